This design comes from an exercise in tuning for small area and a short achievable clock period on the open sky130 flow, not from production work.
RTL that was checked went through simulation tests only; none was proved equivalent to the original.
The runs stand in the order in which they began. Some may have run side by side, so a run need not build on the results above it, and the first need not be the original design.
Some runs may be left out. An edit can pass the tests and still lose a function that they never use.
Function not checked in runs 12 and 13: the RTL went through the layout flow alone.

## flow/run.sh

```bash
#!/bin/bash
# synth_recipe.tcl (not shown) runs the flow's synth.tcl, then flattens the netlist and writes it again
# the make line also repeats each setting of config.mk as NAME=value (left out here)
make -C /OpenROAD-flow-scripts/flow DESIGN_CONFIG=/design/flow/config.mk WORK_HOME=/design/flow/orfs CLKGATE_MAP_FILE= SYNTH_SCRIPT=/design/flow/synth_recipe.tcl finish
```

## flow/config.mk

```make
export PLATFORM = sky130hd
export DESIGN_NAME = ALU_TOP
export DESIGN_NICKNAME = ALU_TOP
export VERILOG_FILES = /design/flow/design.v
export SDC_FILE = /design/flow/constraint.sdc
export NUM_CORES = 4
export LEC_CHECK = 0
export CAP_MARGIN = 20
export CORE_MARGIN = 2
export CORE_UTILIZATION = 40
export SLEW_MARGIN = 20
```

## flow/constraint.sdc

```tcl
create_clock -name core_clock -period 106.0 [get_ports {CLK}]
set_input_delay 21.2000 -clock core_clock [delete_from_list [all_inputs] [get_ports {CLK}]]
set_output_delay 21.2000 -clock core_clock [all_outputs]
set_load 0.01 [all_outputs]
```

## flow/design.v

```verilog
module Decoder (
input  wire [1:0] IN ,
output reg  [3:0] OUT
);
always @(*)
  begin
  OUT = 4'b0000 ;
    case (IN)
     2'b00 : OUT = 4'b0001 ;
     2'b01 : OUT = 4'b0010 ;          
     2'b10 : OUT = 4'b0100 ;     
     2'b11 : OUT = 4'b1000 ;     
   endcase
 end 
 endmodule
module ARITHMETIC_UNIT 
#( parameter IN_DATA_WIDTH = 16,
             OUT_DATA_WIDTH = 32
)
(
input  wire [IN_DATA_WIDTH-1:0]   A   ,
input  wire [IN_DATA_WIDTH-1:0]   B   ,
input  wire [1:0]                 ALU_FUNC ,
input  wire                       CLK ,
input  wire                       RST ,
input  wire                       Arith_enable ,
output reg                        Carry_OUT,
output reg [OUT_DATA_WIDTH-1:0]   Arith_OUT,
output reg                        Arith_Flag
);
reg [OUT_DATA_WIDTH-1:0]  Arith_OUT_comb  ;
reg                       Arith_Flag_comb ;
wire                      Carry_OUT_comb  ;
always @ (posedge CLK or negedge RST)
 begin 
   if (!RST)
     begin
      Arith_OUT  <= 'b0 ;
      Carry_OUT  <= 'b0 ;	
      Arith_Flag <= 'b0 ;		  
	 end
   else
     begin   
      Arith_OUT  <= Arith_OUT_comb ;
      Carry_OUT  <= Carry_OUT_comb ;
      Arith_Flag <= Arith_Flag_comb ;
	 end
 end		
always @ (*)
 begin 
    Arith_OUT_comb = 1'b0 ;
    Arith_Flag_comb = 1'b0 ;
	if(Arith_enable)
      case (ALU_FUNC)
      2'b00 : begin
              Arith_OUT_comb = A + B ;
              Arith_Flag_comb = 1'b1 ;              
		      end
      2'b01 : begin
              Arith_OUT_comb = A - B ;
              Arith_Flag_comb = 1'b1 ;           
		      end
      2'b10 : begin
              Arith_OUT_comb = A * B ;
              Arith_Flag_comb = 1'b1 ;           
		      end
      2'b11 : begin
              Arith_OUT_comb = (B == 'b0) ? {{(OUT_DATA_WIDTH-IN_DATA_WIDTH){1'b0}}, {IN_DATA_WIDTH{1'b1}}} : A / B ;
              Arith_Flag_comb = 1'b1 ;           
		      end
      endcase
	else
	 begin
      Arith_OUT_comb = 'b0 ;
      Arith_Flag_comb = 1'b0 ;
     end
 end
assign Carry_OUT_comb = Arith_OUT_comb [IN_DATA_WIDTH] ;
 endmodule
module LOGIC_UNIT 
#( parameter IN_DATA_WIDTH = 16 ,
             OUT_DATA_WIDTH = 16
)
(
input  wire [IN_DATA_WIDTH-1:0]  A   ,
input  wire [IN_DATA_WIDTH-1:0]  B   ,
input  wire [1:0]                ALU_FUNC ,
input  wire                      CLK ,
input  wire                      RST ,
input  wire                      Logic_enable ,
output reg [OUT_DATA_WIDTH-1:0]  Logic_OUT,
output reg                       Logic_Flag
);
reg [OUT_DATA_WIDTH-1:0]  Logic_OUT_comb  ;
reg                       Logic_Flag_comb ;
always @ (posedge CLK or negedge RST)
 begin 
   if (!RST)
     begin
      Logic_OUT  <= 'b0 ;
      Logic_Flag <= 'b0 ;	
	 end
   else
     begin   
      Logic_OUT  <= Logic_OUT_comb ;
      Logic_Flag <= Logic_Flag_comb ;
	 end
 end	 
always @ (*)
 begin 
    Logic_OUT_comb = 1'b0 ;
    Logic_Flag_comb = 1'b0 ;
	if(Logic_enable)
      case (ALU_FUNC)
      2'b00 : begin
              Logic_OUT_comb = A & B ;
              Logic_Flag_comb = 1'b1 ;              
		      end
      2'b01 : begin
              Logic_OUT_comb = A | B ;
              Logic_Flag_comb = 1'b1 ;           
		      end
      2'b10 : begin
              Logic_OUT_comb = ~(A & B) ;
              Logic_Flag_comb = 1'b1 ;           
		      end
      2'b11 : begin
              Logic_OUT_comb = ~(A | B) ;
              Logic_Flag_comb = 1'b1 ;           
		      end
      endcase
	else
	 begin
      Logic_OUT_comb = 1'b0 ;
      Logic_Flag_comb = 1'b0 ;
     end
 end
 endmodule
module SHIFT_UNIT 
#( parameter IN_DATA_WIDTH = 16 ,
             OUT_DATA_WIDTH = 16
)
(
input  wire [IN_DATA_WIDTH-1:0]  A   ,
input  wire [IN_DATA_WIDTH-1:0]  B   ,
input  wire [1:0]                ALU_FUNC ,
input  wire                      CLK ,
input  wire                      RST ,
input  wire                      Shift_enable ,
output reg  [OUT_DATA_WIDTH-1:0] Shift_OUT,
output reg                       Shift_Flag
);
reg [OUT_DATA_WIDTH-1:0]  Shift_OUT_comb  ;
reg                       Shift_Flag_comb ;
always @ (posedge CLK or negedge RST)
 begin 
   if (!RST)
     begin
      Shift_OUT  <= 'b0 ;
      Shift_Flag <= 'b0 ;	
	 end
   else
     begin   
      Shift_OUT  <= Shift_OUT_comb ;
      Shift_Flag <= Shift_Flag_comb ;
	 end
 end	
always @ (*)
 begin 
    Shift_OUT_comb = 1'b0 ;
    Shift_Flag_comb = 1'b0 ;
	if(Shift_enable)
      case (ALU_FUNC)
      2'b00 : begin
              Shift_OUT_comb = A >> 1  ;
              Shift_Flag_comb = 1'b1 ;              
		      end
      2'b01 : begin
              Shift_OUT_comb = A << 1 ;
              Shift_Flag_comb = 1'b1 ;           
		      end
      2'b10 : begin
              Shift_OUT_comb = B >> 1 ;
              Shift_Flag_comb = 1'b1 ;           
		      end
      2'b11 : begin
              Shift_OUT_comb = B << 1 ;
              Shift_Flag_comb = 1'b1 ;           
		      end
      endcase
	else
	 begin
      Shift_OUT_comb = 'b0 ;
      Shift_Flag_comb = 1'b0 ;
     end
 end
 endmodule
module CMP_UNIT 
#( parameter IN_DATA_WIDTH  = 16,
             OUT_DATA_WIDTH = 16
)
(
input  wire [IN_DATA_WIDTH-1:0]   A   ,
input  wire [IN_DATA_WIDTH-1:0]   B   ,
input  wire [1:0]                 ALU_FUNC ,
input  wire                       CLK ,
input  wire                       RST ,
input  wire                       CMP_enable ,
output reg  [OUT_DATA_WIDTH-1:0]  CMP_OUT ,
output reg                        CMP_Flag
);
reg [OUT_DATA_WIDTH-1:0]  CMP_OUT_comb  ;
reg                       CMP_Flag_comb ;
always @ (posedge CLK or negedge RST)
 begin 
   if (!RST)
     begin
      CMP_OUT  <= 'b0 ;
      CMP_Flag <= 'b0 ;	
	 end
   else
     begin   
      CMP_OUT  <= CMP_OUT_comb ;
      CMP_Flag <= CMP_Flag_comb ;
	 end
 end	
always @ (*)
 begin 
    CMP_OUT_comb = 1'b0 ;
    CMP_Flag_comb = 1'b0 ;
	if(CMP_enable)
      case (ALU_FUNC)
      2'b00 : begin
              CMP_OUT_comb = 'b0  ;
              CMP_Flag_comb = 1'b1 ;              
		      end
      2'b01 : begin
              CMP_Flag_comb = 1'b1 ;  
              if (A==B)
                CMP_OUT_comb = 'b1;
              else
                CMP_OUT_comb = 'b0;			  
		      end
      2'b10 : begin
              CMP_Flag_comb = 1'b1 ;  
              if (A>B)
                CMP_OUT_comb = 'b10;
              else
                CMP_OUT_comb = 'b0;			  
		      end
      2'b11 : begin
              CMP_Flag_comb = 1'b1 ; 
              if (A<B)
                CMP_OUT_comb = 'b11;
              else
                CMP_OUT_comb = 'b0;			  
		      end
      endcase
	else
	 begin
      CMP_OUT_comb = 'b0 ;
      CMP_Flag_comb = 1'b0 ;
     end
 end
 endmodule
module ALU_TOP 
#( parameter OP_DATA_WIDTH = 16 ,
             Arith_OUT_WIDTH = OP_DATA_WIDTH + OP_DATA_WIDTH ,            
             Logic_OUT_WIDTH = OP_DATA_WIDTH ,
             Shift_OUT_WIDTH = OP_DATA_WIDTH ,
             CMP_OUT_WIDTH = 3 
)
(
input  wire [OP_DATA_WIDTH-1:0]    A   ,
input  wire [OP_DATA_WIDTH-1:0]    B   ,
input  wire [3:0]                  ALU_FUNC ,
input  wire                        CLK ,
input  wire                        RST ,
output wire [Arith_OUT_WIDTH-1:0]  Arith_OUT,
output wire                        Carry_OUT,
output wire                        Arith_Flag,
output wire [Logic_OUT_WIDTH-1:0]  Logic_OUT,
output wire                        Logic_Flag,
output wire [Shift_OUT_WIDTH-1:0]  Shift_OUT,
output wire                        Shift_Flag,
output wire [CMP_OUT_WIDTH-1:0]    CMP_OUT,
output wire                        CMP_Flag
);
wire                  CMP_enable ;
wire                  Shift_enable ;
wire                  Logic_enable ;
wire                  Arith_enable ;
Decoder U0 (
.IN(ALU_FUNC[3:2]),
.OUT({Shift_enable,CMP_enable,Logic_enable,Arith_enable})
);
ARITHMETIC_UNIT # ( .IN_DATA_WIDTH(OP_DATA_WIDTH), .OUT_DATA_WIDTH(Arith_OUT_WIDTH)) U0_ARITHMETIC_UNIT (
.A(A),
.B(B),
.ALU_FUNC(ALU_FUNC[1:0]),
.CLK(CLK),
.RST(RST),
.Arith_enable(Arith_enable),
.Arith_OUT(Arith_OUT),
.Carry_OUT(Carry_OUT),
.Arith_Flag(Arith_Flag)
);
LOGIC_UNIT # ( .IN_DATA_WIDTH(OP_DATA_WIDTH), .OUT_DATA_WIDTH(Logic_OUT_WIDTH)) U0_LOGIC_UNIT (
.A(A),
.B(B),
.ALU_FUNC(ALU_FUNC[1:0]),
.CLK(CLK),
.RST(RST),
.Logic_enable(Logic_enable),
.Logic_OUT(Logic_OUT),
.Logic_Flag(Logic_Flag)
);
SHIFT_UNIT # ( .IN_DATA_WIDTH(OP_DATA_WIDTH), .OUT_DATA_WIDTH(Shift_OUT_WIDTH)) U0_SHIFT_UNIT (
.A(A),
.B(B),
.ALU_FUNC(ALU_FUNC[1:0]),
.CLK(CLK),
.RST(RST),
.Shift_enable(Shift_enable),
.Shift_OUT(Shift_OUT),
.Shift_Flag(Shift_Flag)
);
CMP_UNIT # ( .IN_DATA_WIDTH(OP_DATA_WIDTH), .OUT_DATA_WIDTH(CMP_OUT_WIDTH)) U0_CMP_UNIT (
.A(A),
.B(B),
.ALU_FUNC(ALU_FUNC[1:0]),
.CLK(CLK),
.RST(RST),
.CMP_enable(CMP_enable),
.CMP_OUT(CMP_OUT),
.CMP_Flag(CMP_Flag)
);
endmodule
```

==> results.txt, run 1 <==
maximum buffer depth of the clock tree -> 2
site row count -> 107
die width -> 298 microns
TritonCTS clock tree -> done
Routed wire per std cell -> 20.9 microns
actual slew at the worst max-slew pin -> 0.939 ns
Antenna Violating Nets Remaining -> 0
number of pins with negative max-slew slack in the final report -> 0
Max-Slew Margin vs Limit -> 37.4%
most used flip-flop cell after synthesis -> sky130_fd_sc_hd__dfrtp_1
fraction of final layout cells sized beyond drive strength 1 -> 19.9%
number of buffers created by CTS -> 9
post-layout minimum cycle time -> 102.93 ns
start-to-end type of the worst setup path -> input port to flip-flop
total count of hold-check failures in the final report -> 0
detail-routed via count per cell -> 5.89
kind of cell adding the most delay to the critical path -> compound AO/OA/AOI/OAI gates
distinct cell type count of the synthesized netlist -> 119
final WL -> 129,000 microns
overall fraction of global-route tracks in use -> 27.8%
Critical Path Most Common Cell -> sky130_fd_sc_hd__o21a_1
asr flop ratio synth -> 100%
CP max stage cell -> sky130_fd_sc_hd__or4_4
top-level I/O count -> 110
number of instances in the synthesized netlist -> 4,596
starting DRC count in detailed routing -> 2,892
CP endpoint kind -> flip-flop
maximum number of pins on one net before global-route repair -> 58
number of hold buffers added after CTS -> 0
ant diodes -> 0
required time of the worst setup path -> 106.27 ns
setup violation total in the final timing report -> 0
data arrival time at the worst-slack endpoint -> 103.20 ns
Post-layout nets -> 5,797
Worst Hold Margin -> 20.68 ns
antenna violations before repair -> 4
global-route wire length before repair -> 196,000 microns
TritonCTS Sinks -> 70
fraction of synthesized cell area taken by the top area cell type -> 19.7%
grt ovf -> 0
buffer type at the clock tree root -> sky130_fd_sc_hd__clkbuf_16
number of synthesized register bits -> 70
most frequent cells after synthesis -> sky130_fd_sc_hd__ha_1, sky130_fd_sc_hd__nor2_1, sky130_fd_sc_hd__nand2_1
type of element launching the critical path -> input port
CTS clk-pin slew, worst paths -> 0.07 ns
via total after detailed routing -> 36,300
peak per-stage delay on the critical path -> 0.56 ns
unrepaired setup endpoints after global routing -> yes
largest fanout on the critical path -> 7
Post-synth EDFFs -> 0
syn_area_per_cell -> 7.54 sq um
leading cell types by total area after synthesis -> sky130_fd_sc_hd__ha_1, sky130_fd_sc_hd__fa_1, sky130_fd_sc_hd__nor2_1
part of the Yosys area used for sequential elements -> 5.05%
run status -> no timing/DRC/antenna violations
Final HPWL DP -> 99,800 microns
post-synthesis cell type with the largest combined area -> sky130_fd_sc_hd__ha_1
number of global-route vias before repair -> 33,900
final weighted congestion in routability-driven placement -> 0.950
cell with the most instances after synthesis -> sky130_fd_sc_hd__ha_1
post-route DRC violation count -> 0
Max Cap Viol -> 0
class of the tightest hold or removal check -> input port to asynchronous set/reset pin
layout-stage area growth over the synthesis result -> 21.9%
area of the die -> 89,000 sq um
core area -> 85,500 sq um
number of port buffers -> 108
initial standard-cell utilization of the core -> 40.5%
peak clock frequency supported by timing -> 0.00972 GHz
portion of the clock cycle consumed by the worst path in the final layout -> 97.1%
number of H-tree levels -> 3
warnings from Yosys -> 5
die boundary height -> 298 microns
post-synthesis instance area -> 34,700 sq um
detailed-router iteration count before antenna repair -> 5
count of buffering cells on the critical path with inverters included -> 21
[stage by stage]
step	instances	setup WS (ns)	area [sq um]	util [%]	TNS, ns
floorplan	4612	0.0115	35300	-	0
global route	6166	-1.20	42300	49.4	-1.20
CTS	6046	0.00551	39800	46.6	0
global placement	6027	-0.668	39400	46.1	-0.668
detailed placement	6027	-2.24	39400	46.1	-2.24
finish	6166	3.07	42300	49.4	0
[cell type report]
| cell class | count | area [sq um] |
|---|---|---|
| fill | 8303 | 43300 |
| multi-input combinational | 4034 | 32900 |
| timing repair buffer | 560 | 4620 |
| sequential | 70 | 1750 |
| tap | 1144 | 1430 |
| inverter | 342 | 1280 |
| clock buffer | 9 | 225 |
| clock inverter | 7 | 80.1 |
[placed cells by master (no fill, tap or decap), drive strengths merged, types with 70 or more instances in the layout]
cell           Yosys  routed
nor3             219     219
o21a             204     204
a21oi            335     335
ha               546     546
nor2             480     481
xor2              70      70
dfrtp             70      70
buf               49     453
clkdlybuf4s50      0      94
nand3             69      71
or2               80      80
a21o              84      84
mux2              85      85
o31ai             79      79
nand2            442     442
o21ai            194     194
xnor2            179     179
fa               196     196
inv              338     340
[metal layers]
metal	wire, microns	part of all wire, %	vias up	track usage, %
li1	-	-	17300	-
met1	58500	45	17500	39.7
met2	57700	45	1311	44.3
met3	9340	7.2	178	3.18
met4	3420	2.6	4	7.30
met5	27	0.021	-	0
[sequential cells by signal, indices dropped and copies added (netlist names)]
name and flops:
U0_LOGIC_UNIT.Logic_Flag 1, U0_CMP_UNIT.CMP_Flag 1, U0_ARITHMETIC_UNIT.Arith_OUT 32, U0_CMP_UNIT.CMP_OUT 2
U0_SHIFT_UNIT.Shift_OUT 16, U0_LOGIC_UNIT.Logic_OUT 16, U0_ARITHMETIC_UNIT.Arith_Flag 1, U0_SHIFT_UNIT.Shift_Flag 1
[cells by family after synthesis]
group	synth area share [%]
simple gates	22.5
compound gates	24.8
fa+ha+maj	31.0
buf+inv	5.81
xor+xnor	6.38
mux	4.37
flops	5.05
other cells	0.0108
[repair_timing]
item,4_1_cts,5_1_grt
cloned,2,6
pin swaps,1,165
gates resized for setup,16,299
setup buffers,1,114
endpoints found under the setup margin,1,2
[final timing paths]
path | start | to | slack [ns] | cells past startpoint
worst min-delay path | RST | U0_ARITHMETIC_UNIT.Arith_OUT[24] | 20.68 | 1
max in group asynchronous | RST | U0_ARITHMETIC_UNIT.Arith_OUT[12] | 84.26 | 2
worst max-delay path | A[5] | U0_ARITHMETIC_UNIT.Arith_OUT[0] | 3.07 | 434
min in group core_clock | ALU_FUNC[0] | U0_SHIFT_UNIT.Shift_OUT[13] | 21.33 | 3
Power of run 1 is not shown: default switching activity piles up to over one toggle a cycle in this logic, so the estimate is an artifact.
==> run 2: changes to the inputs <==
==> flow/design.v (replaced) <==
module Decoder (
input  wire [1:0] IN ,
output wire [3:0] OUT
);
assign OUT = 4'b0001 << IN;
endmodule
module ARITHMETIC_UNIT (
input  wire [15:0] A ,
input  wire [15:0] B ,
input  wire [3:0]  ALU_FUNC ,
input  wire        Arith_enable ,
input  wire        CMP_enable ,
output reg  [31:0] Arith_OUT ,
output wire [1:0]  CMP_OUT
);
wire sub = ALU_FUNC[0] | ALU_FUNC[3];
wire [15:0] s;
wire        co;
ADDSUB16 u_add (.A(A), .B(B), .sub(sub), .S(s), .CO(co));
CMP_UNIT u_cmp (.ge(co), .zero(~|s), .ALU_FUNC(ALU_FUNC[1:0]),
                .CMP_enable(CMP_enable), .CMP_OUT(CMP_OUT));
wire [31:0] p;
MUL16 u_mul (.A(A), .B(B), .P(p));
wire [15:0] q;
DIV16 u_div (.A(A), .B(B), .Q(q));
always @(*) begin
  Arith_OUT = 32'b0;
  if (Arith_enable)
    case (ALU_FUNC[1:0])
      2'b00: Arith_OUT = {15'b0, co, s};
      2'b01: Arith_OUT = {{16{~co}}, s};
      2'b10: Arith_OUT = p;
      default: Arith_OUT = {16'b0, q};
    endcase
end
endmodule
module ADDSUB16 (
input  wire [15:0] A ,
input  wire [15:0] B ,
input  wire        sub ,
output wire [15:0] S ,
output wire        CO
);
wire [15:0] b = B ^ {16{sub}};
wire [16:0] c;
assign c[0] = sub;
genvar j;
generate for (j = 0; j < 16; j = j + 1) begin : g_bit
  assign S[j]   = A[j] ^ b[j] ^ c[j];
  assign c[j+1] = (A[j] & b[j]) | (A[j] & c[j]) | (b[j] & c[j]);
end endgenerate
assign CO = c[16];
endmodule
module MUL16 (
input  wire [15:0] A ,
input  wire [15:0] B ,
output wire [31:0] P
);
wire [15:0] s [0:15];
wire [15:0] c [0:15];
assign s[0] = A & {16{B[0]}};
assign c[0] = 16'b0;
assign P[0] = s[0][0];
genvar j, k;
generate for (j = 1; j < 16; j = j + 1) begin : g_row
  for (k = 0; k < 16; k = k + 1) begin : g_cell
    wire x = A[k] & B[j];
    wire y = (k == 15) ? 1'b0 : s[j-1][(k == 15) ? 0 : k+1];
    wire z = c[j-1][k];
    assign s[j][k] = x ^ y ^ z;
    assign c[j][k] = (x & y) | (x & z) | (y & z);
  end
  assign P[j] = s[j][0];
end endgenerate
wire [16:0] fc;
assign fc[0] = 1'b0;
generate for (k = 0; k < 16; k = k + 1) begin : g_fin
  wire x = (k == 15) ? 1'b0 : s[15][(k == 15) ? 0 : k+1];
  wire y = c[15][k];
  assign P[16+k] = x ^ y ^ fc[k];
  assign fc[k+1] = (x & y) | (x & fc[k]) | (y & fc[k]);
end endgenerate
endmodule
module DIV16 (
input  wire [15:0] A ,
input  wire [15:0] B ,
output wire [15:0] Q
);
wire [16:0] bz;
assign bz[16] = 1'b1;
genvar i, j;
generate for (j = 15; j >= 1; j = j - 1) begin : g_bz
  assign bz[j] = bz[j+1] & ~B[j];
end endgenerate
assign bz[0] = 1'b0;
wire [15:0] rem [0:16];
assign rem[16] = 16'b0;
generate for (i = 15; i >= 0; i = i - 1) begin : g_row
  localparam W = 16 - i;
  wire [W-1:0] t;
  wire [15:0] tw = {rem[i+1][14:0], A[i]};
  assign t = tw[W-1:0];
  wire [W:0] c;
  wire [W-1:0] d;
  assign c[0] = 1'b1;
  for (j = 0; j < W; j = j + 1) begin : g_bit
    wire nb = ~B[j];
    assign d[j]   = t[j] ^ nb ^ c[j];
    assign c[j+1] = (t[j] & nb) | (t[j] & c[j]) | (nb & c[j]);
  end
  assign Q[i] = c[W] & bz[W];
  if (W < 16) begin : g_r
    assign rem[i] = {{(16-W){1'b0}}, Q[i] ? d : t};
  end else begin : g_r
    assign rem[i] = 16'b0;
  end
end endgenerate
endmodule
module LOGIC_UNIT (
input  wire [15:0] A ,
input  wire [15:0] B ,
input  wire [1:0]  ALU_FUNC ,
input  wire        Logic_enable ,
output wire [15:0] Logic_OUT
);
wire [15:0] r = (ALU_FUNC[0] ? (A | B) : (A & B)) ^ {16{ALU_FUNC[1]}};
assign Logic_OUT = Logic_enable ? r : 16'b0;
endmodule
module SHIFT_UNIT (
input  wire [15:0] A ,
input  wire [15:0] B ,
input  wire [1:0]  ALU_FUNC ,
input  wire        Shift_enable ,
output wire [15:0] Shift_OUT
);
wire [15:0] x = ALU_FUNC[1] ? B : A;
wire [15:0] r = ALU_FUNC[0] ? {x[14:0], 1'b0} : {1'b0, x[15:1]};
assign Shift_OUT = Shift_enable ? r : 16'b0;
endmodule
module CMP_UNIT (
input  wire       ge ,
input  wire       zero ,
input  wire [1:0] ALU_FUNC ,
input  wire       CMP_enable ,
output wire [1:0] CMP_OUT
);
wire eq = zero;
wire lt = ~ge;
wire gt = ge & ~zero;
reg [1:0] r;
always @(*)
  case (ALU_FUNC)
    2'b00: r = 2'b00;
    2'b01: r = {1'b0, eq};
    2'b10: r = {gt, 1'b0};
    default: r = {lt, lt};
  endcase
assign CMP_OUT = CMP_enable ? r : 2'b00;
endmodule
module ALU_TOP
#( parameter OP_DATA_WIDTH = 16 ,
             Arith_OUT_WIDTH = OP_DATA_WIDTH + OP_DATA_WIDTH ,
             Logic_OUT_WIDTH = OP_DATA_WIDTH ,
             Shift_OUT_WIDTH = OP_DATA_WIDTH ,
             CMP_OUT_WIDTH = 3
)
(
input  wire [OP_DATA_WIDTH-1:0]    A   ,
input  wire [OP_DATA_WIDTH-1:0]    B   ,
input  wire [3:0]                  ALU_FUNC ,
input  wire                        CLK ,
input  wire                        RST ,
output reg  [Arith_OUT_WIDTH-1:0]  Arith_OUT,
output wire                        Carry_OUT,
output reg                         Arith_Flag,
output reg  [Logic_OUT_WIDTH-1:0]  Logic_OUT,
output reg                         Logic_Flag,
output reg  [Shift_OUT_WIDTH-1:0]  Shift_OUT,
output reg                         Shift_Flag,
output wire [CMP_OUT_WIDTH-1:0]    CMP_OUT,
output reg                         CMP_Flag
);
wire CMP_enable, Shift_enable, Logic_enable, Arith_enable;
Decoder U0 (
.IN(ALU_FUNC[3:2]),
.OUT({Shift_enable,CMP_enable,Logic_enable,Arith_enable})
);
wire [31:0] arith_d;
wire [15:0] logic_d, shift_d;
wire [1:0]  cmp_d;
ARITHMETIC_UNIT U0_ARITHMETIC_UNIT (
.A(A), .B(B), .ALU_FUNC(ALU_FUNC), .Arith_enable(Arith_enable),
.CMP_enable(CMP_enable), .Arith_OUT(arith_d), .CMP_OUT(cmp_d)
);
LOGIC_UNIT U0_LOGIC_UNIT (
.A(A), .B(B), .ALU_FUNC(ALU_FUNC[1:0]), .Logic_enable(Logic_enable),
.Logic_OUT(logic_d)
);
SHIFT_UNIT U0_SHIFT_UNIT (
.A(A), .B(B), .ALU_FUNC(ALU_FUNC[1:0]), .Shift_enable(Shift_enable),
.Shift_OUT(shift_d)
);
reg [1:0] cmp_q;
always @(posedge CLK or negedge RST)
  if (!RST) begin
    Arith_OUT  <= 32'b0;
    Arith_Flag <= 1'b0;
    Logic_OUT  <= 16'b0;
    Logic_Flag <= 1'b0;
    Shift_OUT  <= 16'b0;
    Shift_Flag <= 1'b0;
    cmp_q      <= 2'b0;
    CMP_Flag   <= 1'b0;
  end else begin
    Arith_OUT  <= arith_d;
    Arith_Flag <= Arith_enable;
    Logic_OUT  <= logic_d;
    Logic_Flag <= Logic_enable;
    Shift_OUT  <= shift_d;
    Shift_Flag <= Shift_enable;
    cmp_q      <= cmp_d;
    CMP_Flag   <= CMP_enable;
  end
assign Carry_OUT = Arith_OUT[16];
assign CMP_OUT = {1'b0, cmp_q};
endmodule
--- a/flow/config.mk
+++ b/flow/config.mk
@@ -6,4 +6,5 @@
 export NUM_CORES = 4
 export LEC_CHECK = 0
+export ABC_AREA = 1
 export CAP_MARGIN = 20
 export CORE_MARGIN = 2
==> run 2 against run 1 <==
Net effect:
- largest cell class unchanged
- hold slack better by 0.30 ns
- setup slack better by 29 ns
- non-clock buffer count down 419
- final cell count down 60%
- synthesized area down 54%
- highest routed layer is now met4
- clock-buffer cell count up 4
- maximum frequency up 39%
- first-iteration DRC count down 71%
- critical path depth down 233
==> results.txt, run 2 <==
run status -> no timing/DRC/antenna violations (unchanged)
data arrival time at the worst-slack endpoint -> 74.46 ns (was 103.20 ns)
part of the Yosys area used for sequential elements -> 11.1% (was 5.05%)
count of buffering cells on the critical path with inverters included -> 19 (was 21)
die boundary height -> 203 microns (was 298 microns)
Placement Setup Slack -> 31.70 ns (was -2.24 ns)
antenna violations before repair -> 0 (was 4)
overall fraction of global-route tracks in use -> 22.5% (was 27.8%)
detailed-router iteration count before antenna repair -> 6 (was 5)
number of synthesized register bits -> 70 (unchanged)
worst setup margin -> 31.82 ns (was 3.07 ns)
required time of the worst setup path -> 106.27 ns (about the same)
starting DRC count in detailed routing -> 842 (was 2,892)
post-layout minimum cycle time -> 74.18 ns (was 102.93 ns)
syn_area_per_cell -> 8.41 sq um (was 7.54 sq um)
met1 layer usage reported by global route -> 31.7% (was 39.7%)
start-to-end type of the worst setup path -> input port to flip-flop (unchanged)
met3 track utilization from global routing -> 2.92% (was 3.18%)
CP endpoint kind -> flip-flop (unchanged)
Finished Cell Area -> 17,500 sq um (was 42,300 sq um)
number of pins with negative max-slew slack in the final report -> 0 (unchanged)
fraction of final layout cells sized beyond drive strength 1 -> 8.88% (was 19.9%)
most heavily used metal layer in global routing -> met2 (unchanged)
via total after detailed routing -> 12,300 (was 36,300)
actual slew at the worst max-slew pin -> 0.985 ns (was 0.939 ns)
cell with the most instances after synthesis -> sky130_fd_sc_hd__nand2_1 (was sky130_fd_sc_hd__ha_1)
number of buffers created by CTS -> 9 (unchanged)
peak clock frequency supported by timing -> 0.0135 GHz (was 0.00972 GHz)
CP max stage cell -> sky130_fd_sc_hd__nor2_2 (was sky130_fd_sc_hd__or4_4)
Worst Hold Margin -> 20.98 ns (was 20.68 ns)
maximum number of pins on one net before global-route repair -> 71 (was 58)
most frequent cells after synthesis -> sky130_fd_sc_hd__nand2_1, sky130_fd_sc_hd__inv_1, sky130_fd_sc_hd__fa_1 (was sky130_fd_sc_hd__ha_1, sky130_fd_sc_hd__nor2_1, sky130_fd_sc_hd__nand2_1)
placed cell areas -> 17,200 sq um (was 39,400 sq um)
distinct cell type count of the synthesized netlist -> 45 (was 119)
layout-stage area growth over the synthesis result -> 10.5% (was 21.9%)
number of buffers inserted to repair setup after CTS -> 0 (was 1)
maximum buffer depth of the clock tree -> 2 (unchanged)
top-level I/O count -> 110 (unchanged)
largest reg by FF count -> Arith_OUT (was U0_ARITHMETIC_UNIT.Arith_OUT)
Critical Path Most Common Cell -> sky130_fd_sc_hd__fa_1 (was sky130_fd_sc_hd__o21a_1)
buffer type at the clock tree root -> sky130_fd_sc_hd__clkbuf_16 (unchanged)
Final HPWL DP -> 33,800 microns (was 99,800 microns)
final WL -> 43,800 microns (was 129,000 microns)
Layout fillers -> 3,825 (was 8,303)
warnings from Yosys -> 5 (unchanged)
TritonCTS Sinks -> 70 (unchanged)
final-layout setup total negative slack -> 0 ns (unchanged)
number of instances in the synthesized netlist -> 1,879 (was 4,596)
number of hold buffers added after CTS -> 0 (unchanged)
grt ovf -> 0 (unchanged)
global-route wire length before repair -> 71,400 microns (was 196,000 microns)
flip-flop count of the largest register after layout -> 32 (unchanged)
largest registers -> Arith_OUT: 32 flops, Logic_OUT: 16 flops, Shift_OUT: 16 flops (was U0_ARITHMETIC_UNIT.Arith_OUT: 32 flops, U0_LOGIC_UNIT.Logic_OUT: 16 flops, U0_SHIFT_UNIT.Shift_OUT: 16 flops)
leading cell types by total area after synthesis -> sky130_fd_sc_hd__fa_1, sky130_fd_sc_hd__nand2_1, sky130_fd_sc_hd__dfrtp_1 (was sky130_fd_sc_hd__ha_1, sky130_fd_sc_hd__fa_1, sky130_fd_sc_hd__nor2_1)
Max Cap Viol -> 0 (unchanged)
number of H-tree levels -> 3 (unchanged)
commonest cells after routing, fill and taps aside -> sky130_fd_sc_hd__nand2_1, sky130_fd_sc_hd__inv_1, sky130_fd_sc_hd__fa_1 (was sky130_fd_sc_hd__ha_1, sky130_fd_sc_hd__nor2_1, sky130_fd_sc_hd__buf_4)
post-synthesis cell type with the largest combined area -> sky130_fd_sc_hd__fa_1 (was sky130_fd_sc_hd__ha_1)
Post-layout nets -> 2,363 (was 5,797)
type of element launching the critical path -> input port (unchanged)
post-cts gate resize count -> 0 (was 16)
initial standard-cell utilization of the core -> 40.7% (was 40.5%)
kind of cell adding the most delay to the critical path -> adder cells (was compound AO/OA/AOI/OAI gates)
Antenna Violating Nets Remaining -> 0 (unchanged)
number of port buffers -> 108 (unchanged)
fraction of synthesized cell area taken by the top area cell type -> 42.8% (was 19.7%)
Routed wire per std cell -> 17.8 microns (was 20.9 microns)
Max-Slew Margin vs Limit -> 34.4% (was 37.4%)
post-route DRC violation count -> 0 (unchanged)
setup violation total in the final timing report -> 0 (unchanged)
class of the tightest hold or removal check -> input port to asynchronous set/reset pin (unchanged)
portion of the clock cycle consumed by the worst path in the final layout -> 70.0% (was 97.1%)
peak per-stage delay on the critical path -> 0.53 ns (was 0.56 ns)
leading cell type in the layout, fill and taps excluded -> sky130_fd_sc_hd__nand2_1 (was sky130_fd_sc_hd__ha_1)
total count of hold-check failures in the final report -> 0 (unchanged)
area of the die -> 41,100 sq um (was 89,000 sq um)
TritonCTS clock tree -> done (unchanged)
Post-synth EDFFs -> 0 (unchanged)
WP depth -> 201 (was 434)
post-synthesis instance area -> 15,800 sq um (was 34,700 sq um)
largest fanout on the critical path -> 29 (was 7)
CTS clk-pin slew, worst paths -> 0.06 ns (was 0.07 ns)
met2 track demand over resource in global routing -> 36.7% (was 44.3%)
detail-routed via count per cell -> 4.99 (was 5.89)
ant diodes -> 0 (unchanged)
die width -> 203 microns (was 298 microns)
asr flop ratio synth -> 100% (unchanged)
unrepaired setup endpoints after global routing -> no (was yes)
final weighted congestion in routability-driven placement -> 0.870 (was 0.950)
number of global-route vias before repair -> 13,000 (was 33,900)
core area -> 38,800 sq um (was 85,500 sq um)
most used flip-flop cell after synthesis -> sky130_fd_sc_hd__dfrtp_1 (unchanged)
site row count -> 72 (was 107)
## run 2: cell families after synthesis
| family | after synthesis | share of synthesized area [%] |
|---|---|---|
| fa+ha+maj | 393 | 47.2 |
| buf+inv | 505 | 13.3 |
| flops | 70 | 11.1 |
| simple gates | 740 | 21.6 |
| xor+xnor | 24 | 1.33 |
| other cells | 1 | 0.0237 |
| compound gates | 146 | 5.50 |
## run 2: worst paths after layout
path,start,end,slack [ns]
setup / recovery,B[11],Arith_OUT[0],31.82
hold / removal,RST,Arith_OUT[30],20.98
max in group asynchronous,RST,Shift_OUT[9],84.43
min in group core_clock,ALU_FUNC[1],Logic_OUT[3],21.54
## run 2: layer usage
metal	wire length, microns	vias up
met5	0	-
met4	1130	0
met3	3110	60
met2	20300	407
met1	19200	6167
li1	-	5627
## run 2: area by class of cell
class | count | area, sq um | share of cell area (%)
clock buffer | 13 | 260 | 1.49
clock inverter | 3 | 42.5 | 0.244
inverter | 406 | 1520 | 8.73
multi-input combinational | 1304 | 11900 | 68.4
sequential | 70 | 1750 | 10.0
tap | 518 | 648 | 3.71
timing repair buffer | 141 | 1290 | 7.37
## run 2: per-stage QoR
step	cells	util, %
after floorplan	1879	-
after global placement	2439	44.2
after detailed placement	2439	44.2
after CTS	2455	45.0
after global routing	2455	45.0
final	2455	45.0
Power of run 2 is not shown: the default activity estimate is doubtful for this run.
==> run 3: changes to the inputs <==
--- a/flow/design.v
+++ b/flow/design.v
@@ -94,22 +94,30 @@
 end endgenerate
 assign bz[0] = 1'b0;
+wire [15:0] nb = ~B;
 wire [15:0] rem [0:16];
 assign rem[16] = 16'b0;
 generate for (i = 15; i >= 0; i = i - 1) begin : g_row
   localparam W = 16 - i;
-  wire [W-1:0] t;
   wire [15:0] tw = {rem[i+1][14:0], A[i]};
-  assign t = tw[W-1:0];
-  wire [W:0] c;
-  wire [W-1:0] d;
-  assign c[0] = 1'b1;
-  for (j = 0; j < W; j = j + 1) begin : g_bit
-    wire nb = ~B[j];
-    assign d[j]   = t[j] ^ nb ^ c[j];
-    assign c[j+1] = (t[j] & nb) | (t[j] & c[j]) | (nb & c[j]);
+  wire [W-1:0] t = tw[W-1:0];
+  reg  [W-1:0] g, p, d;
+  reg  [W:0]   c;
+  integer k, s;
+  always @(*) begin
+    p = t | nb[W-1:0];
+    g = t & nb[W-1:0];
+    g[0] = p[0];                   
+    for (s = 1; s < W; s = s * 2)
+      for (k = 0; k < W; k = k + 1)
+        if ((k & s) != 0) begin
+          g[k] = g[k] | (p[k] & g[(k & ~(2*s-1)) + s - 1]);
+          p[k] = p[k] & p[(k & ~(2*s-1)) + s - 1];
+        end
+    c = {g, 1'b1};                 
+    d = B[W-1:0] ~^ c[W-1:0];
   end
   assign Q[i] = c[W] & bz[W];
   if (W < 16) begin : g_r
-    assign rem[i] = {{(16-W){1'b0}}, Q[i] ? d : t};
+    assign rem[i] = {{(16-W){1'b0}}, t ^ ({W{Q[i]}} & d)};
   end else begin : g_r
     assign rem[i] = 16'b0;
==> run 3 against run 2 <==
Net effect:
- still clean
- via count rose by 52%
- wire length rose by 34%
- clock-buffer cell count fell by 3
- sequential cell count did not move
- first-iteration DRC count rose by 38%
- final cell count rose by 46%
- sequential share of layout area fell by 1.5 points
- synthesized cell count rose by 57%
- critical endpoint unchanged
- largest cell class unchanged
==> results.txt, run 3 <==
kind of cell adding the most delay to the critical path -> simple AND/OR/NAND/NOR gates (was adder cells)
initial standard-cell utilization of the core -> 40.4% (was 40.7%)
maximum buffer depth of the clock tree -> 2 (unchanged)
post-synthesis cell type with the largest combined area -> sky130_fd_sc_hd__fa_1 (unchanged)
TritonCTS Sinks -> 70 (unchanged)
cell with the most instances after synthesis -> sky130_fd_sc_hd__nand2_1 (unchanged)
Final HPWL DP -> 44,200 microns (was 33,800 microns)
syn_area_per_cell -> 6.52 sq um (was 8.41 sq um)
overall fraction of global-route tracks in use -> 24.5% (was 22.5%)
asr flop ratio synth -> 100% (unchanged)
commonest cells after routing, fill and taps aside -> sky130_fd_sc_hd__nand2_1, sky130_fd_sc_hd__inv_1, sky130_fd_sc_hd__nand3_1 (was sky130_fd_sc_hd__nand2_1, sky130_fd_sc_hd__inv_1, sky130_fd_sc_hd__fa_1)
post-layout minimum cycle time -> 37.73 ns (was 74.18 ns)
maximum number of pins on one net before global-route repair -> 71 (unchanged)
start-to-end type of the worst setup path -> input port to flip-flop (unchanged)
peak per-stage delay on the critical path -> 0.71 ns (was 0.53 ns)
top-level I/O count -> 110 (unchanged)
leading cell types by total area after synthesis -> sky130_fd_sc_hd__fa_1, sky130_fd_sc_hd__nand2_1, sky130_fd_sc_hd__inv_1 (was sky130_fd_sc_hd__fa_1, sky130_fd_sc_hd__nand2_1, sky130_fd_sc_hd__dfrtp_1)
starting DRC count in detailed routing -> 1,163 (was 842)
peak clock frequency supported by timing -> 0.0265 GHz (was 0.0135 GHz)
number of port buffers -> 108 (unchanged)
site row count -> 80 (was 72)
number of synthesized register bits -> 70 (unchanged)
most used flip-flop cell after synthesis -> sky130_fd_sc_hd__dfrtp_1 (unchanged)
type of element launching the critical path -> input port (unchanged)
count of buffering cells on the critical path with inverters included -> 10 (was 19)
antenna violations before repair -> 0 (unchanged)
Post-synth EDFFs -> 0 (unchanged)
core area -> 47,500 sq um (was 38,800 sq um)
distinct cell type count of the synthesized netlist -> 62 (was 45)
final WL -> 58,700 microns (was 43,800 microns)
Critical Path Most Common Cell -> sky130_fd_sc_hd__nand2_1 (was sky130_fd_sc_hd__fa_1)
number of global-route vias before repair -> 19,200 (was 13,000)
largest fanout on the critical path -> 24 (was 29)
TritonCTS clock tree -> done (unchanged)
number of instances in the synthesized netlist -> 2,951 (was 1,879)
fraction of synthesized cell area taken by the top area cell type -> 24.9% (was 42.8%)
largest registers -> Arith_OUT: 32 flops, Logic_OUT: 16 flops, Shift_OUT: 16 flops (unchanged)
post-cts gate resize count -> 0 (unchanged)
data arrival time at the worst-slack endpoint -> 37.94 ns (was 74.46 ns)
required time of the worst setup path -> 106.22 ns (was 106.27 ns)
leading cell type in the layout, fill and taps excluded -> sky130_fd_sc_hd__nand2_1 (unchanged)
final weighted congestion in routability-driven placement -> 0.895 (was 0.870)
CTS clk-pin slew, worst paths -> 0.06 ns (about the same)
actual slew at the worst max-slew pin -> 0.976 ns (was 0.985 ns)
Antenna Violating Nets Remaining -> 0 (unchanged)
Max-Slew Margin vs Limit -> 34.9% (was 34.4%)
area of the die -> 49,800 sq um (was 41,100 sq um)
CP max stage cell -> sky130_fd_sc_hd__nor2_2 (unchanged)
Max Cap Viol -> 0 (unchanged)
post-synthesis instance area -> 19,200 sq um (was 15,800 sq um)
grt ovf -> 0 (unchanged)
global-route wire length before repair -> 98,200 microns (was 71,400 microns)
number of buffers inserted to repair setup after CTS -> 0 (unchanged)
flip-flop count of the largest register after layout -> 32 (unchanged)
most frequent cells after synthesis -> sky130_fd_sc_hd__nand2_1, sky130_fd_sc_hd__inv_1, sky130_fd_sc_hd__nand3_1 (was sky130_fd_sc_hd__nand2_1, sky130_fd_sc_hd__inv_1, sky130_fd_sc_hd__fa_1)
largest reg by FF count -> Arith_OUT (unchanged)
detail-routed via count per cell -> 5.19 (was 4.99)
number of buffers created by CTS -> 9 (unchanged)
Post-layout nets -> 3,266 (was 2,363)
buffer type at the clock tree root -> sky130_fd_sc_hd__clkbuf_16 (unchanged)
layout-stage area growth over the synthesis result -> 7.24% (was 10.5%)
Routed wire per std cell -> 16.3 microns (was 17.8 microns)
run status -> no timing/DRC/antenna violations (unchanged)
die width -> 223 microns (was 203 microns)
part of the Yosys area used for sequential elements -> 9.11% (was 11.1%)
post-route DRC violation count -> 0 (unchanged)
CP endpoint kind -> flip-flop (unchanged)
die boundary height -> 223 microns (was 203 microns)
setup violation total in the final timing report -> 0 (unchanged)
fraction of final layout cells sized beyond drive strength 1 -> 9.48% (was 8.88%)
total count of hold-check failures in the final report -> 0 (unchanged)
detailed-router iteration count before antenna repair -> 6 (unchanged)
portion of the clock cycle consumed by the worst path in the final layout -> 35.6% (was 70.0%)
number of H-tree levels -> 3 (unchanged)
number of hold buffers added after CTS -> 0 (unchanged)
ant diodes -> 0 (unchanged)
final-layout setup total negative slack -> 0 ns (unchanged)
class of the tightest hold or removal check -> input port to asynchronous set/reset pin (unchanged)
number of pins with negative max-slew slack in the final report -> 0 (unchanged)
unrepaired setup endpoints after global routing -> no (unchanged)
warnings from Yosys -> 5 (unchanged)
via total after detailed routing -> 18,600 (was 12,300)
-- run 3: cell types whose count changed after synthesis, moves of 26 or more --
cell and delta:
sky130_fd_sc_hd__fa_1 -99, sky130_fd_sc_hd__nand2_1 +482, sky130_fd_sc_hd__xor2_1 +26, sky130_fd_sc_hd__nand3_1 +216, sky130_fd_sc_hd__nor2_1 +110, sky130_fd_sc_hd__ha_1 -36
sky130_fd_sc_hd__and2_1 -31, sky130_fd_sc_hd__inv_1 +144, sky130_fd_sc_hd__nand4_1 +73, sky130_fd_sc_hd__nand2_2 +59, sky130_fd_sc_hd__or2_2 -39
-- run 3: layout make-up --
| cell class | instances | area (sq um) |
|---|---|---|
| fillers | 4903 | 26900 |
| clock buffers | 10 | 229 |
| well taps | 615 | 769 |
| clock inverters | 6 | 45.0 |
| flip-flops and latches | 70 | 1750 |
| multi-input cells | 2149 | 14200 |
| repair buffers | 151 | 1370 |
| inverters | 589 | 2260 |
-- run 3: kinds of logic (layout without fill, tap and decap cells) --
logic type                 Yosys count  count (layout)  synth area share [%]
buffers and inverters              732             756                  17.1
and+or+nand+nor                   1646            1646                  39.1
AOI/OAI and AO/OA                  194             194                  6.27
adders and majority gates          258             258                  26.1
xor gates and xnor gates            50              50                  2.28
DFF                                 70              70                  9.11
other                                1               1                0.0195
-- run 3: metrics by stage --
stage	utilization (%)	worst slack (ns)	area [sq um]	cells	hold WS [ns]
after floorplan	-	70.90	19200	2951	20.90
after global placement	42.8	68.66	20300	3573	21.40
after detailed placement	42.8	68.13	20300	3573	21.41
after CTS	43.3	68.49	20600	3589	21.05
after global routing	43.4	66.13	20600	3590	21.09
final	43.4	68.27	20600	3590	21.01
-- run 3: how the worst max path moves through the flow --
stage	from	endpoint	slack [ns]	depth (start not counted)
final	B[15]	Arith_OUT[0]	68.27	136
after global routing	B[15]	Arith_OUT[0]	66.13	132
after CTS	B[15]	Arith_OUT[0]	68.49	138
after detailed placement	B[15]	Arith_OUT[0]	68.13	136
after global placement	B[15]	Arith_OUT[0]	68.66	134
after floorplan	B[1]	Arith_OUT[30]	70.90	45
-- run 3: per-layer routing --
metal	wire (microns)	share of wire, %	up-vias	track usage (%)
li1	-	-	8981	-
met1	24100	41	9002	29.0
met2	29400	50	473	44.9
met3	2160	3.7	163	1.70
met4	3040	5.2	0	12.0
met5	0	0	-	0
Power of run 3 is not shown: the default activity estimate is doubtful for this run.
==> run 4: changes to the inputs <==
--- a/flow/design.v
+++ b/flow/design.v
@@ -51,34 +51,4 @@
 end endgenerate
 assign CO = c[16];
-endmodule
-module MUL16 (
-input  wire [15:0] A ,
-input  wire [15:0] B ,
-output wire [31:0] P
-);
-wire [15:0] s [0:15];
-wire [15:0] c [0:15];
-assign s[0] = A & {16{B[0]}};
-assign c[0] = 16'b0;
-assign P[0] = s[0][0];
-genvar j, k;
-generate for (j = 1; j < 16; j = j + 1) begin : g_row
-  for (k = 0; k < 16; k = k + 1) begin : g_cell
-    wire x = A[k] & B[j];
-    wire y = (k == 15) ? 1'b0 : s[j-1][(k == 15) ? 0 : k+1];
-    wire z = c[j-1][k];
-    assign s[j][k] = x ^ y ^ z;
-    assign c[j][k] = (x & y) | (x & z) | (y & z);
-  end
-  assign P[j] = s[j][0];
-end endgenerate
-wire [16:0] fc;
-assign fc[0] = 1'b0;
-generate for (k = 0; k < 16; k = k + 1) begin : g_fin
-  wire x = (k == 15) ? 1'b0 : s[15][(k == 15) ? 0 : k+1];
-  wire y = c[15][k];
-  assign P[16+k] = x ^ y ^ fc[k];
-  assign fc[k+1] = (x & y) | (x & fc[k]) | (y & fc[k]);
-end endgenerate
 endmodule
 module DIV16 (
@@ -125,4 +95,26 @@
 end endgenerate
 endmodule
+module MUL16 (
+input  wire [15:0] A ,
+input  wire [15:0] B ,
+output wire [31:0] P
+);
+wire [15:0] s [0:15];
+wire [15:0] c [0:15];
+assign s[0] = A & {16{B[0]}};
+assign c[0] = 16'b0;
+assign P[0] = s[0][0];
+genvar j, k;
+generate for (j = 1; j < 16; j = j + 1) begin : g_row
+  for (k = 0; k < 16; k = k + 1) begin : g_cell
+    wire x = A[k] & B[j];
+    wire y = (k == 15) ? 1'b0 : s[j-1][(k == 15) ? 0 : k+1];
+    wire z = c[j-1][k];
+    assign {c[j][k], s[j][k]} = x + y + z;
+  end
+  assign P[j] = s[j][0];
+end endgenerate
+assign P[31:16] = {1'b0, s[15][15:1]} + c[15];
+endmodule
 module LOGIC_UNIT (
 input  wire [15:0] A ,
==> run 4 against run 3 <==
Net effect:
- highest routed layer is now met5
- maximum frequency down 1.7%
- die area up 0.37%
- setup slack worse by 0.67 ns
- core utilization down 0.35 points
- critical path type unchanged
- first-iteration DRC count up 13%
- synthesized cell count down 4.0%
- synthesized area up 0.38%
- final cell count down 3.4%
==> results.txt, run 4 <==
unrepaired setup endpoints after global routing -> no (unchanged)
Layout fillers -> 5,051 (was 4,903)
top-level I/O count -> 110 (unchanged)
leading cell types by total area after synthesis -> sky130_fd_sc_hd__fa_1, sky130_fd_sc_hd__nand2_1, sky130_fd_sc_hd__dfrtp_1 (was sky130_fd_sc_hd__fa_1, sky130_fd_sc_hd__nand2_1, sky130_fd_sc_hd__inv_1)
final-layout setup total negative slack -> 0 ns (unchanged)
met2 wire len -> 28,400 microns (was 29,400 microns)
Routed wire per std cell -> 17.6 microns (was 16.3 microns)
maximum buffer depth of the clock tree -> 2 (unchanged)
number of pins with negative max-slew slack in the final report -> 0 (unchanged)
Max-Slew Margin vs Limit -> 28.1% (was 34.9%)
largest registers -> Arith_OUT: 32 flops, Logic_OUT: 16 flops, Shift_OUT: 16 flops (unchanged)
Final HPWL DP -> 46,100 microns (was 44,200 microns)
Post-synth EDFFs -> 0 (unchanged)
layout-stage area growth over the synthesis result -> 6.19% (was 7.24%)
detail-routed via count per cell -> 5.33 (was 5.19)
number of global-route vias before repair -> 18,600 (was 19,200)
final WL -> 60,900 microns (was 58,700 microns)
CTS clk-pin slew, worst paths -> 0.07 ns (was 0.06 ns)
type of element launching the critical path -> input port (unchanged)
CP max stage cell -> sky130_fd_sc_hd__clkdlybuf4s50_1 (was sky130_fd_sc_hd__nor2_2)
wl on met1 -> 26,500 microns (was 24,100 microns)
number of H-tree levels -> 3 (unchanged)
fraction of synthesized cell area taken by the top area cell type -> 23.4% (was 24.9%)
core area -> 47,600 sq um (was 47,500 sq um)
start-to-end type of the worst setup path -> input port to flip-flop (unchanged)
post-synthesis cell type with the largest combined area -> sky130_fd_sc_hd__fa_1 (unchanged)
asr flop ratio synth -> 100% (unchanged)
CP endpoint kind -> flip-flop (unchanged)
starting DRC count in detailed routing -> 1,311 (was 1,163)
area of the die -> 50,000 sq um (was 49,800 sq um)
global-route wire length before repair -> 98,300 microns (was 98,200 microns)
actual slew at the worst max-slew pin -> 1.07 ns (was 0.976 ns)
placed cell areas -> 20,200 sq um (was 20,300 sq um)
number of instances in the synthesized netlist -> 2,832 (was 2,951)
Util after Layout -> 43.0% (was 43.4%)
largest reg by FF count -> Arith_OUT (unchanged)
number of buffers created by CTS -> 9 (unchanged)
via total after detailed routing -> 18,500 (was 18,600)
Worst Hold Margin -> 20.84 ns (was 21.01 ns)
Post-layout nets -> 3,143 (was 3,266)
number of synthesized register bits -> 70 (unchanged)
Routed met3 length -> 3920 microns (was 2160 microns)
TritonCTS Sinks -> 70 (unchanged)
post-layout minimum cycle time -> 38.40 ns (was 37.73 ns)
cell with the most instances after synthesis -> sky130_fd_sc_hd__nand2_1 (unchanged)
post-synthesis instance area -> 19,300 sq um (was 19,200 sq um)
Finished Cell Area -> 20,500 sq um (was 20,600 sq um)
flip-flop count of the largest register after layout -> 32 (unchanged)
fraction of final layout cells sized beyond drive strength 1 -> 12.5% (was 9.48%)
leading cell type in the layout, fill and taps excluded -> sky130_fd_sc_hd__nand2_1 (unchanged)
die width -> 224 microns (was 223 microns)
overall fraction of global-route tracks in use -> 24.9% (was 24.5%)
total count of hold-check failures in the final report -> 0 (unchanged)
warnings from Yosys -> 5 (unchanged)
buffer type at the clock tree root -> sky130_fd_sc_hd__clkbuf_16 (unchanged)
syn_area_per_cell -> 6.82 sq um (was 6.52 sq um)
required time of the worst setup path -> 106.26 ns (was 106.22 ns)
class of the tightest hold or removal check -> input port to asynchronous set/reset pin (unchanged)
Max Cap Viol -> 0 (unchanged)
antenna violations before repair -> 2 (was 0)
final weighted congestion in routability-driven placement -> 0.905 (was 0.895)
run status -> no timing/DRC/antenna violations (unchanged)
number of buffers inserted to repair setup after CTS -> 0 (unchanged)
largest fanout on the critical path -> 22 (was 24)
number of port buffers -> 108 (unchanged)
peak clock frequency supported by timing -> 0.0260 GHz (was 0.0265 GHz)
initial standard-cell utilization of the core -> 40.5% (was 40.4%)
Antenna Violating Nets Remaining -> 0 (unchanged)
most used flip-flop cell after synthesis -> sky130_fd_sc_hd__dfrtp_1 (unchanged)
most frequent cells after synthesis -> sky130_fd_sc_hd__nand2_1, sky130_fd_sc_hd__inv_1, sky130_fd_sc_hd__nand3_1 (unchanged)
post-route DRC violation count -> 0 (unchanged)
detailed-router iteration count before antenna repair -> 5 (was 6)
part of the Yosys area used for sequential elements -> 9.08% (was 9.11%)
grt ovf -> 0 (unchanged)
post-cts gate resize count -> 0 (unchanged)
die boundary height -> 224 microns (was 223 microns)
data arrival time at the worst-slack endpoint -> 38.66 ns (was 37.94 ns)
distinct cell type count of the synthesized netlist -> 67 (was 62)
highest routed metal layer -> met5 (was met4)
commonest cells after routing, fill and taps aside -> sky130_fd_sc_hd__nand2_1, sky130_fd_sc_hd__inv_1, sky130_fd_sc_hd__nand3_1 (unchanged)
Critical Path Most Common Cell -> sky130_fd_sc_hd__nand2_1 (unchanged)
setup violation total in the final timing report -> 0 (unchanged)
peak per-stage delay on the critical path -> 0.94 ns (was 0.71 ns)
portion of the clock cycle consumed by the worst path in the final layout -> 36.2% (was 35.6%)
number of hold buffers added after CTS -> 0 (unchanged)
maximum number of pins on one net before global-route repair -> 71 (unchanged)
TritonCTS clock tree -> done (unchanged)
site row count -> 80 (unchanged)
==> run 4: logic make-up after synthesis <==
kind of cell	count (synthesis)	synth area share (%)
buffers and inverters	546	14.6
AO/OA/AOI/OAI	223	7.14
XOR/XNOR	54	2.45
adder cells (fa/ha/maj)	259	25.6
flip-flops	70	9.08
AND/OR/NAND/NOR	1679	41.2
other	1	0.0194
==> run 4: final timing paths <==
| check | from | to | slack, ns | cells past startpoint |
|---|---|---|---|---|
| hold / removal | RST | Logic_OUT[6] | 20.84 | 1 |
| min in group core_clock | ALU_FUNC[1] | Logic_OUT[11] | 21.43 | 3 |
| setup / recovery | B[14] | Arith_OUT[0] | 67.60 | 124 |
| max in group asynchronous | RST | Arith_OUT[5] | 84.61 | 1 |
==> run 4: final cells by class <==
class                           instances  area [sq um]  area share (%)
Multi-Input combinational cell       2216         14700            71.9
Sequential cell                        70          1750            8.55
Inverter                              400          1560            7.61
Timing Repair Buffer                  149          1350            6.59
Tap cell                              615           769            3.75
Clock buffer                            9           225            1.10
Clock inverter                          7          98.8           0.482
Antenna cell                            1          2.50          0.0122
==> run 4: through the flow <==
step / setup WS [ns] / cells
after floorplan: 72.94 / 2832
final: 67.60 / 3467
after CTS: 67.85 / 3466
after global placement: 68.11 / 3450
after global routing: 65.38 / 3466
after detailed placement: 67.47 / 3450
==> run 4: critical path: cells and delay by family <==
kind / cells / cell delay (ns)
simple gates: 111 / 14.28
xor+xnor: 1 / 0.31
buf+inv: 5 / 1.20
compound gates: 7 / 1.61
==> run 4: metal layers <==
metal,vias to the layer above,global-route usage [%]
li1,8844,-
met1,8884,32.6
met2,621,42.1
met3,126,2.77
met4,4,9.55
met5,-,0
Power of run 4 is not shown: the default activity estimate is doubtful for this run.
==> run 5: changes to the inputs <==
--- a/flow/config.mk
+++ b/flow/config.mk
@@ -9,4 +9,5 @@
 export CAP_MARGIN = 20
 export CORE_MARGIN = 2
-export CORE_UTILIZATION = 40
+export CORE_UTILIZATION = 70
+export PLACE_DENSITY = 0.85
 export SLEW_MARGIN = 20
==> run 5 against run 4 <==
Net effect:
- clock-buffer cell count is 1 higher
- setup slack better by 0.64 ns
- die area is 42% lower
- cell area is 1.9% lower
- final cell count is 8.2% lower
- core utilization increased by 31 points
- non-clock buffer count is 7 lower
==> results.txt, run 5 <==
Max-Slew Margin vs Limit -> 22.5% (was 28.1%)
start-to-end type of the worst setup path -> input port to flip-flop (unchanged)
site row count -> 60 (was 80)
final WL -> 60,400 microns (was 60,900 microns)
most used flip-flop cell after synthesis -> sky130_fd_sc_hd__dfrtp_1 (unchanged)
run status -> no timing/DRC/antenna violations (unchanged)
number of buffers inserted to repair setup after CTS -> 0 (unchanged)
syn_area_per_cell -> 6.82 sq um (unchanged)
data arrival time at the worst-slack endpoint -> 38.04 ns (was 38.66 ns)
peak clock frequency supported by timing -> 0.0265 GHz (was 0.0260 GHz)
leading cell type in the layout, fill and taps excluded -> sky130_fd_sc_hd__nand2_1 (unchanged)
maximum buffer depth of the clock tree -> 2 (unchanged)
post-synthesis cell type with the largest combined area -> sky130_fd_sc_hd__fa_1 (unchanged)
initial standard-cell utilization of the core -> 71.4% (was 40.5%)
distinct cell type count of the synthesized netlist -> 67 (unchanged)
largest registers -> Arith_OUT: 32 flops, Logic_OUT: 16 flops, Shift_OUT: 16 flops (unchanged)
post-layout minimum cycle time -> 37.76 ns (was 38.40 ns)
number of instances in the synthesized netlist -> 2,832 (unchanged)
setup violation total in the final timing report -> 0 (unchanged)
Routed wire per std cell -> 19.0 microns (was 17.6 microns)
Max Cap Viol -> 0 (unchanged)
fraction of synthesized cell area taken by the top area cell type -> 23.4% (unchanged)
number of hold buffers added after CTS -> 0 (unchanged)
post-synthesis instance area -> 19,300 sq um (unchanged)
warnings from Yosys -> 5 (unchanged)
leading cell types by total area after synthesis -> sky130_fd_sc_hd__fa_1, sky130_fd_sc_hd__nand2_1, sky130_fd_sc_hd__dfrtp_1 (unchanged)
Final HPWL DP -> 44,000 microns (was 46,100 microns)
overall fraction of global-route tracks in use -> 43.2% (was 24.9%)
number of port buffers -> 108 (unchanged)
layout-stage area growth over the synthesis result -> 4.17% (was 6.19%)
core area -> 27,000 sq um (was 47,600 sq um)
number of pins with negative max-slew slack in the final report -> 0 (unchanged)
via total after detailed routing -> 19,300 (was 18,500)
CTS clk-pin slew, worst paths -> 0.06 ns (was 0.07 ns)
maximum number of pins on one net before global-route repair -> 71 (unchanged)
Layout fillers -> 2,199 (was 5,051)
actual slew at the worst max-slew pin -> 1.16 ns (was 1.07 ns)
number of buffers created by CTS -> 9 (unchanged)
CP max stage cell -> sky130_fd_sc_hd__nor2_2 (was sky130_fd_sc_hd__clkdlybuf4s50_1)
flip-flop count of the largest register after layout -> 32 (unchanged)
portion of the clock cycle consumed by the worst path in the final layout -> 35.6% (was 36.2%)
largest reg by FF count -> Arith_OUT (unchanged)
buffer type at the clock tree root -> sky130_fd_sc_hd__clkbuf_16 (unchanged)
Post-layout nets -> 3,136 (was 3,143)
TritonCTS Sinks -> 70 (unchanged)
class of the tightest hold or removal check -> input port to asynchronous set/reset pin (unchanged)
grt ovf -> 0 (unchanged)
unrepaired setup endpoints after global routing -> no (unchanged)
post-cts gate resize count -> 0 (unchanged)
kind of cell adding the most delay to the critical path -> simple AND/OR/NAND/NOR gates (unchanged)
ant diodes -> 0 (was 1)
cell with the most instances after synthesis -> sky130_fd_sc_hd__nand2_1 (unchanged)
number of global-route vias before repair -> 19,100 (was 18,600)
detailed-router iteration count before antenna repair -> 8 (was 5)
fraction of final layout cells sized beyond drive strength 1 -> 12.1% (was 12.5%)
global-route wire length before repair -> 96,900 microns (was 98,300 microns)
final-layout setup total negative slack -> 0 ns (unchanged)
detail-routed via count per cell -> 6.07 (was 5.33)
peak per-stage delay on the critical path -> 0.74 ns (was 0.94 ns)
number of instances in the placed design -> 3,169 (was 3,450)
die width -> 170 microns (was 224 microns)
area of the die -> 28,900 sq um (was 50,000 sq um)
final weighted congestion in routability-driven placement -> 0.960 (was 0.905)
starting DRC count in detailed routing -> 2,085 (was 1,311)
Post-synth EDFFs -> 0 (unchanged)
count of placed standard cells in the final layout, fillers left out -> 3,184 (was 3,467)
most frequent cells after synthesis -> sky130_fd_sc_hd__nand2_1, sky130_fd_sc_hd__inv_1, sky130_fd_sc_hd__nand3_1 (unchanged)
total count of hold-check failures in the final report -> 0 (unchanged)
top-level I/O count -> 110 (unchanged)
Critical Path Most Common Cell -> sky130_fd_sc_hd__nand2_1 (unchanged)
number of H-tree levels -> 3 (unchanged)
required time of the worst setup path -> 106.28 ns (was 106.26 ns)
die boundary height -> 170 microns (was 224 microns)
number of synthesized register bits -> 70 (unchanged)
type of element launching the critical path -> input port (unchanged)
CP endpoint kind -> flip-flop (unchanged)
commonest cells after routing, fill and taps aside -> sky130_fd_sc_hd__nand2_1, sky130_fd_sc_hd__inv_1, sky130_fd_sc_hd__nand3_1 (unchanged)
TritonCTS clock tree -> done (unchanged)
asr flop ratio synth -> 100% (unchanged)
count of buffering cells on the critical path with inverters included -> 9 (was 5)
antenna violations before repair -> 2 (unchanged)
largest fanout on the critical path -> 22 (unchanged)
Antenna Violating Nets Remaining -> 0 (unchanged)
part of the Yosys area used for sequential elements -> 9.08% (unchanged)
post-route DRC violation count -> 0 (unchanged)
[run 5: cell counts after synthesis]
Identical to the previous run, type by type.
[run 5: metrics by stage]
step	setup WS, ns	util [%]	hold slack, ns	cell area [sq um]
after floorplan	72.94	-	20.90	19300
after global placement	69.04	73.2	21.39	19800
after detailed placement	68.36	73.2	21.41	19800
after CTS	68.68	74.4	21.04	20100
after global routing	66.51	74.4	21.10	20100
final	68.24	74.4	21.02	20100
[run 5: routing by layer]
metal / vias to the layer above / track usage [%] / wire (microns)
met5: - / 0 / 11
met4: 2 / 27.4 / 4240
met3: 290 / 8.16 / 6360
met2: 1126 / 70.4 / 27600
met1: 9085 / 53.0 / 22100
li1: 8822 / - / -
[run 5: logic make-up after synthesis]
group | after synthesis | synth area share, %
other cells | 1 | 0.0194
buf+inv | 546 | 14.6
fa+ha+maj | 259 | 25.6
simple gates | 1679 | 41.2
compound gates | 223 | 7.14
xor+xnor | 54 | 2.45
flops | 70 | 9.08
[run 5: worst max-delay path by stage]
| stage | from | endpoint | slack (ns) | cells past startpoint |
|---|---|---|---|---|
| final | B[14] | Arith_OUT[0] | 68.24 | 130 |
| after global routing | B[14] | Arith_OUT[0] | 66.51 | 127 |
| after CTS | B[15] | Arith_OUT[0] | 68.68 | 130 |
| after detailed placement | B[14] | Arith_OUT[0] | 68.36 | 130 |
| after global placement | B[14] | Arith_OUT[0] | 69.04 | 131 |
| after floorplan | B[14] | Arith_OUT[0] | 72.94 | 137 |
[run 5: layout make-up]
type / count / area, sq um / share of cell area (%)
clock buffers: 10 / 239 / 1.19
clock inverters: 5 / 81.3 / 0.405
inverters: 400 / 1560 / 7.76
multi-input cells: 2216 / 14700 / 73.3
flip-flops and latches: 70 / 1750 / 8.71
well taps: 341 / 427 / 2.12
repair buffers: 142 / 1310 / 6.51
Power of run 5 is not shown: the default activity estimate is doubtful for this run.
==> run 6: changes to the inputs <==
--- a/flow/design.v
+++ b/flow/design.v
@@ -57,4 +57,73 @@
 output wire [15:0] Q
 );
+function automatic [5:0] topq (input [5:0] x);
+  case (x)
+    6'd0: topq = 6'd56;
+    6'd1: topq = 6'd0;
+    6'd2: topq = 6'd0;
+    6'd3: topq = 6'd0;
+    6'd4: topq = 6'd0;
+    6'd5: topq = 6'd0;
+    6'd6: topq = 6'd0;
+    6'd7: topq = 6'd0;
+    6'd8: topq = 6'd57;
+    6'd9: topq = 6'd8;
+    6'd10: topq = 6'd1;
+    6'd11: topq = 6'd1;
+    6'd12: topq = 6'd1;
+    6'd13: topq = 6'd1;
+    6'd14: topq = 6'd1;
+    6'd15: topq = 6'd1;
+    6'd16: topq = 6'd58;
+    6'd17: topq = 6'd16;
+    6'd18: topq = 6'd8;
+    6'd19: topq = 6'd2;
+    6'd20: topq = 6'd2;
+    6'd21: topq = 6'd2;
+    6'd22: topq = 6'd2;
+    6'd23: topq = 6'd2;
+    6'd24: topq = 6'd59;
+    6'd25: topq = 6'd24;
+    6'd26: topq = 6'd9;
+    6'd27: topq = 6'd8;
+    6'd28: topq = 6'd3;
+    6'd29: topq = 6'd3;
+    6'd30: topq = 6'd3;
+    6'd31: topq = 6'd3;
+    6'd32: topq = 6'd60;
+    6'd33: topq = 6'd32;
+    6'd34: topq = 6'd16;
+    6'd35: topq = 6'd9;
+    6'd36: topq = 6'd8;
+    6'd37: topq = 6'd4;
+    6'd38: topq = 6'd4;
+    6'd39: topq = 6'd4;
+    6'd40: topq = 6'd61;
+    6'd41: topq = 6'd40;
+    6'd42: topq = 6'd17;
+    6'd43: topq = 6'd10;
+    6'd44: topq = 6'd9;
+    6'd45: topq = 6'd8;
+    6'd46: topq = 6'd5;
+    6'd47: topq = 6'd5;
+    6'd48: topq = 6'd62;
+    6'd49: topq = 6'd48;
+    6'd50: topq = 6'd24;
+    6'd51: topq = 6'd16;
+    6'd52: topq = 6'd10;
+    6'd53: topq = 6'd9;
+    6'd54: topq = 6'd8;
+    6'd55: topq = 6'd6;
+    6'd56: topq = 6'd63;
+    6'd57: topq = 6'd56;
+    6'd58: topq = 6'd25;
+    6'd59: topq = 6'd17;
+    6'd60: topq = 6'd11;
+    6'd61: topq = 6'd10;
+    6'd62: topq = 6'd9;
+    6'd63: topq = 6'd8;
+    default: topq = 6'd0;
+  endcase
+endfunction
 wire [16:0] bz;
 assign bz[16] = 1'b1;
@@ -66,6 +135,8 @@
 wire [15:0] nb = ~B;
 wire [15:0] rem [0:16];
-assign rem[16] = 16'b0;
-generate for (i = 15; i >= 0; i = i - 1) begin : g_row
+wire [5:0] tq = topq({A[15:13], B[2:0]});
+assign Q[15:13] = bz[3] ? tq[5:3] : 3'd0;
+assign rem[13] = {13'b0, bz[3] ? tq[2:0] : A[15:13]};
+generate for (i = 12; i >= 0; i = i - 1) begin : g_row
   localparam W = 16 - i;
   wire [15:0] tw = {rem[i+1][14:0], A[i]};
==> run 6 against run 5 <==
Net effect:
- non-clock buffer count up 3
- wire length rose by 2.2%
- cell area down 2.1%
- via count is 3.5% higher
- synthesized area is 4.5% lower
- core utilization rose by 1.4 points
- global-route usage is 1.2 points higher
- synthesized cell count is 0.95% higher
- first-iteration DRC count rose by 25%
- maximum frequency grew 1.9%
- critical endpoint unchanged
- largest cell class unchanged
==> results.txt, run 6 <==
Routed wire per std cell -> 19.2 microns (was 19.0 microns)
start-to-end type of the worst setup path -> input port to flip-flop (unchanged)
number of hold buffers added after CTS -> 0 (unchanged)
most used flip-flop cell after synthesis -> sky130_fd_sc_hd__dfrtp_1 (unchanged)
leading cell type in the layout, fill and taps excluded -> sky130_fd_sc_hd__nand2_1 (unchanged)
number of port buffers -> 108 (unchanged)
flip-flop count of the largest register after layout -> 32 (unchanged)
number of synthesized register bits -> 70 (unchanged)
Post-layout nets -> 3,170 (was 3,136)
TritonCTS Sinks -> 70 (unchanged)
Antenna Violating Nets Remaining -> 0 (unchanged)
commonest cells after routing, fill and taps aside -> sky130_fd_sc_hd__nand2_1, sky130_fd_sc_hd__inv_1, sky130_fd_sc_hd__nand3_1 (unchanged)
number of buffers inserted to repair setup after CTS -> 0 (unchanged)
antenna violations before repair -> 1 (was 2)
CP max stage cell -> sky130_fd_sc_hd__inv_1 (was sky130_fd_sc_hd__nor2_2)
final-layout setup total negative slack -> 0 ns (unchanged)
initial standard-cell utilization of the core -> 71.0% (was 71.4%)
detailed-router iteration count before antenna repair -> 9 (was 8)
setup violation total in the final timing report -> 0 (unchanged)
syn_area_per_cell -> 6.45 sq um (was 6.82 sq um)
maximum buffer depth of the clock tree -> 2 (unchanged)
post-cts gate resize count -> 0 (unchanged)
CTS clk-pin slew, worst paths -> 0.07 ns (was 0.06 ns)
via total after detailed routing -> 20,000 (was 19,300)
Critical Path Sink -> Arith_OUT[0] (unchanged)
Critical Path Most Common Cell -> sky130_fd_sc_hd__nand2_1 (unchanged)
warnings from Yosys -> 5 (unchanged)
Post-synth EDFFs -> 0 (unchanged)
startpoint of the most critical setup path -> B[12] (was B[14])
asr flop ratio synth -> 100% (unchanged)
layout-stage area growth over the synthesis result -> 6.81% (was 4.17%)
leading cell types by total area after synthesis -> sky130_fd_sc_hd__fa_1, sky130_fd_sc_hd__nand2_1, sky130_fd_sc_hd__dfrtp_1 (unchanged)
CP endpoint kind -> flip-flop (unchanged)
number of buffers created by CTS -> 9 (unchanged)
top-level I/O count -> 110 (unchanged)
die boundary height -> 166 microns (was 170 microns)
portion of the clock cycle consumed by the worst path in the final layout -> 35.0% (was 35.6%)
peak per-stage delay on the critical path -> 0.62 ns (was 0.74 ns)
Util after Layout -> 75.8% (was 74.4%)
TritonCTS clock tree -> done (unchanged)
post-synthesis instance area -> 18,400 sq um (was 19,300 sq um)
actual slew at the worst max-slew pin -> 1.17 ns (was 1.16 ns)
maximum number of pins on one net before global-route repair -> 71 (unchanged)
post-layout minimum cycle time -> 37.06 ns (was 37.76 ns)
run status -> no timing/DRC/antenna violations (unchanged)
site row count -> 59 (was 60)
core area -> 26,000 sq um (was 27,000 sq um)
Final HPWL DP -> 43,900 microns (was 44,000 microns)
die width -> 166 microns (was 170 microns)
area of the die -> 27,700 sq um (was 28,900 sq um)
detail-routed via count per cell -> 6.23 (was 6.07)
distinct cell type count of the synthesized netlist -> 63 (was 67)
Finished Cell Area -> 19,700 sq um (was 20,100 sq um)
data arrival time at the worst-slack endpoint -> 37.28 ns (was 38.04 ns)
most frequent cells after synthesis -> sky130_fd_sc_hd__nand2_1, sky130_fd_sc_hd__inv_1, sky130_fd_sc_hd__nand3_1 (unchanged)
number of global-route vias before repair -> 19,500 (was 19,100)
class of the tightest hold or removal check -> input port to asynchronous set/reset pin (unchanged)
total count of hold-check failures in the final report -> 0 (unchanged)
Max-Slew Margin vs Limit -> 20.8% (was 22.5%)
type of element launching the critical path -> input port (unchanged)
unrepaired setup endpoints after global routing -> no (unchanged)
cell with the most instances after synthesis -> sky130_fd_sc_hd__nand2_1 (unchanged)
overall fraction of global-route tracks in use -> 44.5% (was 43.2%)
fraction of final layout cells sized beyond drive strength 1 -> 7.24% (was 12.1%)
required time of the worst setup path -> 106.21 ns (was 106.28 ns)
number of instances in the synthesized netlist -> 2,859 (was 2,832)
Max Cap Viol -> 0 (unchanged)
ant diodes -> 0 (unchanged)
largest fanout on the critical path -> 23 (was 22)
post-route DRC violation count -> 0 (unchanged)
largest registers -> Arith_OUT: 32 flops, Logic_OUT: 16 flops, Shift_OUT: 16 flops (unchanged)
placed cell areas -> 19,400 sq um (was 19,800 sq um)
global-route wire length before repair -> 97,900 microns (was 96,900 microns)
largest reg by FF count -> Arith_OUT (unchanged)
post-synthesis cell type with the largest combined area -> sky130_fd_sc_hd__fa_1 (unchanged)
fraction of synthesized cell area taken by the top area cell type -> 24.5% (was 23.4%)
final WL -> 61,700 microns (was 60,400 microns)
grt ovf -> 0 (unchanged)
part of the Yosys area used for sequential elements -> 9.50% (was 9.08%)
number of pins with negative max-slew slack in the final report -> 0 (unchanged)
peak clock frequency supported by timing -> 0.0270 GHz (was 0.0265 GHz)
buffer type at the clock tree root -> sky130_fd_sc_hd__clkbuf_16 (unchanged)
final weighted congestion in routability-driven placement -> 1.00 (was 0.960)
number of H-tree levels -> 3 (unchanged)
starting DRC count in detailed routing -> 2,600 (was 2,085)
## run 6: changes by cell type in the layout (fill, tap and decap cells not counted), sizes merged, moves of 3 or more
cell,change
nand3b,+7
clkinv,-5
bufinv,-3
buf,+3
ha,+6
nand3,-10
nor2,-19
o21ai,+5
xor2,-4
inv,+10
nand2,+23
nand4,+8
## run 6: through the flow
| stage | setup WS, ns | hold slack [ns] | instances |
|---|---|---|---|
| detailed placement | 69.07 | 21.40 | 3191 |
| floorplan | 73.37 | 20.90 | 2859 |
| finish | 68.94 | 21.02 | 3207 |
| global route | 67.27 | 21.09 | 3207 |
| CTS | 69.35 | 21.03 | 3207 |
| global placement | 69.47 | 21.38 | 3191 |
## run 6: cell type report
class,instances,area (sq um)
tap,335,419
fill,2020,6290
inverter,401,1530
multi-input combinational,2240,14400
clock inverter,6,68.8
sequential,70,1750
clock buffer,10,229
timing repair buffer,145,1330
## run 6: kinds of logic (layout without fill, tap and decap cells)
kind of cell    Yosys count  after routing  synth area share (%)
compound gates          230            230                  7.54
xor+xnor                 50             50                  2.38
fa+ha+maj               265            265                  27.2
buf+inv                 549            562                  12.6
flops                    70             70                  9.50
other cells               1              1                0.0203
simple gates           1694           1694                  40.8
## run 6: worst min path at each step
stage / from / end / slack (ns) / cells after the start
detailed placement: RST / Arith_OUT[22] / 21.40 / 1
CTS: RST / Logic_OUT[1] / 21.03 / 1
global route: RST / Arith_OUT[20] / 21.09 / 1
floorplan: RST / Arith_Flag / 20.90 / 0
global placement: RST / Arith_OUT[24] / 21.38 / 1
finish: RST / Arith_OUT[20] / 21.02 / 1
## run 6: worst max-delay path: cells and delay by family
kind,cells,cell delay (ns)
buf+inv,5,1.39
compound gates,11,2.09
simple gates,104,12.49
## run 6: routing by layer
metal	GRT usage, %	wire, microns
met4	28.7	4670
met3	9.18	7800
met1	54.5	21200
met5	0	0
met2	71.8	28100
Power of run 6 is not shown: the default activity estimate is doubtful for this run.
==> run 7: changes to the inputs <==
--- a/flow/config.mk
+++ b/flow/config.mk
@@ -7,7 +7,7 @@
 export LEC_CHECK = 0
 export ABC_AREA = 1
-export CAP_MARGIN = 20
+export CAP_MARGIN = 70
 export CORE_MARGIN = 2
 export CORE_UTILIZATION = 70
 export PLACE_DENSITY = 0.85
-export SLEW_MARGIN = 20
+export SLEW_MARGIN = 70
==> run 7 against run 6 <==
Net effect:
- still clean on timing, DRC and antenna
- clock-buffer cell count is the same
- first-iteration DRC count grew 3.5%
- via count grew 1.4%
- hold slack lost 0.36 ns
- setup slack gained 0.68 ns
- critical path depth grew 3
- wire length grew 3.3%
- maximum frequency grew 1.9%
- final cell count grew 0.16%
- sequential cell count is the same
- sequential share of layout area shrank 0.089 points
- critical endpoint unchanged
==> results.txt, run 7 <==
run status -> no timing/DRC/antenna violations (unchanged)
ant diodes -> 0 (unchanged)
largest reg by FF count -> Arith_OUT (unchanged)
class of the tightest hold or removal check -> input port to asynchronous set/reset pin (unchanged)
number of buffers created by CTS -> 9 (unchanged)
number of global-route vias before repair -> 19,900 (was 19,500)
largest registers -> Arith_OUT: 32 flops, Logic_OUT: 16 flops, Shift_OUT: 16 flops (unchanged)
post-synthesis instance area -> 18,400 sq um (unchanged)
CP max stage cell -> sky130_fd_sc_hd__clkdlybuf4s50_1 (was sky130_fd_sc_hd__inv_1)
Post-layout nets -> 3,175 (was 3,170)
area of the die -> 27,700 sq um (unchanged)
startpoint of the most critical setup path -> B[11] (was B[12])
portion of the clock cycle consumed by the worst path in the final layout -> 34.3% (was 35.0%)
overall fraction of global-route tracks in use -> 45.9% (was 44.5%)
buffer type at the clock tree root -> sky130_fd_sc_hd__clkbuf_16 (unchanged)
total count of hold-check failures in the final report -> 0 (unchanged)
Post-synth EDFFs -> 0 (unchanged)
grt ovf -> 0 (unchanged)
fraction of final layout cells sized beyond drive strength 1 -> 8.41% (was 7.24%)
fraction of synthesized cell area taken by the top area cell type -> 24.5% (unchanged)
antenna violations before repair -> 1 (unchanged)
start-to-end type of the worst setup path -> input port to flip-flop (unchanged)
unrepaired setup endpoints after global routing -> no (unchanged)
top-level I/O count -> 110 (unchanged)
number of H-tree levels -> 3 (unchanged)
Antenna Violating Nets Remaining -> 0 (unchanged)
final weighted congestion in routability-driven placement -> 1.00 (unchanged)
number of buffers inserted to repair setup after CTS -> 0 (unchanged)
setup violation total in the final timing report -> 0 (unchanged)
number of synthesized register bits -> 70 (unchanged)
Max Cap Viol -> 0 (unchanged)
post-cts gate resize count -> 0 (unchanged)
Critical Path Most Common Cell -> sky130_fd_sc_hd__nand2_1 (unchanged)
CP endpoint kind -> flip-flop (unchanged)
worst setup margin -> 69.62 ns (was 68.94 ns)
initial standard-cell utilization of the core -> 71.0% (unchanged)
site row count -> 59 (unchanged)
peak per-stage delay on the critical path -> 0.40 ns (was 0.62 ns)
CTS clk-pin slew, worst paths -> 0.07 ns (about the same)
Worst Hold Margin -> 20.67 ns (was 21.02 ns)
final WL -> 63,800 microns (was 61,700 microns)
die width -> 166 microns (unchanged)
leading cell type in the layout, fill and taps excluded -> sky130_fd_sc_hd__nand2_1 (unchanged)
Placement Setup Slack -> 69.66 ns (was 69.07 ns)
number of pins with negative max-slew slack in the final report -> 0 (unchanged)
maximum number of pins on one net before global-route repair -> 47 (was 71)
post-route DRC violation count -> 0 (unchanged)
cell with the most instances after synthesis -> sky130_fd_sc_hd__nand2_1 (unchanged)
detail-routed via count per cell -> 6.31 (was 6.23)
distinct cell type count of the synthesized netlist -> 63 (unchanged)
core area -> 26,000 sq um (unchanged)
starting DRC count in detailed routing -> 2,690 (was 2,600)
global-route wire length before repair -> 101,000 microns (was 97,900 microns)
peak clock frequency supported by timing -> 0.0275 GHz (was 0.0270 GHz)
required time of the worst setup path -> 106.29 ns (was 106.21 ns)
Layout fillers -> 1,972 (was 2,020)
most frequent cells after synthesis -> sky130_fd_sc_hd__nand2_1, sky130_fd_sc_hd__inv_1, sky130_fd_sc_hd__nand3_1 (unchanged)
number of port buffers -> 108 (unchanged)
Final HPWL DP -> 44,400 microns (was 43,900 microns)
number of instances in the placed design -> 3,195 (was 3,191)
asr flop ratio synth -> 100% (unchanged)
maximum buffer depth of the clock tree -> 2 (unchanged)
commonest cells after routing, fill and taps aside -> sky130_fd_sc_hd__nand2_1, sky130_fd_sc_hd__inv_1, sky130_fd_sc_hd__nand3_1 (unchanged)
via total after detailed routing -> 20,300 (was 20,000)
post-synthesis cell type with the largest combined area -> sky130_fd_sc_hd__fa_1 (unchanged)
final-layout setup total negative slack -> 0 ns (unchanged)
post-layout minimum cycle time -> 36.38 ns (was 37.06 ns)
TritonCTS Sinks -> 70 (unchanged)
most used flip-flop cell after synthesis -> sky130_fd_sc_hd__dfrtp_1 (unchanged)
die boundary height -> 166 microns (unchanged)
part of the Yosys area used for sequential elements -> 9.50% (unchanged)
detailed-router iteration count before antenna repair -> 9 (unchanged)
warnings from Yosys -> 5 (unchanged)
TritonCTS clock tree -> done (unchanged)
layout-stage area growth over the synthesis result -> 7.89% (was 6.81%)
flip-flop count of the largest register after layout -> 32 (unchanged)
leading cell types by total area after synthesis -> sky130_fd_sc_hd__fa_1, sky130_fd_sc_hd__nand2_1, sky130_fd_sc_hd__dfrtp_1 (unchanged)
data arrival time at the worst-slack endpoint -> 36.67 ns (was 37.28 ns)
type of element launching the critical path -> input port (unchanged)
largest fanout on the critical path -> 25 (was 23)
Routed wire per std cell -> 19.9 microns (was 19.2 microns)
number of hold buffers added after CTS -> 0 (unchanged)
number of instances in the synthesized netlist -> 2,859 (unchanged)
syn_area_per_cell -> 6.45 sq um (unchanged)
count of placed standard cells in the final layout, fillers left out -> 3,212 (was 3,207)
## run 7: critical path, delay by kind of cell
kind	cells	cell delay (ns)
AND/OR/NAND/NOR	108	12.60
AO/OA/AOI/OAI	8	1.55
buffers and inverters	7	1.28
## run 7: logic make-up after synthesis
group | count (synthesis) | share of synthesized area, %
fa+ha+maj | 265 | 27.2
simple gates | 1694 | 40.8
compound gates | 230 | 7.54
flops | 70 | 9.50
other cells | 1 | 0.0203
xor+xnor | 50 | 2.38
buf+inv | 549 | 12.6
## run 7: layer usage
metal	part of all wire, %	GRT usage [%]	up-vias
li1	-	-	8946
met1	34	55.7	9392
met2	45	73.0	1482
met3	14	11.2	443
met4	8.2	30.7	2
met5	0.020	0	-
## run 7: worst paths after layout
path / endpoint / slack (ns) / cells past startpoint
max: Arith_OUT[0] / 69.62 / 123
min: Logic_OUT[13] / 20.67 / 1
max in group asynchronous: Arith_OUT[14] / 84.69 / 3
min in group core_clock: Shift_OUT[1] / 21.43 / 3
## run 7: cell type report
cell class	count	area, sq um	share of cell area [%]
clock buffers	10	239	1.20
clock inverters	6	45.0	0.226
inverters	401	1550	7.77
multi-input cells	2240	14400	72.5
flip-flops and latches	70	1750	8.81
well taps	335	419	2.11
repair buffers	150	1480	7.42
## run 7: through the flow
stage                     cell area, sq um  util (%)
after floorplan                      18400         -
after global placement               19400      74.6
after detailed placement             19600      75.3
after CTS                            19800      76.3
after global routing                 19900      76.5
final                                19900      76.5
Power of run 7 is not shown: the default activity estimate is doubtful for this run.
==> run 8: changes to the inputs <==
--- a/flow/config.mk
+++ b/flow/config.mk
@@ -7,7 +7,8 @@
 export LEC_CHECK = 0
 export ABC_AREA = 1
-export CAP_MARGIN = 70
+export CAP_MARGIN = 20
 export CORE_MARGIN = 2
 export CORE_UTILIZATION = 70
+export GPL_TIMING_DRIVEN = 0
 export PLACE_DENSITY = 0.85
-export SLEW_MARGIN = 70
+export SLEW_MARGIN = 20
==> run 8 against run 7 <==
Net effect:
- cell area rose by 1.5%
- hold slack improved by 0.070 ns
- sequential cell count did not move
- first-iteration DRC count fell by 16%
- critical path depth fell by 3
- die area did not move
- sequential share of layout area fell by 0.13 points
- via count barely moved
- final cell count rose by 3.1%
- non-clock buffer count rose by 98
==> results.txt, run 8 <==
warnings from Yosys -> 5 (unchanged)
final-layout setup total negative slack -> 0 ns (unchanged)
maximum buffer depth of the clock tree -> 2 (unchanged)
Post-layout nets -> 3,273 (was 3,175)
grt ovf -> 0 (unchanged)
final weighted congestion in routability-driven placement -> 0.983 (was 1.00)
detail-routed via count per cell -> 6.12 (was 6.31)
CP max stage cell -> sky130_fd_sc_hd__clkdlybuf4s50_1 (unchanged)
post-layout minimum cycle time -> 36.69 ns (was 36.38 ns)
Max-Slew Margin vs Limit -> 27.8%
largest fanout on the critical path -> 12 (was 25)
fraction of synthesized cell area taken by the top area cell type -> 24.5% (unchanged)
via total after detailed routing -> 20,200 (was 20,300)
leading cell type in the layout, fill and taps excluded -> sky130_fd_sc_hd__nand2_1 (unchanged)
detailed-router iteration count before antenna repair -> 8 (was 9)
unrepaired setup endpoints after global routing -> no (unchanged)
ant diodes -> 0 (unchanged)
run status -> no timing/DRC/antenna violations (unchanged)
number of H-tree levels -> 3 (unchanged)
number of pins with negative max-slew slack in the final report -> 0 (unchanged)
largest registers -> Arith_OUT: 32 flops, Logic_OUT: 16 flops, Shift_OUT: 16 flops (unchanged)
most frequent cells after synthesis -> sky130_fd_sc_hd__nand2_1, sky130_fd_sc_hd__inv_1, sky130_fd_sc_hd__nand3_1 (unchanged)
sequential cell area -> 1750 sq um (unchanged)
fraction of final layout cells sized beyond drive strength 1 -> 7.76% (was 8.41%)
peak clock frequency supported by timing -> 0.0273 GHz (was 0.0275 GHz)
syn_area_per_cell -> 6.45 sq um (unchanged)
antenna violations before repair -> 1 (unchanged)
global-route wire length before repair -> 97,800 microns (was 101,000 microns)
start-to-end type of the worst setup path -> input port to flip-flop (unchanged)
number of buffers created by CTS -> 9 (unchanged)
CTS clk-pin slew, worst paths -> 0.07 ns (about the same)
post-cts gate resize count -> 0 (unchanged)
number of hold buffers added after CTS -> 0 (unchanged)
initial standard-cell utilization of the core -> 71.0% (unchanged)
core area -> 26,000 sq um (unchanged)
CP endpoint kind -> flip-flop (unchanged)
number of buffers inserted to repair setup after CTS -> 0 (unchanged)
part of the Yosys area used for sequential elements -> 9.50% (unchanged)
die boundary height -> 166 microns (unchanged)
Util after Layout -> 77.7% (was 76.5%)
Critical Path Most Common Cell -> sky130_fd_sc_hd__nand2_1 (unchanged)
asr flop ratio synth -> 100% (unchanged)
post-synthesis cell type with the largest combined area -> sky130_fd_sc_hd__fa_1 (unchanged)
overall fraction of global-route tracks in use -> 44.3% (was 45.9%)
cell with the most instances after synthesis -> sky130_fd_sc_hd__nand2_1 (unchanged)
buffer type at the clock tree root -> sky130_fd_sc_hd__clkbuf_16 (unchanged)
area of the die -> 27,700 sq um (unchanged)
most used flip-flop cell after synthesis -> sky130_fd_sc_hd__dfrtp_1 (unchanged)
final WL -> 61,300 microns (was 63,800 microns)
data arrival time at the worst-slack endpoint -> 36.92 ns (was 36.67 ns)
class of the tightest hold or removal check -> input port to asynchronous set/reset pin (unchanged)
Final HPWL DP -> 49,300 microns (was 44,400 microns)
post-synthesis instance area -> 18,400 sq um (unchanged)
required time of the worst setup path -> 106.22 ns (was 106.29 ns)
total count of hold-check failures in the final report -> 0 (unchanged)
actual slew at the worst max-slew pin -> 1.08 ns
maximum number of pins on one net before global-route repair -> 54 (was 47)
largest reg by FF count -> Arith_OUT (unchanged)
portion of the clock cycle consumed by the worst path in the final layout -> 34.6% (was 34.3%)
number of port buffers -> 99 (was 108)
TritonCTS Sinks -> 70 (unchanged)
Post-synth EDFFs -> 0 (unchanged)
number of synthesized register bits -> 70 (unchanged)
Max Cap Viol -> 0 (unchanged)
starting DRC count in detailed routing -> 2,268 (was 2,690)
number of global-route vias before repair -> 20,000 (was 19,900)
layout-stage area growth over the synthesis result -> 9.46% (was 7.89%)
area used by multi-input combinational logic -> 14,400 sq um (about the same)
distinct cell type count of the synthesized netlist -> 63 (unchanged)
top-level I/O count -> 110 (unchanged)
TritonCTS clock tree -> done (unchanged)
number of instances in the synthesized netlist -> 2,859 (unchanged)
Layout fillers -> 2,069 (was 1,972)
setup violation total in the final timing report -> 0 (unchanged)
post-route DRC violation count -> 0 (unchanged)
Antenna Violating Nets Remaining -> 0 (unchanged)
Routed wire per std cell -> 18.5 microns (was 19.9 microns)
leading cell types by total area after synthesis -> sky130_fd_sc_hd__fa_1, sky130_fd_sc_hd__nand2_1, sky130_fd_sc_hd__dfrtp_1 (unchanged)
peak per-stage delay on the critical path -> 0.89 ns (was 0.40 ns)
flip-flop count of the largest register after layout -> 32 (unchanged)
commonest cells after routing, fill and taps aside -> sky130_fd_sc_hd__nand2_1, sky130_fd_sc_hd__inv_1, sky130_fd_sc_hd__nand3_1 (unchanged)
site row count -> 59 (unchanged)
die width -> 166 microns (unchanged)
type of element launching the critical path -> input port (unchanged)
run 8: cell families after synthesis:
kind of cell,synth area share (%)
simple gates,40.8
buf+inv,12.6
fa+ha+maj,27.2
compound gates,7.54
flops,9.50
xor+xnor,2.38
other cells,0.0203
run 8: cell type report:
| cell class | instances | share of cell area (%) |
|---|---|---|
| Buffer | 148 | 3.94 |
| Timing Repair Buffer | 100 | 5.03 |
| Clock inverter | 6 | 0.347 |
| Inverter | 401 | 7.56 |
| Multi-Input combinational cell | 2240 | 71.2 |
| Sequential cell | 70 | 8.68 |
| Tap cell | 335 | 2.08 |
| Clock buffer | 10 | 1.18 |
run 8: final timing paths:
path                       startpoint            end  slack, ns  cells past startpoint
min in group core_clock         A[15]  Arith_OUT[13]      21.45                      5
max in group asynchronous         RST  Arith_OUT[13]      84.70                      2
max                              B[0]   Arith_OUT[0]      69.31                    120
min                               RST  Arith_OUT[25]      20.74                      1
run 8: per-stage QoR:
| stage | area, sq um | hold WS, ns | worst slack [ns] | std cells |
|---|---|---|---|---|
| 3_5_place_dp | 19900 | 21.12 | 69.56 | 3294 |
| 4_1_cts | 20200 | 20.74 | 69.88 | 3310 |
| 5_1_grt | 20200 | 20.75 | 67.59 | 3310 |
| 6_report | 20200 | 20.74 | 69.31 | 3310 |
| 3_3_place_gp | 19800 | 21.77 | 69.87 | 3293 |
| 2_1_floorplan | 18400 | 20.90 | 73.37 | 2859 |
run 8: layer usage:
layer | vias to the layer above | track usage (%) | routed length [microns]
met3 | 299 | 7.65 | 6290
met2 | 1232 | 75.0 | 28800
met5 | - | 0 | 9
met1 | 9567 | 52.6 | 21800
li1 | 9145 | - | -
met4 | 2 | 27.7 | 4450
run 8: worst max-delay path, delay by kind of cell:
kind            cells  cell delay [ns]
simple gates       95            10.63
compound gates     13             2.44
fa+ha+maj           1             0.24
buf+inv            11             2.30
Power of run 8 is not shown: the default activity estimate is doubtful for this run.
==> run 9: changes to the inputs <==
==> flow/flow/run.sh (new file) <==
#!/bin/bash
# The standard layout, except that the port buffers are plain buffers
# (buf_4 on inputs, buf_2 on outputs) instead of ORFS's default delay cells.
set -euo pipefail
here=$(pwd)
export BUFFER_PORTS_ARGS="-buffer_cell sky130_fd_sc_hd__buf_2"
export PRE_RESIZE_TCL="$here/flow/port_buffers.tcl"
bash standard.sh > "$here/standard_flow.log" 2>&1
==> flow/flow/port_buffers.tcl (new file) <==
# Before repair_design: input port buffers drive the operands' large fanout,
# so make them buf_4; output port buffers stay buf_2.
set n 0
foreach port [get_ports -filter "direction == input"] {
  set net [get_nets -of_objects $port]
  foreach pin [get_pins -of_objects $net -filter "direction == input"] {
    set inst [get_cells -of_objects $pin]
    if {[get_property $inst ref_name] == "sky130_fd_sc_hd__buf_2"} {
      replace_cell $inst sky130_fd_sc_hd__buf_4
      incr n
    }
  }
}
puts "port_buffers.tcl: $n input port buffers made buf_4"
==> flow/standard.sh (new file) <==
#!/bin/bash
# synth_recipe.tcl (not shown) runs the flow's synth.tcl, then flattens the netlist and writes it again
# the make line also repeats each setting of config.mk as NAME=value (left out here)
make -C /OpenROAD-flow-scripts/flow DESIGN_CONFIG=/design/flow/config.mk WORK_HOME=/design/flow/orfs CLKGATE_MAP_FILE= SYNTH_SCRIPT=/design/flow/synth_recipe.tcl "${@:-finish}"
--- a/flow/config.mk
+++ b/flow/config.mk
@@ -10,5 +10,4 @@
 export CORE_MARGIN = 2
 export CORE_UTILIZATION = 70
-export GPL_TIMING_DRIVEN = 0
 export PLACE_DENSITY = 0.85
 export SLEW_MARGIN = 20
removed: flow/run.sh
==> run 9 against run 8 <==
Net effect:
- the run now fails in placement repair (3_4_place_resized)
- synthesized area stayed put
- synthesized cell count is the same
==> results.txt, run 9 <==
run status -> did not finish (was no timing/DRC/antenna violations)
stage where the flow stopped -> placement repair (3_4_place_resized)
Run Error -> [ERROR STA-0100] unsupported object type Port.
post-synthesis cell type with the largest combined area -> sky130_fd_sc_hd__fa_1 (unchanged)
warnings from Yosys -> 5 (unchanged)
most frequent cells after synthesis -> sky130_fd_sc_hd__nand2_1, sky130_fd_sc_hd__inv_1, sky130_fd_sc_hd__nand3_1 (unchanged)
most used flip-flop cell after synthesis -> sky130_fd_sc_hd__dfrtp_1 (unchanged)
cell with the most instances after synthesis -> sky130_fd_sc_hd__nand2_1 (unchanged)
leading cell types by total area after synthesis -> sky130_fd_sc_hd__fa_1, sky130_fd_sc_hd__nand2_1, sky130_fd_sc_hd__dfrtp_1 (unchanged)
top-level I/O count -> 110 (unchanged)
site row count -> 59 (unchanged)
die boundary height -> 166 microns (unchanged)
fraction of synthesized cell area taken by the top area cell type -> 24.5% (unchanged)
die width -> 166 microns (unchanged)
number of synthesized register bits -> 70 (unchanged)
Post-synth EDFFs -> 0 (unchanged)
part of the Yosys area used for sequential elements -> 9.50% (unchanged)
syn_area_per_cell -> 6.45 sq um (unchanged)
distinct cell type count of the synthesized netlist -> 63 (unchanged)
asr flop ratio synth -> 100% (unchanged)
number of port buffers -> 108 (was 99)
final weighted congestion in routability-driven placement -> 0.980 (was 0.983)
number of instances in the synthesized netlist -> 2,859 (unchanged)
post-synthesis instance area -> 18,400 sq um (unchanged)
initial standard-cell utilization of the core -> 71.0% (unchanged)
run 9: cell counts after synthesis:
Identical to the previous run, type by type.
run 9: worst min path at each step:
stage                   startpoint  cells past startpoint            end  slack, ns
after floorplan                RST                      0     Arith_Flag      20.90
after global placement         RST                      1  Arith_OUT[24]      21.38
run 9: cell families after synthesis:
family          synth area share (%)
flops                           9.50
simple gates                    40.8
buf+inv                         12.6
xor+xnor                        2.38
other cells                   0.0203
compound gates                  7.54
fa+ha+maj                       27.2
run 9: metrics by stage:
step	area [sq um]	cells	hold WS, ns	worst slack, ns
after floorplan	18400	2859	20.90	73.37
after global placement	18700	3170	21.38	69.83
==> run 10: changes to the inputs <==
==> flow/flow/port_buffers.tcl (replaced) <==
# Before repair_design: input port buffers drive the operands' large fanout,
# so make them buf_4; output port buffers stay buf_2.
set n 0
foreach inst [get_cells input*] {
  if {[get_property $inst ref_name] == "sky130_fd_sc_hd__buf_2"} {
    replace_cell $inst sky130_fd_sc_hd__buf_4
    incr n
  }
}
puts "port_buffers.tcl: $n input port buffers made buf_4"
==> run 10 against run 9 <==
Net effect:
- now clean on timing, DRC and antenna
- synthesized area unchanged
- synthesized cell count unchanged
==> results.txt, run 10 <==
run status -> no timing/DRC/antenna violations (was did not finish)
unrepaired setup endpoints after global routing -> no
part of the Yosys area used for sequential elements -> 9.50% (unchanged)
detailed-router iteration count before antenna repair -> 8
syn_area_per_cell -> 6.45 sq um (unchanged)
final WL -> 59,800 microns
post-synthesis instance area -> 18,400 sq um (unchanged)
Routed wire per std cell -> 18.8 microns
number of pins with negative max-slew slack in the final report -> 0
Post-synth EDFFs -> 0 (unchanged)
initial standard-cell utilization of the core -> 71.0% (unchanged)
number of buffers inserted to repair setup after CTS -> 0
most frequent cells after synthesis -> sky130_fd_sc_hd__nand2_1, sky130_fd_sc_hd__inv_1, sky130_fd_sc_hd__nand3_1 (unchanged)
largest reg by FF count -> Arith_OUT
grt ovf -> 0
Final HPWL DP -> 42,600 microns
maximum buffer depth of the clock tree -> 2
antenna violations before repair -> 0
number of port buffers -> 108 (unchanged)
global-route wire length before repair -> 96,500 microns
required time of the worst setup path -> 106.22 ns
portion of the clock cycle consumed by the worst path in the final layout -> 34.5%
CP max stage cell -> sky130_fd_sc_hd__inv_1
post-layout minimum cycle time -> 36.62 ns
data arrival time at the worst-slack endpoint -> 36.84 ns
asr flop ratio synth -> 100% (unchanged)
start-to-end type of the worst setup path -> input port to flip-flop
number of instances in the synthesized netlist -> 2,859 (unchanged)
core area -> 26,000 sq um
cell with the most instances after synthesis -> sky130_fd_sc_hd__nand2_1 (unchanged)
most used flip-flop cell after synthesis -> sky130_fd_sc_hd__dfrtp_1 (unchanged)
overall fraction of global-route tracks in use -> 43.5%
warnings from Yosys -> 5 (unchanged)
die boundary height -> 166 microns (unchanged)
buffer type at the clock tree root -> sky130_fd_sc_hd__clkbuf_16
area of the die -> 27,700 sq um
Antenna Violating Nets Remaining -> 0
detail-routed via count per cell -> 6.19
final weighted congestion in routability-driven placement -> 0.980 (unchanged)
CP endpoint kind -> flip-flop
via total after detailed routing -> 19,700
number of synthesized register bits -> 70 (unchanged)
starting DRC count in detailed routing -> 2,213
top-level I/O count -> 110 (unchanged)
number of hold buffers added after CTS -> 0
number of H-tree levels -> 3
largest fanout on the critical path -> 39
fraction of synthesized cell area taken by the top area cell type -> 24.5% (unchanged)
peak clock frequency supported by timing -> 0.0273 GHz
distinct cell type count of the synthesized netlist -> 63 (unchanged)
class of the tightest hold or removal check -> input port to asynchronous set/reset pin
flip-flop count of the largest register after layout -> 32
fraction of final layout cells sized beyond drive strength 1 -> 10.2%
number of buffers created by CTS -> 9
final-layout setup total negative slack -> 0 ns
site row count -> 59 (unchanged)
Post-layout nets -> 3,149
kind of cell adding the most delay to the critical path -> simple AND/OR/NAND/NOR gates
Critical Path Most Common Cell -> sky130_fd_sc_hd__nand2_1
leading cell types by total area after synthesis -> sky130_fd_sc_hd__fa_1, sky130_fd_sc_hd__nand2_1, sky130_fd_sc_hd__dfrtp_1 (unchanged)
actual slew at the worst max-slew pin -> 1.00 ns
leading cell type in the layout, fill and taps excluded -> sky130_fd_sc_hd__nand2_1
die width -> 166 microns (unchanged)
post-synthesis cell type with the largest combined area -> sky130_fd_sc_hd__fa_1 (unchanged)
count of buffering cells on the critical path with inverters included -> 6
setup violation total in the final timing report -> 0
TritonCTS Sinks -> 70
Max Cap Viol -> 0
commonest cells after routing, fill and taps aside -> sky130_fd_sc_hd__nand2_1, sky130_fd_sc_hd__inv_1, sky130_fd_sc_hd__nand3_1
Max-Slew Margin vs Limit -> 32.9%
type of element launching the critical path -> input port
TritonCTS clock tree -> done
total count of hold-check failures in the final report -> 0
number of global-route vias before repair -> 19,500
largest registers -> Arith_OUT: 32 flops, Logic_OUT: 16 flops, Shift_OUT: 16 flops
CTS clk-pin slew, worst paths -> 0.07 ns
post-cts gate resize count -> 0
post-route DRC violation count -> 0
peak per-stage delay on the critical path -> 0.58 ns
layout-stage area growth over the synthesis result -> 3.85%
maximum number of pins on one net before global-route repair -> 71
## run 10: path summary, 6_finish.rpt
check,start,end,depth (start not counted)
max in group asynchronous,RST,Arith_OUT[8],1
min,RST,Logic_OUT[12],1
max,B[0],Arith_OUT[0],123
min in group core_clock,ALU_FUNC[2],CMP_Flag,2
## run 10: logic make-up after synthesis
kind of cell / after synthesis / synth area share, %
buffers and inverters: 549 / 12.6
other: 1 / 0.0203
AND/OR/NAND/NOR: 1694 / 40.8
flip-flops: 70 / 9.50
AO/OA/AOI/OAI: 230 / 7.54
XOR/XNOR: 50 / 2.38
adder cells (fa/ha/maj): 265 / 27.2
## run 10: layout make-up
| type | count | area [sq um] |
|---|---|---|
| fill | 2200 | 6840 |
| clock inverter | 7 | 103 |
| inverter | 401 | 1530 |
| tap | 335 | 419 |
| antenna | 2 | 5.00 |
| timing repair buffer | 124 | 753 |
| clock buffer | 9 | 225 |
| multi-input combinational | 2240 | 14400 |
| sequential | 70 | 1750 |
## run 10: per-stage QoR
step | hold WS, ns | worst slack [ns] | instances | utilization [%] | cell area (sq um)
after CTS | 21.01 | 69.85 | 3186 | 73.7 | 19100
after global routing | 21.06 | 67.61 | 3186 | 73.7 | 19100
final | 21.00 | 69.38 | 3188 | 73.7 | 19100
after floorplan | 20.90 | 73.37 | 2859 | - | 18400
after global placement | 21.38 | 69.83 | 3170 | 72.1 | 18700
after detailed placement | 21.39 | 69.53 | 3170 | 72.4 | 18800
## run 10: layer usage
layer / wire, microns / track usage (%) / vias up
met3: 6950 / 9.22 / 367
met4: 4280 / 26.2 / 2
met1: 21800 / 54.5 / 9165
li1: - / - / 8915
met2: 26800 / 69.6 / 1296
met5: 44 / 1.22 / -
Power of run 10 is not shown: the default activity estimate is doubtful for this run.
==> run 11: changes to the inputs <==
--- a/flow/config.mk
+++ b/flow/config.mk
@@ -7,7 +7,8 @@
 export LEC_CHECK = 0
 export ABC_AREA = 1
-export CAP_MARGIN = 20
+export CAP_MARGIN = 70
 export CORE_MARGIN = 2
 export CORE_UTILIZATION = 70
+export CTS_BUF_LIST = sky130_fd_sc_hd__clkbuf_8
 export PLACE_DENSITY = 0.85
-export SLEW_MARGIN = 20
+export SLEW_MARGIN = 70
==> run 11 against run 10 <==
Net effect:
- still clean on timing, DRC and antenna
- clock-buffer cell count is the same
- synthesized cell count did not move
- die area unchanged
- critical path depth is 1 higher
- non-clock buffer count increased by 3
- synthesized area is the same
- cell area increased by 0.17%
- highest routed layer is now met4
==> results.txt, run 11 <==
detail-routed via count per cell -> 6.17 (was 6.19)
run status -> no timing/DRC/antenna violations (unchanged)
mux share of post-synthesis cell area -> 0% (unchanged)
number of buffers inserted to repair setup after CTS -> 0 (unchanged)
largest registers -> Arith_OUT: 32 flops, Logic_OUT: 16 flops, Shift_OUT: 16 flops (unchanged)
commonest cells after routing, fill and taps aside -> sky130_fd_sc_hd__nand2_1, sky130_fd_sc_hd__inv_1, sky130_fd_sc_hd__nand3_1 (unchanged)
Synth Area in Simple Gates -> 40.8% (unchanged)
Post-synth EDFFs -> 0 (unchanged)
number of H-tree levels -> 3 (unchanged)
portion of the clock cycle consumed by the worst path in the final layout -> 33.8% (was 34.5%)
post-layout minimum cycle time -> 35.80 ns (was 36.62 ns)
global-route wire length before repair -> 95,500 microns (was 96,500 microns)
leading cell type in the layout, fill and taps excluded -> sky130_fd_sc_hd__nand2_1 (unchanged)
total count of hold-check failures in the final report -> 0 (unchanged)
CP endpoint kind -> flip-flop (unchanged)
largest fanout on the critical path -> 29 (was 39)
area of the die -> 27,700 sq um (unchanged)
area used by multi-input combinational logic -> 14,400 sq um (about the same)
number of instances in the synthesized netlist -> 2,859 (unchanged)
flip-flop count of the largest register after layout -> 32 (unchanged)
asr flop ratio synth -> 100% (unchanged)
ant diodes -> 0 (was 2)
post-synthesis compound-gate area fraction -> 7.54% (unchanged)
site row count -> 59 (unchanged)
final WL -> 59,500 microns (was 59,800 microns)
number of synthesized register bits -> 70 (unchanged)
Final HPWL DP -> 43,200 microns (was 42,600 microns)
final-layout setup total negative slack -> 0 ns (unchanged)
post-cts gate resize count -> 0 (unchanged)
Layout fillers -> 2,157 (was 2,200)
unrepaired setup endpoints after global routing -> no (unchanged)
class of the tightest hold or removal check -> input port to asynchronous set/reset pin (unchanged)
core area -> 26,000 sq um (unchanged)
post-synthesis instance area -> 18,400 sq um (unchanged)
grt ovf -> 0 (unchanged)
die boundary height -> 166 microns (unchanged)
leading cell types by total area after synthesis -> sky130_fd_sc_hd__fa_1, sky130_fd_sc_hd__nand2_1, sky130_fd_sc_hd__dfrtp_1 (unchanged)
most frequent cells after synthesis -> sky130_fd_sc_hd__nand2_1, sky130_fd_sc_hd__inv_1, sky130_fd_sc_hd__nand3_1 (unchanged)
post-route DRC violation count -> 0 (unchanged)
warnings from Yosys -> 5 (unchanged)
fraction of final layout cells sized beyond drive strength 1 -> 10.9% (was 10.2%)
starting DRC count in detailed routing -> 2,289 (was 2,213)
Critical Path Most Common Cell -> sky130_fd_sc_hd__nand2_1 (unchanged)
post-synthesis cell type with the largest combined area -> sky130_fd_sc_hd__fa_1 (unchanged)
setup violation total in the final timing report -> 0 (unchanged)
number of port buffers -> 108 (unchanged)
Antenna Violating Nets Remaining -> 0 (unchanged)
number of global-route vias before repair -> 19,200 (was 19,500)
syn_area_per_cell -> 6.45 sq um (unchanged)
Routed wire per std cell -> 18.6 microns (was 18.8 microns)
number of buffers created by CTS -> 9 (unchanged)
distinct cell type count of the synthesized netlist -> 63 (unchanged)
largest reg by FF count -> Arith_OUT (unchanged)
data arrival time at the worst-slack endpoint -> 36.07 ns (was 36.84 ns)
CP max stage cell -> sky130_fd_sc_hd__inv_2 (was sky130_fd_sc_hd__inv_1)
maximum number of pins on one net before global-route repair -> 47 (was 71)
peak per-stage delay on the critical path -> 0.35 ns (was 0.58 ns)
detailed-router iteration count before antenna repair -> 10 (was 8)
synthesized-area fraction occupied by adder cells -> 27.2% (unchanged)
number of hold buffers added after CTS -> 0 (unchanged)
fraction of synthesized cell area taken by the top area cell type -> 24.5% (unchanged)
via total after detailed routing -> 19,700 (about the same)
final weighted congestion in routability-driven placement -> 0.980 (unchanged)
overall fraction of global-route tracks in use -> 43.0% (was 43.5%)
buffer type at the clock tree root -> sky130_fd_sc_hd__clkbuf_8 (was sky130_fd_sc_hd__clkbuf_16)
most used flip-flop cell after synthesis -> sky130_fd_sc_hd__dfrtp_1 (unchanged)
xor/xnor share of the synthesized area -> 2.38% (unchanged)
initial standard-cell utilization of the core -> 71.0% (unchanged)
top-level I/O count -> 110 (unchanged)
layout-stage area growth over the synthesis result -> 4.02% (was 3.85%)
sequential cell area -> 1750 sq um (unchanged)
maximum buffer depth of the clock tree -> 2 (unchanged)
type of element launching the critical path -> input port (unchanged)
TritonCTS clock tree -> done (unchanged)
part of the Yosys area used for sequential elements -> 9.50% (unchanged)
die width -> 166 microns (unchanged)
start-to-end type of the worst setup path -> input port to flip-flop (unchanged)
largest family of logic cells by synthesized area -> simple AND/OR/NAND/NOR gates (unchanged)
Post-layout nets -> 3,152 (was 3,149)
number of pins with negative max-slew slack in the final report -> 0 (unchanged)
cell with the most instances after synthesis -> sky130_fd_sc_hd__nand2_1 (unchanged)
CTS clk-pin slew, worst paths -> 0.10 ns (was 0.07 ns)
required time of the worst setup path -> 106.27 ns (was 106.22 ns)
antenna violations before repair -> 1 (was 0)
TritonCTS Sinks -> 70 (unchanged)
peak clock frequency supported by timing -> 0.0279 GHz (was 0.0273 GHz)
Max Cap Viol -> 0 (unchanged)
-- run 11: cell count changes in the layout (fill, tap and decap cells not counted), moves of 4 or more --
cell                        before   now
sky130_fd_sc_hd__buf_4          53    40
sky130_fd_sc_hd__buf_6           0     9
sky130_fd_sc_hd__clkbuf_16       9     0
sky130_fd_sc_hd__clkbuf_8        0    13
sky130_fd_sc_hd__inv_1         352   341
sky130_fd_sc_hd__inv_2          31    36
sky130_fd_sc_hd__inv_4           5    10
sky130_fd_sc_hd__nand2_1      1030  1026
sky130_fd_sc_hd__nand2_2        40    44
-- run 11: cell type report --
cell class / instances / area share, %
Multi-Input combinational cell: 2240 / 75.0
Sequential cell: 70 / 9.13
Clock buffer: 9 / 0.646
Clock inverter: 7 / 0.411
Timing Repair Buffer: 127 / 4.52
Inverter: 401 / 8.06
Tap cell: 335 / 2.19
-- run 11: through the flow --
stage	cell area (sq um)	setup slack [ns]	util [%]	hold slack, ns	std cells
2_1_floorplan	18400	73.37	-	20.90	2859
3_3_place_gp	18700	69.83	72.1	21.38	3170
3_5_place_dp	18900	70.06	72.9	21.15	3173
4_1_cts	19200	70.43	73.7	20.74	3189
5_1_grt	19200	68.57	73.8	20.75	3189
6_report	19200	70.20	73.8	20.74	3189
-- run 11: cell families after synthesis --
| logic type | count (synthesis) |
|---|---|
| buffers and inverters | 549 |
| AO/OA/AOI/OAI | 230 |
| XOR/XNOR | 50 |
| other | 1 |
| adder cells (fa/ha/maj) | 265 |
| flip-flops | 70 |
| AND/OR/NAND/NOR | 1694 |
-- run 11: metal layers --
layer / track usage, % / wire length (microns) / vias up / part of all wire [%]
met5: 0 / 0 / - / 0
li1: - / - / 8900 / -
met4: 23.7 / 3950 / 0 / 6.6
met1: 54.9 / 21500 / 9187 / 36
met3: 7.75 / 6990 / 330 / 12
met2: 69.9 / 27000 / 1258 / 45
-- run 11: final timing paths --
path	slack, ns	endpoint	cells past startpoint	start
min	20.74	Arith_OUT[18]	2	RST
max in group asynchronous	84.79	Arith_OUT[8]	3	RST
min in group core_clock	21.03	CMP_Flag	2	ALU_FUNC[2]
max	70.20	Arith_OUT[0]	124	B[11]
-- run 11: critical path, delay by kind of cell --
kind	cells	cell delay, ns
AOI/OAI and AO/OA	10	1.92
buffers and inverters	8	0.98
and+or+nand+nor	106	11.89
Power of run 11 is not shown: the default activity estimate is doubtful for this run.
==> run 12: changes to the inputs <==
--- a/flow/design.v
+++ b/flow/design.v
@@ -151,7 +151,13 @@
     for (s = 1; s < W; s = s * 2)
       for (k = 0; k < W; k = k + 1)
-        if ((k & s) != 0) begin
-          g[k] = g[k] | (p[k] & g[(k & ~(2*s-1)) + s - 1]);
-          p[k] = p[k] & p[(k & ~(2*s-1)) + s - 1];
+        if ((k + 1) % (2 * s) == 0) begin
+          g[k] = g[k] | (p[k] & g[k-s]);
+          p[k] = p[k] & p[k-s];
+        end
+    for (s = 8; s >= 1; s = s / 2)
+      for (k = 0; k < W; k = k + 1)
+        if (((k + 1) % (2 * s) == s) && (k + 1 > 2 * s)) begin
+          g[k] = g[k] | (p[k] & g[k-s]);
+          p[k] = p[k] & p[k-s];
         end
     c = {g, 1'b1};                 
--- a/flow/flow/run.sh
+++ b/flow/flow/run.sh
@@ -1,5 +1,5 @@
 #!/bin/bash
 # The standard layout, except that the port buffers are plain buffers
-# (buf_4 on inputs, buf_2 on outputs) instead of ORFS's default delay cells.
+# (buf_4 on inputs, buf_1 on outputs) instead of ORFS's default delay cells.
 set -euo pipefail
 here=$(pwd)
==> flow/flow/port_buffers.tcl (replaced) <==
# Runs before repair_design. buffer_ports put a buf_2 on every port: input
# port buffers drive the operands' large fanout, so make them buf_4; output
# port buffers drive only the port, so make them buf_1.
set n_in 0
set n_out 0
foreach inst [get_cells input*] {
  if {[get_property $inst ref_name] == "sky130_fd_sc_hd__buf_2"} {
    replace_cell $inst sky130_fd_sc_hd__buf_4
    incr n_in
  }
}
foreach inst [get_cells output*] {
  if {[get_property $inst ref_name] == "sky130_fd_sc_hd__buf_2"} {
    replace_cell $inst sky130_fd_sc_hd__buf_1
    incr n_out
  }
}
puts "port_buffers.tcl: $n_in input port buffers made buf_4, $n_out output port buffers made buf_1"
==> run 12 against run 11 <==
Net effect:
- non-clock buffer count rose by 11
- final cell count fell by 4.3%
- sequential share of layout area rose by 0.19 points
- core utilization rose by 0.83 points
- sequential cell count did not move
==> results.txt, run 12 <==
CP max stage cell -> sky130_fd_sc_hd__nor2_4 (was sky130_fd_sc_hd__inv_2)
site row count -> 58 (was 59)
die width -> 164 microns (was 166 microns)
leading cell type in the layout, fill and taps excluded -> sky130_fd_sc_hd__nand2_1 (unchanged)
final WL -> 57,100 microns (was 59,500 microns)
number of H-tree levels -> 3 (unchanged)
run status -> no timing/DRC/antenna violations (unchanged)
peak per-stage delay on the critical path -> 0.34 ns (was 0.35 ns)
Routed wire per std cell -> 18.7 microns (was 18.6 microns)
commonest cells after routing, fill and taps aside -> sky130_fd_sc_hd__nand2_1, sky130_fd_sc_hd__inv_1, sky130_fd_sc_hd__nand3_1 (unchanged)
leading cell types by total area after synthesis -> sky130_fd_sc_hd__fa_1, sky130_fd_sc_hd__nand2_1, sky130_fd_sc_hd__dfrtp_1 (unchanged)
overall fraction of global-route tracks in use -> 43.7% (was 43.0%)
number of global-route vias before repair -> 17,800 (was 19,200)
detailed-router iteration count before antenna repair -> 6 (was 10)
post-route DRC violation count -> 0 (unchanged)
part of the Yosys area used for sequential elements -> 9.76% (was 9.50%)
post-synthesis cell type with the largest combined area -> sky130_fd_sc_hd__fa_1 (unchanged)
Post-synth EDFFs -> 0 (unchanged)
global-route wire length before repair -> 91,100 microns (was 95,500 microns)
largest reg by FF count -> Arith_OUT (unchanged)
portion of the clock cycle consumed by the worst path in the final layout -> 34.4% (was 33.8%)
CP endpoint kind -> flip-flop (unchanged)
Post-layout nets -> 3,021 (was 3,152)
starting DRC count in detailed routing -> 2,134 (was 2,289)
detail-routed via count per cell -> 6.10 (was 6.17)
total count of hold-check failures in the final report -> 0 (unchanged)
cell with the most instances after synthesis -> sky130_fd_sc_hd__nand2_1 (unchanged)
fraction of final layout cells sized beyond drive strength 1 -> 9.40% (was 10.9%)
number of pins with negative max-slew slack in the final report -> 0 (unchanged)
area of the die -> 26,900 sq um (was 27,700 sq um)
largest fanout on the critical path -> 24 (was 29)
asr flop ratio synth -> 100% (unchanged)
Finished Cell Area -> 18,800 sq um (was 19,200 sq um)
final weighted congestion in routability-driven placement -> 1.00 (was 0.980)
top-level I/O count -> 110 (unchanged)
buffer type at the clock tree root -> sky130_fd_sc_hd__clkbuf_8 (unchanged)
unrepaired setup endpoints after global routing -> no (unchanged)
type of element launching the critical path -> input port (unchanged)
number of port buffers -> 108 (unchanged)
most used flip-flop cell after synthesis -> sky130_fd_sc_hd__dfrtp_1 (unchanged)
syn_area_per_cell -> 6.61 sq um (was 6.45 sq um)
maximum buffer depth of the clock tree -> 2 (unchanged)
TritonCTS Sinks -> 70 (unchanged)
number of buffers created by CTS -> 9 (unchanged)
class of the tightest hold or removal check -> input port to asynchronous set/reset pin (unchanged)
peak clock frequency supported by timing -> 0.0274 GHz (was 0.0279 GHz)
Final HPWL DP -> 42,100 microns (was 43,200 microns)
via total after detailed routing -> 18,600 (was 19,700)
post-cts gate resize count -> 0 (unchanged)
number of instances in the synthesized netlist -> 2,717 (was 2,859)
fraction of synthesized cell area taken by the top area cell type -> 25.2% (was 24.5%)
die boundary height -> 164 microns (was 166 microns)
maximum number of pins on one net before global-route repair -> 49 (was 47)
Critical Path Most Common Cell -> sky130_fd_sc_hd__nand2_1 (unchanged)
required time of the worst setup path -> 106.32 ns (was 106.27 ns)
grt ovf -> 0 (unchanged)
number of hold buffers added after CTS -> 0 (unchanged)
post-synthesis instance area -> 18,000 sq um (was 18,400 sq um)
layout-stage area growth over the synthesis result -> 4.68% (was 4.02%)
CTS clk-pin slew, worst paths -> 0.10 ns (about the same)
flip-flop count of the largest register after layout -> 32 (unchanged)
initial standard-cell utilization of the core -> 71.3% (was 71.0%)
final-layout setup total negative slack -> 0 ns (unchanged)
setup violation total in the final timing report -> 0 (unchanged)
start-to-end type of the worst setup path -> input port to flip-flop (unchanged)
placed cell areas -> 18,500 sq um (was 18,900 sq um)
post-layout minimum cycle time -> 36.44 ns (was 35.80 ns)
Antenna Violating Nets Remaining -> 0 (unchanged)
data arrival time at the worst-slack endpoint -> 36.76 ns (was 36.07 ns)
Max Cap Viol -> 0 (unchanged)
largest registers -> Arith_OUT: 32 flops, Logic_OUT: 16 flops, Shift_OUT: 16 flops (unchanged)
core area -> 25,200 sq um (was 26,000 sq um)
antenna violations before repair -> 1 (unchanged)
most frequent cells after synthesis -> sky130_fd_sc_hd__nand2_1, sky130_fd_sc_hd__inv_1, sky130_fd_sc_hd__nand3_1 (unchanged)
number of buffers inserted to repair setup after CTS -> 0 (unchanged)
Worst Hold Margin -> 20.63 ns (was 20.74 ns)
number of synthesized register bits -> 70 (unchanged)
TritonCTS clock tree -> done (unchanged)
startpoint of the most critical setup path -> B[14] (was B[11])
warnings from Yosys -> 5 (unchanged)
ant diodes -> 0 (unchanged)
distinct cell type count of the synthesized netlist -> 61 (was 63)
-- run 12: changes by cell type in the layout (fill, tap and decap cells not counted), moves of 6 or more --
| cell | change |
|---|---|
| sky130_fd_sc_hd__inv_4 | -8 |
| sky130_fd_sc_hd__inv_1 | -31 |
| sky130_fd_sc_hd__buf_1 | +71 |
| sky130_fd_sc_hd__nand3_2 | +11 |
| sky130_fd_sc_hd__nand2_1 | -110 |
| sky130_fd_sc_hd__nor2_1 | +11 |
| sky130_fd_sc_hd__nand4_2 | +6 |
| sky130_fd_sc_hd__buf_2 | -71 |
| sky130_fd_sc_hd__xor2_1 | +24 |
| sky130_fd_sc_hd__buf_4 | +10 |
| sky130_fd_sc_hd__nand3_1 | -32 |
-- run 12: cell type report --
cell class / instances / area (sq um)
timing repair buffer: 138 / 893
clock inverter: 6 / 61.3
inverter: 355 / 1340
sequential: 70 / 1750
fill: 2053 / 6390
multi-input combinational: 2144 / 14200
tap: 330 / 413
clock buffer: 10 / 138
-- run 12: worst max-delay path by stage --
stage	endpoint
2_1_floorplan	Arith_OUT[0]
3_3_place_gp	Arith_OUT[0]
3_5_place_dp	Arith_OUT[0]
4_1_cts	Arith_OUT[0]
5_1_grt	Arith_OUT[0]
6_report	Arith_OUT[0]
-- run 12: cells by family after synthesis --
| group | count (synthesis) | share of synthesized area (%) |
|---|---|---|
| adder cells (fa/ha/maj) | 265 | 27.9 |
| XOR/XNOR | 78 | 3.85 |
| other | 1 | 0.0209 |
| flip-flops | 70 | 9.76 |
| AND/OR/NAND/NOR | 1579 | 39.5 |
| AO/OA/AOI/OAI | 221 | 7.34 |
| buffers and inverters | 503 | 11.6 |
-- run 12: critical path, delay by kind of cell --
kind / cells / cell delay, ns
and+or+nand+nor: 102 / 12.58
xor gates and xnor gates: 2 / 0.59
buffers and inverters: 8 / 0.91
AOI/OAI and AO/OA: 8 / 1.42
-- run 12: metal layers --
| metal | wire [microns] | vias up | GRT usage (%) |
|---|---|---|---|
| li1 | - | 8512 | - |
| met3 | 7450 | 252 | 9.87 |
| met4 | 3420 | 0 | 22.0 |
| met2 | 25500 | 1240 | 68.5 |
| met1 | 20800 | 8610 | 57.0 |
| met5 | 0 | - | 0 |
-- run 12: metrics by stage --
stage	cells	worst slack [ns]	utilization [%]
after floorplan	2717	72.95	-
after global placement	3030	69.30	72.8
after detailed placement	3035	69.63	73.6
after CTS	3051	69.98	74.4
after global routing	3053	67.98	74.6
final	3053	69.56	74.6
Power of run 12 is not shown: the default activity estimate is doubtful for this run.
==> run 13: changes to the inputs <==
--- a/flow/config.mk
+++ b/flow/config.mk
@@ -9,6 +9,6 @@
 export CAP_MARGIN = 70
 export CORE_MARGIN = 2
-export CORE_UTILIZATION = 70
+export CORE_UTILIZATION = 80
 export CTS_BUF_LIST = sky130_fd_sc_hd__clkbuf_8
-export PLACE_DENSITY = 0.85
+export PLACE_DENSITY = 0.9
 export SLEW_MARGIN = 70
==> run 13 against run 12 <==
Net effect:
- synthesized area is the same
- synthesized cell count unchanged
- hold slack gained 0.020 ns
- core utilization up 10 points
- non-clock buffer count decreased by 5
- critical path depth fell by 9
- first-iteration DRC count is 60% higher
- setup slack got worse by 0.35 ns
- final cell count fell by 1.8%
- global-route usage up 11 points
==> results.txt, run 13 <==
via total after detailed routing -> 20,100 (was 18,600)
Max Cap Viol -> 0 (unchanged)
number of H-tree levels -> 3 (unchanged)
Worst Hold Margin -> 20.65 ns (was 20.63 ns)
start-to-end type of the worst setup path -> input port to flip-flop (unchanged)
antenna violations before repair -> 1 (unchanged)
maximum buffer depth of the clock tree -> 2 (unchanged)
die width -> 154 microns (was 164 microns)
post-synthesis cell type with the largest combined area -> sky130_fd_sc_hd__fa_1 (unchanged)
Final HPWL DP -> 43,800 microns (was 42,100 microns)
kind of cell adding the most delay to the critical path -> simple AND/OR/NAND/NOR gates (unchanged)
largest reg by FF count -> Arith_OUT (unchanged)
Critical Path Most Common Cell -> sky130_fd_sc_hd__nand2_1 (unchanged)
TritonCTS Sinks -> 70 (unchanged)
post-layout minimum cycle time -> 36.79 ns (was 36.44 ns)
final-layout setup total negative slack -> 0 ns (unchanged)
fraction of final layout cells sized beyond drive strength 1 -> 9.24% (was 9.40%)
cell with the most instances after synthesis -> sky130_fd_sc_hd__nand2_1 (unchanged)
count of buffering cells on the critical path with inverters included -> 8 (unchanged)
Routed wire per std cell -> 21.3 microns (was 18.7 microns)
detailed-router iteration count before antenna repair -> 10 (was 6)
CTS clk-pin slew, worst paths -> 0.10 ns (about the same)
detail-routed via count per cell -> 6.69 (was 6.10)
post-route DRC violation count -> 0 (unchanged)
post-cts gate resize count -> 0 (unchanged)
grt ovf -> 0 (unchanged)
setup violation total in the final timing report -> 0 (unchanged)
die boundary height -> 154 microns (was 164 microns)
buffer type at the clock tree root -> sky130_fd_sc_hd__clkbuf_8 (unchanged)
flip-flop count of the largest register after layout -> 32 (unchanged)
number of buffers created by CTS -> 9 (unchanged)
initial standard-cell utilization of the core -> 81.8% (was 71.3%)
CP max stage cell -> sky130_fd_sc_hd__xor2_1 (was sky130_fd_sc_hd__nor2_4)
number of pins with negative max-slew slack in the final report -> 0 (unchanged)
top-level I/O count -> 110 (unchanged)
distinct cell type count of the synthesized netlist -> 61 (unchanged)
overall fraction of global-route tracks in use -> 55.0% (was 43.7%)
number of port buffers -> 108 (unchanged)
largest fanout on the critical path -> 24 (unchanged)
warnings from Yosys -> 5 (unchanged)
required time of the worst setup path -> 106.33 ns (was 106.32 ns)
Post-synth EDFFs -> 0 (unchanged)
post-synthesis instance area -> 18,000 sq um (unchanged)
Post-layout nets -> 3,016 (was 3,021)
number of synthesized register bits -> 70 (unchanged)
largest registers -> Arith_OUT: 32 flops, Logic_OUT: 16 flops, Shift_OUT: 16 flops (unchanged)
starting DRC count in detailed routing -> 3,411 (was 2,134)
peak clock frequency supported by timing -> 0.0272 GHz (was 0.0274 GHz)
number of global-route vias before repair -> 20,400 (was 17,800)
CP endpoint kind -> flip-flop (unchanged)
leading cell types by total area after synthesis -> sky130_fd_sc_hd__fa_1, sky130_fd_sc_hd__nand2_1, sky130_fd_sc_hd__dfrtp_1 (unchanged)
area of the die -> 23,700 sq um (was 26,900 sq um)
final weighted congestion in routability-driven placement -> 1.01 (was 1.00)
unrepaired setup endpoints after global routing -> no (unchanged)
area used by multi-input combinational logic -> 14,200 sq um (about the same)
global-route wire length before repair -> 101,000 microns (was 91,100 microns)
final WL -> 63,900 microns (was 57,100 microns)
type of element launching the critical path -> input port (unchanged)
core area -> 22,000 sq um (was 25,200 sq um)
number of hold buffers added after CTS -> 0 (unchanged)
commonest cells after routing, fill and taps aside -> sky130_fd_sc_hd__nand2_1, sky130_fd_sc_hd__inv_1, sky130_fd_sc_hd__nand3_1 (unchanged)
site row count -> 54 (was 58)
portion of the clock cycle consumed by the worst path in the final layout -> 34.7% (was 34.4%)
ant diodes -> 0 (unchanged)
Antenna Violating Nets Remaining -> 0 (unchanged)
layout-stage area growth over the synthesis result -> 3.85% (was 4.68%)
maximum number of pins on one net before global-route repair -> 49 (unchanged)
part of the Yosys area used for sequential elements -> 9.76% (unchanged)
most frequent cells after synthesis -> sky130_fd_sc_hd__nand2_1, sky130_fd_sc_hd__inv_1, sky130_fd_sc_hd__nand3_1 (unchanged)
WP depth -> 111 (was 120)
syn_area_per_cell -> 6.61 sq um (unchanged)
leading cell type in the layout, fill and taps excluded -> sky130_fd_sc_hd__nand2_1 (unchanged)
total count of hold-check failures in the final report -> 0 (unchanged)
number of instances in the synthesized netlist -> 2,717 (unchanged)
most used flip-flop cell after synthesis -> sky130_fd_sc_hd__dfrtp_1 (unchanged)
number of buffers inserted to repair setup after CTS -> 0 (unchanged)
class of the tightest hold or removal check -> input port to asynchronous set/reset pin (unchanged)
asr flop ratio synth -> 100% (unchanged)
fraction of synthesized cell area taken by the top area cell type -> 25.2% (unchanged)
run status -> no timing/DRC/antenna violations (unchanged)
TritonCTS clock tree -> done (unchanged)
data arrival time at the worst-slack endpoint -> 37.12 ns (was 36.76 ns)
sequential cell area -> 1750 sq um (unchanged)
peak per-stage delay on the critical path -> 0.37 ns (was 0.34 ns)
Layout fillers -> 1,341 (was 2,053)
run 13: cell counts after synthesis:
No cell type changed its count.
run 13: final cells by class:
| cell class | instances | share of cell area [%] |
|---|---|---|
| Tap cell | 280 | 1.88 |
| Sequential cell | 70 | 9.39 |
| Inverter | 355 | 7.22 |
| Timing Repair Buffer | 133 | 4.37 |
| Clock inverter | 5 | 0.315 |
| Clock buffer | 10 | 0.738 |
| Multi-Input combinational cell | 2144 | 76.1 |
run 13: logic make-up after synthesis:
kind of cell    share of synthesized area [%]
flops                                    9.76
compound gates                           7.34
xor+xnor                                 3.85
simple gates                             39.5
fa+ha+maj                                27.9
other cells                            0.0209
buf+inv                                  11.6
run 13: layer usage:
metal	wire length, microns	GRT usage, %	vias to the layer above
met1	20100	64.5	8984
met4	6060	43.9	0
met2	27000	81.7	1923
li1	-	-	8502
met3	10700	20.1	654
met5	0	1.04	-
run 13: path summary, 6_finish.rpt:
check                       startpoint       endpoint  slack (ns)
setup / recovery                 B[14]   Arith_OUT[0]       69.21
hold / removal                     RST  Arith_OUT[20]       20.65
max in group asynchronous          RST   Arith_OUT[2]       84.81
min in group core_clock    ALU_FUNC[2]       CMP_Flag       21.04
run 13: metrics by stage:
step                cells  setup WS [ns]  instance area [sq um]  utilization, %
detailed placement   2982          69.55                  18400            83.9
finish               2997          69.21                  18600            84.9
global placement     2980          69.39                  18300            83.2
CTS                  2997          69.87                  18600            84.8
global route         2997          67.95                  18600            84.9
floorplan            2717          72.95                  18000               -
Power of run 13 is not shown: default switching activity piles up to over one toggle a cycle in this logic, so the estimate is an artifact.
==> run 14: changes to the inputs <==
--- a/flow/design.v
+++ b/flow/design.v
@@ -149,20 +149,16 @@
     g = t & nb[W-1:0];
     g[0] = p[0];                   
+    g[W-1] = g[W-1] & bz[W];
+    p[W-1] = p[W-1] & bz[W];
     for (s = 1; s < W; s = s * 2)
       for (k = 0; k < W; k = k + 1)
-        if ((k + 1) % (2 * s) == 0) begin
-          g[k] = g[k] | (p[k] & g[k-s]);
-          p[k] = p[k] & p[k-s];
-        end
-    for (s = 8; s >= 1; s = s / 2)
-      for (k = 0; k < W; k = k + 1)
-        if (((k + 1) % (2 * s) == s) && (k + 1 > 2 * s)) begin
-          g[k] = g[k] | (p[k] & g[k-s]);
-          p[k] = p[k] & p[k-s];
+        if ((k & s) != 0) begin
+          g[k] = g[k] | (p[k] & g[(k & ~(2*s-1)) + s - 1]);
+          p[k] = p[k] & p[(k & ~(2*s-1)) + s - 1];
         end
     c = {g, 1'b1};                 
     d = B[W-1:0] ~^ c[W-1:0];
   end
-  assign Q[i] = c[W] & bz[W];
+  assign Q[i] = c[W];
   if (W < 16) begin : g_r
     assign rem[i] = {{(16-W){1'b0}}, t ^ ({W{Q[i]}} & d)};
--- a/flow/config.mk
+++ b/flow/config.mk
@@ -9,6 +9,6 @@
 export CAP_MARGIN = 70
 export CORE_MARGIN = 2
-export CORE_UTILIZATION = 80
+export CORE_UTILIZATION = 70
 export CTS_BUF_LIST = sky130_fd_sc_hd__clkbuf_8
-export PLACE_DENSITY = 0.9
+export PLACE_DENSITY = 0.85
 export SLEW_MARGIN = 70
==> run 14 against run 13 <==
Net effect:
- largest cell class unchanged
- global-route usage decreased by 13 points
- non-clock buffer count decreased by 8
- cell area increased by 0.37%
- die area increased by 16%
- first-iteration DRC count decreased by 41%
- sequential share of layout area about the same
- setup slack improved by 1.3 ns
- wire length decreased by 12%
- hold slack got worse by 0.0050 ns
==> results.txt, run 14 <==
run status -> no timing/DRC/antenna violations (unchanged)
Layout fillers -> 2,179 (was 1,341)
TritonCTS clock tree -> done (unchanged)
asr flop ratio synth -> 100% (unchanged)
leading cell types by total area after synthesis -> sky130_fd_sc_hd__fa_1, sky130_fd_sc_hd__nand2_1, sky130_fd_sc_hd__nand3_1 (was sky130_fd_sc_hd__fa_1, sky130_fd_sc_hd__nand2_1, sky130_fd_sc_hd__dfrtp_1)
via total after detailed routing -> 19,000 (was 20,100)
die width -> 165 microns (was 154 microns)
commonest cells after routing, fill and taps aside -> sky130_fd_sc_hd__nand2_1, sky130_fd_sc_hd__nand3_1, sky130_fd_sc_hd__inv_1 (was sky130_fd_sc_hd__nand2_1, sky130_fd_sc_hd__inv_1, sky130_fd_sc_hd__nand3_1)
Post-synth EDFFs -> 0 (unchanged)
start-to-end type of the worst setup path -> input port to flip-flop (unchanged)
post-synthesis cell type with the largest combined area -> sky130_fd_sc_hd__fa_1 (unchanged)
cell with the most instances after synthesis -> sky130_fd_sc_hd__nand2_1 (unchanged)
initial standard-cell utilization of the core -> 70.5% (was 81.8%)
warnings from Yosys -> 5 (unchanged)
die boundary height -> 165 microns (was 154 microns)
CTS clk-pin slew, worst paths -> 0.10 ns (about the same)
highest routed metal layer -> met5 (was met4)
count of buffering cells on the critical path with inverters included -> 7 (was 8)
most frequent cells after synthesis -> sky130_fd_sc_hd__nand2_1, sky130_fd_sc_hd__nand3_1, sky130_fd_sc_hd__inv_1 (was sky130_fd_sc_hd__nand2_1, sky130_fd_sc_hd__inv_1, sky130_fd_sc_hd__nand3_1)
maximum buffer depth of the clock tree -> 2 (unchanged)
CP endpoint kind -> flip-flop (unchanged)
Critical Path Sink -> Arith_OUT[0] (unchanged)
TritonCTS Sinks -> 70 (unchanged)
global-route wire length before repair -> 89,900 microns (was 101,000 microns)
post-synthesis instance area -> 18,200 sq um (was 18,000 sq um)
met2 wire len -> 24,900 microns (was 27,000 microns)
number of H-tree levels -> 3 (unchanged)
fraction of synthesized cell area taken by the top area cell type -> 24.8% (was 25.2%)
Post-layout nets -> 3,112 (was 3,016)
number of buffers created by CTS -> 9 (unchanged)
overall fraction of global-route tracks in use -> 42.2% (was 55.0%)
Critical Path Most Common Cell -> sky130_fd_sc_hd__nand2_1 (unchanged)
flip-flop count of the largest register after layout -> 32 (unchanged)
antenna violations before repair -> 1 (unchanged)
Routed wire per std cell -> 17.8 microns (was 21.3 microns)
portion of the clock cycle consumed by the worst path in the final layout -> 33.5% (was 34.7%)
peak clock frequency supported by timing -> 0.0282 GHz (was 0.0272 GHz)
grt ovf -> 0 (unchanged)
part of the Yosys area used for sequential elements -> 9.61% (was 9.76%)
most used flip-flop cell after synthesis -> sky130_fd_sc_hd__dfrtp_1 (unchanged)
kind of cell adding the most delay to the critical path -> simple AND/OR/NAND/NOR gates (unchanged)
number of synthesized register bits -> 70 (unchanged)
detail-routed via count per cell -> 6.03 (was 6.69)
number of pins with negative max-slew slack in the final report -> 0 (unchanged)
peak per-stage delay on the critical path -> 0.37 ns (about the same)
detailed-router iteration count before antenna repair -> 8 (was 10)
required time of the worst setup path -> 106.31 ns (was 106.33 ns)
final-layout setup total negative slack -> 0 ns (unchanged)
post-route DRC violation count -> 0 (unchanged)
largest registers -> Arith_OUT: 32 flops, Logic_OUT: 16 flops, Shift_OUT: 16 flops (unchanged)
post-layout minimum cycle time -> 35.47 ns (was 36.79 ns)
unrepaired setup endpoints after global routing -> no (unchanged)
wl on met1 -> 20,900 microns (was 20,100 microns)
Final HPWL DP -> 41,700 microns (was 43,800 microns)
startpoint of the most critical setup path -> B[12] (was B[14])
number of hold buffers added after CTS -> 0 (unchanged)
total count of hold-check failures in the final report -> 0 (unchanged)
largest reg by FF count -> Arith_OUT (unchanged)
type of element launching the critical path -> input port (unchanged)
Antenna Violating Nets Remaining -> 0 (unchanged)
buffer type at the clock tree root -> sky130_fd_sc_hd__clkbuf_8 (unchanged)
leading cell type in the layout, fill and taps excluded -> sky130_fd_sc_hd__nand2_1 (unchanged)
Max Cap Viol -> 0 (unchanged)
CP max stage cell -> sky130_fd_sc_hd__nor2_2 (was sky130_fd_sc_hd__xor2_1)
number of instances in the synthesized netlist -> 2,822 (was 2,717)
area used by multi-input combinational logic -> 14,000 sq um (was 14,200 sq um)
Routed met3 length -> 6450 microns (was 10,700 microns)
starting DRC count in detailed routing -> 2,022 (was 3,411)
data arrival time at the worst-slack endpoint -> 35.78 ns (was 37.12 ns)
top-level I/O count -> 110 (unchanged)
setup violation total in the final timing report -> 0 (unchanged)
fraction of final layout cells sized beyond drive strength 1 -> 8.17% (was 9.24%)
syn_area_per_cell -> 6.46 sq um (was 6.61 sq um)
number of buffers inserted to repair setup after CTS -> 0 (unchanged)
sequential cell area -> 1750 sq um (unchanged)
WP depth -> 118 (was 111)
number of global-route vias before repair -> 18,200 (was 20,400)
site row count -> 59 (was 54)
class of the tightest hold or removal check -> input port to asynchronous set/reset pin (unchanged)
post-cts gate resize count -> 0 (unchanged)
final WL -> 56,000 microns (was 63,900 microns)
area of the die -> 27,300 sq um (was 23,700 sq um)
largest fanout on the critical path -> 31 (was 24)
layout-stage area growth over the synthesis result -> 2.69% (was 3.85%)
core area -> 25,800 sq um (was 22,000 sq um)
distinct cell type count of the synthesized netlist -> 53 (was 61)
number of port buffers -> 108 (unchanged)
maximum number of pins on one net before global-route repair -> 57 (was 49)
final weighted congestion in routability-driven placement -> 0.995 (was 1.01)
ant diodes -> 0 (unchanged)
[run 14: logic make-up after synthesis]
group / share of synthesized area [%]
fa+ha+maj: 27.5
xor+xnor: 2.31
other cells: 0.0206
simple gates: 40.3
compound gates: 6.44
buf+inv: 13.8
flops: 9.61
[run 14: layout make-up]
type,instances,share of cell area [%]
clock buffers,10,0.735
clock inverters,6,0.281
inverters,406,8.51
multi-input cells,2197,74.9
flip-flops and latches,70,9.36
well taps,335,2.24
repair buffers,125,4.02
[run 14: per-stage QoR]
step / setup WS, ns / cells / hold slack [ns] / utilization [%] / area [sq um]
after global routing: 68.70 / 3149 / 20.67 / 72.4 / 18700
after CTS: 70.72 / 3149 / 20.65 / 72.3 / 18700
final: 70.53 / 3149 / 20.65 / 72.4 / 18700
after global placement: 70.33 / 3132 / 21.36 / 71.1 / 18400
after floorplan: 73.58 / 2822 / 20.90 / - / 18200
after detailed placement: 70.31 / 3133 / 21.08 / 71.6 / 18500
[run 14: how the worst min path moves through the flow]
stage / slack, ns / depth (start not counted) / startpoint / endpoint
3_5_place_dp: 21.08 / 1 / RST / Arith_OUT[26]
2_1_floorplan: 20.90 / 0 / RST / Arith_Flag
5_1_grt: 20.67 / 1 / RST / Arith_OUT[17]
3_3_place_gp: 21.36 / 1 / RST / Arith_OUT[22]
6_report: 20.65 / 1 / RST / Logic_OUT[14]
4_1_cts: 20.65 / 1 / RST / Arith_OUT[17]
[run 14: routing by layer]
metal / vias to the layer above / GRT usage, %
met5: - / 0
met4: 2 / 25.9
met3: 276 / 10.6
met2: 1142 / 65.8
met1: 8823 / 53.0
li1: 8748 / -
Power of run 14 is not shown: the default activity estimate is doubtful for this run.
==> run 15: changes to the inputs <==
==> flow/flow/run.sh (replaced) <==
#!/bin/bash
# The standard layout with two changes:
# - synthesis is the standard flow's own script, but ABC maps with flow/map.abc: ORFS's
#   area script without its buffering pass (placement removes those buffers);
# - the port buffers are buf_4 on inputs and buf_1 on outputs instead of
#   ORFS's default delay cells (flow/port_buffers.tcl).
set -euo pipefail
here=$(pwd)
{ head -n 1 synth_recipe.tcl; cat flow/abc_wrap.tcl; tail -n +2 synth_recipe.tcl; } > my_synth.tcl
sed "s#SYNTH_SCRIPT=[^ ]*#SYNTH_SCRIPT=$here/my_synth.tcl#" standard.sh > my_standard.sh
grep -q "SYNTH_SCRIPT=$here/my_synth.tcl" my_standard.sh
export FLOW_ABC_SCRIPT="$here/flow/map.abc"
export BUFFER_PORTS_ARGS="-buffer_cell sky130_fd_sc_hd__buf_2"
export PRE_RESIZE_TCL="$here/flow/port_buffers.tcl"
bash my_standard.sh > "$here/standard_flow.log" 2>&1
==> flow/flow/abc_wrap.tcl (new file) <==
# ABC runs with this flow's mapping script (flow/map.abc) in place of ORFS's
# abc_area.script; everything else is the standard flow's own synthesis script.
proc abc {args} {
  set i [lsearch $args -script]
  if {$i >= 0} { lset args [expr {$i + 1}] $::env(FLOW_ABC_SCRIPT) }
  yosys abc {*}$args
}
==> flow/flow/map.abc (new file) <==
strash
dch
map -B 0.9
topo
stime -c
upsize -c
dnsize -c
==> run 15 against run 14 <==
Net effect:
- still clean
- global-route usage is 1.1 points higher
- final cell count is 0.38% lower
- first-iteration DRC count is 5.2% higher
- maximum frequency is 2.0% higher
- clock-buffer cell count is 1 lower
- cell area is 1.3% higher
- sequential share of layout area is 0.12 points lower
- synthesized cell count is 5.2% lower
- core utilization is 5.1 points higher
- synthesized area is 3.6% lower
- sequential cell count stayed put
- largest cell class unchanged
==> results.txt, run 15 <==
layout-stage area growth over the synthesis result -> 7.89% (was 2.69%)
Critical Path Most Common Cell -> sky130_fd_sc_hd__nand2_1 (unchanged)
Finished Cell Area -> 19,000 sq um (was 18,700 sq um)
syn_area_per_cell -> 6.57 sq um (was 6.46 sq um)
part of the Yosys area used for sequential elements -> 9.97% (was 9.61%)
post-layout minimum cycle time -> 34.78 ns (was 35.47 ns)
die boundary height -> 162 microns (was 165 microns)
warnings from Yosys -> 5 (unchanged)
distinct cell type count of the synthesized netlist -> 53 (unchanged)
TritonCTS Sinks -> 70 (unchanged)
leading cell types by total area after synthesis -> sky130_fd_sc_hd__fa_1, sky130_fd_sc_hd__nand2_1, sky130_fd_sc_hd__nand3_1 (unchanged)
number of pins with negative max-slew slack in the final report -> 0 (unchanged)
CTS clk-pin slew, worst paths -> 0.10 ns (about the same)
detail-routed via count per cell -> 6.10 (was 6.03)
number of hold buffers added after CTS -> 0 (unchanged)
number of buffers inserted to repair setup after CTS -> 0 (unchanged)
grt ovf -> 0 (unchanged)
fraction of final layout cells sized beyond drive strength 1 -> 9.78% (was 8.17%)
most used flip-flop cell after synthesis -> sky130_fd_sc_hd__dfrtp_1 (unchanged)
flip-flop count of the largest register after layout -> 32 (unchanged)
number of instances in the synthesized netlist -> 2,675 (was 2,822)
final-layout setup total negative slack -> 0 ns (unchanged)
starting DRC count in detailed routing -> 2,127 (was 2,022)
required time of the worst setup path -> 106.26 ns (was 106.31 ns)
antenna violations before repair -> 0 (was 1)
data arrival time at the worst-slack endpoint -> 35.04 ns (was 35.78 ns)
detailed-router iteration count before antenna repair -> 7 (was 8)
number of synthesized register bits -> 70 (unchanged)
peak clock frequency supported by timing -> 0.0288 GHz (was 0.0282 GHz)
initial standard-cell utilization of the core -> 71.8% (was 70.5%)
run status -> no timing/DRC/antenna violations (unchanged)
maximum number of pins on one net before global-route repair -> 57 (unchanged)
ant diodes -> 0 (unchanged)
Post-synth EDFFs -> 0 (unchanged)
Worst Hold Margin -> 20.66 ns (was 20.65 ns)
unrepaired setup endpoints after global routing -> no (unchanged)
Routed wire per std cell -> 17.8 microns (about the same)
site row count -> 57 (was 59)
final weighted congestion in routability-driven placement -> 0.949 (was 0.995)
most frequent cells after synthesis -> sky130_fd_sc_hd__nand2_1, sky130_fd_sc_hd__nand3_1, sky130_fd_sc_hd__clkinv_1 (was sky130_fd_sc_hd__nand2_1, sky130_fd_sc_hd__nand3_1, sky130_fd_sc_hd__inv_1)
leading cell type in the layout, fill and taps excluded -> sky130_fd_sc_hd__nand2_1 (unchanged)
Post-layout nets -> 3,111 (was 3,112)
buffer type at the clock tree root -> sky130_fd_sc_hd__clkbuf_8 (unchanged)
peak per-stage delay on the critical path -> 0.38 ns (was 0.37 ns)
largest fanout on the critical path -> 31 (unchanged)
Placement Setup Slack -> 71.23 ns (was 70.31 ns)
placed cell areas -> 18,700 sq um (was 18,500 sq um)
post-synthesis instance area -> 17,600 sq um (was 18,200 sq um)
largest reg by FF count -> Arith_OUT (unchanged)
post-cts gate resize count -> 0 (unchanged)
die width -> 162 microns (was 165 microns)
commonest cells after routing, fill and taps aside -> sky130_fd_sc_hd__nand2_1, sky130_fd_sc_hd__nand3_1, sky130_fd_sc_hd__clkinv_1 (was sky130_fd_sc_hd__nand2_1, sky130_fd_sc_hd__nand3_1, sky130_fd_sc_hd__inv_1)
post-synthesis cell type with the largest combined area -> sky130_fd_sc_hd__fa_1 (unchanged)
asr flop ratio synth -> 100% (unchanged)
core area -> 24,500 sq um (was 25,800 sq um)
TritonCTS clock tree -> done (unchanged)
maximum buffer depth of the clock tree -> 2 (unchanged)
via total after detailed routing -> 19,100 (was 19,000)
number of buffers created by CTS -> 9 (unchanged)
global-route wire length before repair -> 90,700 microns (was 89,900 microns)
portion of the clock cycle consumed by the worst path in the final layout -> 32.8% (was 33.5%)
start-to-end type of the worst setup path -> input port to flip-flop (unchanged)
overall fraction of global-route tracks in use -> 43.3% (was 42.2%)
number of H-tree levels -> 3 (unchanged)
CP max stage cell -> sky130_fd_sc_hd__nand4_1 (was sky130_fd_sc_hd__nor2_2)
worst setup margin -> 71.22 ns (was 70.53 ns)
Antenna Violating Nets Remaining -> 0 (unchanged)
Max Cap Viol -> 0 (unchanged)
post-route DRC violation count -> 0 (unchanged)
CP endpoint kind -> flip-flop (unchanged)
largest registers -> Arith_OUT: 32 flops, Logic_OUT: 16 flops, Shift_OUT: 16 flops (unchanged)
total count of hold-check failures in the final report -> 0 (unchanged)
cell with the most instances after synthesis -> sky130_fd_sc_hd__nand2_1 (unchanged)
top-level I/O count -> 110 (unchanged)
Final HPWL DP -> 40,900 microns (was 41,700 microns)
setup violation total in the final timing report -> 0 (unchanged)
number of port buffers -> 108 (unchanged)
area of the die -> 26,400 sq um (was 27,300 sq um)
class of the tightest hold or removal check -> input port to asynchronous set/reset pin (unchanged)
fraction of synthesized cell area taken by the top area cell type -> 25.7% (was 24.8%)
type of element launching the critical path -> input port (unchanged)
final WL -> 56,000 microns (about the same)
number of global-route vias before repair -> 18,600 (was 18,200)
==> run 15: final timing paths <==
check                       startpoint       endpoint  slack (ns)  cells after the start
max                              B[12]   Arith_OUT[0]       71.22                    121
min                                RST  Arith_OUT[20]       20.66                      1
max in group asynchronous          RST  Arith_OUT[18]       84.83                      2
min in group core_clock    ALU_FUNC[2]       CMP_Flag       21.03                      2
==> run 15: cells by family after synthesis <==
| kind of cell | Yosys count | share of synthesized area (%) |
|---|---|---|
| other cells | 1 | 0.0213 |
| flops | 70 | 9.97 |
| xor+xnor | 48 | 2.39 |
| compound gates | 206 | 6.74 |
| fa+ha+maj | 265 | 28.5 |
| buf+inv | 408 | 9.24 |
| simple gates | 1677 | 43.1 |
==> run 15: per-stage QoR <==
step                      cells  util, %
after detailed placement   3121     76.5
after floorplan            2675        -
final                      3137     77.5
after CTS                  3137     77.4
after global routing       3137     77.5
after global placement     3118     76.0
==> run 15: final cells by class <==
class / count / area, sq um
Inverter: 406 / 1620
Tap cell: 324 / 405
Clock buffer: 9 / 124
Clock inverter: 7 / 103
Sequential cell: 70 / 1750
Fill cell: 1933 / 5500
Timing Repair Buffer: 124 / 732
Multi-Input combinational cell: 2197 / 14200
==> run 15: routing by layer <==
| layer | up-vias | routed length, microns | track usage [%] |
|---|---|---|---|
| met5 | - | 0 | 0 |
| met3 | 257 | 7560 | 10.8 |
| met4 | 0 | 2740 | 19.1 |
| li1 | 8772 | - | - |
| met2 | 1276 | 24800 | 69.4 |
| met1 | 8816 | 20900 | 56.1 |
==> run 15: worst max-delay path, delay by kind of cell <==
family | cells | cell delay, ns
AO/OA/AOI/OAI | 2 | 0.28
buffers and inverters | 5 | 0.64
AND/OR/NAND/NOR | 114 | 12.83
Power of run 15 is not shown: the default activity estimate is doubtful for this run.
==> run 16: changes to the inputs <==
--- a/flow/flow/run.sh
+++ b/flow/flow/run.sh
@@ -2,5 +2,6 @@
 # The standard layout with two changes:
 # - synthesis is the standard flow's own script, but ABC maps with flow/map.abc: ORFS's
-#   area script without its buffering pass (placement removes those buffers);
+#   area script with an extra dc2 restructuring pass and without its
+#   buffering pass (placement removes those buffers);
 # - the port buffers are buf_4 on inputs and buf_1 on outputs instead of
 #   ORFS's default delay cells (flow/port_buffers.tcl).
==> flow/flow/map.abc (replaced) <==
strash
dc2
dch
map -B 0.9
topo
stime -c
upsize -c
dnsize -c
==> run 16 against run 15 <==
Net effect:
- critical path depth is 97 higher
- critical path type unchanged
- synthesized area fell by 16%
- sequential share of layout area up 1.7 points
- critical endpoint unchanged
- core utilization decreased by 0.59 points
==> results.txt, run 16 <==
largest reg by FF count -> Arith_OUT (unchanged)
worst setup margin -> 61.71 ns (was 71.22 ns)
commonest cells after routing, fill and taps aside -> sky130_fd_sc_hd__nand2_1, sky130_fd_sc_hd__fa_1, sky130_fd_sc_hd__clkinv_1, sky130_fd_sc_hd__nand3_1, sky130_fd_sc_hd__nor2_1 (was sky130_fd_sc_hd__nand2_1, sky130_fd_sc_hd__nand3_1, sky130_fd_sc_hd__clkinv_1)
post-cts gate resize count -> 0 (unchanged)
post-route DRC violation count -> 0 (unchanged)
peak clock frequency supported by timing -> 0.0226 GHz (was 0.0288 GHz)
peak per-stage delay on the critical path -> 0.34 ns (was 0.38 ns)
portion of the clock cycle consumed by the worst path in the final layout -> 41.8% (was 32.8%)
post-synthesis cell type with the largest combined area -> sky130_fd_sc_hd__fa_1 (unchanged)
distinct cell type count of the synthesized netlist -> 49 (was 53)
asr flop ratio synth -> 100% (unchanged)
Max Cap Viol -> 0 (unchanged)
number of global-route vias before repair -> 14,100 (was 18,600)
syn_area_per_cell -> 7.48 sq um (was 6.57 sq um)
top-level I/O count -> 110 (unchanged)
Finished Cell Area -> 16,100 sq um (was 19,000 sq um)
site row count -> 53 (was 57)
number of H-tree levels -> 3 (unchanged)
data arrival time at the worst-slack endpoint -> 44.54 ns (was 35.04 ns)
post-layout minimum cycle time -> 44.29 ns (was 34.78 ns)
fraction of final layout cells sized beyond drive strength 1 -> 10.7% (was 9.78%)
type of element launching the critical path -> input port (unchanged)
Final HPWL DP -> 31,800 microns (was 40,900 microns)
maximum buffer depth of the clock tree -> 2 (unchanged)
kind of cell adding the most delay to the critical path -> simple AND/OR/NAND/NOR gates (unchanged)
most used flip-flop cell after synthesis -> sky130_fd_sc_hd__dfrtp_1 (unchanged)
start-to-end type of the worst setup path -> input port to flip-flop (unchanged)
area of the die -> 22,300 sq um (was 26,400 sq um)
number of instances in the placed design -> 2,364 (was 3,121)
via total after detailed routing -> 14,400 (was 19,100)
core area -> 20,900 sq um (was 24,500 sq um)
CP max stage cell -> sky130_fd_sc_hd__nor2_1 (was sky130_fd_sc_hd__nand4_1)
largest fanout on the critical path -> 20 (was 31)
initial standard-cell utilization of the core -> 70.7% (was 71.8%)
detailed-router iteration count before antenna repair -> 8 (was 7)
buffer type at the clock tree root -> sky130_fd_sc_hd__clkbuf_8 (unchanged)
final-layout setup total negative slack -> 0 ns (unchanged)
warnings from Yosys -> 5 (unchanged)
post-synthesis instance area -> 14,800 sq um (was 17,600 sq um)
antenna violations before repair -> 1 (was 0)
die width -> 149 microns (was 162 microns)
Placement Setup Slack -> 61.90 ns (was 71.23 ns)
final weighted congestion in routability-driven placement -> 0.925 (was 0.949)
Routed wire per std cell -> 18.0 microns (was 17.8 microns)
cell with the most instances after synthesis -> sky130_fd_sc_hd__nand2_1 (unchanged)
leading cell type in the layout, fill and taps excluded -> sky130_fd_sc_hd__nand2_1 (unchanged)
overall fraction of global-route tracks in use -> 40.1% (was 43.3%)
TritonCTS clock tree -> done (unchanged)
CP endpoint kind -> flip-flop (unchanged)
part of the Yosys area used for sequential elements -> 11.9% (was 9.97%)
layout-stage area growth over the synthesis result -> 8.85% (was 7.89%)
class of the tightest hold or removal check -> input port to asynchronous set/reset pin (unchanged)
grt ovf -> 0 (unchanged)
Antenna Violating Nets Remaining -> 0 (unchanged)
Critical Path Most Common Cell -> sky130_fd_sc_hd__nand2_1 (unchanged)
die boundary height -> 149 microns (was 162 microns)
global-route wire length before repair -> 69,600 microns (was 90,700 microns)
number of port buffers -> 108 (unchanged)
count of placed standard cells in the final layout, fillers left out -> 2,381 (was 3,137)
setup violation total in the final timing report -> 0 (unchanged)
number of hold buffers added after CTS -> 0 (unchanged)
largest registers -> Arith_OUT: 32 flops, Logic_OUT: 16 flops, Shift_OUT: 16 flops (unchanged)
number of buffers inserted to repair setup after CTS -> 0 (unchanged)
total count of hold-check failures in the final report -> 0 (unchanged)
number of buffers created by CTS -> 9 (unchanged)
number of pins with negative max-slew slack in the final report -> 0 (unchanged)
final WL -> 42,900 microns (was 56,000 microns)
actual slew at the worst max-slew pin -> 0.500 ns
Max-Slew Margin vs Limit -> 66.3%
number of instances in the synthesized netlist -> 1,974 (was 2,675)
detail-routed via count per cell -> 6.06 (was 6.10)
ant diodes -> 0 (unchanged)
placed cell areas -> 15,800 sq um (was 18,700 sq um)
most frequent cells after synthesis -> sky130_fd_sc_hd__nand2_1, sky130_fd_sc_hd__fa_1, sky130_fd_sc_hd__clkinv_1 (was sky130_fd_sc_hd__nand2_1, sky130_fd_sc_hd__nand3_1, sky130_fd_sc_hd__clkinv_1)
TritonCTS Sinks -> 70 (unchanged)
unrepaired setup endpoints after global routing -> no (unchanged)
fraction of synthesized cell area taken by the top area cell type -> 30.7% (was 25.7%)
run status -> no timing/DRC/antenna violations (unchanged)
required time of the worst setup path -> 106.26 ns (about the same)
leading cell types by total area after synthesis -> sky130_fd_sc_hd__fa_1, sky130_fd_sc_hd__nand2_1, sky130_fd_sc_hd__dfrtp_1 (was sky130_fd_sc_hd__fa_1, sky130_fd_sc_hd__nand2_1, sky130_fd_sc_hd__nand3_1)
flip-flop count of the largest register after layout -> 32 (unchanged)
number of synthesized register bits -> 70 (unchanged)
count of buffering cells on the critical path with inverters included -> 7 (was 5)
Post-synth EDFFs -> 0 (unchanged)
CTS clk-pin slew, worst paths -> 0.12 ns (was 0.10 ns)
starting DRC count in detailed routing -> 1,374 (was 2,127)
Post-layout nets -> 2,404 (was 3,111)
maximum number of pins on one net before global-route repair -> 66 (was 57)
startpoint of the most critical setup path -> B[14] (was B[12])
==> run 16: changes by cell type in the layout (fill, tap and decap cells not counted), sizes merged, moves of 21 or more <==
| cell | before | now |
|---|---|---|
| nor2 | 138 | 99 |
| nand3 | 394 | 227 |
| xnor2 | 0 | 21 |
| inv | 99 | 46 |
| xor2 | 48 | 78 |
| nand2 | 1078 | 709 |
| clkinv | 307 | 204 |
==> run 16: metrics by stage <==
step | utilization (%) | hold WS, ns
floorplan | - | 20.90
global placement | 75.1 | 21.37
detailed placement | 75.5 | 21.08
CTS | 76.7 | 20.65
global route | 76.9 | 20.66
finish | 76.9 | 20.64
==> run 16: worst max path at each step <==
stage,to,depth (start not counted),slack [ns]
floorplan,Arith_OUT[0],216,65.87
global placement,Arith_OUT[0],219,62.55
detailed placement,Arith_OUT[0],218,61.90
CTS,Arith_OUT[0],218,62.22
global route,Arith_OUT[0],224,58.81
finish,Arith_OUT[0],218,61.71
==> run 16: area by class of cell <==
cell class	count	area (sq um)
Tap cell	275	344
Inverter	255	1100
Multi-Input combinational cell	1647	11900
Fill cell	1608	4820
Sequential cell	70	1750
Clock buffer	10	138
Clock inverter	6	116
Timing Repair Buffer	118	674
==> run 16: routing by layer <==
layer	global-route usage [%]	vias to the layer above	wire length [microns]
met2	61.7	932	18600
met1	55.3	6789	16900
li1	-	6543	-
met4	16.9	2	1770
met5	0	-	16
met3	8.90	166	5650
==> run 16: kinds of logic after synthesis <==
group	after synthesis	share of synthesized area [%]
and+or+nand+nor	1081	32.7
adders and majority gates	265	34.0
buffers and inverters	257	7.54
AOI/OAI and AO/OA	201	7.98
xor gates and xnor gates	99	5.98
DFF	70	11.9
other	1	0.0254
Power of run 16 is left out: the tool's default activity adds up to more than one toggle a clock period on the data nets, which glitch-free logic cannot reach.
==> run 17: changes to the inputs <==
--- a/flow/design.v
+++ b/flow/design.v
@@ -138,5 +138,5 @@
 assign Q[15:13] = bz[3] ? tq[5:3] : 3'd0;
 assign rem[13] = {13'b0, bz[3] ? tq[2:0] : A[15:13]};
-generate for (i = 12; i >= 0; i = i - 1) begin : g_row
+generate for (i = 12; i >= 2; i = i - 1) begin : g_row
   localparam W = 16 - i;
   wire [15:0] tw = {rem[i+1][14:0], A[i]};
@@ -167,4 +167,40 @@
   end
 end endgenerate
+wire [15:0] T = {rem[2][13:0], A[1:0]};
+wire [17:0] b1 = {2'b00, B};
+wire [17:0] b2 = {1'b0, B, 1'b0};
+wire [17:0] b3;
+wire [17:0] b3c;
+assign b3[0]  = B[0];
+assign b3c[0] = 1'b0;
+generate for (j = 1; j < 18; j = j + 1) begin : g_b3
+  assign {b3c[j], b3[j]} = b1[j] + b2[j] + b3c[j-1];
+end endgenerate
+wire ge1, ge2, ge3;
+GE18 u_ge1 (.X({2'b00, T}), .Y(b1), .GE(ge1));
+GE18 u_ge2 (.X({2'b00, T}), .Y(b2), .GE(ge2));
+GE18 u_ge3 (.X({2'b00, T}), .Y(b3), .GE(ge3));
+assign Q[1] = ge2;
+assign Q[0] = ge3 | (ge1 & ~ge2);
+endmodule
+module GE18 (
+input  wire [17:0] X ,
+input  wire [17:0] Y ,
+output wire        GE
+);
+reg [17:0] g, p;
+integer k, s;
+always @(*) begin
+  p = X | ~Y;
+  g = X & ~Y;
+  g[0] = p[0];                     
+  for (s = 1; s < 18; s = s * 2)
+    for (k = 0; k < 18; k = k + 1)
+      if ((k & s) != 0) begin
+        g[k] = g[k] | (p[k] & g[(k & ~(2*s-1)) + s - 1]);
+        p[k] = p[k] & p[(k & ~(2*s-1)) + s - 1];
+      end
+end
+assign GE = g[17];
 endmodule
 module MUL16 (
==> flow/flow/run.sh (replaced) <==
#!/bin/bash
# The standard layout, except that the port buffers are plain buffers
# (buf_4 on inputs, buf_1 on outputs) instead of ORFS's default delay cells.
set -euo pipefail
here=$(pwd)
export BUFFER_PORTS_ARGS="-buffer_cell sky130_fd_sc_hd__buf_2"
export PRE_RESIZE_TCL="$here/flow/port_buffers.tcl"
bash standard.sh > "$here/standard_flow.log" 2>&1
removed: flow/flow/abc_wrap.tcl
removed: flow/flow/map.abc
==> run 17 against run 16 <==
Net effect:
- hold slack improved by 0.13 ns
- synthesized area up 22%
- critical path type unchanged
- synthesized cell count grew 40%
- cell area grew 16%
- sequential cell count did not move
==> results.txt, run 17 <==
syn_area_per_cell -> 6.51 sq um (was 7.48 sq um)
sequential cell area -> 1750 sq um (unchanged)
leading cell type in the layout, fill and taps excluded -> sky130_fd_sc_hd__nand2_1 (unchanged)
number of port buffers -> 108 (unchanged)
overall fraction of global-route tracks in use -> 43.2% (was 40.1%)
largest reg by FF count -> Arith_OUT (unchanged)
class of the tightest hold or removal check -> input port to asynchronous set/reset pin (unchanged)
number of global-route vias before repair -> 18,000 (was 14,100)
via total after detailed routing -> 18,700 (was 14,400)
Final HPWL DP -> 42,300 microns (was 31,800 microns)
top-level I/O count -> 110 (unchanged)
CTS clk-pin slew, worst paths -> 0.10 ns (was 0.12 ns)
maximum number of pins on one net before global-route repair -> 58 (was 66)
number of pins with negative max-slew slack in the final report -> 0 (unchanged)
site row count -> 58 (was 53)
required time of the worst setup path -> 106.30 ns (was 106.26 ns)
post-cts gate resize count -> 0 (unchanged)
peak clock frequency supported by timing -> 0.0286 GHz (was 0.0226 GHz)
die width -> 164 microns (was 149 microns)
flip-flop count of the largest register after layout -> 32 (unchanged)
detail-routed via count per cell -> 6.04 (was 6.06)
cell with the most instances after synthesis -> sky130_fd_sc_hd__nand2_1 (unchanged)
most frequent cells after synthesis -> sky130_fd_sc_hd__nand2_1, sky130_fd_sc_hd__nand3_1, sky130_fd_sc_hd__inv_1 (was sky130_fd_sc_hd__nand2_1, sky130_fd_sc_hd__fa_1, sky130_fd_sc_hd__clkinv_1)
Routed wire per std cell -> 18.4 microns (was 18.0 microns)
post-synthesis instance area -> 18,000 sq um (was 14,800 sq um)
warnings from Yosys -> 6 (was 5)
TritonCTS clock tree -> done (unchanged)
commonest cells after routing, fill and taps aside -> sky130_fd_sc_hd__nand2_1, sky130_fd_sc_hd__nand3_1, sky130_fd_sc_hd__inv_1 (was sky130_fd_sc_hd__nand2_1, sky130_fd_sc_hd__fa_1, sky130_fd_sc_hd__clkinv_1, sky130_fd_sc_hd__nand3_1, sky130_fd_sc_hd__nor2_1)
start-to-end type of the worst setup path -> input port to flip-flop (unchanged)
Layout fillers -> 2,115 (was 1,608)
starting DRC count in detailed routing -> 2,166 (was 1,374)
CP max stage cell -> sky130_fd_sc_hd__nor2_2 (was sky130_fd_sc_hd__nor2_1)
area of the die -> 27,000 sq um (was 22,300 sq um)
post-layout minimum cycle time -> 34.96 ns (was 44.29 ns)
detailed-router iteration count before antenna repair -> 9 (was 8)
total count of hold-check failures in the final report -> 0 (unchanged)
Util after Layout -> 74.1% (was 76.9%)
asr flop ratio synth -> 100% (unchanged)
antenna violations before repair -> 0 (was 1)
area used by multi-input combinational logic -> 14,000 sq um (was 11,900 sq um)
final WL -> 56,900 microns (was 42,900 microns)
number of synthesized register bits -> 70 (unchanged)
leading cell types by total area after synthesis -> sky130_fd_sc_hd__fa_1, sky130_fd_sc_hd__nand2_1, sky130_fd_sc_hd__nand3_1 (was sky130_fd_sc_hd__fa_1, sky130_fd_sc_hd__nand2_1, sky130_fd_sc_hd__dfrtp_1)
grt ovf -> 0 (unchanged)
post-synthesis cell type with the largest combined area -> sky130_fd_sc_hd__fa_1 (unchanged)
number of H-tree levels -> 3 (unchanged)
core area -> 25,200 sq um (was 20,900 sq um)
Max-Slew Margin vs Limit -> 66.4% (was 66.3%)
final weighted congestion in routability-driven placement -> 0.933 (was 0.925)
setup violation total in the final timing report -> 0 (unchanged)
Critical Path Most Common Cell -> sky130_fd_sc_hd__nand2_1 (unchanged)
fraction of final layout cells sized beyond drive strength 1 -> 7.16% (was 10.7%)
Finished Cell Area -> 18,700 sq um (was 16,100 sq um)
count of buffering cells on the critical path with inverters included -> 6 (was 7)
die boundary height -> 164 microns (was 149 microns)
post-route DRC violation count -> 0 (unchanged)
type of element launching the critical path -> input port (unchanged)
Antenna Violating Nets Remaining -> 0 (unchanged)
run status -> no timing/DRC/antenna violations (unchanged)
part of the Yosys area used for sequential elements -> 9.74% (was 11.9%)
data arrival time at the worst-slack endpoint -> 35.26 ns (was 44.54 ns)
peak per-stage delay on the critical path -> 0.34 ns (about the same)
number of instances in the synthesized netlist -> 2,761 (was 1,974)
CP endpoint kind -> flip-flop (unchanged)
largest registers -> Arith_OUT: 32 flops, Logic_OUT: 16 flops, Shift_OUT: 16 flops (unchanged)
initial standard-cell utilization of the core -> 71.4% (was 70.7%)
distinct cell type count of the synthesized netlist -> 53 (was 49)
kind of cell adding the most delay to the critical path -> simple AND/OR/NAND/NOR gates (unchanged)
fraction of synthesized cell area taken by the top area cell type -> 26.7% (was 30.7%)
TritonCTS Sinks -> 70 (unchanged)
Post-synth EDFFs -> 0 (unchanged)
portion of the clock cycle consumed by the worst path in the final layout -> 33.0% (was 41.8%)
number of buffers created by CTS -> 9 (unchanged)
largest fanout on the critical path -> 34 (was 20)
ant diodes -> 0 (unchanged)
buffer type at the clock tree root -> sky130_fd_sc_hd__clkbuf_8 (unchanged)
Post-layout nets -> 3,077 (was 2,404)
most used flip-flop cell after synthesis -> sky130_fd_sc_hd__dfrtp_1 (unchanged)
maximum buffer depth of the clock tree -> 2 (unchanged)
final-layout setup total negative slack -> 0 ns (unchanged)
unrepaired setup endpoints after global routing -> no (unchanged)
global-route wire length before repair -> 90,300 microns (was 69,600 microns)
number of hold buffers added after CTS -> 0 (unchanged)
placed cell areas -> 18,400 sq um (was 15,800 sq um)
layout-stage area growth over the synthesis result -> 3.77% (was 8.85%)
actual slew at the worst max-slew pin -> 0.499 ns (was 0.500 ns)
Max Cap Viol -> 0 (unchanged)
number of buffers inserted to repair setup after CTS -> 0 (unchanged)
==> run 17: area by class of cell <==
class | instances | share of cell area (%)
Multi-Input combinational cell | 2162 | 75.2
Inverter | 385 | 7.81
Sequential cell | 70 | 9.39
Tap cell | 330 | 2.21
Clock inverter | 6 | 0.369
Clock buffer | 10 | 0.738
Timing Repair Buffer | 131 | 4.32
==> run 17: worst max-delay path by stage <==
| stage | start | slack, ns | endpoint | cells after the start |
|---|---|---|---|---|
| 2_1_floorplan | B[0] | 74.37 | Arith_OUT[0] | 121 |
| 3_3_place_gp | B[1] | 70.72 | Arith_OUT[0] | 112 |
| 3_5_place_dp | B[11] | 70.91 | Arith_OUT[0] | 112 |
| 4_1_cts | B[11] | 71.27 | Arith_OUT[0] | 110 |
| 5_1_grt | B[11] | 69.39 | Arith_OUT[1] | 113 |
| 6_report | B[11] | 71.04 | Arith_OUT[0] | 110 |
==> run 17: stage by stage <==
stage / hold WS [ns] / setup WS (ns) / std cells
2_1_floorplan: 20.90 / 74.37 / 2761
3_3_place_gp: 21.44 / 70.72 / 3076
3_5_place_dp: 21.18 / 70.91 / 3078
4_1_cts: 20.77 / 71.27 / 3094
5_1_grt: 20.79 / 69.39 / 3094
6_report: 20.77 / 71.04 / 3094
==> run 17: per-layer routing <==
layer	up-vias	part of all wire, %	track usage, %	routed length, microns
li1	8594	-	-	-
met1	8808	37	54.9	21000
met2	1057	46	70.1	26200
met3	226	12	9.44	6670
met4	0	5.2	21.3	2960
met5	-	0	0	0
==> run 17: cells by family after synthesis <==
| kind of cell | Yosys count | share of synthesized area, % |
|---|---|---|
| flops | 70 | 9.74 |
| other cells | 1 | 0.0209 |
| fa+ha+maj | 280 | 29.5 |
| compound gates | 202 | 6.39 |
| simple gates | 1630 | 39.2 |
| xor+xnor | 49 | 2.39 |
| buf+inv | 529 | 12.7 |
Power of run 17 is not shown: the default activity estimate is doubtful for this run.
==> run 18: changes to the inputs <==
==> flow/flow/run.sh (replaced) <==
#!/bin/bash
# The standard layout with two changes:
# - synthesis is the standard flow's own script, but ABC maps with flow/map.abc: ORFS's
#   area script without its buffering pass (placement removes those buffers);
# - the port buffers are buf_4 on inputs and buf_1 on outputs instead of
#   ORFS's default delay cells (flow/port_buffers.tcl).
set -euo pipefail
here=$(pwd)
{ head -n 1 synth_recipe.tcl; cat flow/abc_wrap.tcl; tail -n +2 synth_recipe.tcl; } > my_synth.tcl
sed "s#SYNTH_SCRIPT=[^ ]*#SYNTH_SCRIPT=$here/my_synth.tcl#" standard.sh > my_standard.sh
grep -q "SYNTH_SCRIPT=$here/my_synth.tcl" my_standard.sh
export FLOW_ABC_SCRIPT="$here/flow/map.abc"
export BUFFER_PORTS_ARGS="-buffer_cell sky130_fd_sc_hd__buf_2"
export PRE_RESIZE_TCL="$here/flow/port_buffers.tcl"
bash my_standard.sh > "$here/standard_flow.log" 2>&1
==> flow/flow/abc_wrap.tcl (new file) <==
# ABC runs with this flow's mapping script (flow/map.abc) in place of ORFS's
# abc_area.script; everything else is the standard flow's own synthesis script.
proc abc {args} {
  set i [lsearch $args -script]
  if {$i >= 0} { lset args [expr {$i + 1}] $::env(FLOW_ABC_SCRIPT) }
  yosys abc {*}$args
}
==> flow/flow/map.abc (new file) <==
strash
dch
map -B 0.9
topo
stime -c
upsize -c
dnsize -c
==> run 18 against run 17 <==
Net effect:
- sequential share of layout area fell by 0.075 points
- setup slack improved by 0.48 ns
- critical path type unchanged
- wire length fell by 2.9%
- via count rose by 0.64%
- non-clock buffer count fell by 1
- clock-buffer cell count fell by 1
- hold slack got worse by 0.16 ns
- first-iteration DRC count rose by 2.2%
- synthesized cell count fell by 5.1%
- final cell count fell by 0.23%
- sequential cell count did not move
- die area fell by 3.5%
==> results.txt, run 18 <==
total count of hold-check failures in the final report -> 0 (unchanged)
leading cell types by total area after synthesis -> sky130_fd_sc_hd__fa_1, sky130_fd_sc_hd__nand2_1, sky130_fd_sc_hd__nand3_1 (unchanged)
Post-layout nets -> 3,076 (was 3,077)
grt ovf -> 0 (unchanged)
setup violation total in the final timing report -> 0 (unchanged)
global-route wire length before repair -> 88,800 microns (was 90,300 microns)
run status -> no timing/DRC/antenna violations (unchanged)
detail-routed via count per cell -> 6.09 (was 6.04)
distinct cell type count of the synthesized netlist -> 54 (was 53)
layout-stage area growth over the synthesis result -> 8.45% (was 3.77%)
actual slew at the worst max-slew pin -> 0.486 ns (was 0.499 ns)
peak per-stage delay on the critical path -> 0.40 ns (was 0.34 ns)
post-layout minimum cycle time -> 34.48 ns (was 34.96 ns)
cell with the most instances after synthesis -> sky130_fd_sc_hd__nand2_1 (unchanged)
starting DRC count in detailed routing -> 2,214 (was 2,166)
TritonCTS Sinks -> 70 (unchanged)
detailed-router iteration count before antenna repair -> 6 (was 9)
initial standard-cell utilization of the core -> 71.3% (was 71.4%)
number of hold buffers added after CTS -> 0 (unchanged)
Max Cap Viol -> 0 (unchanged)
peak clock frequency supported by timing -> 0.0290 GHz (was 0.0286 GHz)
portion of the clock cycle consumed by the worst path in the final layout -> 32.5% (was 33.0%)
part of the Yosys area used for sequential elements -> 10.1% (was 9.74%)
Routed wire per std cell -> 17.9 microns (was 18.4 microns)
Layout fillers -> 1,929 (was 2,115)
met2 track demand over resource in global routing -> 69.3% (was 70.1%)
number of synthesized register bits -> 70 (unchanged)
commonest cells after routing, fill and taps aside -> sky130_fd_sc_hd__nand2_1, sky130_fd_sc_hd__nand3_1, sky130_fd_sc_hd__clkinv_1 (was sky130_fd_sc_hd__nand2_1, sky130_fd_sc_hd__nand3_1, sky130_fd_sc_hd__inv_1)
CP endpoint kind -> flip-flop (unchanged)
Max-Slew Margin vs Limit -> 67.2% (was 66.4%)
post-route DRC violation count -> 0 (unchanged)
largest registers -> Arith_OUT: 32 flops, Logic_OUT: 16 flops, Shift_OUT: 16 flops (unchanged)
Antenna Violating Nets Remaining -> 0 (unchanged)
maximum buffer depth of the clock tree -> 2 (unchanged)
antenna violations before repair -> 0 (unchanged)
met1 layer usage reported by global route -> 56.0% (was 54.9%)
final weighted congestion in routability-driven placement -> 0.938 (was 0.933)
largest reg by FF count -> Arith_OUT (unchanged)
type of element launching the critical path -> input port (unchanged)
Post-synth EDFFs -> 0 (unchanged)
overall fraction of global-route tracks in use -> 43.0% (was 43.2%)
most heavily used metal layer in global routing -> met2 (unchanged)
post-synthesis cell type with the largest combined area -> sky130_fd_sc_hd__fa_1 (unchanged)
site row count -> 57 (was 58)
CTS clk-pin slew, worst paths -> 0.10 ns (about the same)
start-to-end type of the worst setup path -> input port to flip-flop (unchanged)
top-level I/O count -> 110 (unchanged)
buffer type at the clock tree root -> sky130_fd_sc_hd__clkbuf_8 (unchanged)
TritonCTS clock tree -> done (unchanged)
syn_area_per_cell -> 6.62 sq um (was 6.51 sq um)
number of global-route vias before repair -> 18,000 (about the same)
warnings from Yosys -> 6 (unchanged)
number of port buffers -> 108 (unchanged)
most frequent cells after synthesis -> sky130_fd_sc_hd__nand2_1, sky130_fd_sc_hd__nand3_1, sky130_fd_sc_hd__clkinv_1 (was sky130_fd_sc_hd__nand2_1, sky130_fd_sc_hd__nand3_1, sky130_fd_sc_hd__inv_1)
maximum number of pins on one net before global-route repair -> 58 (unchanged)
Critical Path Most Common Cell -> sky130_fd_sc_hd__nand2_1 (unchanged)
post-synthesis instance area -> 17,300 sq um (was 18,000 sq um)
number of buffers inserted to repair setup after CTS -> 0 (unchanged)
Final HPWL DP -> 41,000 microns (was 42,300 microns)
required time of the worst setup path -> 106.27 ns (was 106.30 ns)
class of the tightest hold or removal check -> input port to asynchronous set/reset pin (unchanged)
area of the die -> 26,000 sq um (was 27,000 sq um)
post-cts gate resize count -> 0 (unchanged)
CP max stage cell -> sky130_fd_sc_hd__nor2_1 (was sky130_fd_sc_hd__nor2_2)
ant diodes -> 0 (unchanged)
flip-flop count of the largest register after layout -> 32 (unchanged)
fraction of final layout cells sized beyond drive strength 1 -> 7.89% (was 7.16%)
number of pins with negative max-slew slack in the final report -> 0 (unchanged)
leading cell type in the layout, fill and taps excluded -> sky130_fd_sc_hd__nand2_1 (unchanged)
data arrival time at the worst-slack endpoint -> 34.74 ns (was 35.26 ns)
number of buffers created by CTS -> 9 (unchanged)
number of instances in the synthesized netlist -> 2,619 (was 2,761)
core area -> 24,300 sq um (was 25,200 sq um)
largest fanout on the critical path -> 34 (unchanged)
unrepaired setup endpoints after global routing -> no (unchanged)
met3 track utilization from global routing -> 10.7% (was 9.44%)
final-layout setup total negative slack -> 0 ns (unchanged)
number of H-tree levels -> 3 (unchanged)
die boundary height -> 161 microns (was 164 microns)
most used flip-flop cell after synthesis -> sky130_fd_sc_hd__dfrtp_1 (unchanged)
final WL -> 55,200 microns (was 56,900 microns)
die width -> 161 microns (was 164 microns)
asr flop ratio synth -> 100% (unchanged)
via total after detailed routing -> 18,800 (was 18,700)
fraction of synthesized cell area taken by the top area cell type -> 27.7% (was 26.7%)
==> run 18: cell types whose count changed after synthesis, moves of 10 or more <==
| cell | delta |
|---|---|
| sky130_fd_sc_hd__clkinv_1 | +291 |
| sky130_fd_sc_hd__inv_2 | +10 |
| sky130_fd_sc_hd__clkbuf_1 | -53 |
| sky130_fd_sc_hd__buf_6 | -20 |
| sky130_fd_sc_hd__nand2_4 | +12 |
| sky130_fd_sc_hd__buf_2 | -20 |
| sky130_fd_sc_hd__buf_4 | -29 |
| sky130_fd_sc_hd__inv_1 | -308 |
| sky130_fd_sc_hd__buf_1 | -19 |
==> run 18: layout make-up <==
class	instances	area, sq um	share of cell area (%)
tap	324	405	2.16
clock buffer	9	124	0.659
timing repair buffer	130	805	4.28
sequential	70	1750	9.32
inverter	385	1530	8.13
multi-input combinational	2162	14100	74.9
clock inverter	7	105	0.559
==> run 18: kinds of logic after synthesis <==
family,after synthesis,share of synthesized area [%]
and+or+nand+nor,1630,41.3
buffers and inverters,387,8.82
adders and majority gates,280,30.6
AOI/OAI and AO/OA,202,6.65
DFF,70,10.1
xor gates and xnor gates,49,2.48
other,1,0.0216
==> run 18: final timing paths <==
path | from | to | slack (ns) | cells past startpoint
max | B[11] | Arith_OUT[0] | 71.52 | 116
min | RST | Arith_OUT[24] | 20.61 | 1
max in group asynchronous | RST | cmp_q[0] | 84.79 | 3
min in group core_clock | ALU_FUNC[2] | CMP_Flag | 21.03 | 2
==> run 18: critical path: cells and delay by family <==
family / cells / cell delay, ns
AND/OR/NAND/NOR: 107 / 12.26
AO/OA/AOI/OAI: 3 / 0.48
buffers and inverters: 6 / 0.75
==> run 18: metrics by stage <==
stage / util (%) / area [sq um] / worst slack, ns / hold WS [ns] / instances
2_1_floorplan: - / 17300 / 74.16 / 20.90 / 2619
3_3_place_gp: 75.7 / 18400 / 71.54 / 21.36 / 3067
3_5_place_dp: 76.2 / 18500 / 71.50 / 21.04 / 3069
4_1_cts: 77.2 / 18800 / 71.86 / 20.62 / 3085
5_1_grt: 77.3 / 18800 / 69.91 / 20.61 / 3087
6_report: 77.3 / 18800 / 71.52 / 20.61 / 3087
==> run 18: metal layers <==
metal  wire, microns  vias up  part of all wire (%)
li1                -     8627                     -
met1           20600     8748                    37
met2           24800     1182                    45
met3            7090      247                    13
met4            2640        0                   4.8
met5               0        -                     0
Power of run 18 is not shown: the default activity estimate is doubtful for this run.

port drivers added, routing unchanged:
The flow's constraints put no driver on any port. The routed layouts listed below were extracted and timed again, unchanged, in two steps.
Step 1 assumes that a clkbuf_16 drives the clock port and a buf_2 every other input.
Step 2 times the ports against the registers' clock, not the clock port: input delays grow and output delays shrink by t, the midpoint of the rising clock arrivals with the driver on.
a / b / c = ideal ports / drivers / drivers and shift; a / b = the first two.
run	t, ns	setup slack, ns	worst setup path after step 2
run 1	0.448	3.073 / 3.099 / 2.652	input to register
run 2	0.382	31.816 / 31.841 / 31.459	input to register
run 3	0.387	68.274 / 68.299 / 67.912	input to register
run 4	0.435	67.605 / 67.624 / 67.189	input to register
run 5	0.393	68.242 / 68.224 / 67.831	input to register
run 6	0.391	68.938 / 68.959 / 68.568	input to register
run 7	0.397	69.620 / 69.641 / 69.244	input to register
run 8	0.394	69.305 / 69.312 / 68.918	input to register
run 10	0.391	69.382 / 69.398 / 69.007	input to register
run 11	0.412	70.195 / 70.211 / 69.799	input to register
run 12	0.407	69.558 / 69.569 / 69.162	input to register
run 13	0.437	69.206 / 69.225 / 68.788	input to register
run 14	0.418	70.532 / 70.544 / 70.125	input to register
run 15	0.420	71.218 / 71.227 / 70.806	input to register
run 16	0.431	61.712 / 61.728 / 61.297	input to register
run 17	0.401	71.043 / 71.050 / 70.648	input to register
run 18	0.429	71.524 / 71.536 / 71.107	input to register
After both steps setup and hold are still met in every run listed. The setup slack of run 1, which loses most, moves by +0.026 ns with the drivers and by -0.421 ns with both steps.
